This design comes from an exercise in tuning for small area, a short achievable clock period and few clock cycles on the open sky130 flow, not from production work.
RTL that was checked went through simulation tests only; none was proved equivalent to the original.
The runs stand in the order in which they began. Some may have run side by side, so a run need not build on the results above it, and the first need not be the original design.
The series may have gaps, and a smaller design here may also do less where the tests do not look.
For runs 2 to 4 and 10, only the layout was checked, not whether the RTL still works.
No activity file was given, so power comes from the tool's default toggle rates.

### design/flow/config.mk
export PLATFORM = sky130hd
export DESIGN_NAME = divider
export DESIGN_NICKNAME = divider
export VERILOG_FILES = /design/flow/design.v
export SDC_FILE = /design/flow/constraint.sdc
export NUM_CORES = 4
export LEC_CHECK = 0
export CAP_MARGIN = 20
export CORE_MARGIN = 2
export CORE_UTILIZATION = 40
export SLEW_MARGIN = 20
### design/flow/constraint.sdc
create_clock -name core_clock -period 10.0 [get_ports {div_clk}]
set_input_delay 2.0000 -clock core_clock [delete_from_list [all_inputs] [get_ports {div_clk}]]
set_output_delay 2.0000 -clock core_clock [all_outputs]
set_load 0.01 [all_outputs]
### design/flow/design.v
module oppo (
    input [31:0] in,
    input        cin,
    output [31:0] in_abs
);
    assign in_abs = ({32{cin}} ^ in) + $unsigned(cin);
endmodule
module lzd_4 (
    input [3:0] in,
    output [1:0] out,
    output       zero
);
    assign zero = ~(|in); 
    assign out[0] = (in[2] | ~in[1]) & ~in[3];
    assign out[1] = ~(in[3] | in[2]);
endmodule
module lzd_16 (
    input [15:0] in,
    output [3:0] out,
    output       zero
);
    wire [3:0] z;
    wire [1:0] out_2 [3:0];
    lzd_4 lzd_4_0(in[15:12], out_2[0], z[0]);
    lzd_4 lzd_4_1(in[11: 8], out_2[1], z[1]);
    lzd_4 lzd_4_2(in[ 7: 4], out_2[2], z[2]);
    lzd_4 lzd_4_3(in[ 3: 0], out_2[3], z[3]);
    assign out[2] = z[0] & (~z[1] | z[2] & ~z[3]);
    assign out[3] = z[0] & z[1] & (~z[2] | ~z[3]);
    assign out[1:0] = {2{~out[3] & ~out[2]}} & out_2[0]
                    | {2{~out[3] &  out[2]}} & out_2[1]
                    | {2{ out[3] & ~out[2]}} & out_2[2]
                    | {2{ out[3] &  out[2]}} & out_2[3];
    assign zero = &z;
endmodule
module lzd_32 (
    input [31:0] in,
    output [4:0] out,
    output       zero
);
    wire [1:0] z;
    wire [3:0] out_3_0 [1:0];
    lzd_16 lzd_16_0(in[31:16], out_3_0[0], z[0]);
    lzd_16 lzd_16_1(in[15: 0], out_3_0[1], z[1]);
    assign out[4] = z[0];
    assign out[3:0] = {4{~z[0]}} & out_3_0[0] |
                      {4{ z[0]}} & out_3_0[1];
    assign zero = z[0] & z[1];
endmodule
module divider (
    input div_clk,
    input resetn,
    input div,
    input div_signed,
    input [31:0] x,
    input [31:0] y,
    output [31:0] s,
    output [31:0] r,
    output complete
);
    (*MAX_FANOUT = 50*) reg [64:0] rem;
    reg [31:0] quot;
    reg [31:0] quotM;
    reg [32:0] divisor;
    reg [ 5:0] cout;
    (*MAX_FANOUT = 50*) reg [ 4:0] current_state;
    reg [ 4:0] next_state;
    reg [31:0] x_abs_reg;
    reg [31:0] y_abs_reg;
    wire [31:0] s_abs;
    wire [31:0] r_abs;
    wire s_sign;
    wire r_sign;
    wire [31:0] x_abs;
    wire [31:0] y_abs;
    oppo oppo1(x, x[31] & div_signed, x_abs);
    oppo oppo2(y, y[31] & div_signed, y_abs);
    assign s_sign = x[31] ^ y[31];
    assign r_sign = x[31];
    always @(posedge div_clk) begin
        if (~resetn) begin
            x_abs_reg <= 0;
            y_abs_reg <= 0;
        end
        else if (current_state[0] & div)
            x_abs_reg <= x_abs;
            y_abs_reg <= y_abs;
    end
    wire [31:0] lzd_in;
    wire [ 4:0] lzd_out;
    wire [ 5:0] shft_amt;
    wire long_shft;
    wire short_shft;
    wire [ 5:0] lzd_shamt;
    wire [ 5:0] min_shamt;
    wire quot_one;
    wire [32:0] result;  
    wire zero;
    wire [64:0] shft_src;
    wire [64:0] shft_out;
    wire [32:0] add_A;
    wire [32:0] add_B;
    wire cin;
    wire [32:0] add_out;
    wire final_shift;
    reg  [5:0] first_shft;
    always @(posedge div_clk) begin
        if (~resetn)
            first_shft <= 6'b0;
        else if (current_state[1])
            first_shft <= shft_amt;
    end
    assign final_shift = cout <= lzd_shamt;
    assign shft_src = (current_state[1]) ? {33'b0, x_abs_reg}
                                         : rem;
    assign shft_out = shft_src << shft_amt;
    assign long_shft = ~(rem[64] ^ rem[63]);
    assign short_shft = rem[64] ^ rem[63];
    assign quot_one = shft_out[64] ^ shft_out[63];
    assign lzd_shamt = {zero, {5{~zero}} & lzd_out};
    assign min_shamt  = (~final_shift) ? lzd_shamt : cout;
    assign shft_amt = {6{short_shft}} & 6'b1
                    | {6{long_shft }} & min_shamt;
    assign lzd_in = (current_state[1]) ? y_abs_reg : rem[63:32] ^ {32{rem[64]}};
    assign add_A = shft_out[64:32];
    assign add_B = {33{~rem[64]}} ^ divisor;
    assign cin   = ~rem[64];
    assign add_out = add_A + add_B + $unsigned(cin);
    assign result = (quot_one) ? add_out
                               : shft_out[64:32];
    lzd_32 lzd(lzd_in, lzd_out, zero);
    always @(posedge div_clk) begin
        if (~resetn)
            divisor <= 33'b0;
        else if (current_state[1])
            divisor <= {1'b0, y_abs_reg << lzd_out};
    end
    always @(posedge div_clk) begin
        if (~resetn)
            rem <= 65'b0;
        else if (current_state[1])
            rem <= shft_out;
        else if (current_state[2])
            rem <= {result, rem[30:0], 1'b0};
    end
    wire [31:0] shft_quot = quot << shft_amt[4:0];
    wire [31:0] shft_quotM = ~(~quotM << shft_amt[4:0]);
    always @(posedge div_clk) begin
        if (~resetn | current_state[0]) begin
            quot  <= 32'b0;
            quotM <= 32'b0;
        end
        else if (current_state[2]) begin
            if (~shft_out[64] | shft_out[64] & shft_out[63]) 
                quot <= {shft_quot[31:1], ~shft_out[64] & shft_out[63]};
            else 
                quot <= {shft_quotM[31:1], 1'b1};
            if (~shft_out[64] & shft_out[63])
                quotM <= {shft_quot[31:1], 1'b0};
            else
                quotM <= {shft_quotM[31:1], ~(shft_out[64] & ~shft_out[63])};
        end
    end
    always @(posedge div_clk) begin
        if (~resetn | current_state[0])
            cout <= 6'b100000;
        else if (current_state[2])
            cout <= cout - shft_amt;
    end
    localparam IDLE = 5'b00001,
               INIT = 5'b00010,
               QUOT = 5'b00100,
               FIX  = 5'b01000,
               DONE = 5'b10000;
    always @(posedge div_clk) begin
        if (~resetn)
            current_state <= IDLE;
        else
            current_state <= next_state;
    end
    always @(*) begin
        case (current_state)
            IDLE: begin
                if (~resetn) 
                    next_state = IDLE;
                else if (div)
                    next_state = INIT;
                else
                    next_state = IDLE;
            end
            INIT: next_state = QUOT;
            QUOT: begin
                if (final_shift)
                    next_state = FIX;
                else 
                    next_state = QUOT;
            end
            FIX  :next_state = DONE;
            DONE: next_state = IDLE;
            default: next_state = IDLE;
        endcase
    end
    reg [31:0] s_abs_reg;
    reg [31:0] r_abs_reg;
    assign s_abs = (rem[64]) ? quotM : quot;
    assign r_abs = ((rem[64]) ? rem[63:32] + divisor[31:0] : rem[63:32]) >> first_shft;
    always @(posedge div_clk) begin
        if (~resetn) begin
            s_abs_reg <= 0;
            r_abs_reg <= 0;
        end
        else if (current_state[3])
            s_abs_reg <= s_abs;
            r_abs_reg <= r_abs;
    end
    oppo oppo3(s_abs_reg, s_sign & div_signed, s);
    oppo oppo4(r_abs_reg, r_sign & div_signed, r);
    assign complete = current_state[4];
endmodule
### design/flow/run.sh
#!/bin/bash
# synth_recipe.tcl (not shown) runs the flow's synth.tcl, then flattens the netlist and writes it again
# the make line also repeats each setting of config.mk as NAME=value (left out here)
make -C /OpenROAD-flow-scripts/flow DESIGN_CONFIG=/design/flow/config.mk WORK_HOME=/design/flow/orfs CLKGATE_MAP_FILE= SYNTH_SCRIPT=/design/flow/synth_recipe.tcl finish
==> flow_metrics.env, run 1 <==
export IMPL_ant_nets=0
export IMPL_drive_gt1_share_pct=8.53
export IMPL_max_slew_margin_pct=33.9
export IMPL_fill_cells=8308
export IMPL_routed_wl_um=130000
export IMPL_dpl_cell_area_sq_um=34800
export IMPL_gp_congestion=1.05
export IMPL_clock_sinks=306
export IMPL_cp_data_required_time_ps=10450
export IMPL_fin_util_pct=45.5
export IMPL_fmax_mhz=102
export IMPL_io_buffers=132
export IMPL_drv_slew=0
export IMPL_clockRootBuffer="clkbuf_16"
export IMPL_synth_edf_count=0
export IMPL_fin_crit_sh_pct=97.8
export IMPL_path_class="reg -> reg"
export IMPL_fin_skew_ps=44.1
export IMPL_synthCells=4480
export IMPL_regMostFlops="rem"
export IMPL_r2r_start="current_state[1]$_SDFF_PN0_"
export IMPL_stdcell_count=5561
export IMPL_synthArstFlopShare_pct=0
export IMPL_largest_reg_flops=65
export IMPL_clk_latency_ps=610
export IMPL_dr_pass1_iters=7
export IMPL_cp_depth=42
export IMPL_htreeDepth=2
export IMPL_cpLargestDelayFamily="compound AO/OA/AOI/OAI gates"
export IMPL_start_util_pct=40.2
export IMPL_worstPathArrival_ps=10230
export IMPL_setup_viol=0
export IMPL_clk_pin_slew_ps=60
export IMPL_core_area_sq_um=80000
export IMPL_ys_ff_latch=306
export IMPL_finalHoldViolations=0
export IMPL_drc_errors=0
export IMPL_yosysMostFrequentCell="nor2_1"
export IMPL_synth_flop_cell="dfxtp_1"
export IMPL_status="no timing/DRC/antenna violations"
export IMPL_fin_crit_ps=9780
export IMPL_cts_tree="done"
export IMPL_grt_pass1_vias=31300
export IMPL_r2r_end="rem[62]$_SDFFE_PN0P_"
export IMPL_critPathBufInv=4
export IMPL_whs_ps=454
export IMPL_drtIter0Drc=3551
export IMPL_via_per_inst=6.09
export IMPL_cp_slowest_cell="or4_4"
export IMPL_grt_first_pass_wirelength_um=196000
export IMPL_cp_end_kind="flop"
export IMPL_ys_warn_count=3
export IMPL_worst_path_max_fanout=74
export IMPL_synth_area_top_cells="dfxtp_1, mux2i_1, nor2_1"
export IMPL_hpwl_um=97800
export IMPL_syn_area_sq_um=32200
export IMPL_grt_overflow_total=0
export IMPL_routedWlPerCell_um=23.4
export IMPL_fp_dieW_um=288
export IMPL_synth_top_cell_area_share_pct=19.0
export IMPL_r2r_slack_ps=220
export IMPL_n_antenna_cell=0
export IMPL_final_cell_area_sq_um=36400
export IMPL_track_usage_pct=30.3
export IMPL_holdPathStages=2
export IMPL_syn_area_per_cell_sq_um=7.18
export IMPL_synth_cell_types=102
export IMPL_cts_buffers=40
export IMPL_reg2reg_depth=42
export IMPL_vias=33900
export IMPL_critPathLaunchType="flop"
export IMPL_grt_max_degree=78
export IMPL_ys_seq_area_share_pct=19.0
export IMPL_placed_cells=5483
export IMPL_row_count=104
export IMPL_worstHoldStart="x_abs_reg[20]$_SDFFE_PN0P_"
export IMPL_hold_path_class="reg -> reg"
export IMPL_clk_path_buf_depth=3
export IMPL_die_h_um=288
export IMPL_area_delta_synth_final_pct=13.1
export IMPL_fp_dieArea_sq_um=82700
export IMPL_antenna_found_initial=2
export IMPL_max_cap_violations=0
export IMPL_startpoint="current_state[1]$_SDFF_PN0_"
export IMPL_synth_common_cells="nor2_1, nand2_1, mux2i_1"
export IMPL_yosysTopAreaCell="dfxtp_1"
export IMPL_io_pins=133
export IMPL_tightest_slew_ps=979
export IMPL_max_stage_delay_ps=600
export IMPL_nNetsFinal=4625
export IMPL_crit_end="rem[62]$_SDFFE_PN0P_"
export IMPL_timing_critical_path_mode_cell="a21oi_1"
-- worst register-to-register path, delay by kind of cell, from the launching register on --
kind                       cells  cell delay (ps)
buffers and inverters          4              890
AOI/OAI and AO/OA             19             4300
DFF                            1              390
xor gates and xnor gates       1              200
and+or+nand+nor               15             2940
muxes                          1              240
adders and majority gates      2              690
-- metal layers --
layer,part of all wire [%],global-route usage [%],up-vias
met4,5.9,15.2,4
met3,7.5,4.23,336
li1,-,-,16200
met1,43,41.0,15900
met5,0.018,0,-
met2,43,47.2,1378
-- cells by family (layout without fill, tap and decap cells) --
group                      after synthesis  count (layout)  share of synthesized area (%)
DFF                                    306             306                           19.0
and+or+nand+nor                       1617            1617                           22.7
adders and majority gates               86              86                           3.41
AOI/OAI and AO/OA                     1195            1195                           23.9
muxes                                  571             571                           18.3
xor gates and xnor gates               268             268                           7.29
buffers and inverters                  437             458                           5.37
-- layout make-up --
| class | instances | area (sq um) | share of cell area [%] |
|---|---|---|---|
| Multi-Input combinational cell | 3737 | 24500 | 67.4 |
| Sequential cell | 306 | 6140 | 16.9 |
| Clock buffer | 54 | 1150 | 3.17 |
| Inverter | 88 | 362 | 0.994 |
| Timing Repair Buffer | 298 | 2670 | 7.32 |
| Clock inverter | 18 | 208 | 0.571 |
| Tap cell | 1060 | 1330 | 3.64 |
-- timing repair --
action,in CTS,in global routing
setup endpoints to repair,0,6
setup buffers,0,5
gates resized for setup,0,42
hold buffers,0,0
-- worst min path at each step --
stage | to | slack [ps]
global route | x_abs_reg[28]$_SDFFE_PN0P_ | 480
global placement | x_abs_reg[9]$_SDFFE_PN0P_ | 440
CTS | x_abs_reg[20]$_SDFFE_PN0P_ | 460
finish | x_abs_reg[20]$_SDFFE_PN0P_ | 450
detailed placement | x_abs_reg[20]$_SDFFE_PN0P_ | 450
floorplan | x_abs_reg[20]$_SDFFE_PN0P_ | 430
-- through the flow --
step	setup WS [ps]	setup TNS, ps
6_report	224	0
5_1_grt	-96.2	-185
4_1_cts	119	0
3_5_place_dp	133	0
3_3_place_gp	236	0
2_1_floorplan	56.2	0
-- layout by cell type (no fill, tap or decap), types with 60 or more instances in the layout --
cell type / netlist / layout
a211oi_1: 146 / 143
a21oi_1: 360 / 355
a31oi_1: 63 / 61
buf_4: 5 / 154
clkdlybuf4s50_1: 0 / 132
dfxtp_1: 306 / 301
ha_1: 83 / 83
inv_1: 75 / 74
mux2_2: 60 / 60
mux2i_1: 501 / 499
nand2_1: 503 / 502
nand2b_1: 62 / 61
nand3_1: 122 / 122
nor2_1: 560 / 557
nor3_1: 113 / 112
o21ai_0: 256 / 251
xnor2_1: 223 / 223
Testbench counts, summed over its fixed seeds: cycles 236,442.
Power of run 1 is not shown: the default activity estimate is doubtful for this run.
==> inputs of run 2 (changes only) <==
==> design/flow/design.v (replaced) <==
module oppo (
    input [31:0] in,
    input        cin,
    output [31:0] in_abs
);
    assign in_abs = ({32{cin}} ^ in) + $unsigned(cin);
endmodule
module lzd_4 (
    input [3:0] in,
    output [1:0] out,
    output       zero
);
    assign zero = ~(|in); 
    assign out[0] = (in[2] | ~in[1]) & ~in[3];
    assign out[1] = ~(in[3] | in[2]);
endmodule
module lzd_16 (
    input [15:0] in,
    output [3:0] out,
    output       zero
);
    wire [3:0] z;
    wire [1:0] out_2 [3:0];
    lzd_4 lzd_4_0(in[15:12], out_2[0], z[0]);
    lzd_4 lzd_4_1(in[11: 8], out_2[1], z[1]);
    lzd_4 lzd_4_2(in[ 7: 4], out_2[2], z[2]);
    lzd_4 lzd_4_3(in[ 3: 0], out_2[3], z[3]);
    assign out[2] = z[0] & (~z[1] | z[2] & ~z[3]);
    assign out[3] = z[0] & z[1] & (~z[2] | ~z[3]);
    assign out[1:0] = {2{~out[3] & ~out[2]}} & out_2[0]
                    | {2{~out[3] &  out[2]}} & out_2[1]
                    | {2{ out[3] & ~out[2]}} & out_2[2]
                    | {2{ out[3] &  out[2]}} & out_2[3];
    assign zero = &z;
endmodule
module lzd_32 (
    input [31:0] in,
    output [4:0] out,
    output       zero
);
    wire [1:0] z;
    wire [3:0] out_3_0 [1:0];
    lzd_16 lzd_16_0(in[31:16], out_3_0[0], z[0]);
    lzd_16 lzd_16_1(in[15: 0], out_3_0[1], z[1]);
    assign out[4] = z[0];
    assign out[3:0] = {4{~z[0]}} & out_3_0[0] |
                      {4{ z[0]}} & out_3_0[1];
    assign zero = z[0] & z[1];
endmodule
module divider (
    input div_clk,
    input resetn,
    input div,
    input div_signed,
    input [31:0] x,
    input [31:0] y,
    output [31:0] s,
    output [31:0] r,
    output complete
);
    localparam B  = 2;            
    localparam LB = 1;            
    localparam DW = 32 + B - 1;   
    wire sx = div_signed & x[31];
    wire sy = div_signed & y[31];
    wire [31:0] xa, ya;
    oppo oppo1(x, sx, xa);
    oppo oppo2(y, sy, ya);
    wire [4:0] lzx, lzy;
    wire zx, zy;
    lzd_32 lzd_x(xa, lzx, zx);
    lzd_32 lzd_y(ya, lzy, zy);
    wire        qzero = zx | (lzx > lzy);
    wire [4:0]  sh    = lzy - lzx;
    wire [4:0]  shp   = sh | (B - 1);
    wire [DW-1:0] dinit = {{(B-1){1'b0}}, ya} << shp;
    reg [31:0]   R;
    reg [DW-1:0] D;
    reg [31:0]   Q;
    reg [4-LB:0] cnt;
    reg          busy, fin;
    reg          sq, sr;
    wire [31:0] rs [0:B];
    wire [B-1:0] qb;
    assign rs[0] = R;
    genvar k;
    generate
        for (k = 0; k < B; k = k + 1) begin : step
            wire [DW-1:0] dk = D >> k;
            wire [32:0] t = {1'b0, rs[k]} - {1'b0, dk[31:0]};
            wire ok = ~t[32] & ~(|(dk >> 32));
            assign qb[B-1-k] = ok;
            assign rs[k+1] = ok ? t[31:0] : rs[k];
        end
    endgenerate
    always @(posedge div_clk) begin
        if (div) begin
            R  <= xa;
            D  <= dinit;
            Q  <= 32'b0;
            cnt <= sh >> LB;
            sq <= sx ^ sy;
            sr <= sx;
        end else begin
            R <= rs[B];
            D <= D >> B;
            Q <= {Q[31-B:0], qb};
            cnt <= cnt - 1'b1;
        end
    end
    always @(posedge div_clk) begin
        if (~resetn) begin
            busy <= 1'b0;
            fin  <= 1'b0;
        end else if (div) begin
            busy <= ~qzero;
            fin  <= qzero;
        end else begin
            busy <= busy & (cnt != 0);
            fin  <= busy & (cnt == 0);
        end
    end
    oppo oppo3(Q, sq, s);
    oppo oppo4(R, sr, r);
    assign complete = fin;
endmodule
==> run 2 against run 1 <==
Compared with the run above:
- flip-flop and latch count is 201 lower
- critical path type unchanged
- clock-buffer cell count is 41 lower
- first-iteration DRC count is 70% lower
- non-clock buffer count is 141 lower
- setup slack better by 690 ps
- wire length is 66% lower
- register-to-register slack better by 690 ps
==> flow_metrics.env, run 2 <==
export IMPL_synth_edf_count=2
export IMPL_clockRootBuffer="clkbuf_16"
export IMPL_clk_latency_ps=350
export IMPL_clock_sinks=105
export IMPL_rsz0062_at_grt="false"
export IMPL_synth_flop_cell="dfxtp_1"
export IMPL_grt_first_pass_wirelength_um=69200
export IMPL_grt_max_degree=67
export IMPL_htreeDepth=3
export IMPL_finalHoldViolations=0
export IMPL_startpoint="R[0]$_DFF_P_"
export IMPL_ant_nets=0
export IMPL_grt_pass1_vias=12900
export IMPL_critPathLaunchType="flop"
export IMPL_cts_tree="done"
export IMPL_synth_compound_area_share_pct=25.5
export IMPL_largest_reg_flops=33
export IMPL_cp_end_kind="flop"
export IMPL_crit_end="R[30]$_DFF_P_"
export IMPL_synth_top_family_by_area="simple AND/OR/NAND/NOR gates"
export IMPL_ys_seq_area_share_pct=14.9
export IMPL_synth_area_top_cells="dfxtp_1, xnor2_1, ha_1"
export IMPL_clk_path_buf_depth=2
export IMPL_ys_warn_count=3
export IMPL_drc_errors=0
export IMPL_synthCells=1944
export IMPL_yosysTopAreaCell="dfxtp_1"
export IMPL_syn_area_per_cell_sq_um=7.31
export IMPL_fin_crit_sh_pct=90.9
export IMPL_grt_overflow_total=0
export IMPL_synthXorXnorAreaFrac_pct=14.5
export IMPL_io_pins=133
export IMPL_max_stage_delay_ps=750
export IMPL_max_cap_violations=0
export IMPL_core_area_sq_um=35300
export IMPL_fmax_mhz=110
export IMPL_final_common_cell="nor2_1"
export IMPL_r2r_start="R[0]$_DFF_P_"
export IMPL_routed_wl_um=43600
export IMPL_max_slew_margin_pct=30.9
export IMPL_gp_congestion=0.955
export IMPL_regMostFlops="D"
export IMPL_cts_resized=0
export IMPL_antenna_found_initial=2
export IMPL_r2r_end="R[30]$_DFF_P_"
export IMPL_ys_ff_latch=105
export IMPL_worstPathArrival_ps=9300
export IMPL_die_h_um=193
export IMPL_synth_top_cell_area_share_pct=14.5
export IMPL_synth_common_cells="nor2_1, nand2_1, xnor2_1"
export IMPL_routedWlPerCell_um=17.7
export IMPL_fin_crit_ps=9090
export IMPL_cts_buffers=9
export IMPL_drv_slew=0
export IMPL_path_class="reg -> reg"
export IMPL_n_antenna_cell=0
export IMPL_hpwl_um=35100
export IMPL_synth_simple_area_share_pct=26.2
export IMPL_cts_hold_buffers_added=0
export IMPL_status="no timing/DRC/antenna violations"
export IMPL_vias=14400
export IMPL_fp_dieW_um=193
export IMPL_tightest_slew_ps=1030
export IMPL_synthArstFlopShare_pct=0
export IMPL_nNetsFinal=2145
export IMPL_reg2reg_depth=29
export IMPL_yosys_area_share_adder_pct=7.02
export IMPL_clk_pin_slew_ps=70
export IMPL_syn_area_sq_um=14200
export IMPL_area_delta_synth_final_pct=13.5
export IMPL_cp_data_required_time_ps=10210
export IMPL_r2r_slack_ps=910
export IMPL_row_count=69
export IMPL_worst_path_max_fanout=37
export IMPL_io_buffers=132
export IMPL_via_per_inst=5.82
export IMPL_synthMuxAreaShare_pct=6.38
export IMPL_post_cts_repair_setup_buffers=0
export IMPL_reg_top3="D: 33 flops, Q: 32 flops, R: 32 flops"
export IMPL_setup_viol=0
export IMPL_tns_ps=0
export IMPL_dr_pass1_iters=5
export IMPL_fin_skew_ps=10.3
export IMPL_drtIter0Drc=1054
export IMPL_timing_critical_path_mode_cell="a31oi_1"
export IMPL_drive_gt1_share_pct=6.04
export IMPL_hold_path_class="reg -> reg"
export IMPL_yosysMostFrequentCell="nor2_1"
export IMPL_start_util_pct=40.3
export IMPL_synth_cell_types=98
export IMPL_fp_dieArea_sq_um=37100
export IMPL_final_cell_mix="nor2_1, nand2_1, xnor2_1"
export IMPL_track_usage_pct=23.1
export IMPL_cp_slowest_cell="a2111oi_0"
run 2: changes by cell type after synthesis, sizes merged, moves of 69 or more:
cell / delta
o21ai: -157
nand3: -78
a21oi: -223
nor3: -69
nand2: -347
mux2i: -453
buf: -104
dfxtp: -203
clkbuf: -132
a211oi: -123
xnor2: -69
nor2: -380
run 2: metal layers:
layer | GRT usage (%) | wire length, um | vias up
li1 | - | - | 7198
met1 | 33.5 | 21100 | 6643
met2 | 35.2 | 18500 | 445
met3 | 3.56 | 2920 | 63
met4 | 6.37 | 1010 | 4
met5 | 0 | 23 | -
run 2: final cells by class:
class                           instances  area [sq um]
Inverter                               88           330
Fill cell                            3551         19200
Sequential cell                       105          2120
Multi-Input combinational cell       1638         11300
Timing Repair Buffer                  157          1510
Clock inverter                          3          25.0
Tap cell                              461           577
Clock buffer                           13           250
run 2: worst min-delay path by stage:
stage	start	cells after the start	slack [ps]	endpoint
6_report	Q[0]$_SDFF_PP0_	2	440	Q[2]$_SDFF_PP0_
5_1_grt	Q[0]$_SDFF_PP0_	2	490	Q[2]$_SDFF_PP0_
4_1_cts	Q[0]$_SDFF_PP0_	2	440	Q[2]$_SDFF_PP0_
3_5_place_dp	Q[0]$_SDFF_PP0_	2	430	Q[2]$_SDFF_PP0_
3_3_place_gp	Q[0]$_SDFF_PP0_	2	420	Q[2]$_SDFF_PP0_
2_1_floorplan	Q[0]$_SDFF_PP0_	2	420	Q[2]$_SDFF_PP0_
run 2: critical path: cells and delay by family (launching register included):
family | cells | cell delay, ps
adder cells (fa/ha/maj) | 3 | 960
flip-flops | 1 | 320
buffers and inverters | 3 | 520
AND/OR/NAND/NOR | 4 | 1300
multiplexers | 1 | 350
AO/OA/AOI/OAI | 18 | 5420
run 2: metrics by stage:
step | setup slack, ps | cell area, sq um | hold slack [ps] | cells | util (%)
finish | 914 | 16100 | 438 | 2465 | 45.7
detailed placement | 940 | 15900 | 429 | 2449 | 44.9
global route | 607 | 16100 | 490 | 2465 | 45.7
floorplan | 1520 | 14200 | 416 | 1944 | -
CTS | 1280 | 16100 | 440 | 2465 | 45.7
global placement | 1120 | 15900 | 423 | 2449 | 44.9
run 2: logic make-up after synthesis:
group,after synthesis
flops,105
simple gates,706
mux,83
buf+inv,201
xor+xnor,231
compound gates,540
fa+ha+maj,78
Power of run 2 is not shown: the default activity estimate is doubtful for this run.
==> inputs of run 3 (changes only) <==
--- a/design/flow/design.v
+++ b/design/flow/design.v
@@ -58,53 +58,43 @@
     output [31:0] r,
     output complete
 );
-    localparam B  = 2;            
-    localparam LB = 1;            
-    localparam DW = 32 + B - 1;   
     wire sx = div_signed & x[31];
     wire sy = div_signed & y[31];
-    wire [31:0] xa, ya;
-    oppo oppo1(x, sx, xa);
-    oppo oppo2(y, sy, ya);
+    wire [31:0] lx_in = sx ? {~x[30:0], 1'b1} : x;
+    wire [31:0] ly_in = sy ? {~y[31:1], 1'b1} : y;
     wire [4:0] lzx, lzy;
     wire zx, zy;
-    lzd_32 lzd_x(xa, lzx, zx);
-    lzd_32 lzd_y(ya, lzy, zy);
+    lzd_32 lzd_x(lx_in, lzx, zx);
+    lzd_32 lzd_y(ly_in, lzy, zy);
     wire        qzero = zx | (lzx > lzy);
     wire [4:0]  sh    = lzy - lzx;
-    wire [4:0]  shp   = sh | (B - 1);
-    wire [DW-1:0] dinit = {{(B-1){1'b0}}, ya} << shp;
-    reg [31:0]   R;
-    reg [DW-1:0] D;
-    reg [31:0]   Q;
-    reg [4-LB:0] cnt;
-    reg          busy, fin;
-    reg          sq, sr;
-    wire [31:0] rs [0:B];
-    wire [B-1:0] qb;
-    assign rs[0] = R;
-    genvar k;
-    generate
-        for (k = 0; k < B; k = k + 1) begin : step
-            wire [DW-1:0] dk = D >> k;
-            wire [32:0] t = {1'b0, rs[k]} - {1'b0, dk[31:0]};
-            wire ok = ~t[32] & ~(|(dk >> 32));
-            assign qb[B-1-k] = ok;
-            assign rs[k+1] = ok ? t[31:0] : rs[k];
-        end
-    endgenerate
+    wire [4:0]  shp   = sh | 5'd1;
+    wire [33:0] yin   = {2'b0, y ^ {32{sy}}};
+    wire [33:0] dinit = (yin << shp) | ({34{sy}} & ~({34{1'b1}} << shp));
+    reg [31:0] R;
+    reg [33:0] D;
+    reg [31:0] Q;
+    reg [3:0]  cnt;
+    reg        busy, fin;
+    reg        rx, rq;            
+    reg        rm;                
+    wire [31:0] rs0, rs1;
+    wire        a0, a1;
+    divstep st0(R,   D,         rx, rm, rs0, a0);
+    divstep st1(rs0, {1'b0, D[33:1]}, rx, rm, rs1, a1);
     always @(posedge div_clk) begin
         if (div) begin
-            R  <= xa;
-            D  <= dinit;
-            Q  <= 32'b0;
-            cnt <= sh >> LB;
-            sq <= sx ^ sy;
-            sr <= sx;
+            R   <= x;
+            D   <= dinit;
+            Q   <= 32'b0;
+            cnt <= sh[4:1];
+            rx  <= sx;
+            rq  <= sx ^ sy;
+            rm  <= sy;
         end else begin
-            R <= rs[B];
-            D <= D >> B;
-            Q <= {Q[31-B:0], qb};
+            R   <= rs1;
+            D   <= {2'b0, D[33:2]};
+            Q   <= {Q[29:0], a0, a1};
             cnt <= cnt - 1'b1;
         end
     end
@@ -116,11 +106,27 @@
             busy <= ~qzero;
             fin  <= qzero;
         end else begin
-            busy <= busy & (cnt != 0);
-            fin  <= busy & (cnt == 0);
+            busy <= busy & (|cnt);
+            fin  <= busy & ~(|cnt);
         end
     end
-    oppo oppo3(Q, sq, s);
-    oppo oppo4(R, sr, r);
+    oppo oppo_s(Q, rq, s);
+    assign r = R;
     assign complete = fin;
 endmodule
+module divstep (
+    input  [31:0] v,
+    input  [33:0] d,
+    input         neg,
+    input         m,
+    output [31:0] nv,
+    output        take
+);
+    wire [32:0] a = {neg & v[31], v};
+    wire [32:0] b = {1'b0, d[31:0]} ^ {33{~neg}};
+    wire        ci = ~(neg ^ m);
+    wire [32:0] t = a + b + ci;
+    wire        zero = ~(|t);
+    assign take = ~(|d[33:32]) & ((t[32] ^ ~neg) | (neg & zero));
+    assign nv = take ? t[31:0] : v;
+endmodule
--- a/design/flow/config.mk
+++ b/design/flow/config.mk
@@ -5,7 +5,9 @@
 export SDC_FILE = /design/flow/constraint.sdc
 export NUM_CORES = 4
 export LEC_CHECK = 0
+export ABC_CLOCK_PERIOD_IN_PS = 5000
 export CAP_MARGIN = 20
 export CORE_MARGIN = 2
 export CORE_UTILIZATION = 40
+export SETUP_SLACK_MARGIN = 4.5
 export SLEW_MARGIN = 20
==> run 3 against run 2 <==
Compared with the run above:
- flip-flop and latch count rose by 2
- utilization rose by 12 points
- register-to-register slack improved by 1600 ps
- synthesized cell count fell by 1.7%
- synthesized area rose by 0.43%
- global-route usage rose by 8.4 points
- wire length rose by 43%
- die area rose by 0.42%
- first-iteration DRC count rose by 87%
- critical endpoint is now R[8]$_DFF_P_
==> flow_metrics.env, run 3 <==
export IMPL_synth_common_cells="a21oi_1, nor2_1, nand2_1"
export IMPL_holdPathStages=1
export IMPL_gp_congestion=0.980
export IMPL_status="no timing/DRC/antenna violations"
export IMPL_htreeDepth=3
export IMPL_reg2reg_depth=32
export IMPL_clock_sinks=107
export IMPL_synthArstFlopShare_pct=0
export IMPL_ys_seq_area_share_pct=15.2
export IMPL_cts_buffers=9
export IMPL_io_pins=133
export IMPL_nNetsFinal=2270
export IMPL_max_slew_margin_pct=42.4
export IMPL_syn_area_per_cell_sq_um=7.48
export IMPL_r2r_slack_ps=2530
export IMPL_synthCells=1910
export IMPL_grt_max_degree=71
export IMPL_synth_flop_cell="dfxtp_1"
export IMPL_regMostFlops="D"
export IMPL_hpwl_um=44900
export IMPL_cp_data_required_time_ps=10280
export IMPL_drc_errors=0
export IMPL_tns_ps=0
export IMPL_worst_path_max_fanout=21
export IMPL_setup_viol=0
export IMPL_grt_first_pass_wirelength_um=89800
export IMPL_yosysMostFrequentCell="a21oi_1"
export IMPL_clk_path_buf_depth=2
export IMPL_vias=16900
export IMPL_final_common_cell="buf_4"
export IMPL_antenna_found_initial=0
export IMPL_path_class="reg -> reg"
export IMPL_n_antenna_cell=0
export IMPL_clockRootBuffer="clkbuf_16"
export IMPL_cp_slowest_cell="or4b_1"
export IMPL_ys_ff_latch=107
export IMPL_fp_dieArea_sq_um=37200
export IMPL_fin_skew_ps=15.3
export IMPL_largest_reg_flops=34
export IMPL_routed_wl_um=62300
export IMPL_io_buffers=132
export IMPL_die_h_um=193
export IMPL_fin_crit_ps=7470
export IMPL_r2r_start="rx$_DFFE_PP_"
export IMPL_cpLargestDelayFamily="simple AND/OR/NAND/NOR gates"
export IMPL_fmax_mhz=134
export IMPL_dr_pass1_iters=8
export IMPL_drive_gt1_share_pct=28.9
export IMPL_row_count=69
export IMPL_ys_warn_count=3
export IMPL_track_usage_pct=31.5
export IMPL_worstHoldStart="cnt[0]$_DFF_P_"
export IMPL_start_util_pct=40.3
export IMPL_timing_critical_path_mode_cell="buf_6"
export IMPL_yosysTopAreaCell="dfxtp_1"
export IMPL_synth_cell_types=109
export IMPL_finalHoldViolations=0
export IMPL_max_stage_delay_ps=470
export IMPL_synth_top_cell_area_share_pct=14.6
export IMPL_cp_depth=32
export IMPL_hold_path_class="reg -> reg"
export IMPL_worstPathArrival_ps=7750
export IMPL_fill_cells=3185
export IMPL_critPathBufInv=9
export IMPL_via_per_inst=6.51
export IMPL_tightest_slew_ps=864
export IMPL_syn_area_sq_um=14300
export IMPL_fp_dieW_um=193
export IMPL_ant_nets=0
export IMPL_drv_slew=0
export IMPL_reg_top3="D: 34 flops, Q: 32 flops, R: 32 flops"
export IMPL_max_cap_violations=0
export IMPL_final_cell_mix="buf_4, nor2_1, a21oi_1"
export IMPL_area_delta_synth_final_pct=42.3
export IMPL_grt_pass1_vias=15000
export IMPL_startpoint="rx$_DFFE_PP_"
export IMPL_cts_hold_buffers_added=0
export IMPL_core_area_sq_um=35400
export IMPL_drtIter0Drc=1973
export IMPL_critPathLaunchType="flop"
export IMPL_synth_edf_count=3
export IMPL_grt_overflow_total=0
export IMPL_clk_latency_ps=380
export IMPL_fin_crit_sh_pct=74.7
export IMPL_cts_tree="done"
export IMPL_synth_area_top_cells="dfxtp_1, xnor2_1, ha_1"
export IMPL_cp_end_kind="flop"
export IMPL_routedWlPerCell_um=24.0
export IMPL_rsz0062_at_grt="true"
export IMPL_clk_pin_slew_ps=90
[run 3: logic make-up after synthesis]
| kind of cell | after synthesis | share of synthesized area, % |
|---|---|---|
| buffers and inverters | 195 | 5.47 |
| AOI/OAI and AO/OA | 632 | 31.2 |
| DFF | 107 | 15.2 |
| muxes | 80 | 7.26 |
| and+or+nand+nor | 667 | 24.6 |
| adders and majority gates | 75 | 6.84 |
| xor gates and xnor gates | 154 | 9.45 |
[run 3: timing repair]
item	CTS	global route
pin swaps	82	71
buffers inserted	108	62
gates cloned	10	7
endpoints found under the setup margin	89	77
gates resized for setup	321	197
endpoints found under the hold margin	0	0
[run 3: final timing paths]
kind,to
worst min-delay path,cnt[0]$_DFF_P_
worst max register to register,R[8]$_DFF_P_
worst max-delay path,R[8]$_DFF_P_
worst min register to register,cnt[0]$_DFF_P_
[run 3: metal layers]
metal  up-vias  share of wire [%]  global-route usage (%)
li1       7668                  -                       -
met5         -                  0                       0
met4         0                3.6                    11.2
met2      1009                 42                    45.1
met3       115                 10                    5.56
met1      8096                 44                    46.7
[run 3: stage by stage]
| step | worst slack (ps) | hold WS [ps] | utilization, % | cell area, sq um | std cells |
|---|---|---|---|---|---|
| final | 2530 | 488 | 57.4 | 20300 | 2593 |
| after global routing | 2390 | 521 | 57.4 | 20300 | 2593 |
| after CTS | 2700 | 482 | 53.3 | 18900 | 2524 |
| after detailed placement | 1160 | 470 | 46.0 | 16300 | 2390 |
| after global placement | 1120 | 464 | 46.0 | 16300 | 2390 |
| after floorplan | 3230 | 422 | - | 15000 | 1910 |
[run 3: final cells by class]
class / count / area (sq um) / share of cell area [%]
Clock buffer: 10 / 229 / 1.13
Clock inverter: 6 / 48.8 / 0.240
Inverter: 66 / 259 / 1.27
Multi-Input combinational cell: 1613 / 13900 / 68.2
Sequential cell: 107 / 2170 / 10.7
Tap cell: 461 / 577 / 2.84
Timing Repair Buffer: 329 / 3170 / 15.6
Timing Repair inverter: 1 / 7.51 / 0.0370
[run 3: worst register-to-register path: cells and delay by family (launching register included)]
kind	cells	cell delay, ps
and+or+nand+nor	12	2590
DFF	1	390
AOI/OAI and AO/OA	7	1490
xor gates and xnor gates	1	320
adders and majority gates	2	740
muxes	1	330
buffers and inverters	9	1530
Power of run 3 is not shown: default switching activity piles up to over one toggle a cycle in this logic, so the estimate is an artifact.
==> inputs of run 4 (changes only) <==
==> design/flow/design.v (replaced) <==
module oppo (
    input [31:0] in,
    input        cin,
    output [31:0] in_abs
);
    wire [31:0] lo;    
    pfx_or #(.N(32)) por({in[30:0], 1'b0}, lo);
    assign in_abs = in ^ ({32{cin}} & lo);
endmodule
module pfx_or #(parameter N = 32) (
    input  [N-1:0] v,
    output reg [N-1:0] o
);
    integer l, i;
    always @(*) begin
        o = v;
        for (l = 0; (1 << l) < N; l = l + 1)
            for (i = N - 1; i >= 0; i = i - 1)
                if ((i >> l) & 1)
                    o[i] = o[i] | o[((i >> l) << l) - 1];
    end
endmodule
module lzd_4 (
    input [3:0] in,
    output [1:0] out,
    output       zero
);
    assign zero = ~(|in); 
    assign out[0] = (in[2] | ~in[1]) & ~in[3];
    assign out[1] = ~(in[3] | in[2]);
endmodule
module padd #(parameter N = 33) (
    input  [N-1:0] a,
    input  [N-1:0] b,
    input          ci,
    output [N-1:0] s,
    output         co
);
    wire [N-1:0] hp = a ^ b;
    reg  [N:0] g, p;
    integer l, i;
    always @(*) begin
        g = {a & b, ci};
        p = {hp, 1'b0};
        for (l = 0; (1 << l) < N + 1; l = l + 1)
            for (i = N; i >= 0; i = i - 1)
                if ((i >> l) & 1) begin
                    g[i] = g[i] | (p[i] & g[((i >> l) << l) - 1]);
                    p[i] = p[i] & p[((i >> l) << l) - 1];
                end
    end
    assign s  = hp ^ g[N-1:0];
    assign co = g[N];
endmodule
module lzd_16 (
    input [15:0] in,
    output [3:0] out,
    output       zero
);
    wire [3:0] z;
    wire [1:0] out_2 [3:0];
    lzd_4 lzd_4_0(in[15:12], out_2[0], z[0]);
    lzd_4 lzd_4_1(in[11: 8], out_2[1], z[1]);
    lzd_4 lzd_4_2(in[ 7: 4], out_2[2], z[2]);
    lzd_4 lzd_4_3(in[ 3: 0], out_2[3], z[3]);
    assign out[2] = z[0] & (~z[1] | z[2] & ~z[3]);
    assign out[3] = z[0] & z[1] & (~z[2] | ~z[3]);
    assign out[1:0] = {2{~out[3] & ~out[2]}} & out_2[0]
                    | {2{~out[3] &  out[2]}} & out_2[1]
                    | {2{ out[3] & ~out[2]}} & out_2[2]
                    | {2{ out[3] &  out[2]}} & out_2[3];
    assign zero = &z;
endmodule
module lzd_32 (
    input [31:0] in,
    output [4:0] out,
    output       zero
);
    wire [1:0] z;
    wire [3:0] out_3_0 [1:0];
    lzd_16 lzd_16_0(in[31:16], out_3_0[0], z[0]);
    lzd_16 lzd_16_1(in[15: 0], out_3_0[1], z[1]);
    assign out[4] = z[0];
    assign out[3:0] = {4{~z[0]}} & out_3_0[0] |
                      {4{ z[0]}} & out_3_0[1];
    assign zero = z[0] & z[1];
endmodule
module divider (
    input div_clk,
    input resetn,
    input div,
    input div_signed,
    input [31:0] x,
    input [31:0] y,
    output [31:0] s,
    output [31:0] r,
    output complete
);
    wire sx = div_signed & x[31];
    wire sy = div_signed & y[31];
    wire [31:0] xa;
    oppo oppo_x(x, sx, xa);
    wire [31:0] lx_in = sx ? {~x[30:0], 1'b1} : x;
    wire [31:0] ly_in = sy ? {~y[31:1], 1'b1} : y;
    wire [4:0] lzx, lzy;
    wire zx, zy;
    lzd_32 lzd_x(lx_in, lzx, zx);
    lzd_32 lzd_y(ly_in, lzy, zy);
    wire        qzero = zx | (lzx > lzy);
    wire [4:0]  sh    = lzy - lzx;
    reg [3:0]  shr;
    wire [4:0]  she   = {shr, 1'b0};
    wire [33:0] ysrc  = {2'b11, y ^ {32{~sy}}};
    wire [33:0] fill  = {34{~sy}} & ~({34{1'b1}} << she);
    wire [33:0] dinit = (ysrc << she) | fill;
    reg [31:0] R;
    reg [33:0] D;
    reg [31:0] Q;
    reg [3:0]  cnt;
    reg        ld, busy, fin;
    reg        rc, rq, rr;
    wire [35:0] a  = {4'b0, R};
    wire [35:0] b1 = {2'b11, D};
    wire [35:0] b2 = {1'b1, D, rc};
    wire [35:0] cs = a ^ b1 ^ b2;
    wire [35:0] cc = {(a[34:0] & b1[34:0]) | (a[34:0] & b2[34:0]) | (b1[34:0] & b2[34:0]), rc};
    wire [35:0] t1, t2, t3;
    wire        c1, c2, c3;
    padd #(.N(36)) add1(a,  b1, rc, t1, c1);
    padd #(.N(36)) add2(a,  b2, rc, t2, c2);
    padd #(.N(36)) add3(cs, cc, rc, t3, c3);
    wire ok1 = ~t1[35];
    wire ok2 = ~t2[35];
    wire ok3 = ~t3[35];
    wire [31:0] rn = ok3 ? t3[31:0] : ok2 ? t2[31:0] : ok1 ? t1[31:0] : R;
    always @(posedge div_clk) begin
        if (div) begin
            shr <= sh[4:1];
            rc  <= ~sy;
            rq  <= sx ^ sy;
            rr  <= sx;
        end
        if (div | ld) begin
            R   <= xa;
            D   <= dinit;
            Q   <= 32'b0;
            cnt <= shr;
        end else begin
            R   <= rn;
            D   <= {2'b11, D[33:2]};
            Q   <= {Q[29:0], ok2, ok3 | (ok1 & ~ok2)};
            cnt <= cnt - 1'b1;
        end
    end
    always @(posedge div_clk) begin
        if (~resetn) begin
            ld   <= 1'b0;
            busy <= 1'b0;
            fin  <= 1'b0;
        end else begin
            ld   <= div & ~qzero;
            busy <= ld | (busy & (|cnt));
            fin  <= (div & qzero) | (busy & ~(|cnt));
        end
    end
    oppo oppo_s(Q, rq, s);
    oppo oppo_r(R, rr, r);
    assign complete = fin;
endmodule
==> design/flow/config.mk (replaced) <==
export PLATFORM = sky130hd
export DESIGN_NAME = divider
export DESIGN_NICKNAME = divider
export VERILOG_FILES = /design/flow/design.v
export SDC_FILE = /design/flow/constraint.sdc
export NUM_CORES = 4
export LEC_CHECK = 0
export CAP_MARGIN = 20
export CORE_MARGIN = 2
export CORE_UTILIZATION = 40
export SETUP_SLACK_MARGIN = 5
export SLEW_MARGIN = 20
==> run 4 against run 3 <==
Compared with the run above:
- via count fell by 17%
- still clean
- global-route usage decreased by 6.2 points
- critical path type is now reg -> out
- flip-flop and latch count increased by 5
- non-clock buffer count shrank 114
- highest routed layer unchanged
- cell area is 16% lower
- synthesized cell count is 9.0% lower
==> flow_metrics.env, run 4 <==
export IMPL_status="no timing/DRC/antenna violations"
export IMPL_synthArstFlopShare_pct=0
export IMPL_drive_gt1_share_pct=14.0
export IMPL_synth_top_cell_area_share_pct=10.6
export IMPL_die_h_um=191
export IMPL_clk_latency_ps=370
export IMPL_start_util_pct=40.5
export IMPL_synth_area_top_cells="xnor2_1, dfxtp_1, ha_1"
export IMPL_max_slew_margin_pct=27.5
export IMPL_fp_dieArea_sq_um=36400
export IMPL_track_usage_pct=25.2
export IMPL_synthCells=1739
export IMPL_ys_warn_count=5
export IMPL_fp_dieW_um=191
export IMPL_vias=14000
export IMPL_hold_path_class="reg -> reg"
export IMPL_fin_util_pct=49.5
export IMPL_drv_slew=0
export IMPL_fin_crit_sh_pct=65.0
export IMPL_syn_area_sq_um=14000
export IMPL_tightest_slew_ps=1090
export IMPL_antenna_found_initial=2
export IMPL_cts_tree="done"
export IMPL_cp_data_required_time_ps=8000
export IMPL_dr_pass1_iters=5
export IMPL_power_total_uw=5840
export IMPL_drc_errors=0
export IMPL_core_area_sq_um=34500
export IMPL_grt_pass1_vias=13300
export IMPL_nNetsFinal=2100
export IMPL_grt_first_pass_wirelength_um=72800
export IMPL_yosysMostFrequentCell="xnor2_1"
export IMPL_rsz0062_at_grt="true"
export IMPL_drtIter0Drc=1160
export IMPL_finalHoldViolations=0
export IMPL_fmax_mhz=154
export IMPL_gp_congestion=0.932
export IMPL_path_class="reg -> out"
export IMPL_synth_common_cells="xnor2_1, a21oi_1, nand2_1"
export IMPL_pwr_density_cell_nw_per_um2=343
export IMPL_tns_ps=0
export IMPL_syn_area_per_cell_sq_um=8.03
export IMPL_area_delta_synth_final_pct=22.1
export IMPL_clk_pin_slew_ps=90
export IMPL_critPathLaunchType="flop"
export IMPL_power_leakage_uw=0.00670
export IMPL_grt_max_degree=82
export IMPL_synth_flop_cell="dfxtp_1"
export IMPL_dp_worst_setup_slack_ps=3180
export IMPL_setup_viol=0
export IMPL_via_per_inst=5.99
export IMPL_routedWlPerCell_um=19.9
export IMPL_worst_path_max_fanout=3
export IMPL_whs_ps=496
export IMPL_worst_slack_ps=3500
export IMPL_max_cap_violations=0
export IMPL_final_cell_mix="xnor2_1, a21oi_1, nand2_1"
export IMPL_synth_cell_types=78
export IMPL_final_common_cell="xnor2_1"
export IMPL_vdd_drop_max_v=0.000180
export IMPL_synth_edf_count=39
export IMPL_routed_wl_um=46700
export IMPL_row_count=68
export IMPL_grt_overflow_total=0
export IMPL_cts_hold_buffers_added=0
export IMPL_cp_end_kind="primary output"
export IMPL_hpwl_um=34600
export IMPL_io_pins=133
export IMPL_io_buffers=132
export IMPL_reg_top3="D: 34 flops, Q: 32 flops, R: 32 flops"
export IMPL_cts_buffers=9
export IMPL_yosysTopAreaCell="xnor2_1"
export IMPL_fin_crit_ps=6500
export IMPL_regMostFlops="D"
export IMPL_clock_sinks=112
export IMPL_largest_reg_flops=34
export IMPL_worstPathArrival_ps=4500
export IMPL_ys_ff_latch=112
export IMPL_htreeDepth=3
export IMPL_ys_seq_area_share_pct=18.9
export IMPL_fill_cells=3397
export IMPL_clockRootBuffer="clkbuf_16"
export IMPL_ant_nets=0
export IMPL_clk_path_buf_depth=2
export IMPL_fin_skew_ps=13.9
==> run 4: cell types whose count changed in the layout (fill, tap and decap cells not counted), sizes merged, moves of 30 or more <==
cell         delta
fa             +40
nand4          -30
ha             +36
edfxtp         +36
xnor2          +51
nand3          -34
dlygate4sd2    -30
buf            -83
dfxtp          -31
o21ai          +34
==> run 4: layout make-up <==
cell class	count	area, sq um	area share [%]
well taps	455	569	3.34
inverters	59	241	1.42
repair inverters	2	10.0	0.0587
clock inverters	7	97.6	0.572
clock buffers	9	225	1.32
repair buffers	215	1930	11.3
flip-flops and latches	112	2630	15.4
diodes	1	2.50	0.0147
multi-input cells	1482	11300	66.5
==> run 4: timing repair <==
item	in CTS	in global routing
gates cloned	6	0
endpoints found under the hold margin	0	0
setup endpoints to repair	104	55
setup buffers	42	24
pin swaps	30	28
gates resized for setup	229	71
==> run 4: layer usage <==
metal,up-vias,wire length (um),part of all wire [%],GRT usage (%)
met5,-,0,0,0
met4,0,1380,2.9,8.23
met3,86,2850,6.1,2.32
met2,508,21400,46,40.7
met1,6730,21100,45,35.4
li1,6694,-,-,-
==> run 4: final timing paths <==
path	endpoint	from	slack [ps]	cells past startpoint
setup / recovery	r[31]	R[2]$_DFFE_PP_	3500	10
hold / removal	cnt[0]$_DFF_P_	cnt[0]$_DFF_P_	500	1
setup reg to reg	R[14]$_DFFE_PP_	rc$_DFFE_PP_	5360	14
hold reg to reg	cnt[0]$_DFF_P_	cnt[0]$_DFF_P_	500	1
==> run 4: power by group <==
group / total (uW) / switching [uW] / internal (uW)
logic: 4500 / 2470 / 2030
registers: 949 / 287 / 662
clock network: 396 / 210 / 186
total: 5840 / 2960 / 2880
==> run 4: critical path: stages (launching register included) <==
cell and delay (ps):
edfxtp_1 410, or4_4 560, or4b_4 520, or4_4 510, or4b_4 530, or4_4 440
or2_4 280, or3_4 360, o31ai_4 250, xnor2_2 130, buf_2 140
==> run 4: cells by family (layout without fill, tap and decap cells) <==
kind of cell               Yosys count  after routing  share of synthesized area, %
and+or+nand+nor                    541            544                          19.1
DFF                                112            112                          18.9
other                                0              1                             0
adders and majority gates          151            151                          16.0
xor gates and xnor gates           201            201                          12.6
buffers and inverters              148            292                          4.03
AOI/OAI and AO/OA                  538            538                          25.0
muxes                               48             48                          4.44
==> run 4: metrics by stage <==
step | std cells | cell area, sq um
2_1_floorplan | 1739 | 14100
3_3_place_gp | 2252 | 15700
3_5_place_dp | 2252 | 15700
4_1_cts | 2316 | 16600
5_1_grt | 2341 | 17000
6_report | 2342 | 17100
==> inputs of run 5 (changes only) <==
--- a/design/flow/design.v
+++ b/design/flow/design.v
@@ -108,62 +108,62 @@
     lzd_32 lzd_y(ly_in, lzy, zy);
     wire        qzero = zx | (lzx > lzy);
     wire [4:0]  sh    = lzy - lzx;
-    reg [3:0]  shr;
-    wire [4:0]  she   = {shr, 1'b0};
+    wire [4:0]  shp   = sh | 5'd1;
     wire [33:0] ysrc  = {2'b11, y ^ {32{~sy}}};
-    wire [33:0] fill  = {34{~sy}} & ~({34{1'b1}} << she);
-    wire [33:0] dinit = (ysrc << she) | fill;
+    wire [33:0] fill  = {34{~sy}} & ~({34{1'b1}} << shp);
+    wire [33:0] dinit = (ysrc << shp) | fill;
     reg [31:0] R;
     reg [33:0] D;
     reg [31:0] Q;
     reg [3:0]  cnt;
-    reg        ld, busy, fin;
+    reg        busy, fin;
     reg        rc, rq, rr;
-    wire [35:0] a  = {4'b0, R};
-    wire [35:0] b1 = {2'b11, D};
-    wire [35:0] b2 = {1'b1, D, rc};
-    wire [35:0] cs = a ^ b1 ^ b2;
-    wire [35:0] cc = {(a[34:0] & b1[34:0]) | (a[34:0] & b2[34:0]) | (b1[34:0] & b2[34:0]), rc};
-    wire [35:0] t1, t2, t3;
-    wire        c1, c2, c3;
-    padd #(.N(36)) add1(a,  b1, rc, t1, c1);
-    padd #(.N(36)) add2(a,  b2, rc, t2, c2);
-    padd #(.N(36)) add3(cs, cc, rc, t3, c3);
-    wire ok1 = ~t1[35];
-    wire ok2 = ~t2[35];
-    wire ok3 = ~t3[35];
-    wire [31:0] rn = ok3 ? t3[31:0] : ok2 ? t2[31:0] : ok1 ? t1[31:0] : R;
+    wire [31:0] rs0, rs1;
+    wire        a0, a1;
+    divstep st0(R,   D,              rc, rs0, a0);
+    divstep st1(rs0, {1'b1, D[33:1]}, rc, rs1, a1);
     always @(posedge div_clk) begin
         if (div) begin
-            shr <= sh[4:1];
+            R   <= xa;
+            D   <= dinit;
+            Q   <= 32'b0;
+            cnt <= sh[4:1];
             rc  <= ~sy;
             rq  <= sx ^ sy;
             rr  <= sx;
-        end
-        if (div | ld) begin
-            R   <= xa;
-            D   <= dinit;
-            Q   <= 32'b0;
-            cnt <= shr;
         end else begin
-            R   <= rn;
+            R   <= rs1;
             D   <= {2'b11, D[33:2]};
-            Q   <= {Q[29:0], ok2, ok3 | (ok1 & ~ok2)};
+            Q   <= {Q[29:0], a0, a1};
             cnt <= cnt - 1'b1;
         end
     end
     always @(posedge div_clk) begin
         if (~resetn) begin
-            ld   <= 1'b0;
             busy <= 1'b0;
             fin  <= 1'b0;
+        end else if (div) begin
+            busy <= ~qzero;
+            fin  <= qzero;
         end else begin
-            ld   <= div & ~qzero;
-            busy <= ld | (busy & (|cnt));
-            fin  <= (div & qzero) | (busy & ~(|cnt));
+            busy <= busy & (|cnt);
+            fin  <= busy & ~(|cnt);
         end
     end
     oppo oppo_s(Q, rq, s);
     oppo oppo_r(R, rr, r);
     assign complete = fin;
 endmodule
+module divstep (
+    input  [31:0] v,
+    input  [33:0] d,
+    input         ci,
+    output [31:0] nv,
+    output        take
+);
+    wire [31:0] t;
+    wire        co;
+    padd #(.N(32)) add(v, d[31:0], ci, t, co);
+    assign take = co & d[33] & d[32];
+    assign nv = take ? t : v;
+endmodule
--- a/design/flow/config.mk
+++ b/design/flow/config.mk
@@ -8,5 +8,4 @@
 export CAP_MARGIN = 20
 export CORE_MARGIN = 2
 export CORE_UTILIZATION = 40
-export SETUP_SLACK_MARGIN = 5
 export SLEW_MARGIN = 20
==> run 5 against run 4 <==
Compared with the run above:
- hold slack got worse by 7.1 ps
- critical endpoint is now R[29]$_DFF_P_
- synthesized cell count fell by 14%
- sequential power fell by 18%
- largest cell class unchanged
- die area fell by 17%
- flip-flop and latch count fell by 5
==> flow_metrics.env, run 5 <==
export IMPL_ant_nets=0
export IMPL_drtIter0Drc=932
export IMPL_cp_data_required_time_ps=10240
export IMPL_power_frac_comb_pct=74.4
export IMPL_die_h_um=173
export IMPL_vdd_drop_max_v=0.000126
export IMPL_status="no timing/DRC/antenna violations"
export IMPL_worst_path_max_fanout=22
export IMPL_use_met3_pct=3.29
export IMPL_tns_ps=0
export IMPL_start_util_pct=40.3
export IMPL_hpwl_um=28100
export IMPL_critPathLaunchType="flop"
export IMPL_yosysMostFrequentCell="xnor2_1"
export IMPL_synthCells=1490
export IMPL_dpl_cell_area_sq_um=13100
export IMPL_routed_wl_um=35800
export IMPL_setup_viol=0
export IMPL_ys_ff_latch=107
export IMPL_p_seq_share_pct=17.3
export IMPL_clockRootBuffer="clkbuf_16"
export IMPL_synth_compound_area_share_pct=25.2
export IMPL_whs_ps=489
export IMPL_grt_first_pass_wirelength_um=56900
export IMPL_regMostFlops="D"
export IMPL_clk_path_buf_depth=2
export IMPL_switchingPower_uw=2180
export IMPL_ys_seq_area_share_pct=18.9
export IMPL_area_delta_synth_final_pct=16.6
export IMPL_fin_skew_ps=13.3
export IMPL_synthMuxAreaShare_pct=7.28
export IMPL_grt_pass1_vias=10300
export IMPL_path_class="reg -> reg"
export IMPL_synth_common_cells="xnor2_1, nand2_1, o21ai_0"
export IMPL_gp_congestion=0.936
export IMPL_synthArstFlopShare_pct=0
export IMPL_htreeDepth=3
export IMPL_fin_crit_ps=9220
export IMPL_drv_slew=0
export IMPL_dp_worst_setup_slack_ps=808
export IMPL_final_cell_mix="xnor2_1, nand2_1, clkdlybuf4s50_1"
export IMPL_final_cell_area_sq_um=13400
export IMPL_clock_sinks=107
export IMPL_yosysTopAreaCell="dfxtp_1"
export IMPL_final_common_cell="xnor2_1"
export IMPL_synthXorXnorAreaFrac_pct=13.4
export IMPL_tightest_slew_ps=1020
export IMPL_cp_end_kind="flop"
export IMPL_nNetsFinal=1700
export IMPL_synth_top_cell_area_share_pct=18.1
export IMPL_p_int_uw=2280
export IMPL_synth_flop_cell="dfxtp_1"
export IMPL_p_sw_share_pct=48.9
export IMPL_synth_simple_area_share_pct=20.7
export IMPL_timing_critical_path_mode_cell="a21oi_1"
export IMPL_largest_reg_flops=34
export IMPL_routedWlPerCell_um=18.4
export IMPL_drc_errors=0
export IMPL_synth_cell_types=81
export IMPL_core_area_sq_um=28500
export IMPL_fill_cells=2863
export IMPL_antenna_found_initial=0
export IMPL_synth_top_family_by_area="compound AO/OA/AOI/OAI gates"
export IMPL_fp_dieW_um=173
export IMPL_worstPathArrival_ps=9470
export IMPL_clk_latency_ps=370
export IMPL_grt_overflow_total=0
export IMPL_use_met1_pct=33.0
export IMPL_max_slew_margin_pct=31.9
export IMPL_p_clk_share_pct=8.3
export IMPL_cts_hold_buffers_added=0
export IMPL_track_usage_pct=23.4
export IMPL_reg_top3="D: 34 flops, Q: 32 flops, R: 32 flops"
export IMPL_multiInputGateArea_sq_um=8790
export IMPL_row_count=62
export IMPL_post_cts_repair_setup_buffers=0
export IMPL_via_per_inst=5.85
export IMPL_pwr_density_cell_nw_per_um2=333
export IMPL_vias=11400
export IMPL_fin_crit_sh_pct=92.2
export IMPL_cts_buffers=9
export IMPL_fp_dieArea_sq_um=30100
export IMPL_io_pins=133
export IMPL_fmax_mhz=108
export IMPL_worst_slack_ps=778
export IMPL_synth_area_top_cells="dfxtp_1, xnor2_1, ha_1"
export IMPL_syn_area_sq_um=11500
export IMPL_hold_path_class="reg -> reg"
export IMPL_clk_pin_slew_ps=90
export IMPL_grt_max_degree=60
export IMPL_max_stage_delay_ps=640
export IMPL_syn_area_per_cell_sq_um=7.71
export IMPL_regArea_sq_um=2170
export IMPL_yosys_area_share_adder_pct=9.46
export IMPL_rsz0062_at_grt="false"
export IMPL_power_leakage_uw=0.00516
export IMPL_ys_warn_count=5
export IMPL_busiest_layer="met2"
export IMPL_io_buffers=132
export IMPL_synth_edf_count=3
export IMPL_dr_pass1_iters=7
export IMPL_grt_util_met2_pct=37.3
export IMPL_drive_gt1_share_pct=5.71
export IMPL_cp_slowest_cell="o21ai_0"
export IMPL_finalHoldViolations=0
export IMPL_cts_tree="done"
export IMPL_max_cap_violations=0
## run 5: changes by cell type after synthesis, sizes merged, moves of 31 or more
cell and change:
edfxtp -36, and2 -31, a21oi -53, dfxtp +31, ha -40, fa -32, nor2 -37, nor2b +33
## run 5: cells by family after synthesis
family	after synthesis
simple gates	468
mux	70
fa+ha+maj	79
xor+xnor	176
compound gates	442
flops	107
buf+inv	148
## run 5: repair_timing
| action | CTS | global route |
|---|---|---|
| resized for setup | 0 | 1 |
| setup endpoints to repair | 0 | 1 |
| hold endpoints to repair | 0 | 0 |
## run 5: through the flow
stage	power [uW]	cells	util, %
after floorplan	3120	1490	-
after CTS	4450	1942	47.0
after global placement	4010	1925	45.9
final	4460	1943	47.0
after global routing	4860	1942	47.0
after detailed placement	4050	1926	45.9
## run 5: worst paths after layout
| check | slack [ps] | endpoint | from | cells past startpoint |
|---|---|---|---|---|
| max | 780 | R[29]$_DFF_P_ | R[0]$_DFF_P_ | 32 |
| max reg2reg | 780 | R[29]$_DFF_P_ | R[0]$_DFF_P_ | 32 |
| min | 490 | Q[27]$_SDFF_PP0_ | Q[25]$_SDFF_PP0_ | 1 |
| min reg2reg | 490 | Q[27]$_SDFF_PP0_ | Q[25]$_SDFF_PP0_ | 1 |
## run 5: critical path: cells and delay by family, from the launching register on
kind                     cells  cell delay (ps)
flip-flops                   1              470
AND/OR/NAND/NOR              7             1840
buffers and inverters        1              320
adder cells (fa/ha/maj)      4             1260
AO/OA/AOI/OAI               20             5170
## run 5: layer usage
metal / share of wire (%) / wire length [um] / vias to the layer above
met2: 46 / 16300 / 381
met1: 46 / 16300 / 5405
met3: 7.1 / 2550 / 30
met5: 0 / 0 / -
li1: - / - / 5555
met4: 1.8 / 634 / 0
## run 5: power by group through the flow
stage | Combinational [uW] | Clock (uW) | Sequential (uW)
floorplan | 2430 | 0 | 692
global placement | 3230 | 0 | 781
detailed placement | 3260 | 0 | 784
CTS | 3300 | 378 | 774
global route | 3670 | 394 | 796
finish | 3320 | 371 | 774
## run 5: final cells by class
class | instances | share of cell area [%]
Clock buffer | 9 | 1.68
Clock inverter | 7 | 0.598
Inverter | 52 | 1.46
Tap cell | 384 | 3.59
Multi-Input combinational cell | 1235 | 65.7
Sequential cell | 107 | 16.2
Antenna cell | 1 | 0.0187
Timing Repair Buffer | 148 | 10.8
Testbench counts for the RTL of run 5, summed over its fixed seeds: cycles 162,833.
==> inputs of run 6 (changes only) <==
==> design/flow/design.v (replaced) <==
module oppo (
    input [31:0] in,
    input        cin,
    output [31:0] in_abs
);
    wire [31:0] lo;    
    pfx_or #(.N(32)) por({in[30:0], 1'b0}, lo);
    assign in_abs = in ^ ({32{cin}} & lo);
endmodule
module pfx_or #(parameter N = 32) (
    input  [N-1:0] v,
    output reg [N-1:0] o
);
    integer l, i;
    always @(*) begin
        o = v;
        for (l = 0; (1 << l) < N; l = l + 1)
            for (i = N - 1; i >= 0; i = i - 1)
                if ((i >> l) & 1)
                    o[i] = o[i] | o[((i >> l) << l) - 1];
    end
endmodule
module lzd_4 (
    input [3:0] in,
    output [1:0] out,
    output       zero
);
    assign zero = ~(|in); 
    assign out[0] = (in[2] | ~in[1]) & ~in[3];
    assign out[1] = ~(in[3] | in[2]);
endmodule
module lzd_16 (
    input [15:0] in,
    output [3:0] out,
    output       zero
);
    wire [3:0] z;
    wire [1:0] out_2 [3:0];
    lzd_4 lzd_4_0(in[15:12], out_2[0], z[0]);
    lzd_4 lzd_4_1(in[11: 8], out_2[1], z[1]);
    lzd_4 lzd_4_2(in[ 7: 4], out_2[2], z[2]);
    lzd_4 lzd_4_3(in[ 3: 0], out_2[3], z[3]);
    assign out[2] = z[0] & (~z[1] | z[2] & ~z[3]);
    assign out[3] = z[0] & z[1] & (~z[2] | ~z[3]);
    assign out[1:0] = {2{~out[3] & ~out[2]}} & out_2[0]
                    | {2{~out[3] &  out[2]}} & out_2[1]
                    | {2{ out[3] & ~out[2]}} & out_2[2]
                    | {2{ out[3] &  out[2]}} & out_2[3];
    assign zero = &z;
endmodule
module lzd_32 (
    input [31:0] in,
    output [4:0] out,
    output       zero
);
    wire [1:0] z;
    wire [3:0] out_3_0 [1:0];
    lzd_16 lzd_16_0(in[31:16], out_3_0[0], z[0]);
    lzd_16 lzd_16_1(in[15: 0], out_3_0[1], z[1]);
    assign out[4] = z[0];
    assign out[3:0] = {4{~z[0]}} & out_3_0[0] |
                      {4{ z[0]}} & out_3_0[1];
    assign zero = z[0] & z[1];
endmodule
module align (
    input        div_signed,
    input [31:0] x,
    input [31:0] y,
    output       qzero,
    output [4:0] sh
);
    wire sx = div_signed & x[31];
    wire sy = div_signed & y[31];
    wire [31:0] lx_in = sx ? {~x[30:0], 1'b1} : x;
    wire [31:0] ly_in = sy ? {~y[31:1], 1'b1} : y;
    wire [4:0] lzx, lzy;
    wire zx, zy;
    lzd_32 lzd_x(lx_in, lzx, zx);
    lzd_32 lzd_y(ly_in, lzy, zy);
    assign qzero = zx | (lzx > lzy);
    assign sh    = lzy - lzx;
endmodule
module divider (
    input div_clk,
    input resetn,
    input div,
    input div_signed,
    input [31:0] x,
    input [31:0] y,
    output [31:0] s,
    output [31:0] r,
    output complete
);
    wire sx = div_signed & x[31];
    wire sy = div_signed & y[31];
    wire [31:0] xa;
    oppo oppo_x(x, sx, xa);
    wire        qzero;
    wire [4:0]  sh;
    align al(div_signed, x, y, qzero, sh);
    reg [3:0]  shr;
    wire [4:0]  she   = {shr, 1'b0};
    wire [33:0] ysrc  = {2'b11, y ^ {32{~sy}}};
    wire [33:0] fill  = {34{~sy}} & ~({34{1'b1}} << she);
    wire [33:0] dinit = (ysrc << she) | fill;
    reg [31:0] R;
    reg [33:0] D;
    reg [31:0] Q;
    reg [3:0]  cnt;
    reg        ld, busy, fin;
    reg        rc, rq, rr;
    wire [35:0] a  = {4'b0, R};
    wire [35:0] b1 = {2'b11, D};
    wire [35:0] b2 = {1'b1, D, rc};
    wire [35:0] cs = a ^ b1 ^ b2;
    wire [35:0] cc = {(a[34:0] & b1[34:0]) | (a[34:0] & b2[34:0]) | (b1[34:0] & b2[34:0]), rc};
    wire [35:0] t1 = padd(a,  b1, rc);
    wire [35:0] t2 = padd(a,  b2, rc);
    wire [35:0] t3 = padd(cs, cc, rc);
    wire ok1 = ~t1[35];
    wire ok2 = ~t2[35];
    wire ok3 = ~t3[35];
    wire [31:0] rn = ok3 ? t3[31:0] : ok2 ? t2[31:0] : ok1 ? t1[31:0] : R;
    always @(posedge div_clk) begin
        if (div) begin
            shr <= sh[4:1];
            rc  <= ~sy;
            rq  <= sx ^ sy;
            rr  <= sx;
        end
        if (div | ld) begin
            R   <= xa;
            D   <= dinit;
            Q   <= 32'b0;
            cnt <= shr;
        end else begin
            R   <= rn;
            D   <= {2'b11, D[33:2]};
            Q   <= {Q[29:0], ok2, ok3 | (ok1 & ~ok2)};
            cnt <= cnt - 1'b1;
        end
    end
    always @(posedge div_clk) begin
        if (~resetn) begin
            ld   <= 1'b0;
            busy <= 1'b0;
            fin  <= 1'b0;
        end else begin
            ld   <= div & ~qzero;
            busy <= ld | (busy & (|cnt));
            fin  <= (div & qzero) | (busy & ~(|cnt));
        end
    end
    oppo oppo_s(Q, rq, s);
    oppo oppo_r(R, rr, r);
    assign complete = fin;
    function [35:0] padd;
        input [35:0] a;
        input [35:0] b;
        input        ci;
        reg   [35:0] hp;
        reg   [36:0] g, p;
        integer l, i;
        begin
            hp = a ^ b;
            g = {a & b, ci};
            p = {hp, 1'b0};
            for (l = 0; l < 6; l = l + 1)
                for (i = 36; i >= 0; i = i - 1)
                    if ((i >> l) & 1) begin
                        g[i] = g[i] | (p[i] & g[((i >> l) << l) - 1]);
                        p[i] = p[i] & p[((i >> l) << l) - 1];
                    end
            padd = hp ^ g[35:0];
        end
    endfunction
endmodule
--- a/design/flow/config.mk
+++ b/design/flow/config.mk
@@ -8,4 +8,7 @@
 export CAP_MARGIN = 20
 export CORE_MARGIN = 2
 export CORE_UTILIZATION = 40
+export SETUP_SLACK_MARGIN = 5
 export SLEW_MARGIN = 20
+export SYNTH_HIERARCHICAL = 1
+export SYNTH_MINIMUM_KEEP_SIZE = 0
==> run 6 against run 5 <==
Compared with the run above:
- still clean on timing, DRC and antenna
- utilization down 0.19 points
- synthesized cell count up 24%
- clock-buffer cell count unchanged
- hold slack better by 9.5 ps
- wire length up 22%
- sequential share of layout area down 0.94 points
- cell count up 25%
- setup slack better by 4300 ps
- critical path type is now in -> reg
- critical endpoint is now shr[3]$_DFFE_PP_
- largest cell class unchanged
==> flow_metrics.env, run 6 <==
export IMPL_status="no timing/DRC/antenna violations"
export IMPL_rsz0062_at_grt="true"
export IMPL_tns_ps=0
export IMPL_routed_wl_um=43800
export IMPL_regMostFlops="D"
export IMPL_max_slew_margin_pct=41.0
export IMPL_fin_crit_ps=4930
export IMPL_drc_errors=0
export IMPL_setup_viol=0
export IMPL_grt_first_pass_wirelength_um=69300
export IMPL_clk_path_buf_depth=2
export IMPL_io_buffers=132
export IMPL_r2r_start="R[0]$_DFFE_PP_"
export IMPL_regArea_sq_um=2630
export IMPL_via_per_inst=5.61
export IMPL_wl_met1_um=20600
export IMPL_cts_buffers=9
export IMPL_antenna_found_initial=1
export IMPL_grt_overflow_total=0
export IMPL_nNetsFinal=2173
export IMPL_synthCells=1851
export IMPL_path_class="in -> reg"
export IMPL_fmax_mhz=203
export IMPL_area_delta_synth_final_pct=14.8
export IMPL_worst_path_max_fanout=5
export IMPL_fp_dieArea_sq_um=39100
export IMPL_critPathLaunchType="input port"
export IMPL_clock_sinks=112
export IMPL_ant_nets=0
export IMPL_tightest_slew_ps=885
export IMPL_startpoint="x[13]"
export IMPL_clk_latency_ps=380
export IMPL_start_util_pct=40.8
export IMPL_gp_congestion=0.912
export IMPL_cp_data_required_time_ps=10130
export IMPL_dr_max_layer_used="met4"
export IMPL_fin_crit_sh_pct=49.3
export IMPL_drtIter0Drc=862
export IMPL_fp_dieW_um=198
export IMPL_max_cap_violations=0
export IMPL_fill_cells=3608
export IMPL_dr_pass1_iters=5
export IMPL_cts_tree="done"
export IMPL_drive_gt1_share_pct=8.37
export IMPL_track_usage_pct=22.4
export IMPL_cts_hold_buffers_added=0
export IMPL_grt_max_degree=86
export IMPL_hold_path_class="reg -> reg"
export IMPL_ys_warn_count=10
export IMPL_fin_skew_ps=20.3
export IMPL_routedWlPerCell_um=18.0
export IMPL_hpwl_um=34600
export IMPL_wl_met3_um=2060
export IMPL_clockRootBuffer="clkbuf_16"
export IMPL_drv_slew=0
export IMPL_core_area_sq_um=36800
export IMPL_htreeDepth=3
export IMPL_io_pins=133
export IMPL_syn_area_per_cell_sq_um=8.11
export IMPL_final_cell_mix="nand2_1, xnor2_1, a21oi_1"
export IMPL_worstPathArrival_ps=5060
export IMPL_final_common_cell="nand2_1"
export IMPL_cp_end_kind="flop"
export IMPL_multiInputGateArea_sq_um=11700
export IMPL_routed_wl_met2_um=20200
export IMPL_die_h_um=198
export IMPL_worstHoldStart="cnt[0]$_DFF_P_"
export IMPL_clk_pin_slew_ps=70
export IMPL_finalHoldViolations=0
export IMPL_row_count=70
export IMPL_largest_reg_flops=34
export IMPL_reg_top3="D: 34 flops, Q: 32 flops, R: 32 flops"
export IMPL_syn_area_sq_um=15000
export IMPL_n_antenna_cell=0
export IMPL_vias=13600
export IMPL_grt_pass1_vias=12700
==> run 6: cell count changes in the layout (fill, tap and decap cells not counted), sizes merged, moves of 32 or more <==
cell,previous run,this run
nand2,139,228
xnor2,142,221
a21oi,93,148
inv,55,106
ha,66,106
edfxtp,3,39
nor2b,51,15
and2,7,39
fa,13,45
==> run 6: metal layers <==
metal,GRT usage [%],vias to the layer above
li1,-,6691
met1,31.3,6506
met2,36.7,375
met3,2.52,54
met4,5.46,0
met5,0,-
==> run 6: critical path, cell delays in order <==
cell             delay, ps
clkdlybuf4s50_1        610
o21ai_2                130
nor4_2                 490
inv_1                  180
a211o_1                290
mux2_2                 270
ha_1                   230
fa_1                   460
nand2b_1               160
a21oi_1                150
xor2_1                  80
==> run 6: cell type report <==
type,instances,share of cell area (%)
clock buffer,9,1.31
timing repair buffer,166,9.37
clock inverter,7,0.319
tap,468,3.40
inverter,105,2.29
multi-input combinational,1560,68.0
sequential,112,15.3
==> run 6: worst paths after layout <==
path / endpoint / slack, ps / cells after the start
setup / recovery: shr[3]$_DFFE_PP_ / 5070 / 11
hold / removal: cnt[0]$_DFF_P_ / 500 / 1
setup reg to reg: R[13]$_DFFE_PP_ / 5390 / 15
hold reg to reg: cnt[0]$_DFF_P_ / 500 / 1
==> run 6: timing repair <==
item                       in CTS  in global routing
cloned                          0                  1
pin swaps                       4                  6
setup buffers                   7                 15
setup endpoints to repair      48                 27
resized for setup              26                 20
==> run 6: metrics by stage <==
stage / instance area [sq um] / util, % / std cells / hold slack (ps) / setup WS, ps
floorplan: 15000 / - / 1860 / 450 / 5070
global placement: 16500 / 44.9 / 2386 / 469 / 3640
detailed placement: 16500 / 44.9 / 2386 / 490 / 3490
CTS: 17000 / 46.3 / 2409 / 499 / 4850
global route: 17200 / 46.8 / 2427 / 520 / 4860
finish: 17200 / 46.8 / 2427 / 498 / 5070
Testbench counts for the RTL of run 6, summed over its fixed seeds: cycles 179,558.
Power of run 6 is not shown: the default activity estimate is doubtful for this run.
==> inputs of run 7 (changes only) <==
==> design/flow/flow/run.sh (new file) <==
#!/bin/bash
# The standard layout (standard.sh, so the standard synthesis, floorplan,
# power grid, placement, clock tree and routing), with two changes:
# - the ports are buffered with sky130_fd_sc_hd__buf_1 rather than the delay
#   cell the standard buffer_ports picks on its own;
# - timing repair aims at a 4 ns period (setup margin 6 ns).
# make's full output goes to flow_make.log here; each ORFS step also writes
# its own log under orfs/logs/.
set -euo pipefail
bash standard.sh "BUFFER_PORTS_ARGS=-buffer_cell sky130_fd_sc_hd__buf_1" \
    SETUP_SLACK_MARGIN=6 finish > flow_make.log 2>&1
==> design/flow/standard.sh (new file) <==
#!/bin/bash
# synth_recipe.tcl (not shown) runs the flow's synth.tcl, then flattens the netlist and writes it again
# the make line also repeats each setting of config.mk as NAME=value (left out here)
make -C /OpenROAD-flow-scripts/flow DESIGN_CONFIG=/design/flow/config.mk WORK_HOME=/design/flow/orfs CLKGATE_MAP_FILE= SYNTH_SCRIPT=/design/flow/synth_recipe.tcl "${@:-finish}"
--- a/design/flow/config.mk
+++ b/design/flow/config.mk
@@ -8,7 +8,6 @@
 export CAP_MARGIN = 20
 export CORE_MARGIN = 2
 export CORE_UTILIZATION = 40
-export SETUP_SLACK_MARGIN = 5
 export SLEW_MARGIN = 20
 export SYNTH_HIERARCHICAL = 1
 export SYNTH_MINIMUM_KEEP_SIZE = 0
removed: design/flow/run.sh
==> run 7 against run 6 <==
Compared with the run above:
- non-clock buffer count increased by 129
- first-iteration DRC count up 17%
- hold slack worse by 7.4 ps
- cell area up 13%
- wire length grew 16%
- synthesized area unchanged
- sequential share of layout area shrank 1.7 points
- fmax increased by 8.2%
- critical endpoint is now r[10]
- via count grew 6.3%
- clock-buffer cell count is 1 higher
- synthesized cell count unchanged
- critical path type is now reg -> out
- critical path depth down 5
==> flow_metrics.env, run 7 <==
export IMPL_status="no timing/DRC/antenna violations"
export IMPL_cts_buffers=9
export IMPL_clockRootBuffer="clkbuf_16"
export IMPL_grt_overflow_total=0
export IMPL_fin_crit_ps=4560
export IMPL_grt_first_pass_wirelength_um=77600
export IMPL_critPathBufInv=1
export IMPL_ys_warn_count=10
export IMPL_grt_pass1_vias=13900
export IMPL_path_class="reg -> out"
export IMPL_drv_slew=0
export IMPL_start_util_pct=40.8
export IMPL_hpwl_um=34900
export IMPL_rsz0062_at_grt="true"
export IMPL_area_delta_synth_final_pct=29.9
export IMPL_row_count=70
export IMPL_die_h_um=198
export IMPL_nNetsFinal=2314
export IMPL_synthCells=1851
export IMPL_routedWlPerCell_um=19.7
export IMPL_reg_top3="D: 34 flops, Q: 32 flops, R: 32 flops"
export IMPL_track_usage_pct=25.3
export IMPL_fp_dieW_um=198
export IMPL_fp_dieArea_sq_um=39100
export IMPL_tns_ps=0
export IMPL_r2r_slack_ps=5560
export IMPL_fmax_mhz=219
export IMPL_syn_area_sq_um=15000
export IMPL_clk_latency_ps=380
export IMPL_setup_viol=0
export IMPL_max_slew_margin_pct=35.0
export IMPL_worstPathCellList="or4_4 > or3_4 > or3_4 > nand2_2 > xnor2_2 > buf_2"
export IMPL_syn_area_per_cell_sq_um=8.11
export IMPL_final_common_cell="nand2_1"
export IMPL_gp_congestion=0.926
export IMPL_cts_tree="done"
export IMPL_cp_end_kind="primary output"
export IMPL_core_area_sq_um=36800
export IMPL_drive_gt1_share_pct=27.1
export IMPL_clk_pin_slew_ps=90
export IMPL_clk_path_buf_depth=2
export IMPL_max_cap_violations=0
export IMPL_cpLargestDelayFamily="simple AND/OR/NAND/NOR gates"
export IMPL_grt_max_degree=87
export IMPL_clock_sinks=112
export IMPL_io_pins=133
export IMPL_cts_hold_buffers_added=0
export IMPL_dr_pass1_iters=5
export IMPL_critPathLaunchType="flop"
export IMPL_drc_errors=0
export IMPL_worst_path_max_fanout=7
export IMPL_worstPathArrival_ps=2560
export IMPL_cp_data_required_time_ps=8000
export IMPL_hold_path_class="reg -> reg"
export IMPL_fin_crit_sh_pct=45.6
export IMPL_timing_critical_path_mode_cell="or3_4"
export IMPL_ant_nets=0
export IMPL_io_buffers=132
export IMPL_final_cell_mix="nand2_1, xnor2_1, a21oi_1"
export IMPL_via_per_inst=5.64
export IMPL_htreeDepth=3
export IMPL_finalHoldViolations=0
export IMPL_vias=14500
export IMPL_regMostFlops="D"
export IMPL_drtIter0Drc=1011
export IMPL_max_stage_delay_ps=640
export IMPL_cp_slowest_cell="or4_4"
export IMPL_largest_reg_flops=34
export IMPL_routed_wl_um=50700
export IMPL_tightest_slew_ps=975
export IMPL_fin_skew_ps=20.4
export IMPL_antenna_found_initial=2
[run 7: what timing repair did]
action                     CTS  global route
cloned                      14             2
setup endpoints to repair  164           142
resized for setup          256           145
buffers inserted           104            48
pin swaps                   90            80
[run 7: path summary, 6_finish.rpt]
check,end,start,depth (start not counted)
worst max register to register,R[10]$_DFFE_PP_,R[0]$_DFFE_PP_,22
worst min-delay path,Q[16]$_SDFF_PN0_,Q[14]$_SDFF_PN0_,1
worst max-delay path,r[10],R[0]$_DFFE_PP_,6
worst min register to register,Q[16]$_SDFF_PN0_,Q[14]$_SDFF_PN0_,1
[run 7: area by class of cell]
cell class | instances | area (sq um)
inverter | 105 | 404
tap | 468 | 586
clock inverter | 6 | 75.1
fill | 3386 | 17300
multi-input combinational | 1572 | 13300
clock buffer | 10 | 229
antenna | 2 | 5.00
timing repair buffer | 295 | 2260
sequential | 112 | 2650
[run 7: per-stage QoR]
step / utilization, % / hold slack [ps] / setup WS, ps / std cells / cell area [sq um]
finish: 53.0 / 491 / 5440 / 2570 / 19500
CTS: 49.8 / 497 / 5480 / 2518 / 18300
floorplan: - / 450 / 5530 / 1860 / 15400
global placement: 43.5 / 471 / 4180 / 2384 / 16000
global route: 53.0 / 511 / 5420 / 2570 / 19500
detailed placement: 43.5 / 488 / 3990 / 2384 / 16000
[run 7: worst register-to-register path, cell delays in order (launching register included)]
cell and delay [ps]:
edfxtp_1 460, buf_4 160, buf_6 80, buf_6 80, buf_6 90, buf_6 100
inv_4 30, fa_2 370, inv_2 100, ha_4 210, a211oi_2 250, o211ai_1 260
a32oi_1 300, o21a_2 240, o2bb2ai_4 90, a31oi_4 210, mux2_4 370, buf_6 140
buf_12 120, nor2_4 120, buf_12 150, nand3_4 80, buf_12 170
[run 7: per-layer routing]
| layer | routed length [um] | vias to the layer above | global-route usage, % |
|---|---|---|---|
| li1 | - | 7001 | - |
| met4 | 1750 | 0 | 9.13 |
| met1 | 22600 | 7006 | 33.5 |
| met3 | 2190 | 75 | 2.96 |
| met2 | 24200 | 409 | 42.3 |
| met5 | 0 | - | 0 |
Power of run 7 is not shown: the default activity estimate is doubtful for this run.
==> inputs of run 8 (changes only) <==
==> design/flow/flow/run.sh (replaced) <==
#!/bin/bash
# The standard layout (standard.sh, so the standard synthesis, floorplan,
# power grid, placement, clock tree and routing), with two changes:
# - the ports are buffered with sky130_fd_sc_hd__buf_1 rather than the delay
#   cell the standard buffer_ports picks on its own;
# - timing repair aims at a 5 ns period (setup margin 5 ns).
# make's full output goes to flow_make.log here; each ORFS step also writes
# its own log under orfs/logs/.
set -euo pipefail
bash standard.sh "BUFFER_PORTS_ARGS=-buffer_cell sky130_fd_sc_hd__buf_1" \
    SETUP_SLACK_MARGIN=5 finish > flow_make.log 2>&1
==> run 8 against run 7 <==
Compared with the run above:
- clock-buffer cell count stayed put
- via count decreased by 5.6%
- sequential share of layout area is 2.6 points higher
- first-iteration DRC count down 14%
- critical endpoint is now shr[3]$_DFFE_PP_
==> flow_metrics.env, run 8 <==
export IMPL_row_count=70
export IMPL_routed_wl_met2_um=20200
export IMPL_clk_pin_slew_ps=70
export IMPL_antenna_found_initial=0
export IMPL_grt_overflow_total=0
export IMPL_finalHoldViolations=0
export IMPL_fp_dieW_um=198
export IMPL_clock_sinks=112
export IMPL_fin_skew_ps=21.2
export IMPL_fill_cells=3779
export IMPL_final_common_cell="nand2_1"
export IMPL_largest_reg_flops=34
export IMPL_max_cap_violations=0
export IMPL_io_pins=133
export IMPL_tns_ps=0
export IMPL_multiInputGateArea_sq_um=11700
export IMPL_dr_pass1_iters=5
export IMPL_grt_max_degree=86
export IMPL_max_slew_margin_pct=26.2
export IMPL_drv_slew=0
export IMPL_cts_hold_buffers_added=0
export IMPL_final_cell_area_sq_um=16300
export IMPL_clk_path_buf_depth=2
export IMPL_regMostFlops="D"
export IMPL_status="no timing/DRC/antenna violations"
export IMPL_io_buffers=132
export IMPL_fmax_mhz=205
export IMPL_dpl_cell_area_sq_um=15700
export IMPL_fin_crit_sh_pct=48.7
export IMPL_synthCells=1851
export IMPL_drc_errors=0
export IMPL_reg_top3="D: 34 flops, Q: 32 flops, R: 32 flops"
export IMPL_wl_met3_um=2290
export IMPL_clk_latency_ps=390
export IMPL_vias=13700
export IMPL_die_h_um=198
export IMPL_syn_area_sq_um=15000
export IMPL_grt_first_pass_wirelength_um=69800
export IMPL_cpLargestDelayFamily="simple AND/OR/NAND/NOR gates"
export IMPL_syn_area_per_cell_sq_um=8.11
export IMPL_fin_crit_ps=4870
export IMPL_dr_max_layer_used="met4"
export IMPL_worstPathArrival_ps=4990
export IMPL_critPathBufInv=1
export IMPL_clockRootBuffer="clkbuf_16"
export IMPL_hpwl_um=34500
export IMPL_gp_congestion=0.931
export IMPL_start_util_pct=40.8
export IMPL_cp_data_required_time_ps=10120
export IMPL_cts_buffers=9
export IMPL_drtIter0Drc=869
export IMPL_htreeDepth=3
export IMPL_rsz0062_at_grt="true"
export IMPL_track_usage_pct=22.5
export IMPL_via_per_inst=5.67
export IMPL_fin_util_pct=44.3
export IMPL_cp_slowest_cell="fa_1"
export IMPL_max_stage_delay_ps=450
export IMPL_drive_gt1_share_pct=7.21
export IMPL_fp_dieArea_sq_um=39100
export IMPL_ys_warn_count=10
export IMPL_cp_end_kind="flop"
export IMPL_tightest_slew_ps=1110
export IMPL_timing_critical_path_mode_cell="a21oi_1"
export IMPL_worstPathCellList="buf_2 > nand2_8 > nand2_1 > o21ai_1 > nor4_4 > nand3b_1 > a21oi_1 > a211o_1 > mux2_2 > ha_1 > fa_1 > nand2b_1 > a21oi_1 > xor2_1"
export IMPL_hold_path_class="reg -> reg"
export IMPL_nNetsFinal=2157
export IMPL_final_cell_mix="nand2_1, xnor2_1, a21oi_1"
export IMPL_worst_path_max_fanout=31
export IMPL_area_delta_synth_final_pct=8.47
export IMPL_core_area_sq_um=36800
export IMPL_ant_nets=0
export IMPL_setup_viol=0
export IMPL_critPathLaunchType="input port"
export IMPL_cts_tree="done"
export IMPL_regArea_sq_um=2630
export IMPL_routedWlPerCell_um=18.2
export IMPL_wl_met1_um=20800
export IMPL_routed_wl_um=43900
export IMPL_path_class="in -> reg"
export IMPL_grt_pass1_vias=12700
## run 8: area by class of cell
class                   count  area share (%)
diodes                      1          0.0154
multi-input cells        1560            72.0
inverters                 105            2.42
clock inverters             6           0.353
clock buffers              10            1.43
well taps                 468            3.60
flip-flops and latches    112            16.2
repair buffers            150            4.06
## run 8: repair_timing
action,4_1_cts,5_1_grt
setup buffers,1,7
hold endpoints to repair,0,0
pin swaps,1,9
gates cloned,0,1
resized for setup,13,17
endpoints found under the setup margin,23,53
## run 8: per-stage QoR
stage	cells	hold slack, ps	setup WS [ps]
after floorplan	1860	450	5070
after global placement	2386	476	3960
after detailed placement	2386	488	3730
after CTS	2403	501	4850
after global routing	2411	526	4990
final	2412	501	5130
## run 8: final timing paths
check                       from               end  slack [ps]  cells past startpoint
hold reg to reg   cnt[0]$_DFF_P_    cnt[0]$_DFF_P_         500                      1
setup reg to reg  R[1]$_DFFE_PP_   R[28]$_DFFE_PP_        5410                     14
setup / recovery           x[31]  shr[3]$_DFFE_PP_        5130                     14
hold / removal    cnt[0]$_DFF_P_    cnt[0]$_DFF_P_         500                      1
## run 8: worst reg2reg max path, cell delays in order (launching register included)
cell and delay (ps):
edfxtp_1 540, inv_1 170, fa_1 510, inv_1 60, ha_1 290, a211oi_1 300, o211ai_1 250, a32oi_1 280
o21a_1 230, o2bb2ai_2 110, a31oi_1 230, mux2_4 470, and2_1 480, a22oi_1 320, o211ai_1 130
## run 8: layer usage
layer,vias up,GRT usage [%]
li1,6673,-
met1,6559,31.9
met2,412,36.6
met3,38,2.52
met4,0,5.18
met5,-,0
Power of run 8 is not shown: the default activity estimate is doubtful for this run.
==> inputs of run 9 (changes only) <==
--- a/design/flow/design.v
+++ b/design/flow/design.v
@@ -3,22 +3,16 @@
     input        cin,
     output [31:0] in_abs
 );
-    wire [31:0] lo;    
-    pfx_or #(.N(32)) por({in[30:0], 1'b0}, lo);
+    reg [31:0] lo;
+    integer l, k;
+    always @(*) begin
+        lo = {in[30:0], 1'b0};
+        for (l = 0; l < 5; l = l + 1)
+            for (k = 31; k >= 0; k = k - 1)
+                if ((k >> l) & 1)
+                    lo[k] = lo[k] | lo[((k >> l) << l) - 1];
+    end
     assign in_abs = in ^ ({32{cin}} & lo);
-endmodule
-module pfx_or #(parameter N = 32) (
-    input  [N-1:0] v,
-    output reg [N-1:0] o
-);
-    integer l, i;
-    always @(*) begin
-        o = v;
-        for (l = 0; (1 << l) < N; l = l + 1)
-            for (i = N - 1; i >= 0; i = i - 1)
-                if ((i >> l) & 1)
-                    o[i] = o[i] | o[((i >> l) << l) - 1];
-    end
 endmodule
 module lzd_4 (
     input [3:0] in,
@@ -73,12 +67,41 @@
     wire sy = div_signed & y[31];
     wire [31:0] lx_in = sx ? {~x[30:0], 1'b1} : x;
     wire [31:0] ly_in = sy ? {~y[31:1], 1'b1} : y;
-    wire [4:0] lzx, lzy;
-    wire zx, zy;
-    lzd_32 lzd_x(lx_in, lzx, zx);
-    lzd_32 lzd_y(ly_in, lzy, zy);
-    assign qzero = zx | (lzx > lzy);
-    assign sh    = lzy - lzx;
+    wire [5:0] lzx = lzc(lx_in);
+    wire [5:0] lzy = lzc(ly_in);
+    assign qzero = lzx > lzy;
+    assign sh    = lzy[4:0] - lzx[4:0];
+    function [5:0] lzc;
+        input [31:0] v;
+        reg [7:0] z;           
+        reg [15:0] n;          
+        reg [3:0] zh;          
+        reg [1:0] c16 [0:1];
+        reg [3:0] o16 [0:1];
+        reg [1:0] z16;
+        integer k, h;
+        reg [3:0] nb;
+        begin
+            for (k = 0; k < 8; k = k + 1) begin
+                nb = v[31 - 4*k -: 4];
+                z[k] = ~(|nb);
+                n[2*k]   = (nb[2] | ~nb[1]) & ~nb[3];
+                n[2*k+1] = ~(nb[3] | nb[2]);
+            end
+            for (h = 0; h < 2; h = h + 1) begin
+                o16[h][2] = z[4*h] & (~z[4*h+1] | z[4*h+2] & ~z[4*h+3]);
+                o16[h][3] = z[4*h] & z[4*h+1] & (~z[4*h+2] | ~z[4*h+3]);
+                o16[h][1:0] = {2{~o16[h][3] & ~o16[h][2]}} & n[8*h+1 -: 2]
+                            | {2{~o16[h][3] &  o16[h][2]}} & n[8*h+3 -: 2]
+                            | {2{ o16[h][3] & ~o16[h][2]}} & n[8*h+5 -: 2]
+                            | {2{ o16[h][3] &  o16[h][2]}} & n[8*h+7 -: 2];
+                z16[h] = &z[4*h+3 -: 4];
+            end
+            lzc[5] = z16[0] & z16[1];
+            lzc[4] = z16[0] & ~z16[1];
+            lzc[3:0] = z16[0] ? o16[1] : o16[0];
+        end
+    endfunction
 endmodule
 module divider (
     input div_clk,
==> run 9 against run 8 <==
Compared with the run above:
- still clean on timing, DRC and antenna
- sequential share of layout area grew 0.50 points
- clock-buffer cell count grew 2
- hold slack lost 9.0 ps
- clock skew shrank 7.1 ps
- flip-flop and latch count is the same
- utilization shrank 0.087 points
- global-route usage grew 0.83 points
- critical path type unchanged
==> flow_metrics.env, run 9 <==
export IMPL_gp_congestion=0.918
export IMPL_rsz0062_at_grt="true"
export IMPL_clock_sinks=112
export IMPL_fp_dieArea_sq_um=38000
export IMPL_io_buffers=132
export IMPL_reg_top3="D: 34 flops, Q: 32 flops, R: 32 flops"
export IMPL_grt_max_degree=89
export IMPL_htreeDepth=3
export IMPL_clk_latency_ps=370
export IMPL_status="no timing/DRC/antenna violations"
export IMPL_tightest_slew_ps=1110
export IMPL_via_per_inst=5.87
export IMPL_ys_warn_count=11
export IMPL_clockRootBuffer="clkbuf_16"
export IMPL_vdd_drop_max_v=0.000154
export IMPL_fin_skew_ps=14.1
export IMPL_nNetsFinal=2088
export IMPL_worstPathArrival_ps=5180
export IMPL_busiest_layer="met2"
export IMPL_ant_nets=0
export IMPL_synthCells=1785
export IMPL_finalHoldViolations=0
export IMPL_cp_data_required_time_ps=10260
export IMPL_fin_crit_sh_pct=49.2
export IMPL_cts_buffers=9
export IMPL_syn_area_per_cell_sq_um=8.17
export IMPL_clk_pin_slew_ps=80
export IMPL_die_h_um=195
export IMPL_drive_gt1_share_pct=5.99
export IMPL_hpwl_um=34900
export IMPL_fin_crit_ps=4920
export IMPL_vias=13700
export IMPL_use_met3_pct=2.83
export IMPL_clk_path_buf_depth=2
export IMPL_pwr_density_cell_nw_per_um2=354
export IMPL_largest_reg_flops=34
export IMPL_routed_wl_um=44600
export IMPL_grt_first_pass_wirelength_um=71300
export IMPL_cp_end_kind="flop"
export IMPL_final_cell_mix="xnor2_1, a21oi_1, nand2_1"
export IMPL_grt_util_met2_pct=37.6
export IMPL_max_cap_violations=0
export IMPL_worst_path_max_fanout=18
export IMPL_drtIter0Drc=861
export IMPL_fmax_mhz=203
export IMPL_drc_errors=0
export IMPL_hold_path_class="reg -> reg"
export IMPL_row_count=69
export IMPL_setup_viol=0
export IMPL_grt_overflow_total=0
export IMPL_core_area_sq_um=35700
export IMPL_drv_slew=0
export IMPL_area_delta_synth_final_pct=8.23
export IMPL_critPathLaunchType="input port"
export IMPL_start_util_pct=40.8
export IMPL_antenna_found_initial=1
export IMPL_use_met1_pct=32.9
export IMPL_syn_area_sq_um=14600
export IMPL_regMostFlops="D"
export IMPL_path_class="in -> reg"
export IMPL_dr_pass1_iters=5
export IMPL_cts_tree="done"
export IMPL_io_pins=133
export IMPL_power_leakage_uw=0.00610
export IMPL_grt_pass1_vias=13000
export IMPL_final_common_cell="xnor2_1"
export IMPL_cts_hold_buffers_added=0
export IMPL_track_usage_pct=23.3
export IMPL_routedWlPerCell_um=19.1
export IMPL_whs_ps=492
export IMPL_fp_dieW_um=195
export IMPL_max_slew_margin_pct=25.8
export IMPL_tns_ps=0
==> run 9: worst max-delay path, stage by stage <==
cell	delay [ps]
buf_2	220
and2_4	250
buf_12	140
or3_4	340
o32ai_4	280
nand2_2	120
a21oi_1	200
o31a_1	240
ha_1	280
nor2b_1	140
o21a_1	160
o21ai_0	140
nand2b_1	70
a211oi_1	240
nor2_1	100
a32oi_1	170
nor2b_1	70
==> run 9: final timing paths <==
kind / startpoint / to / slack (ps) / depth (start not counted)
worst max-delay path: x[31] / fin$_SDFF_PN0_ / 5080 / 17
worst min-delay path: cnt[0]$_DFF_P_ / cnt[0]$_DFF_P_ / 490 / 1
worst max register to register: R[1]$_DFFE_PP_ / R[2]$_DFFE_PP_ / 5240 / 13
worst min register to register: cnt[0]$_DFF_P_ / cnt[0]$_DFF_P_ / 490 / 1
==> run 9: routing by layer <==
metal  wire [um]  vias up
li1            -     6675
met1       21200     6569
met2       20000      386
met3        2480       48
met4         876        0
met5           0        -
==> run 9: report_power, final <==
group          leakage (uW)  internal, uW  switching [uW]
sequential         0.000998           657             307
combinational       0.00495          1810            2420
clock              0.000154           202             185
==> run 9: what timing repair did <==
action                                  4_1_cts  5_1_grt
buffers inserted                              0        3
endpoints found under the setup margin       33       15
resized for setup                             8        8
pin swaps                                     0        1
==> run 9: stage by stage <==
stage / cell area [sq um] / util [%] / power [uW] / cells / setup WS (ps)
3_5_place_dp: 15400 / 43.1 / 5130 / 2311 / 4120
6_report: 15800 / 44.2 / 5590 / 2331 / 5080
5_1_grt: 15800 / 44.2 / 6140 / 2330 / 4900
4_1_cts: 15700 / 44.0 / 5550 / 2327 / 4940
3_3_place_gp: 15400 / 43.1 / 5060 / 2311 / 4280
2_1_floorplan: 14600 / - / 4130 / 1785 / 5270
==> run 9: layout make-up <==
type / instances / area (sq um)
inverter: 101 / 379
clock inverter: 4 / 32.5
clock buffer: 12 / 279
tap: 461 / 577
sequential: 112 / 2630
fill: 3698 / 19900
antenna: 1 / 2.50
timing repair buffer: 149 / 642
multi-input combinational: 1491 / 11200
Testbench counts for the RTL of run 9, summed over its fixed seeds: cycles 179,558.
==> inputs of run 10 (changes only) <==
--- a/design/flow/design.v
+++ b/design/flow/design.v
@@ -61,7 +61,8 @@
     input [31:0] x,
     input [31:0] y,
     output       qzero,
-    output [4:0] sh
+    output [4:0] sh,
+    output       short
 );
     wire sx = div_signed & x[31];
     wire sy = div_signed & y[31];
@@ -71,6 +72,7 @@
     wire [5:0] lzy = lzc(ly_in);
     assign qzero = lzx > lzy;
     assign sh    = lzy[4:0] - lzx[4:0];
+    assign short = (lzy == lzx) | (lzy == lzx + 6'd1);
     function [5:0] lzc;
         input [31:0] v;
         reg [7:0] z;           
@@ -120,16 +122,16 @@
     oppo oppo_x(x, sx, xa);
     wire        qzero;
     wire [4:0]  sh;
-    align al(div_signed, x, y, qzero, sh);
-    reg [3:0]  shr;
-    wire [4:0]  she   = {shr, 1'b0};
+    wire        short;
+    align al(div_signed, x, y, qzero, sh, short);
+    reg [3:0]  cnt;
+    wire [4:0]  she   = {cnt & {4{ld}}, 1'b0};
     wire [33:0] ysrc  = {2'b11, y ^ {32{~sy}}};
     wire [33:0] fill  = {34{~sy}} & ~({34{1'b1}} << she);
     wire [33:0] dinit = (ysrc << she) | fill;
     reg [31:0] R;
     reg [33:0] D;
     reg [31:0] Q;
-    reg [3:0]  cnt;
     reg        ld, busy, fin;
     reg        rc, rq, rr;
     wire [35:0] a  = {4'b0, R};
@@ -146,7 +148,7 @@
     wire [31:0] rn = ok3 ? t3[31:0] : ok2 ? t2[31:0] : ok1 ? t1[31:0] : R;
     always @(posedge div_clk) begin
         if (div) begin
-            shr <= sh[4:1];
+            cnt <= sh[4:1];
             rc  <= ~sy;
             rq  <= sx ^ sy;
             rr  <= sx;
@@ -155,7 +157,6 @@
             R   <= xa;
             D   <= dinit;
             Q   <= 32'b0;
-            cnt <= shr;
         end else begin
             R   <= rn;
             D   <= {2'b11, D[33:2]};
@@ -169,8 +170,8 @@
             busy <= 1'b0;
             fin  <= 1'b0;
         end else begin
-            ld   <= div & ~qzero;
-            busy <= ld | (busy & (|cnt));
+            ld   <= div & ~qzero & ~short;
+            busy <= (div & short) | ld | (busy & (|cnt));
             fin  <= (div & qzero) | (busy & ~(|cnt));
         end
     end
==> run 10 against run 9 <==
Compared with the run above:
- still clean
- first-iteration DRC count grew 21%
- clock skew fell by 4.5 ps
- die area increased by 2.6%
- non-clock buffer count fell by 3
- fmax up 1.5%
- critical path type unchanged
- critical endpoint unchanged
- largest cell class unchanged
==> flow_metrics.env, run 10 <==
export IMPL_n_antenna_cell=0
export IMPL_grt_pass1_vias=13900
export IMPL_io_pins=133
export IMPL_dr_pass1_iters=7
export IMPL_clk_latency_ps=360
export IMPL_fin_crit_ps=4840
export IMPL_cts_tree="done"
export IMPL_final_cell_mix="xnor2_1, nand2_1, o21ai_0"
export IMPL_synthXorXnorAreaFrac_pct=11.4
export IMPL_core_area_sq_um=36800
export IMPL_clk_pin_slew_ps=80
export IMPL_reg_top3="D: 34 flops, Q: 32 flops, R: 32 flops"
export IMPL_grt_overflow_total=0
export IMPL_ys_seq_area_share_pct=17.0
export IMPL_fp_dieArea_sq_um=39000
export IMPL_path_class="in -> reg"
export IMPL_ys_warn_count=11
export IMPL_drtIter0Drc=1043
export IMPL_hold_path_class="reg -> reg"
export IMPL_drive_gt1_share_pct=5.76
export IMPL_drc_errors=0
export IMPL_track_usage_pct=24.5
export IMPL_max_slew_margin_pct=23.2
export IMPL_gp_congestion=0.956
export IMPL_die_h_um=198
export IMPL_fmax_mhz=206
export IMPL_cp_end_kind="flop"
export IMPL_cts_buffers=9
export IMPL_routed_wl_um=48000
export IMPL_worstPathArrival_ps=5140
export IMPL_synth_common_cells="xnor2_1, nand2_1, o21ai_0"
export IMPL_synth_simple_area_share_pct=20.4
export IMPL_grt_first_pass_wirelength_um=76400
export IMPL_start_util_pct=40.7
export IMPL_synthArstFlopShare_pct=0
export IMPL_grt_max_degree=88
export IMPL_largest_reg_flops=34
export IMPL_via_per_inst=6.06
export IMPL_synth_area_top_cells="xnor2_1, ha_1, dfxtp_1"
export IMPL_max_cap_violations=0
export IMPL_htreeDepth=3
export IMPL_regMostFlops="D"
export IMPL_clockRootBuffer="clkbuf_16"
export IMPL_synth_flop_cell="dfxtp_1"
export IMPL_drv_slew=0
export IMPL_synth_top_cell_area_share_pct=9.76
export IMPL_synthMuxAreaShare_pct=4.03
export IMPL_synthCells=1866
export IMPL_antenna_found_initial=0
export IMPL_yosysMostFrequentCell="xnor2_1"
export IMPL_r2r_slack_ps=5180
export IMPL_yosysTopAreaCell="xnor2_1"
export IMPL_nNetsFinal=2164
export IMPL_vias=14600
export IMPL_io_buffers=132
export IMPL_synth_edf_count=39
export IMPL_yosys_area_share_adder_pct=15.4
export IMPL_synth_compound_area_share_pct=26.4
export IMPL_tightest_slew_ps=1150
export IMPL_area_delta_synth_final_pct=8.28
export IMPL_fin_crit_sh_pct=48.4
export IMPL_ant_nets=0
export IMPL_synth_top_family_by_area="compound AO/OA/AOI/OAI gates"
export IMPL_clk_path_buf_depth=2
export IMPL_tns_ps=0
export IMPL_hpwl_um=37300
export IMPL_final_common_cell="xnor2_1"
export IMPL_dp_worst_setup_slack_ps=3740
export IMPL_critPathLaunchType="input port"
export IMPL_setup_viol=0
export IMPL_cp_data_required_time_ps=10290
export IMPL_fp_dieW_um=198
export IMPL_clock_sinks=108
export IMPL_fin_skew_ps=9.60
export IMPL_finalHoldViolations=0
export IMPL_syn_area_sq_um=15000
export IMPL_syn_area_per_cell_sq_um=8.03
export IMPL_status="no timing/DRC/antenna violations"
export IMPL_ys_ff_latch=108
export IMPL_worst_path_max_fanout=9
export IMPL_routedWlPerCell_um=19.9
export IMPL_row_count=70
export IMPL_rsz0062_at_grt="true"
export IMPL_synth_cell_types=99
export IMPL_worst_slack_ps=5160
-- run 10: final timing paths --
check                endpoint  cells past startpoint             start
min reg2reg  Q[30]$_SDFF_PN0_                      1  Q[28]$_SDFF_PN0_
max reg2reg   R[14]$_DFFE_PP_                     13    R[1]$_DFFE_PP_
min          Q[30]$_SDFF_PN0_                      1  Q[28]$_SDFF_PN0_
max            fin$_SDFF_PN0_                     12              x[8]
-- run 10: worst max-delay path: stages --
cell      delay, ps
buf_1           220
or4_4           600
o21ai_1         340
a31oi_1         170
o21ai_2         320
inv_1           140
ha_1            370
and4_1          250
nand3_1         100
a21boi_0        330
a32oi_1         110
nor2b_1         170
-- run 10: kinds of logic after synthesis --
| logic type | Yosys count |
|---|---|
| compound gates | 584 |
| xor+xnor | 195 |
| fa+ha+maj | 157 |
| buf+inv | 191 |
| flops | 108 |
| mux | 50 |
| simple gates | 581 |
-- run 10: Yosys stat by module, one instance, submodules excluded --
| module | cells | copies in the design | area (sq um) | flip-flops and latches |
|---|---|---|---|---|
| divider | 1292 | 1 | 11000 | 108 |
| align | 313 | 1 | 2010 | 0 |
| oppo | 87 | 3 | 654 | 0 |
-- run 10: layout make-up --
cell class,instances,area [sq um]
fill,3766,20600
clock inverter,7,85.1
timing repair buffer,146,627
tap,468,586
inverter,106,398
clock buffer,9,225
multi-input combinational,1568,11800
sequential,108,2550
-- run 10: timing repair --
item	4_1_cts	5_1_grt
setup buffers	0	3
endpoints found under the hold margin	0	0
gates cloned	1	0
endpoints found under the setup margin	7	11
gates resized for setup	8	24
pin swaps	0	3
hold buffers	0	0
-- run 10: metrics by stage --
step	utilization [%]	instance area, sq um	hold WS [ps]	cells
2_1_floorplan	-	15000	475	1866
3_3_place_gp	42.8	15700	498	2391
3_5_place_dp	42.8	15700	494	2391
4_1_cts	43.7	16100	507	2408
5_1_grt	44.1	16200	530	2412
6_report	44.1	16200	504	2412
-- run 10: layer usage --
metal	track usage, %	share of wire (%)
met3	2.44	6.5
met1	34.1	45
met4	7.21	2.6
met5	0	0
met2	40.2	46
Power of run 10 is not shown: the default activity estimate is doubtful for this run.
==> inputs of run 11 (changes only) <==
--- a/design/flow/design.v
+++ b/design/flow/design.v
@@ -62,7 +62,8 @@
     input [31:0] y,
     output       qzero,
     output [4:0] sh,
-    output       short
+    output       short,
+    output       one
 );
     wire sx = div_signed & x[31];
     wire sy = div_signed & y[31];
@@ -73,6 +74,7 @@
     assign qzero = lzx > lzy;
     assign sh    = lzy[4:0] - lzx[4:0];
     assign short = (lzy == lzx) | (lzy == lzx + 6'd1);
+    assign one   = (y == 32'd1) | (div_signed & (&y));
     function [5:0] lzc;
         input [31:0] v;
         reg [7:0] z;           
@@ -122,8 +124,9 @@
     oppo oppo_x(x, sx, xa);
     wire        qzero;
     wire [4:0]  sh;
-    wire        short;
-    align al(div_signed, x, y, qzero, sh, short);
+    wire        short, one;
+    align al(div_signed, x, y, qzero, sh, short, one);
+    wire        fast = qzero | one;
     reg [3:0]  cnt;
     wire [4:0]  she   = {cnt & {4{ld}}, 1'b0};
     wire [33:0] ysrc  = {2'b11, y ^ {32{~sy}}};
@@ -154,9 +157,9 @@
             rr  <= sx;
         end
         if (div | ld) begin
-            R   <= xa;
+            R   <= xa & {32{~one}};
             D   <= dinit;
-            Q   <= 32'b0;
+            Q   <= xa & {32{one}};
         end else begin
             R   <= rn;
             D   <= {2'b11, D[33:2]};
@@ -170,9 +173,9 @@
             busy <= 1'b0;
             fin  <= 1'b0;
         end else begin
-            ld   <= div & ~qzero & ~short;
-            busy <= (div & short) | ld | (busy & (|cnt));
-            fin  <= (div & qzero) | (busy & ~(|cnt));
+            ld   <= div & ~fast & ~short;
+            busy <= (div & ~one & short) | ld | (busy & (|cnt));
+            fin  <= (div & fast) | (busy & ~(|cnt));
         end
     end
     oppo oppo_s(Q, rq, s);
==> run 11 against run 10 <==
Compared with the run above:
- synthesized cell count barely moved
- flip-flop and latch count unchanged
- cell count grew 0.87%
- non-clock buffer count grew 19
- still clean on timing, DRC and antenna
- wire length up 1.5%
- clock skew increased by 5.4 ps
- via count decreased by 0.77%
- clock-buffer cell count is 1 higher
- critical path depth up 5
- critical path type unchanged
- synthesized area fell by 1.5%
- setup slack lost 140 ps
==> flow_metrics.env, run 11 <==
export IMPL_fin_crit_sh_pct=49.9
export IMPL_max_cap_violations=0
export IMPL_whs_ps=475
export IMPL_clock_sinks=108
export IMPL_io_buffers=132
export IMPL_cts_buffers=9
export IMPL_fp_dieW_um=196
export IMPL_status="no timing/DRC/antenna violations"
export IMPL_nNetsFinal=2185
export IMPL_dr_pass1_iters=8
export IMPL_n_antenna_cell=0
export IMPL_tns_ps=0
export IMPL_clk_path_buf_depth=2
export IMPL_drc_errors=0
export IMPL_syn_area_sq_um=14800
export IMPL_area_delta_synth_final_pct=11.4
export IMPL_cts_tree="done"
export IMPL_fill_cells=3745
export IMPL_final_common_cell="nand2_1"
export IMPL_reg_top3="D: 34 flops, Q: 32 flops, R: 32 flops"
export IMPL_syn_area_per_cell_sq_um=7.91
export IMPL_rsz0062_at_grt="true"
export IMPL_synthCells=1867
export IMPL_critPathLaunchType="input port"
export IMPL_final_cell_area_sq_um=16400
export IMPL_worstPathArrival_ps=5250
export IMPL_fin_skew_ps=15.0
export IMPL_routedWlPerCell_um=20.0
export IMPL_track_usage_pct=24.8
export IMPL_max_slew_margin_pct=30.4
export IMPL_grt_pass1_vias=13400
export IMPL_fp_dieArea_sq_um=38500
export IMPL_ys_warn_count=11
export IMPL_setup_viol=0
export IMPL_row_count=70
export IMPL_path_class="in -> reg"
export IMPL_routed_wl_um=48700
export IMPL_grt_first_pass_wirelength_um=75800
export IMPL_antenna_found_initial=0
export IMPL_regMostFlops="D"
export IMPL_ant_nets=0
export IMPL_cp_end_kind="flop"
export IMPL_clk_latency_ps=370
export IMPL_grt_overflow_total=0
export IMPL_final_cell_mix="nand2_1, xnor2_1, nor2_1, o21ai_0, a21oi_1"
export IMPL_cts_hold_buffers_added=0
export IMPL_grt_max_degree=63
export IMPL_placed_cells=2395
export IMPL_vdd_drop_max_v=0.000168
export IMPL_stdcell_count=2433
export IMPL_drive_gt1_share_pct=8.60
export IMPL_gp_congestion=0.969
export IMPL_drv_slew=0
export IMPL_start_util_pct=40.5
export IMPL_pwr_density_cell_nw_per_um2=344
export IMPL_power_leakage_uw=0.00651
export IMPL_largest_reg_flops=34
export IMPL_die_h_um=196
export IMPL_fin_crit_ps=4990
export IMPL_clockRootBuffer="clkbuf_16"
export IMPL_clk_pin_slew_ps=80
export IMPL_worst_path_max_fanout=18
export IMPL_htreeDepth=3
export IMPL_finalHoldViolations=0
export IMPL_fmax_mhz=201
export IMPL_io_pins=133
export IMPL_tightest_slew_ps=1040
export IMPL_via_per_inst=5.96
export IMPL_hold_path_class="reg -> reg"
export IMPL_vias=14500
export IMPL_dpl_cell_area_sq_um=15600
export IMPL_core_area_sq_um=36400
export IMPL_hpwl_um=38400
export IMPL_cp_data_required_time_ps=10260
export IMPL_drtIter0Drc=1123
run 11: cell count changes in the layout (fill, tap and decap cells not counted), sizes merged, moves of 9 or more:
| cell | previous run | this run |
|---|---|---|
| a21oi | 129 | 117 |
| a22oi | 8 | 23 |
| and2 | 52 | 15 |
| and4 | 13 | 4 |
| clkbuf | 11 | 28 |
| inv | 109 | 90 |
| nand2 | 159 | 210 |
| nand3 | 42 | 58 |
| nor2 | 114 | 133 |
| nor3 | 52 | 41 |
| xor2 | 28 | 39 |
run 11: layer usage:
layer	share of wire, %	track usage [%]	up-vias
met4	1.9	5.78	0
li1	-	-	7045
met5	0	0	-
met1	48	36.5	6976
met3	5.1	1.63	47
met2	45	39.6	426
run 11: area by class of cell:
cell class,count,area (sq um),share of cell area [%]
clock buffer,10,229,1.39
multi-input combinational,1591,11800,71.9
timing repair buffer,165,875,5.32
sequential,108,2550,15.5
tap,468,586,3.56
inverter,85,319,1.94
clock inverter,6,51.3,0.312
run 11: repair_timing:
action | in CTS | in global routing
setup buffers | 4 | 15
resized for setup | 32 | 72
setup endpoints to repair | 26 | 38
pin swaps | 1 | 20
cloned | 0 | 2
run 11: metrics by stage:
step	total power [uW]	setup WS, ps	utilization (%)
floorplan	4180	5030	-
global placement	5140	3170	42.9
detailed placement	5200	3120	42.9
CTS	5610	4860	44.0
global route	6220	4830	45.1
finish	5660	5010	45.1
run 11: worst paths after layout:
path	slack, ps	depth (start not counted)	startpoint	endpoint
worst max-delay path	5010	17	x[31]	busy$_SDFF_PN0_
worst min register to register	480	2	Q[21]$_DFF_P_	Q[23]$_DFF_P_
worst min-delay path	480	2	Q[21]$_DFF_P_	Q[23]$_DFF_P_
worst max register to register	5280	15	rc$_DFFE_PP_	R[8]$_DFFE_PP_
run 11: critical path, stage by stage:
cell	delay, ps
buf_12	140
nand2_8	110
or4_4	560
nand2_2	110
nand2_1	90
o32ai_4	300
nor3_2	80
a221oi_2	310
ha_2	290
buf_4	130
xor2_2	60
xnor2_1	300
a2111oi_4	90
a31o_1	250
nand2_1	70
nor2_1	60
o31a_1	300
run 11: where the power goes:
group	leakage [uW]	total, uW	internal (uW)	switching (uW)
Combinational	0.00539	4300	1860	2450
Sequential	0.000981	987	664	323
Clock	0.000142	368	175	193
Total	0.00651	5660	2700	2960
Testbench counts for the RTL of run 11, summed over its fixed seeds: cycles 159,385.
==> inputs of run 12 (changes only) <==
--- a/design/flow/design.v
+++ b/design/flow/design.v
@@ -67,10 +67,12 @@
 );
     wire sx = div_signed & x[31];
     wire sy = div_signed & y[31];
-    wire [31:0] lx_in = sx ? {~x[30:0], 1'b1} : x;
-    wire [31:0] ly_in = sy ? {~y[31:1], 1'b1} : y;
-    wire [5:0] lzx = lzc(lx_in);
-    wire [5:0] lzy = lzc(ly_in);
+    wire [5:0] lzxp = lzc(x);
+    wire [5:0] lzxn = lzc({~x[30:0], 1'b1});
+    wire [5:0] lzyp = lzc(y);
+    wire [5:0] lzyn = lzc({~y[31:1], 1'b1});
+    wire [5:0] lzx = sx ? lzxn : lzxp;
+    wire [5:0] lzy = sy ? lzyn : lzyp;
     assign qzero = lzx > lzy;
     assign sh    = lzy[4:0] - lzx[4:0];
     assign short = (lzy == lzx) | (lzy == lzx + 6'd1);
==> run 12 against run 11 <==
Compared with the run above:
- critical path type unchanged
- wire length increased by 8.7%
- utilization down 0.98 points
- highest routed layer unchanged
- synthesized area grew 3.8%
- largest cell class unchanged
==> flow_metrics.env, run 12 <==
export IMPL_startpoint="x[12]"
export IMPL_row_count=71
export IMPL_clk_pin_slew_ps=90
export IMPL_hold_path_class="reg -> reg"
export IMPL_cts_buffers=9
export IMPL_nNetsFinal=2233
export IMPL_fin_crit_ps=4880
export IMPL_drv_slew=0
export IMPL_worst_path_max_fanout=11
export IMPL_worstPathCellList="buf_1 > or4_4 > a31oi_1 > o311ai_0 > a32oi_4 > inv_1 > ha_1 > xnor2_2 > nand4_1 > o21bai_1 > a31oi_1 > a21boi_0"
export IMPL_fin_skew_ps=24.7
export IMPL_dr_pass1_iters=7
export IMPL_crit_end="busy$_SDFF_PN0_"
export IMPL_grt_first_pass_wirelength_um=81400
export IMPL_fp_dieW_um=200
export IMPL_clockRootBuffer="clkbuf_16"
export IMPL_ys_warn_count=13
export IMPL_clk_path_buf_depth=2
export IMPL_r2r_end="R[7]$_DFFE_PP_"
export IMPL_n_antenna_cell=0
export IMPL_cts_hold_buffers_added=0
export IMPL_reg2reg_depth=12
export IMPL_timing_critical_path_mode_cell="a31oi_1"
export IMPL_hpwl_um=41000
export IMPL_path_class="in -> reg"
export IMPL_die_h_um=200
export IMPL_ant_nets=0
export IMPL_r2r_start="R[0]$_DFFE_PP_"
export IMPL_cp_slowest_cell="or4_4"
export IMPL_io_pins=133
export IMPL_start_util_pct=40.7
export IMPL_drtIter0Drc=1108
export IMPL_cp_data_required_time_ps=10310
export IMPL_routedWlPerCell_um=21.0
export IMPL_critPathBufInv=2
export IMPL_synthCells=1930
export IMPL_grt_max_degree=68
export IMPL_syn_area_per_cell_sq_um=7.93
export IMPL_grt_overflow_total=0
export IMPL_tightest_slew_ps=1090
export IMPL_critPathLaunchType="input port"
export IMPL_regMostFlops="D"
export IMPL_cp_depth=12
export IMPL_fin_crit_sh_pct=48.8
export IMPL_whs_ps=470
export IMPL_gp_congestion=0.984
export IMPL_largest_reg_flops=34
export IMPL_worstPathArrival_ps=5180
export IMPL_fp_dieArea_sq_um=39900
export IMPL_cp_end_kind="flop"
export IMPL_max_stage_delay_ps=710
export IMPL_area_delta_synth_final_pct=8.56
export IMPL_fmax_mhz=205
export IMPL_clk_latency_ps=380
export IMPL_drive_gt1_share_pct=7.20
export IMPL_routed_wl_um=53000
export IMPL_max_cap_violations=0
export IMPL_io_buffers=132
export IMPL_reg_top3="D: 34 flops, Q: 32 flops, R: 32 flops"
export IMPL_antenna_found_initial=0
export IMPL_htreeDepth=3
export IMPL_finalHoldViolations=0
export IMPL_cts_tree="done"
export IMPL_status="no timing/DRC/antenna violations"
export IMPL_grt_pass1_vias=14100
export IMPL_final_common_cell="nand2_1"
export IMPL_clock_sinks=108
export IMPL_tns_ps=0
export IMPL_drc_errors=0
export IMPL_vias=15100
export IMPL_track_usage_pct=26.3
export IMPL_via_per_inst=5.96
export IMPL_final_cell_mix="nand2_1, xnor2_1, a21oi_1"
export IMPL_setup_viol=0
export IMPL_core_area_sq_um=37700
export IMPL_rsz0062_at_grt="true"
export IMPL_syn_area_sq_um=15300
export IMPL_cpLargestDelayFamily="compound AO/OA/AOI/OAI gates"
export IMPL_max_slew_margin_pct=27.2
export IMPL_r2r_slack_ps=5420
[run 12: cell count changes in the layout (fill, tap and decap cells not counted), moves of 11 or more]
cell	before	now
a21oi_1	114	130
o211ai_1	23	7
buf_4	32	16
o21ai_1	10	31
o21ai_0	131	116
inv_1	84	96
nand3_1	57	71
buf_1	104	115
[run 12: final cells by class]
cell class              instances  area (sq um)
fillers                      3896         21000
multi-input cells            1643         12100
flip-flops and latches        108          2550
well taps                     511           639
repair buffers                148           637
inverters                      98           372
clock buffers                   9           225
clock inverters                 7          78.8
[run 12: worst min-delay path: stages, from the launching register on]
cell      delay [ps]
dfxtp_1          320
nand2_1           50
a21boi_0          60
[run 12: per-stage QoR]
stage	worst slack [ps]	instance area, sq um	util [%]	cells
floorplan	5310	15300	-	1930
global route	4900	16600	44.1	2524
finish	5120	16600	44.1	2524
CTS	5010	16500	43.9	2522
global placement	4560	16200	43.0	2506
detailed placement	4530	16200	43.0	2506
[run 12: worst min-delay path by stage]
stage               cells past startpoint               to            start  slack, ps
finish                                  2  busy$_SDFF_PN0_  busy$_SDFF_PN0_        470
global route                            2    Q[17]$_DFF_P_    Q[15]$_DFF_P_        500
CTS                                     2  busy$_SDFF_PN0_  busy$_SDFF_PN0_        470
detailed placement                      2  busy$_SDFF_PN0_  busy$_SDFF_PN0_        460
floorplan                               2  busy$_SDFF_PN0_  busy$_SDFF_PN0_        440
global placement                        2  busy$_SDFF_PN0_  busy$_SDFF_PN0_        450
[run 12: layer usage]
| metal | part of all wire (%) | vias to the layer above | track usage (%) | wire (um) |
|---|---|---|---|---|
| met5 | 0 | - | 0 | 0 |
| met4 | 3.6 | 0 | 10.1 | 1900 |
| met3 | 4.9 | 75 | 2.13 | 2620 |
| met2 | 45 | 487 | 41.3 | 23900 |
| li1 | - | 7283 | - | - |
| met1 | 46 | 7206 | 37.5 | 24500 |
[run 12: timing repair]
action                     4_1_cts  5_1_grt
setup buffers                    0        2
resized for setup               10       20
pin swaps                        0        2
setup endpoints to repair        1       22
Testbench counts for the RTL of run 12, summed over its fixed seeds: cycles 159,385.
Power of run 12 is not shown: the default activity estimate is doubtful for this run.
==> inputs of run 13 (changes only) <==
==> design/flow/flow/run.sh (replaced) <==
#!/bin/bash
# The standard layout (standard.sh, so the standard synthesis, floorplan,
# power grid, placement, clock tree and routing), with two changes:
# - the ports are buffered with sky130_fd_sc_hd__buf_1 rather than the delay
#   cell the standard buffer_ports picks on its own;
# - timing repair aims at a 4 ns period (setup margin 6 ns).
# make's full output goes to flow_make.log here; each ORFS step also writes
# its own log under orfs/logs/.
set -euo pipefail
bash standard.sh "BUFFER_PORTS_ARGS=-buffer_cell sky130_fd_sc_hd__buf_1" \
    SETUP_SLACK_MARGIN=6 finish > flow_make.log 2>&1
==> run 13 against run 12 <==
Compared with the run above:
- still clean on timing, DRC and antenna
- wire length increased by 11%
- global-route usage increased by 1.8 points
- register-to-register slack better by 650 ps
- utilization is 7.8 points higher
- hold slack got worse by 3.4 ps
- flip-flop and latch count stayed put
- setup slack gained 440 ps
- critical endpoint is now r[10]
==> flow_metrics.env, run 13 <==
export IMPL_dr_pass1_iters=5
export IMPL_p_sw_share_pct=53.6
export IMPL_clock_sinks=108
export IMPL_cp_slowest_cell="or4b_4"
export IMPL_synthCells=1930
export IMPL_syn_area_sq_um=15300
export IMPL_grt_max_degree=68
export IMPL_p_int_uw=3200
export IMPL_final_cell_mix="nand2_1, xnor2_1, a21oi_1"
export IMPL_cts_buffers=9
export IMPL_fp_dieW_um=200
export IMPL_fin_crit_sh_pct=44.4
export IMPL_reg_top3="D: 34 flops, Q: 32 flops, R: 32 flops"
export IMPL_final_cell_area_sq_um=19600
export IMPL_fin_skew_ps=25.2
export IMPL_gp_congestion=0.951
export IMPL_multiInputGateArea_sq_um=13600
export IMPL_r2r_start="R[4]$_DFFE_PP_"
export IMPL_critPathLaunchType="flop"
export IMPL_htreeDepth=3
export IMPL_power_frac_comb_pct=80.3
export IMPL_max_stage_delay_ps=550
export IMPL_regMostFlops="D"
export IMPL_status="no timing/DRC/antenna violations"
export IMPL_worst_slack_ps=5560
export IMPL_drv_slew=0
export IMPL_final_common_cell="nand2_1"
export IMPL_switchingPower_uw=3690
export IMPL_largest_reg_flops=34
export IMPL_p_seq_share_pct=14.1
export IMPL_p_clk_share_pct=5.6
export IMPL_worst_path_max_fanout=5
export IMPL_track_usage_pct=28.1
export IMPL_ant_nets=0
export IMPL_vias=16000
export IMPL_dp_worst_setup_slack_ps=4730
export IMPL_io_buffers=132
export IMPL_cts_hold_buffers_added=0
export IMPL_worstPathArrival_ps=2440
export IMPL_startpoint="R[0]$_DFFE_PP_"
export IMPL_start_util_pct=40.7
export IMPL_drtIter0Drc=1325
export IMPL_cts_tree="done"
export IMPL_max_cap_violations=0
export IMPL_clk_path_buf_depth=2
export IMPL_area_delta_synth_final_pct=27.7
export IMPL_nNetsFinal=2352
export IMPL_ys_warn_count=13
export IMPL_rsz0062_at_grt="true"
export IMPL_dpl_cell_area_sq_um=16300
export IMPL_tns_ps=0
export IMPL_die_h_um=200
export IMPL_grt_first_pass_wirelength_um=86700
export IMPL_worstHoldStart="busy$_SDFF_PN0_"
export IMPL_max_slew_margin_pct=40.3
export IMPL_grt_overflow_total=0
export IMPL_regArea_sq_um=2560
export IMPL_cp_data_required_time_ps=8000
export IMPL_clk_pin_slew_ps=90
export IMPL_path_class="reg -> out"
export IMPL_via_per_inst=6.05
export IMPL_drive_gt1_share_pct=25.5
export IMPL_core_area_sq_um=37700
export IMPL_whs_ps=467
export IMPL_finalHoldViolations=0
export IMPL_vdd_drop_max_v=0.000193
export IMPL_worstPathCellList="nor4_4 > buf_4 > or4b_4 > o41ai_4 > xnor2_1 > buf_2"
export IMPL_pwr_density_cell_nw_per_um2=352
export IMPL_drc_errors=0
export IMPL_clk_latency_ps=380
export IMPL_fill_cells=3655
export IMPL_routedWlPerCell_um=22.1
export IMPL_clockRootBuffer="clkbuf_16"
export IMPL_antenna_found_initial=4
export IMPL_fmax_mhz=225
export IMPL_hold_path_class="reg -> reg"
export IMPL_row_count=71
export IMPL_routed_wl_um=58600
export IMPL_io_pins=133
export IMPL_grt_pass1_vias=15200
export IMPL_cp_end_kind="primary output"
export IMPL_syn_area_per_cell_sq_um=7.93
export IMPL_setup_viol=0
export IMPL_fin_crit_ps=4440
export IMPL_fp_dieArea_sq_um=39900
export IMPL_power_leakage_uw=0.00791
export IMPL_hpwl_um=42300
export IMPL_tightest_slew_ps=896
[run 13: worst paths after layout]
kind | endpoint | slack [ps] | cells after the start
setup / recovery | r[10] | 5560 | 6
hold / removal | busy$_SDFF_PN0_ | 470 | 2
setup reg to reg | R[26]$_DFFE_PP_ | 6070 | 11
hold reg to reg | busy$_SDFF_PN0_ | 470 | 2
[run 13: cell type report]
type,count,area share (%)
Clock inverter,7,0.403
Multi-Input combinational cell,1646,69.6
Tap cell,511,3.27
Sequential cell,108,13.1
Clock buffer,9,1.15
Inverter,98,1.98
Antenna cell,4,0.0512
Timing Repair Buffer,264,10.4
[run 13: power groups by stage]
stage	registers (uW)	logic, uW	clock network, uW
2_1_floorplan	868	3670	0
3_3_place_gp	1010	4590	0
3_5_place_dp	1020	4690	0
4_1_cts	976	5080	387
5_1_grt	998	6040	402
6_report	974	5530	386
[run 13: repair_timing]
item | in CTS | in global routing
buffers inserted | 71 | 42
setup endpoints to repair | 158 | 135
gates resized for setup | 292 | 222
pin swaps | 70 | 82
gates cloned | 1 | 5
[run 13: critical path, delay by kind of cell, from the launching register on]
family	cells	cell delay, ps
AOI/OAI and AO/OA	1	240
and+or+nand+nor	2	850
buffers and inverters	2	340
xor gates and xnor gates	1	150
DFF	1	490
[run 13: routing by layer]
layer,share of wire [%],vias up,global-route usage (%)
met4,4.5,0,13.4
met3,5.6,108,2.62
met1,44,7743,38.2
met5,0,-,0
li1,-,7549,-
met2,46,611,44.7
[run 13: per-stage QoR]
step	power, uW	utilization [%]	instances
finish	6890	51.9	2647
global route	7440	51.9	2647
CTS	6450	48.5	2596
detailed placement	5710	43.3	2508
global placement	5600	43.3	2508
floorplan	4540	-	1930
==> inputs of run 14 (changes only) <==
==> design/flow/flow/run.sh (replaced) <==
#!/bin/bash
# The standard layout (standard.sh, so the standard synthesis, floorplan,
# power grid, placement, clock tree and routing), with two changes:
# - the ports are buffered with sky130_fd_sc_hd__buf_1 rather than the delay
#   cell the standard buffer_ports picks on its own;
# - timing repair aims at a 4.5 ns period (setup margin 5.5 ns).
# make's full output goes to flow_make.log here; each ORFS step also writes
# its own log under orfs/logs/.
set -euo pipefail
bash standard.sh "BUFFER_PORTS_ARGS=-buffer_cell sky130_fd_sc_hd__buf_1" \
    SETUP_SLACK_MARGIN=5.5 finish > flow_make.log 2>&1
==> run 14 against run 13 <==
Compared with the run above:
- sequential power barely moved
- total power fell by 8.6%
- sequential share of layout area up 1.5 points
- synthesized cell count stayed put
- die area unchanged
- cell count fell by 2.8%
- clock skew fell by 3.8 ps
- synthesized area stayed put
==> flow_metrics.env, run 14 <==
export IMPL_syn_area_per_cell_sq_um=7.93
export IMPL_wl_met3_um=2770
export IMPL_grt_pass1_vias=14200
export IMPL_finalHoldViolations=0
export IMPL_fill_cells=3835
export IMPL_fin_util_pct=46.4
export IMPL_cts_tree="done"
export IMPL_reg_top3="D: 34 flops, Q: 32 flops, R: 32 flops"
export IMPL_cts_hold_buffers_added=0
export IMPL_worst_path_max_fanout=18
export IMPL_rsz0062_at_grt="true"
export IMPL_fmax_mhz=222
export IMPL_core_area_sq_um=37700
export IMPL_final_common_cell="nand2_1"
export IMPL_ys_warn_count=13
export IMPL_setup_viol=0
export IMPL_nNetsFinal=2283
export IMPL_cp_end_kind="flop"
export IMPL_track_usage_pct=26.5
export IMPL_grt_first_pass_wirelength_um=82100
export IMPL_hpwl_um=41300
export IMPL_io_buffers=132
export IMPL_worstPathArrival_ps=4620
export IMPL_fp_dieArea_sq_um=39900
export IMPL_vdd_drop_max_v=0.000168
export IMPL_io_pins=133
export IMPL_status="no timing/DRC/antenna violations"
export IMPL_max_cap_violations=0
export IMPL_routed_wl_um=54200
export IMPL_placed_cells=2505
export IMPL_vias=15300
export IMPL_clk_pin_slew_ps=90
export IMPL_tightest_slew_ps=1090
export IMPL_path_class="in -> reg"
export IMPL_max_slew_margin_pct=27.3
export IMPL_critPathLaunchType="input port"
export IMPL_via_per_inst=5.96
export IMPL_clockRootBuffer="clkbuf_16"
export IMPL_largest_reg_flops=34
export IMPL_stdcell_count=2574
export IMPL_routedWlPerCell_um=21.1
export IMPL_fin_skew_ps=21.4
export IMPL_wl_met1_um=24600
export IMPL_cp_data_required_time_ps=10120
export IMPL_dr_max_layer_used="met4"
export IMPL_clk_latency_ps=370
export IMPL_drv_slew=0
export IMPL_hold_path_class="reg -> reg"
export IMPL_fin_crit_sh_pct=45.0
export IMPL_dr_pass1_iters=5
export IMPL_area_delta_synth_final_pct=14.2
export IMPL_drtIter0Drc=1243
export IMPL_fp_dieW_um=200
export IMPL_htreeDepth=3
export IMPL_clock_sinks=108
export IMPL_tns_ps=0
export IMPL_grt_overflow_total=0
export IMPL_fin_crit_ps=4500
export IMPL_ant_nets=0
export IMPL_gp_congestion=0.959
export IMPL_row_count=71
export IMPL_syn_area_sq_um=15300
export IMPL_whs_ps=475
export IMPL_antenna_found_initial=0
export IMPL_synthCells=1930
export IMPL_routed_wl_met2_um=25100
export IMPL_final_cell_mix="nand2_1, xnor2_1, a21oi_1"
export IMPL_cts_buffers=9
export IMPL_drive_gt1_share_pct=13.1
export IMPL_die_h_um=200
export IMPL_power_leakage_uw=0.00696
export IMPL_regMostFlops="D"
export IMPL_grt_max_degree=70
export IMPL_drc_errors=0
export IMPL_n_antenna_cell=0
export IMPL_pwr_density_cell_nw_per_um2=360
export IMPL_clk_path_buf_depth=2
export IMPL_start_util_pct=40.7
[run 14: worst max-delay path, stage by stage]
cell,delay [ps]
buf_1,210
nor4_4,500
nand2_2,130
nor3_4,240
nand3_1,140
o21ai_0,110
and2_4,180
buf_12,180
clkinvlp_4,270
and3_4,240
or2_2,270
o31ai_1,70
a21oi_1,60
[run 14: final timing paths]
path                  startpoint  cells after the start               to  slack [ps]
setup / recovery           y[13]                     13  R[31]$_DFFE_PP_        5500
setup reg to reg  R[0]$_DFFE_PP_                     13  R[25]$_DFFE_PP_        5770
hold / removal     Q[15]$_DFF_P_                      2    Q[17]$_DFF_P_         480
hold reg to reg    Q[15]$_DFF_P_                      2    Q[17]$_DFF_P_         480
[run 14: repair_timing]
action	in CTS	in global routing
resized for setup	65	83
setup buffers	17	35
endpoints found under the setup margin	91	68
pin swaps	13	33
cloned	0	1
[run 14: report_power, final]
part           switching [uW]  leakage [uW]  internal [uW]
combinational            2910       0.00583           2040
sequential                305      0.000979            667
clock                     200      0.000148            179
total                    3410       0.00696           2890
[run 14: final cells by class]
type / instances / area [sq um] / area share, %
multi-input combinational: 1643 / 12500 / 71.3
tap: 511 / 639 / 3.66
clock buffer: 9 / 225 / 1.29
timing repair buffer: 198 / 1140 / 6.52
inverter: 98 / 374 / 2.14
clock inverter: 7 / 78.8 / 0.451
sequential: 108 / 2550 / 14.6
[run 14: routing by layer]
metal | vias up | track usage (%)
li1 | 7371 | -
met1 | 7377 | 36.9
met2 | 529 | 43.6
met3 | 64 | 1.45
met4 | 0 | 9.00
met5 | - | 0
[run 14: stage by stage]
step           instance area (sq um)  power (uW)  worst slack, ps
2_1_floorplan                  15400        4530             5500
3_3_place_gp                   16200        5640             4790
3_5_place_dp                   16200        5720             4740
4_1_cts                        16900        6190             5470
5_1_grt                        17500        6840             5380
6_report                       17500        6300             5500
==> inputs of run 15 (changes only) <==
--- a/design/flow/design.v
+++ b/design/flow/design.v
@@ -63,7 +63,7 @@
     output       qzero,
     output [4:0] sh,
     output       short,
-    output       one
+    output [2:0] pow
 );
     wire sx = div_signed & x[31];
     wire sy = div_signed & y[31];
@@ -76,7 +76,11 @@
     assign qzero = lzx > lzy;
     assign sh    = lzy[4:0] - lzx[4:0];
     assign short = (lzy == lzx) | (lzy == lzx + 6'd1);
-    assign one   = (y == 32'd1) | (div_signed & (&y));
+    wire hz = ~(|y[31:3]);
+    wire ho = div_signed & (&y[31:3]);
+    assign pow[0] = (hz & (y[2:0] == 3'd1)) | (ho & (y[2:0] == 3'd7));
+    assign pow[1] = (hz & (y[2:0] == 3'd2)) | (ho & (y[2:0] == 3'd6));
+    assign pow[2] = (hz & (y[2:0] == 3'd4)) | (ho & (y[2:0] == 3'd4));
     function [5:0] lzc;
         input [31:0] v;
         reg [7:0] z;           
@@ -126,19 +130,20 @@
     oppo oppo_x(x, sx, xa);
     wire        qzero;
     wire [4:0]  sh;
-    wire        short, one;
-    align al(div_signed, x, y, qzero, sh, short, one);
-    wire        fast = qzero | one;
+    wire        short;
+    wire [2:0]  pow;
+    align al(div_signed, x, y, qzero, sh, short, pow);
+    wire        fast = qzero | (|pow);
+    reg [31:0] R;
+    reg [33:0] D;
+    reg [31:0] Q;
     reg [3:0]  cnt;
+    reg        ld, busy, fin;
+    reg        rc, rq, rr;
     wire [4:0]  she   = {cnt & {4{ld}}, 1'b0};
     wire [33:0] ysrc  = {2'b11, y ^ {32{~sy}}};
     wire [33:0] fill  = {34{~sy}} & ~({34{1'b1}} << she);
     wire [33:0] dinit = (ysrc << she) | fill;
-    reg [31:0] R;
-    reg [33:0] D;
-    reg [31:0] Q;
-    reg        ld, busy, fin;
-    reg        rc, rq, rr;
     wire [35:0] a  = {4'b0, R};
     wire [35:0] b1 = {2'b11, D};
     wire [35:0] b2 = {1'b1, D, rc};
@@ -159,9 +164,10 @@
             rr  <= sx;
         end
         if (div | ld) begin
-            R   <= xa & {32{~one}};
+            R   <= xa & {{30{~(|pow)}}, ~(pow[0] | pow[1]), ~pow[0]};
             D   <= dinit;
-            Q   <= xa & {32{one}};
+            Q   <= ({32{pow[0]}} & xa) | ({32{pow[1]}} & {1'b0, xa[31:1]})
+                 | ({32{pow[2]}} & {2'b0, xa[31:2]});
         end else begin
             R   <= rn;
             D   <= {2'b11, D[33:2]};
@@ -176,7 +182,7 @@
             fin  <= 1'b0;
         end else begin
             ld   <= div & ~fast & ~short;
-            busy <= (div & ~one & short) | ld | (busy & (|cnt));
+            busy <= (div & ~(|pow) & short) | ld | (busy & (|cnt));
             fin  <= (div & fast) | (busy & ~(|cnt));
         end
     end
--- a/design/flow/config.mk
+++ b/design/flow/config.mk
@@ -7,7 +7,7 @@
 export LEC_CHECK = 0
 export CAP_MARGIN = 20
 export CORE_MARGIN = 2
-export CORE_UTILIZATION = 40
+export CORE_UTILIZATION = 55
 export SLEW_MARGIN = 20
 export SYNTH_HIERARCHICAL = 1
 export SYNTH_MINIMUM_KEEP_SIZE = 0
==> run 15 against run 14 <==
Compared with the run above:
- wire length is 4.6% lower
- cell count is 8.8% lower
- clock skew is 3.4 ps lower
- global-route usage is 8.3 points higher
- synthesized area is 1.9% lower
- synthesized cell count is 3.8% lower
- clock power is 2% lower
==> flow_metrics.env, run 15 <==
export IMPL_status="no timing/DRC/antenna violations"
export IMPL_placed_cells=2262
export IMPL_cts_tree="done"
export IMPL_fp_dieArea_sq_um=28600
export IMPL_drv_slew=0
export IMPL_final_common_cell="xnor2_1"
export IMPL_worstPathCellList="buf_12 > or4_4 > nor2_4 > or4b_4 > o311ai_4 > a22o_4 > ha_4 > or4b_4 > o21ai_2 > o32ai_2 > a31oi_2 > nor2_1 > and4_1"
export IMPL_worst_slack_ps=5360
export IMPL_ys_warn_count=13
export IMPL_dp_worst_setup_slack_ps=4170
export IMPL_area_delta_synth_final_pct=17.1
export IMPL_cp_end_kind="flop"
export IMPL_vias=15600
export IMPL_cp_depth=13
export IMPL_drtIter0Drc=1773
export IMPL_tightest_slew_ps=1020
export IMPL_grt_overflow_total=0
export IMPL_nNetsFinal=2225
export IMPL_grt_first_pass_wirelength_um=78900
export IMPL_path_class="in -> reg"
export IMPL_vdd_drop_max_v=0.000150
export IMPL_grt_pass1_vias=14300
export IMPL_cp_slowest_cell="or4_4"
export IMPL_holdPathStages=2
export IMPL_critPathLaunchType="input port"
export IMPL_clk_path_buf_depth=2
export IMPL_cts_buffers=9
export IMPL_die_h_um=169
export IMPL_clockRootBuffer="clkbuf_16"
export IMPL_fmax_mhz=215
export IMPL_pwr_density_cell_nw_per_um2=335
export IMPL_clk_latency_ps=370
export IMPL_stdcell_count=2347
export IMPL_routed_wl_um=51700
export IMPL_io_buffers=132
export IMPL_via_per_inst=6.63
export IMPL_fin_crit_ps=4640
export IMPL_track_usage_pct=34.8
export IMPL_htreeDepth=3
export IMPL_antenna_found_initial=1
export IMPL_cts_hold_buffers_added=0
export IMPL_max_cap_violations=0
export IMPL_routedWlPerCell_um=22.0
export IMPL_tns_ps=0
export IMPL_syn_area_sq_um=15000
export IMPL_setup_viol=0
export IMPL_final_cell_mix="xnor2_1, a21oi_1, nor2_1"
export IMPL_fill_cells=2327
export IMPL_drive_gt1_share_pct=15.9
export IMPL_clk_pin_slew_ps=80
export IMPL_power_leakage_uw=0.00686
export IMPL_timing_critical_path_mode_cell="or4b_4"
export IMPL_hpwl_um=38700
export IMPL_cp_data_required_time_ps=10250
export IMPL_dr_pass1_iters=10
export IMPL_synthCells=1856
export IMPL_gp_congestion=1.01
export IMPL_max_slew_margin_pct=32.1
export IMPL_worst_path_max_fanout=7
export IMPL_start_util_pct=55.9
export IMPL_worstPathArrival_ps=4900
export IMPL_core_area_sq_um=26900
export IMPL_critPathBufInv=1
export IMPL_fp_dieW_um=169
export IMPL_hold_path_class="reg -> reg"
export IMPL_largest_reg_flops=34
export IMPL_reg_top3="D: 34 flops, Q: 32 flops, R: 32 flops"
export IMPL_syn_area_per_cell_sq_um=8.09
export IMPL_finalHoldViolations=0
export IMPL_reg2reg_depth=13
export IMPL_ant_nets=0
export IMPL_drc_errors=0
export IMPL_grt_max_degree=65
export IMPL_whs_ps=490
export IMPL_clock_sinks=108
export IMPL_io_pins=133
export IMPL_fin_skew_ps=18.0
export IMPL_fin_crit_sh_pct=46.4
export IMPL_regMostFlops="D"
export IMPL_rsz0062_at_grt="true"
export IMPL_cpLargestDelayFamily="simple AND/OR/NAND/NOR gates"
export IMPL_row_count=60
export IMPL_max_stage_delay_ps=570
## run 15: metrics by stage
| stage | total power, uW | cell area, sq um | utilization (%) |
|---|---|---|---|
| after floorplan | 4200 | 15100 | - |
| after global placement | 5150 | 15800 | 58.9 |
| after detailed placement | 5250 | 15800 | 59.0 |
| after CTS | 5720 | 16900 | 62.9 |
| after global routing | 6400 | 17600 | 65.4 |
| final | 5890 | 17600 | 65.4 |
## run 15: per-layer routing
layer / wire, um / share of wire (%) / vias up / GRT usage, %
met1: 21700 / 42 / 7443 / 48.4
met5: 0 / 0 / - / 0
met2: 24200 / 47 / 739 / 57.7
li1: - / - / 7275 / -
met4: 1500 / 2.9 / 0 / 8.66
met3: 4370 / 8.5 / 100 / 3.96
## run 15: cell type report
type | instances | area [sq um] | area share [%]
Antenna cell | 1 | 2.50 | 0.0142
Clock buffer | 10 | 239 | 1.36
Clock inverter | 6 | 62.6 | 0.356
Inverter | 101 | 384 | 2.18
Multi-Input combinational cell | 1567 | 12500 | 70.8
Sequential cell | 108 | 2550 | 14.5
Tap cell | 341 | 427 | 2.43
Timing Repair Buffer | 213 | 1460 | 8.32
## run 15: what timing repair did
| item | in CTS | in global routing |
|---|---|---|
| resized for setup | 141 | 101 |
| buffers inserted | 30 | 33 |
| pin swaps | 37 | 41 |
| setup endpoints to repair | 94 | 108 |
| gates cloned | 2 | 2 |
## run 15: path summary, 6_finish.rpt
| kind | slack [ps] | to | from |
|---|---|---|---|
| worst max-delay path | 5360 | ld$_SDFF_PN0_ | x[11] |
| worst min-delay path | 490 | Q[31]$_DFF_P_ | Q[29]$_DFF_P_ |
| worst max register to register | 5650 | R[16]$_DFFE_PP_ | R[0]$_DFFE_PP_ |
| worst min register to register | 490 | Q[31]$_DFF_P_ | Q[29]$_DFF_P_ |
## run 15: power breakdown
group          internal [uW]  switching [uW]
combinational           1920            2580
sequential               670             348
clock                    184             188
## run 15: worst min-delay path, stage by stage, from the launching register on
cell and delay, ps:
dfxtp_1 350, nand2_1 60, nand2_1 40
Testbench counts for the RTL of run 15, summed over its fixed seeds: cycles 152,949.
==> inputs of run 16 (changes only) <==
==> design/flow/design.v: back to that of run 12 <==
==> run 16 against run 15 <==
Compared with the run above:
- global-route usage increased by 0.31 points
- clock-buffer cell count stayed put
- still clean on timing, DRC and antenna
- wire length increased by 0.97%
- critical endpoint is now r[10]
- flip-flop and latch count did not move
- fmax increased by 3.7%
- critical path type is now reg -> out
- via count is 1.0% higher
- sequential share of layout area increased by 0.17 points
- synthesized cell count up 4.0%
- cell count up 4.0%
- first-iteration DRC count decreased by 14%
==> flow_metrics.env, run 16 <==
export IMPL_row_count=61
export IMPL_grt_pass1_vias=14400
export IMPL_final_cell_mix="nand2_1, xnor2_1, a21oi_1"
export IMPL_die_h_um=171
export IMPL_hold_path_class="reg -> reg"
export IMPL_hpwl_um=39900
export IMPL_start_util_pct=55.4
export IMPL_worstPathArrival_ps=2480
export IMPL_routedWlPerCell_um=21.4
export IMPL_final_common_cell="nand2_1"
export IMPL_setup_viol=0
export IMPL_clk_latency_ps=380
export IMPL_cts_tree="done"
export IMPL_dr_pass1_iters=6
export IMPL_antenna_found_initial=0
export IMPL_clk_path_buf_depth=2
export IMPL_fp_dieArea_sq_um=29200
export IMPL_nNetsFinal=2284
export IMPL_fp_dieW_um=171
export IMPL_r2r_start="R[3]$_DFFE_PP_"
export IMPL_via_per_inst=6.44
export IMPL_htreeDepth=3
export IMPL_path_class="reg -> out"
export IMPL_worstHoldStart="busy$_SDFF_PN0_"
export IMPL_clk_pin_slew_ps=80
export IMPL_whs_ps=465
export IMPL_fin_crit_sh_pct=44.8
export IMPL_stdcell_count=2442
export IMPL_tightest_slew_ps=997
export IMPL_cts_hold_buffers_added=0
export IMPL_reg_top3="D: 34 flops, Q: 32 flops, R: 32 flops"
export IMPL_largest_reg_flops=34
export IMPL_finalHoldViolations=0
export IMPL_fill_cells=2544
export IMPL_cp_data_required_time_ps=8000
export IMPL_drv_slew=0
export IMPL_max_cap_violations=0
export IMPL_grt_first_pass_wirelength_um=80300
export IMPL_io_pins=133
export IMPL_drc_errors=0
export IMPL_ant_nets=0
export IMPL_vias=15700
export IMPL_track_usage_pct=35.1
export IMPL_regMostFlops="D"
export IMPL_core_area_sq_um=27600
export IMPL_grt_max_degree=77
export IMPL_area_delta_synth_final_pct=13.5
export IMPL_tns_ps=0
export IMPL_synthCells=1930
export IMPL_fmax_mhz=223
export IMPL_critPathLaunchType="flop"
export IMPL_drtIter0Drc=1519
export IMPL_startpoint="R[0]$_DFFE_PP_"
export IMPL_status="no timing/DRC/antenna violations"
export IMPL_placed_cells=2372
export IMPL_ys_warn_count=13
export IMPL_syn_area_sq_um=15300
export IMPL_cp_end_kind="primary output"
export IMPL_routed_wl_um=52200
export IMPL_cts_buffers=9
export IMPL_gp_congestion=0.988
export IMPL_clock_sinks=108
export IMPL_rsz0062_at_grt="true"
export IMPL_fin_skew_ps=23.2
export IMPL_n_antenna_cell=0
export IMPL_io_buffers=132
export IMPL_clockRootBuffer="clkbuf_16"
export IMPL_max_slew_margin_pct=33.5
export IMPL_fin_crit_ps=4480
export IMPL_syn_area_per_cell_sq_um=7.93
export IMPL_worst_path_max_fanout=5
export IMPL_grt_overflow_total=0
export IMPL_drive_gt1_share_pct=14.0
-- run 16: worst max-delay path, stage by stage, from the launching register on --
cell and delay, ps:
edfxtp_1 510, nor4_4 300, buf_4 190, or4b_4 510
o41ai_2 270, xnor2_1 150, buf_1 160
-- run 16: stage by stage --
| stage | cell area (sq um) | utilization [%] | setup slack (ps) |
|---|---|---|---|
| global route | 17400 | 62.9 | 5440 |
| global placement | 16100 | 58.2 | 4820 |
| CTS | 16600 | 60.2 | 5310 |
| detailed placement | 16100 | 58.2 | 4710 |
| finish | 17400 | 62.9 | 5520 |
| floorplan | 15400 | - | 5500 |
-- run 16: final cells by class --
| class | count | area, sq um | share of cell area (%) |
|---|---|---|---|
| inverters | 98 | 374 | 2.15 |
| well taps | 378 | 473 | 2.72 |
| clock inverters | 6 | 70.1 | 0.403 |
| flip-flops and latches | 108 | 2550 | 14.7 |
| repair buffers | 199 | 1230 | 7.06 |
| multi-input cells | 1643 | 12400 | 71.6 |
| clock buffers | 10 | 239 | 1.38 |
-- run 16: worst paths after layout --
kind	cells after the start	end	slack (ps)
worst min-delay path	2	busy$_SDFF_PN0_	470
worst min register to register	2	busy$_SDFF_PN0_	470
worst max-delay path	6	r[10]	5520
worst max register to register	13	R[10]$_DFFE_PP_	5740
-- run 16: layer usage --
layer	vias up	share of wire (%)	global-route usage, %
met5	-	0	0
met4	0	3.0	11.5
met3	85	7.2	3.52
met2	658	46	56.3
met1	7578	44	49.5
li1	7397	-	-
-- run 16: what timing repair did --
action / in CTS / in global routing
resized for setup: 40 / 171
setup endpoints to repair: 80 / 85
endpoints found under the hold margin: 0 / 0
pin swaps: 8 / 44
setup buffers: 14 / 39
Testbench counts for the RTL of run 16, summed over its fixed seeds: cycles 159,385.
Power of run 16 is not shown: the default activity estimate is doubtful for this run.
==> inputs of run 17 (changes only) <==
==> design/flow/design.v: back to that of run 15 <==
--- a/design/flow/config.mk
+++ b/design/flow/config.mk
@@ -7,7 +7,7 @@
 export LEC_CHECK = 0
 export CAP_MARGIN = 20
 export CORE_MARGIN = 2
-export CORE_UTILIZATION = 55
+export CORE_UTILIZATION = 40
 export SLEW_MARGIN = 20
 export SYNTH_HIERARCHICAL = 1
 export SYNTH_MINIMUM_KEEP_SIZE = 0
==> run 17 against run 16 <==
Compared with the run above:
- global-route usage down 8.4 points
- fmax decreased by 1.8%
- die area up 34%
- cell count rose by 1.9%
- via count fell by 1.3%
- critical path type is now in -> reg
==> flow_metrics.env, run 17 <==
export IMPL_p_sw_share_pct=53.1
export IMPL_die_h_um=198
export IMPL_p_clk_share_pct=6.3
export IMPL_vias=15500
export IMPL_stdcell_count=2489
export IMPL_cp_end_kind="flop"
export IMPL_largest_reg_flops=34
export IMPL_tns_ps=0
export IMPL_critPathLaunchType="input port"
export IMPL_drv_slew=0
export IMPL_power_total_uw=5980
export IMPL_clk_pin_slew_ps=70
export IMPL_timing_critical_path_mode_cell="or4b_4"
export IMPL_ant_nets=0
export IMPL_hpwl_um=40600
export IMPL_core_area_sq_um=36800
export IMPL_fp_dieArea_sq_um=39100
export IMPL_multiInputGateArea_sq_um=12500
export IMPL_dpl_cell_area_sq_um=15900
export IMPL_vdd_drop_max_v=0.000161
export IMPL_synthCells=1856
export IMPL_fin_crit_sh_pct=45.6
export IMPL_cp_slowest_cell="or4_4"
export IMPL_placed_cells=2383
export IMPL_htreeDepth=3
export IMPL_finalHoldViolations=0
export IMPL_start_util_pct=40.8
export IMPL_fin_crit_ps=4560
export IMPL_fmax_mhz=219
export IMPL_cp_data_required_time_ps=10280
export IMPL_grt_first_pass_wirelength_um=82400
export IMPL_dp_worst_setup_slack_ps=3670
export IMPL_drc_errors=0
export IMPL_area_delta_synth_final_pct=19.2
export IMPL_regArea_sq_um=2550
export IMPL_path_class="in -> reg"
export IMPL_io_pins=133
export IMPL_clockRootBuffer="clkbuf_16"
export IMPL_power_leakage_uw=0.00695
export IMPL_final_cell_area_sq_um=17900
export IMPL_tightest_slew_ps=1040
export IMPL_final_common_cell="xnor2_1"
export IMPL_p_int_uw=2800
export IMPL_fill_cells=3570
export IMPL_drive_gt1_share_pct=16.4
export IMPL_row_count=70
export IMPL_p_seq_share_pct=17.2
export IMPL_nNetsFinal=2240
export IMPL_syn_area_per_cell_sq_um=8.09
export IMPL_grt_max_degree=92
export IMPL_track_usage_pct=26.7
export IMPL_antenna_found_initial=0
export IMPL_regMostFlops="D"
export IMPL_max_slew_margin_pct=30.7
export IMPL_routedWlPerCell_um=21.7
export IMPL_syn_area_sq_um=15000
export IMPL_cts_tree="done"
export IMPL_switchingPower_uw=3180
export IMPL_clock_sinks=108
export IMPL_power_frac_comb_pct=76.6
export IMPL_drtIter0Drc=1635
export IMPL_reg_top3="D: 34 flops, Q: 32 flops, R: 32 flops"
export IMPL_grt_pass1_vias=14400
export IMPL_max_stage_delay_ps=560
export IMPL_max_cap_violations=0
export IMPL_hold_path_class="reg -> reg"
export IMPL_cts_buffers=9
export IMPL_via_per_inst=6.23
export IMPL_final_cell_mix="xnor2_1, a21oi_1, nor2_1"
export IMPL_io_buffers=132
export IMPL_worst_path_max_fanout=4
export IMPL_fin_skew_ps=17.0
export IMPL_grt_overflow_total=0
export IMPL_rsz0062_at_grt="true"
export IMPL_routed_wl_um=53900
export IMPL_worstPathCellList="buf_12 > or4_4 > nor2_4 > or4b_4 > o311ai_4 > a22o_4 > ha_4 > or4b_4 > o21ai_2 > o32ai_2 > a31oi_2 > nand3_1 > a21boi_1"
export IMPL_pwr_density_cell_nw_per_um2=334
export IMPL_clk_latency_ps=370
export IMPL_worstPathArrival_ps=4850
export IMPL_fp_dieW_um=198
export IMPL_gp_congestion=0.935
export IMPL_setup_viol=0
export IMPL_clk_path_buf_depth=2
export IMPL_ys_warn_count=13
export IMPL_status="no timing/DRC/antenna violations"
export IMPL_worst_slack_ps=5440
export IMPL_dr_pass1_iters=8
[run 17: timing repair]
item | 4_1_cts | 5_1_grt
buffers inserted | 34 | 46
setup endpoints to repair | 128 | 92
pin swaps | 29 | 52
hold buffers | 0 | 0
gates resized for setup | 141 | 125
hold endpoints to repair | 0 | 0
cloned | 3 | 5
[run 17: final timing paths]
kind                    from               to  slack [ps]  depth (start not counted)
min reg2reg  busy$_SDFF_PN0_   fin$_SDFF_PN0_         510                          2
max reg2reg   R[1]$_DFFE_PP_   R[4]$_DFFE_PP_        5630                         15
min          busy$_SDFF_PN0_   fin$_SDFF_PN0_         510                          2
max                    x[14]  busy$_SDFF_PN0_        5440                         13
[run 17: cell type report]
| cell class | instances | area share (%) |
|---|---|---|
| timing repair buffer | 223 | 8.63 |
| tap | 468 | 3.27 |
| clock inverter | 7 | 0.440 |
| multi-input combinational | 1572 | 70.0 |
| clock buffer | 9 | 1.26 |
| inverter | 101 | 2.13 |
| antenna | 1 | 0.0140 |
| sequential | 108 | 14.3 |
[run 17: per-layer routing]
layer	vias to the layer above	track usage, %	wire length [um]
met5	-	0	0
met4	0	7.30	1660
met3	92	3.03	3740
met2	584	43.7	25000
met1	7513	37.2	23500
li1	7319	-	-
[run 17: worst max-delay path: cells and delay by family]
kind	cells	cell delay, ps
adders and majority gates	1	130
AOI/OAI and AO/OA	6	930
and+or+nand+nor	5	1690
buffers and inverters	1	100
[run 17: stage by stage]
stage	hold WS, ps	utilization [%]
final	509	48.7
after global routing	533	48.7
after CTS	517	46.3
after detailed placement	499	43.3
after global placement	489	43.3
after floorplan	451	-
[run 17: power groups by stage]
stage,clock network [uW],logic (uW),registers (uW)
after floorplan,0,3320,882
after detailed placement,0,4260,1040
after global placement,0,4190,1040
final,375,4580,1030
after CTS,379,4420,1030
after global routing,395,5070,1050
Testbench counts for the RTL of run 17, summed over its fixed seeds: cycles 152,949.
==> inputs of run 18 (changes only) <==
==> design/flow/design.v: back to that of run 12 <==
==> design/flow/flow/run.sh (replaced) <==
#!/bin/bash
# The standard layout (standard.sh, so the standard synthesis, floorplan,
# power grid, placement, clock tree and routing), with two changes:
# - the ports are buffered with sky130_fd_sc_hd__buf_1 rather than the delay
#   cell the standard buffer_ports picks on its own;
# - timing repair aims at a 4.25 ns period (setup margin 5.75 ns).
# make's full output goes to flow_make.log here; each ORFS step also writes
# its own log under orfs/logs/.
set -euo pipefail
bash standard.sh "BUFFER_PORTS_ARGS=-buffer_cell sky130_fd_sc_hd__buf_1" \
    SETUP_SLACK_MARGIN=5.75 finish > flow_make.log 2>&1
--- a/design/flow/config.mk
+++ b/design/flow/config.mk
@@ -7,7 +7,7 @@
 export LEC_CHECK = 0
 export CAP_MARGIN = 20
 export CORE_MARGIN = 2
-export CORE_UTILIZATION = 40
+export CORE_UTILIZATION = 55
 export SLEW_MARGIN = 20
 export SYNTH_HIERARCHICAL = 1
 export SYNTH_MINIMUM_KEEP_SIZE = 0
==> run 18 against run 17 <==
Compared with the run above:
- still clean on timing, DRC and antenna
- clock power grew 4%
- combinational power rose by 14%
- total power rose by 10%
- cell area grew 3.5%
- sequential share of layout area fell by 0.42 points
- first-iteration DRC count shrank 2.5%
- critical path depth increased by 1
- synthesized cell count increased by 4.0%
- via count increased by 4.9%
- critical path type unchanged
==> flow_metrics.env, run 18 <==
export IMPL_status="no timing/DRC/antenna violations"
export IMPL_row_count=61
export IMPL_clk_path_buf_depth=2
export IMPL_grt_max_degree=53
export IMPL_antenna_found_initial=0
export IMPL_tns_ps=0
export IMPL_drc_errors=0
export IMPL_track_usage_pct=35.7
export IMPL_drtIter0Drc=1594
export IMPL_holdPathStages=2
export IMPL_fmax_mhz=223
export IMPL_whs_endpoint="busy$_SDFF_PN0_"
export IMPL_grt_overflow_total=0
export IMPL_htreeDepth=3
export IMPL_nNetsFinal=2337
export IMPL_stdcell_count=2496
export IMPL_dp_worst_setup_slack_ps=4740
export IMPL_pwr_density_cell_nw_per_um2=355
export IMPL_finalHoldViolations=0
export IMPL_fin_crit_sh_pct=44.8
export IMPL_clock_sinks=108
export IMPL_via_per_inst=6.52
export IMPL_routed_wl_um=54800
export IMPL_start_util_pct=55.4
export IMPL_regMostFlops="D"
export IMPL_setup_viol=0
export IMPL_placed_cells=2372
export IMPL_fill_cells=2412
export IMPL_fin_skew_ps=16.8
export IMPL_core_area_sq_um=27600
export IMPL_gp_congestion=0.985
export IMPL_io_buffers=132
export IMPL_max_slew_margin_pct=34.4
export IMPL_drv_slew=0
export IMPL_tightest_slew_ps=984
export IMPL_power_frac_comb_pct=79.2
export IMPL_max_cap_violations=0
export IMPL_grt_first_pass_wirelength_um=81800
export IMPL_synthCells=1930
export IMPL_cts_buffers=9
export IMPL_cts_hold_buffers_added=0
export IMPL_path_class="in -> reg"
export IMPL_fin_crit_ps=4480
export IMPL_clockRootBuffer="clkbuf_16"
export IMPL_worst_path_max_fanout=5
export IMPL_io_pins=133
export IMPL_clk_pin_slew_ps=70
export IMPL_r2r_end="R[10]$_DFFE_PP_"
export IMPL_power_leakage_uw=0.00755
export IMPL_whs_ps=462
export IMPL_reg_top3="D: 34 flops, Q: 32 flops, R: 32 flops"
export IMPL_r2r_start="R[0]$_DFFE_PP_"
export IMPL_worst_slack_ps=5520
export IMPL_cp_data_required_time_ps=10100
export IMPL_hpwl_um=39700
export IMPL_ys_warn_count=13
export IMPL_routedWlPerCell_um=22.0
export IMPL_cts_tree="done"
export IMPL_p_int_uw=3050
export IMPL_final_common_cell="nand2_1"
export IMPL_p_seq_share_pct=14.9
export IMPL_rsz0062_at_grt="true"
export IMPL_fp_dieW_um=171
export IMPL_critPathLaunchType="input port"
export IMPL_fp_dieArea_sq_um=29200
export IMPL_p_clk_share_pct=5.9
export IMPL_ant_nets=0
export IMPL_grt_pass1_vias=14700
export IMPL_switchingPower_uw=3540
export IMPL_power_total_uw=6580
export IMPL_p_sw_share_pct=53.7
export IMPL_hold_path_class="reg -> reg"
export IMPL_vdd_drop_max_v=0.000162
export IMPL_r2r_slack_ps=5870
export IMPL_syn_area_per_cell_sq_um=7.93
export IMPL_worstPathArrival_ps=4570
export IMPL_worstHoldStart="busy$_SDFF_PN0_"
export IMPL_dr_pass1_iters=6
export IMPL_largest_reg_flops=34
export IMPL_drive_gt1_share_pct=20.9
export IMPL_die_h_um=171
export IMPL_final_cell_mix="nand2_1, xnor2_1, a21oi_1"
export IMPL_reg2reg_depth=13
export IMPL_area_delta_synth_final_pct=21.0
export IMPL_vias=16300
export IMPL_cp_end_kind="flop"
export IMPL_clk_latency_ps=370
export IMPL_syn_area_sq_um=15300
[run 18: through the flow]
stage	utilization, %	area (sq um)
2_1_floorplan	-	15400
3_3_place_gp	58.3	16100
3_5_place_dp	58.3	16100
4_1_cts	63.3	17500
5_1_grt	67.0	18500
6_report	67.1	18500
[run 18: worst max-delay path by stage]
stage / startpoint / endpoint / depth (start not counted)
2_1_floorplan: y[4] / cnt[3]$_DFFE_PP_ / 15
3_3_place_gp: x[22] / busy$_SDFF_PN0_ / 13
3_5_place_dp: x[22] / busy$_SDFF_PN0_ / 13
4_1_cts: R[0]$_DFFE_PP_ / r[30] / 8
5_1_grt: y[20] / busy$_SDFF_PN0_ / 12
6_report: y[20] / cnt[2]$_DFFE_PP_ / 14
[run 18: final cells by class]
| class | count | area, sq um | share of cell area, % |
|---|---|---|---|
| diodes | 1 | 2.50 | 0.0135 |
| clock buffers | 9 | 225 | 1.22 |
| clock inverters | 7 | 81.3 | 0.439 |
| inverters | 98 | 374 | 2.02 |
| multi-input cells | 1643 | 13100 | 70.6 |
| flip-flops and latches | 108 | 2560 | 13.8 |
| well taps | 378 | 473 | 2.55 |
| repair buffers | 252 | 1730 | 9.36 |
[run 18: critical path: stages]
cell and delay (ps):
buf_12 110, or4_4 570, nor3_4 280, buf_4 170, nand2_1 50, a221oi_2 220, o32ai_2 160, buf_4 190
ha_4 250, a21o_1 170, a21oi_2 140, xnor2_1 100, nand2_1 70, o21ai_1 70
[run 18: layer usage]
layer  wire length, um  up-vias  GRT usage, %
li1                  -     7492             -
met1             22800     7781          49.5
met2             25100      844          58.1
met3              5140      145          4.97
met4              1850        0          10.5
met5                 0        -             0
[run 18: timing repair]
| item | 4_1_cts | 5_1_grt |
|---|---|---|
| pin swaps | 48 | 54 |
| setup buffers | 60 | 42 |
| resized for setup | 176 | 176 |
| gates cloned | 0 | 5 |
| endpoints found under the setup margin | 134 | 111 |
[run 18: power by group through the flow]
stage	logic, uW	clock network [uW]	registers, uW
2_1_floorplan	3660	0	868
5_1_grt	5690	404	999
6_report	5210	389	981
4_1_cts	4900	385	970
3_3_place_gp	4600	0	1000
3_5_place_dp	4660	0	1010
Testbench counts for the RTL of run 18, summed over its fixed seeds: cycles 159,385.

==> re-timing with driven ports <==
No port has a modelled driver above. Below, the same layouts with a new extraction and two added sets of constraints. Step 1: set_driving_cell puts a clkbuf_16 on div_clk and a buf_2 on each other input, an assumption about the parent block. Step 2 moves the port delays by t, midway between the first and last clock arrival at a register: inputs arrive t later, outputs are due t later. That takes back most of the time a late clock gives input paths. a / b / c = no drivers / after step 1 / after step 2; a / b = the first two.
| run | t, ns | setup WS [ns] | latest minus earliest clock arrival (ns) | cell pins on the clock port's net |
|---|---|---|---|---|
| run 1 | 0.660 | 0.224 / 0.224 / 0.224 | 0.044 / 0.044 | 1 |
| run 2 | 0.395 | 0.914 / 0.914 / 0.886 | 0.010 / 0.011 | 1 |
| run 3 | 0.431 | 2.530 / 2.530 / 2.530 | 0.015 / 0.016 | 1 |
| run 4 | 0.414 | 3.501 / 3.450 / 3.864 | 0.014 / 0.015 | 1 |
| run 5 | 0.410 | 0.778 / 0.778 / 0.778 | 0.015 / 0.014 | 1 |
| run 6 | 0.423 | 5.069 / 5.075 / 4.663 | 0.020 / 0.021 | 1 |
| run 7 | 0.419 | 5.444 / 5.389 / 4.972 | 0.021 / 0.021 | 1 |
| run 8 | 0.421 | 5.133 / 5.133 / 4.712 | 0.021 / 0.021 | 1 |
| run 9 | 0.410 | 5.084 / 5.112 / 4.701 | 0.014 / 0.015 | 1 |
| run 10 | 0.407 | 5.157 / 5.178 / 4.770 | 0.009 / 0.009 | 1 |
| run 11 | 0.409 | 5.013 / 4.936 / 4.526 | 0.015 / 0.015 | 1 |
| run 12 | 0.420 | 5.121 / 5.150 / 4.730 | 0.025 / 0.024 | 1 |
| run 13 | 0.414 | 5.565 / 5.517 / 5.212 | 0.025 / 0.025 | 1 |
| run 14 | 0.413 | 5.502 / 5.537 / 5.123 | 0.021 / 0.021 | 1 |
| run 15 | 0.406 | 5.356 / 5.355 / 4.949 | 0.018 / 0.018 | 1 |
| run 16 | 0.417 | 5.521 / 5.471 / 5.164 | 0.023 / 0.024 | 1 |
| run 17 | 0.414 | 5.439 / 5.444 / 5.030 | 0.019 / 0.020 | 1 |
| run 18 | 0.415 | 5.524 / 5.473 / 5.103 | 0.016 / 0.017 | 1 |
After both steps setup and hold are still met in every run listed. The setup slack of run 11, which loses most, moves by -0.077 ns with the drivers and by -0.487 ns with both steps.
